Background: an optimization exercise with open tools, aiming at small area. Do not read the settings as production practice. At most, simulation tests tie the RTL to the original design; equivalence was not proved. Order is by start time. A run may have started before the one above it ended, and the first run may already hold edits. The series may have gaps, and a smaller design here may also do less where the tests do not look. Only the layout flow was run in runs 1 and 3; the RTL was not checked for function there.

<file path="flow/config.mk">
export PLATFORM = sky130hd
export DESIGN_NAME = vending_machine
export DESIGN_NICKNAME = vending_machine
export VERILOG_FILES = /design/flow/design.v
export SDC_FILE = /design/flow/constraint.sdc
export NUM_CORES = 4
export LEC_CHECK = 0
export CAP_MARGIN = 20
export CORE_MARGIN = 2
export CORE_UTILIZATION = 40
export SLEW_MARGIN = 20
</file>
<file path="flow/constraint.sdc">
create_clock -name core_clock -period 30.0 [get_ports {clk}]
set_input_delay 6.0000 -clock core_clock [delete_from_list [all_inputs] [get_ports {clk}]]
set_output_delay 6.0000 -clock core_clock [all_outputs]
set_load 0.01 [all_outputs]
</file>
<file path="flow/design.v">
`timescale 1ns/1ps
module vending_machine #(
    parameter int NUM_ITEMS    = 10,
    parameter int MAX_CLIENTS  = 100,
    parameter logic [31:0] ADMIN_PASSWORD = 32'hA5A5_F00D
)(
    input  logic               clk,
    input  logic               rst_n,
    input  logic [31:0]        regs_data_in,
    output logic [31:0]        regs_data_out,
    input  logic               regs_we,
    input  logic [7:0]         regs_addr,
    input  logic               id_valid,
    input  logic [8:0]         client_id,
    input  logic [5:0]         coin_in,
    input  logic [1:0]         currency_type,
    input  logic               coin_insert,
    input  logic [NUM_ITEMS-1:0] item_select,
    input  logic               confirm,
    input  logic               admin_mode,
    input  logic [31:0]        admin_password,
    input  logic               tamper_detect,
    input  logic               jam_detect,
    input  logic               power_loss,
    output logic                 access_error,
    output logic [NUM_ITEMS-1:0] item_out,
    output logic [31:0]          change_out,
    output logic                 no_change,
    output logic [NUM_ITEMS-1:0] item_empty,
    output logic [7:0]           client_points,
    output logic                 alarm
);
    logic [31:0] r_current_admin_password;
    logic [4:0]  r_num_items;
    logic [7:0]  r_max_coins;
    logic [10:0] r_idle_timeout;
    logic [7:0]  r_exchange_rate;
    logic [7:0]  r_max_clients;
    logic [7:0]  r_item_prices   [NUM_ITEMS];
    logic [7:0]  r_item_count    [NUM_ITEMS];
    logic [7:0]  r_item_discount [NUM_ITEMS];
    logic admin_access_granted;
    always_ff @(posedge clk or negedge rst_n) begin
        if (!rst_n)
            admin_access_granted <= 1'b0;
        else if (admin_mode && admin_password == r_current_admin_password)
            admin_access_granted <= 1'b1;
        else if (!admin_mode)
            admin_access_granted <= 1'b0;
    end
    logic [7:0] regs_off;
    logic [3:0] wr_idx;
    logic [3:0] rd_idx;
    logic [2:0] rd_field;
    assign regs_off = regs_addr - 8'h0C;
    assign wr_idx   = regs_off[5:2];
    assign rd_idx   = regs_off[6:3];
    assign rd_field = regs_off[2:0];
    always_ff @(posedge clk or negedge rst_n) begin
        if (!rst_n) begin
            r_num_items     <= 5'(NUM_ITEMS);
            r_max_coins     <= 8'd100;
            r_idle_timeout  <= 11'd10;
            r_exchange_rate <= 8'd2;
            r_max_clients   <= 8'(MAX_CLIENTS);
            r_current_admin_password <= ADMIN_PASSWORD;
            for (int i = 0; i < NUM_ITEMS; i++) begin
                r_item_prices[i]   <= (i+1)*8'd10;
                r_item_count[i]    <= 8'd5;
                r_item_discount[i] <= 8'd0;
            end
        end else if (regs_we && admin_access_granted) begin
            unique case (regs_addr)
                8'h00: begin
                    r_num_items     <= regs_data_in[4:0];
                    r_max_coins     <= regs_data_in[12:5];
                    r_idle_timeout  <= regs_data_in[23:13];
                    r_exchange_rate <= regs_data_in[31:24];
                end
                8'h04: r_max_clients <= regs_data_in[7:0];
                8'h08: begin
                    if (regs_data_in[31:0] != 32'h0 && |regs_data_in[31:8]) begin
                        r_current_admin_password <= regs_data_in;
                    end
                end
                default: if (regs_addr >= 8'h0C && regs_addr < 8'h0C + NUM_ITEMS*4) begin
                    r_item_prices[wr_idx]   <= regs_data_in[7:0];
                    r_item_count[wr_idx]    <= regs_data_in[15:8];
                    r_item_discount[wr_idx] <= regs_data_in[23:16];
                end
            endcase
        end
    end
    always_comb begin
        regs_data_out = 32'h0;
        if (admin_access_granted) begin
            unique case (regs_addr)
                8'h00: regs_data_out = {r_exchange_rate, r_idle_timeout, r_max_coins, r_num_items};
                8'h04: regs_data_out = {24'h0, r_max_clients};
                8'h08: regs_data_out = r_current_admin_password;
                default: if (regs_addr >= 8'h0C && regs_addr < 8'h0C + NUM_ITEMS*8) begin
                    case (rd_field)
                        3'd0: regs_data_out = {24'h0, r_item_prices[rd_idx]};
                        3'd4: regs_data_out = {24'h0, r_item_count[rd_idx]};
                        3'd6: regs_data_out = {24'h0, r_item_discount[rd_idx]};
                        default: ;
                    endcase
                end
            endcase
        end else begin
            regs_data_out = 32'hDEAD_BEEF;  
        end
    end
    typedef struct packed {
        logic [7:0] points;
        logic [1:0] discount;
        logic       is_vip;
    } client_data_t;
    logic [7:0] client_pts  [MAX_CLIENTS];
    logic [1:0] client_disc [MAX_CLIENTS];
    logic       client_vip  [MAX_CLIENTS];
    client_data_t current_client;
    logic  [8:0]  current_id;
    typedef enum logic [2:0] {
        IDLE,
        ACCEPT_COINS,
        WAIT_CONFIRM,
        DISPENSE_ITEM,
        GIVE_CHANGE,
        ERROR_STATE,
        EMERGENCY
    } state_t;
    state_t current_state, next_state;
    logic [31:0] balance_rubles;
    logic [31:0] idle_timer;
    logic [1:0]  admin_substate;
    logic [5:0] r_id_valid, rr_id_valid;
    logic [8:0] r_client_id, rr_client_id;
    logic [5:0] r_coin_in, rr_coin_in;
    logic [1:0] r_currency_type, rr_currency_type;
    logic       r_coin_insert, rr_coin_insert;
    logic [NUM_ITEMS-1:0] r_item_select, rr_item_select;
    logic       r_confirm, rr_confirm;
    always_ff @(posedge clk or negedge rst_n) begin
        if (!rst_n) begin
            r_id_valid <= 0;
            r_client_id <= 0;
            r_coin_in <= 0;
            r_currency_type <= 0;
            r_coin_insert <= 0;
            r_item_select <= 0;
            r_confirm <= 0;
        end else begin
            r_id_valid <= id_valid;
            r_client_id <= client_id;
            r_coin_in <= coin_in;
            r_currency_type <= currency_type;
            r_coin_insert <= coin_insert;
            r_item_select <= item_select;
            r_confirm <= confirm;
        end
    end
    always_ff @(posedge clk or negedge rst_n) begin
        if (!rst_n) begin
            rr_id_valid <= 0;
            rr_client_id <= 0;
            rr_coin_in <= 0;
            rr_currency_type <= 0;
            rr_coin_insert <= 0;
            rr_item_select <= 0;
            rr_confirm <= 0;
        end else begin
            rr_id_valid <= r_id_valid;
            rr_client_id <= r_client_id;
            rr_coin_in <= r_coin_in;
            rr_currency_type <= r_currency_type;
            rr_coin_insert <= r_coin_insert;
            rr_item_select <= r_item_select;
            rr_confirm <= r_confirm;
        end
    end
    typedef enum logic [2:0] {
        ERR_NO_ERROR,
        ERR_SOLD_OUT,
        ERR_INVALID_ITEM,
        ERR_INSUFFICIENT_FUNDS
    } error_code_t;
    error_code_t current_error;
    always_ff @(posedge clk) begin
        if (current_state == WAIT_CONFIRM && r_confirm) begin
            int item;
            item = get_item_index(r_item_select);
            if (item == -1)
                current_error <= ERR_INVALID_ITEM;
            else if (r_item_count[item] == 0)
                current_error <= ERR_SOLD_OUT;
            else if (balance_rubles < get_discounted_price(item))
                current_error <= ERR_INSUFFICIENT_FUNDS;
        end
    end
    always_ff @(posedge clk or negedge rst_n) begin
        if (!rst_n) alarm <= 1'b0;
        else if (tamper_detect | jam_detect | power_loss) alarm <= 1'b1;
        else if (current_state == EMERGENCY && !(tamper_detect | jam_detect | power_loss)) alarm <= 1'b0;
    end
    always_ff @(posedge clk or negedge rst_n) begin
        if (!rst_n) current_state <= IDLE;
        else        current_state <= next_state;
    end
    always_comb begin
        next_state = current_state;
        unique case (current_state)
            IDLE: begin
                if (r_coin_insert) begin
                    next_state = ACCEPT_COINS;
                end
            end
            ACCEPT_COINS: begin
                if (r_coin_insert) begin
                end else if (r_item_select != '0) begin
                    next_state = WAIT_CONFIRM;
                end else if (idle_timer >= r_idle_timeout) begin
                    next_state = GIVE_CHANGE;
                end
            end
            WAIT_CONFIRM: begin
                if (r_confirm) begin
                    int item;
                    item = get_item_index(r_item_select);
                    if (item == -1) begin
                        next_state = ERROR_STATE;
                    end else if (r_item_count[item] == 0) begin
                        next_state = ERROR_STATE;
                    end else if (balance_rubles >= get_discounted_price(item)) begin
                        next_state = DISPENSE_ITEM;
                    end else if (idle_timer >= r_idle_timeout) begin
                        next_state = GIVE_CHANGE;
                    end
                end
            end
            DISPENSE_ITEM: begin
                next_state = GIVE_CHANGE;
            end
            GIVE_CHANGE: begin
                next_state = IDLE;
            end
            EMERGENCY: begin
                if (!(tamper_detect | jam_detect | power_loss)) next_state = IDLE;
            end
            ERROR_STATE: begin
                if (idle_timer >= r_idle_timeout) begin
                    next_state = IDLE;
                end
            end
        endcase
    end
    always_ff @(posedge clk or negedge rst_n) begin
        if (!rst_n) begin
            balance_rubles <= '0;
            idle_timer     <= '0;
            admin_substate <= 2'd0;
            item_empty     <= '0;
        end else begin
            if (current_state == IDLE && r_id_valid && r_client_id < r_max_clients)
                idle_timer <= 0;
            else if (next_state == current_state)
                idle_timer <= idle_timer + 1;
            else
                idle_timer <= 0;
            if (current_state == ACCEPT_COINS && r_coin_insert)
                balance_rubles <= balance_rubles + convert_to_rubles(r_coin_in, r_currency_type);
            else if (current_state == GIVE_CHANGE)
                balance_rubles <= 0;
            if (current_state == DISPENSE_ITEM) begin
                int item;
                item = get_item_index(rr_item_select);
                if (item != -1) begin
                    balance_rubles <= balance_rubles - get_discounted_price(item);
                end
            end
            if (current_state == DISPENSE_ITEM) begin
                int item;
                item = get_item_index(rr_item_select);
                if (item != -1 && r_item_count[item] == 0) begin
                    item_empty[item] <= 1'b1;
                end else if (current_state == IDLE) begin
                    item_empty <= '0;
                end
            end
        end
    end
    always_ff @(posedge clk or negedge rst_n) begin
        if (!rst_n) begin
            no_change <= 1'b0;
        end else begin
            if (current_state == GIVE_CHANGE) begin
                no_change <= (balance_rubles == 0);
            end else begin
                no_change <= 1'b0;
            end
        end
    end
    always_ff @(posedge clk or negedge rst_n) begin
        if (!rst_n) begin
            access_error <= 1'b0;
        end else begin
            access_error <= 1'b0;
            if (regs_we && !admin_access_granted) begin
                access_error <= 1'b1;
            end
            else if (regs_we && regs_addr == 8'h08 &&
                    (regs_data_in == 32'h0 || !(|regs_data_in[31:8]))) begin
                access_error <= 1'b1;
            end
        end
    end
    always_ff @(posedge clk or negedge rst_n) begin
        if (!rst_n) begin
            item_out <= '0;
        end else begin
            item_out <= '0;
            if (current_state == DISPENSE_ITEM) begin
                int item;
                item = get_item_index(rr_item_select);
                if (item != -1 && item < NUM_ITEMS) begin
                    item_out[item] <= 1'b1;
                end
            end
        end
    end
    always_ff @(posedge clk or negedge rst_n) begin
        if (!rst_n) begin
            change_out <= '0;
        end else if (current_state == GIVE_CHANGE) begin
            change_out <= (balance_rubles > 0) ? balance_rubles : '0;
        end else begin
            change_out <= '0;
        end
    end
    always_ff @(posedge clk or negedge rst_n) begin
        if (!rst_n) begin
            client_points <= '0;
        end else begin
            client_points <= (current_id < MAX_CLIENTS) ? client_pts[current_id] : 8'd0;
        end
    end
    always_ff @(posedge clk or negedge rst_n) begin
        if (!rst_n) begin
            for (int i = 0; i < MAX_CLIENTS; i++) begin
                client_pts[i]  <= 8'(i % 20);
                client_disc[i] <= 2'(i % 3);
                client_vip[i]  <= (i % 10 == 0);
            end
            current_client <= 11'd0;
            current_id <= 0;
        end
        else begin
            if (current_state == IDLE && r_id_valid && r_client_id < r_max_clients) begin
                current_id <= r_client_id;
                current_client <= (r_client_id < MAX_CLIENTS) ? {client_pts[r_client_id], client_disc[r_client_id], client_vip[r_client_id]} : 11'd0;
            end
            if (current_state == DISPENSE_ITEM && current_id < r_max_clients && current_id < MAX_CLIENTS) begin
                int item;
                item = get_item_index(rr_item_select);
                if (item != -1) begin
                    int new_points;
                    new_points = client_pts[current_id] + (get_discounted_price(item)/20);
                    if (new_points > 255) new_points = 255;
                    client_pts[current_id] <= 8'(new_points);
                    current_client.points <= 8'(new_points);
                end
            end
        end
    end
    function automatic int convert_to_rubles(input int amount, input int currency);
        unique case (currency)
            0: convert_to_rubles = amount;                            
            1: convert_to_rubles = amount * r_exchange_rate;          
            2: convert_to_rubles = (amount * r_exchange_rate * 3)/2;  
            default: convert_to_rubles = amount;
        endcase
    endfunction
    function automatic int get_discounted_price(input int item_idx);
        int base;
        int disc;
        base = r_item_prices[item_idx];
        disc = (current_client.discount * 10) + (current_client.is_vip ? 10 : 0);
        get_discounted_price = (base * (100 - disc)) / 100;
    endfunction
    function automatic int get_item_index(input logic [NUM_ITEMS-1:0] sel);
        get_item_index = -1;
        if ($countones(sel) == 1) begin
            for (int i = NUM_ITEMS - 1; i >= 0; i--) begin
                if (sel[i]) get_item_index = i;
            end
        end
    endfunction
endmodule
</file>
<file path="flow/run.sh">
#!/bin/bash
# synth_recipe.tcl (not shown) runs the flow's synth.tcl, then flattens the netlist and writes it again
# the make line also repeats each setting of config.mk as NAME=value (left out here)
make -C /OpenROAD-flow-scripts/flow DESIGN_CONFIG=/design/flow/config.mk WORK_HOME=/design/flow/orfs CLKGATE_MAP_FILE= SYNTH_SCRIPT=/design/flow/synth_recipe.tcl finish
</file>
==> flow_summary_export.csv, run 1 <==
group,metric,value,unit
synthesis,avgSynthCellArea,9.44,sq um
clock_network,numCtsBuffers,145,
sta,finalSetupTns,0,ns
sta,skew,0.0548,ns
critical_path,critPathLaunch,"r_item_select[8]$_DFF_PN0_",
clock_network,clock_latency,0.85,ns
synthesis,synth_top_area_share,34.8,%
synthesis,synth_area,73300,sq um
critical_path,cpMaxStageDelayCell,"nor2_1",
critical_path,cp.required,30.74,ns
critical_path,worst_path_largest_cell_delay,0.87,ns
placement,dpl.hpwl,202,mm
grt,antenna_found_initial,9,
worst_hold_path,hold_start,"r_item_select[4]$_DFF_PN0_",
critical_path,cp_max_fo,32,
detailed_routing,drt_iter0_markers,7467,
synthesis,ys_seq_area_share,44.7,%
run,max_cap_viol_count,0,
sta,period_needed,25.25,ns
critical_path,end_kind,"register",
outcome,status,"timing/DRC/antenna clean",
detailed_routing,routedWlPerCell,27.7,microns
clock_network,htreeDepth,4,
critical_path,worstPathArrival,25.99,ns
critical_path,start_kind,"register",
detailed_routing,drc,0,
floorplanning,die_w,432,microns
clock_network,clk_path_buf_depth,3,
finish,final_cell_mix,"1206 x nor2_1, 1043 x a21oi_1, 1020 x dfrtp_1",
clock_network,cts-root-buf,"clkbuf_16",
sta,period_share,84.2,%
critical_path,r2r_start,"r_item_select[8]$_DFF_PN0_",
synthesis,ys_top_cells_by_area,"dfrtp_1 35%, dfstp_2 9.9%, a21oi_1 7.1%, nor2_1 6.4%, mux2_2 5.0%",
critical_path,critPathKind,"register to register",
sta,fmax,0.0396,GHz
floorplanning,ios,204,
floorplanning,num_rows,157,
worst_hold_path,whs_endpoint,"rr_item_select[4]$_DFF_PN0_",
sta,tightest_slew,1.35,ns
sta,maxSlewViolCount,0,
clock_network,path_clk_slew,0.06,ns
finish,drive_above_1_share,16.7,%
synthesis,synth-edff-count,0,
critical_path,rr_endpoint,"idle_timer[23]$_DFF_PN0_",
grt,grt_pass1_vias,62200,
synthesis,ys_ff_latch,1295,
synthesis,synth_cell_types,130,
critical_path,r2r_slack,4.75,ns
detailed_routing,dr_total_vias,64600,
grt,grtUsageTotal,30.4,%
clock_network,cts_sinks,1295,
worst_hold_path,holdCritPathClass,"register to register",
synthesis,ys.flop_type,"dfrtp_1",
critical_path,path_common_cell,"a21oi_1",
synthesis,yosys.area.top_type,"dfrtp_1",
grt,grt_max_degree,165,
clock_network,cts_resized,0,
placement,place.gp.congestion,1.01,
synthesis,yosysWarnings,7,
placement,portBuffers,203,
clock_network,post-cts-setup-buffers,0,
finish,nNetsFinal,8350,
detailed_routing,drt-total-wl,288,mm
clock_network,cts_tree,"built",
floorplanning,die_area,187000,sq um
sta,slew_headroom,9.93,%
finish,area_growth,15.5,%
synthesis,synthCells,7766,
worst_hold_path,hold_depth,0,
detailed_routing,first_pass_iters,9,
sta,hold_violations,0,
sta,setup_viol,0,
grt,grt_pass1_wl,422,mm
clock_network,postCtsHoldBufs,0,
detailed_routing,final_antenna_net_count,0,
critical_path,r2r_cells,103,
finish,final_common_cell,"nor2_1",
floorplanning,fp.dieH,432,microns
grt,overflow,0,
floorplanning,core_area,182000,sq um
floorplanning,initial_utilization,40.2,%
sta,rsz0062_at_grt,"false",
detailed_routing,viasPerCell,6.21,
synthesis,async_flop_share,100,%
## logic make-up (layout without fill, tap and decap cells)
| family | Yosys count | in the layout | synth area share [%] |
|---|---|---|---|
| AO/OA/AOI/OAI | 2273 | 2273 | 20.4 |
| XOR/XNOR | 235 | 235 | 2.83 |
| adder cells (fa/ha/maj) | 363 | 363 | 7.08 |
| buffers and inverters | 745 | 994 | 3.89 |
| flip-flops | 1295 | 1295 | 44.7 |
| multiplexers | 368 | 368 | 5.67 |
| other | 0 | 3 | 0 |
| AND/OR/NAND/NOR | 2487 | 2487 | 15.4 |
## cell usage after synthesis (61+ instances only)
cell type and n:
inv_1 286, nor3_1 174, fa_1 90, dfstp_2 275, and3_1 71, o21ai_0 164, nor4_1 61, nand2_1 384
nor2_1 1245, mux2_2 325, ha_1 261, xor2_1 67, a21oi_1 1043, a22o_1 144, xnor2_1 166, nand4_1 108
nand3_1 144, a221oi_1 203, a22oi_1 184, dfrtp_1 1020, clkbuf_1 398
## flip-flops by register name (all words and copies together), names as in the netlist, 11 cells and up
register                  flops
idle_timer                   32
r_current_admin_password     32
balance_rubles               32
r_idle_timeout               11
change_out                   32
client_pts                  800
r_item_discount              80
r_item_prices                80
r_item_count                 80
## routing by layer
metal	vias to the layer above	share of wire (%)	global-route usage (%)
met5	-	0.023	0
met2	3369	44	45.6
met3	852	10	7.83
met4	10	6.5	17.6
met1	32000	40	39.7
li1	28400	-	-
## through the flow
step	std cells	cell area [sq um]	utilization, %	hold slack (ns)	setup WS [ns]
floorplan	7766	73300	-	0.387	9.49
global placement	10100	79300	43.4	0.417	5.38
detailed placement	10100	79300	43.5	0.424	5.03
CTS	10400	84400	46.3	0.437	4.91
global route	10400	84600	46.4	0.442	2.78
finish	10400	84600	46.4	0.431	4.75
## area by class of cell
cell class | instances | area (sq um)
fill | 17100 | 97900
multi-input combinational | 5726 | 38800
sequential | 1295 | 32800
clock buffer | 217 | 4240
timing repair buffer | 432 | 3890
tap | 2385 | 2980
inverter | 290 | 1090
clock inverter | 55 | 851
antenna | 3 | 7.51
## critical path: cells and delay by family (launching register included)
kind / cells / cell delay, ns
fa+ha+maj: 13 / 5.08
simple gates: 28 / 5.84
buf+inv: 9 / 1.19
flops: 1 / 0.48
mux: 2 / 0.69
xor+xnor: 2 / 0.62
compound gates: 49 / 11.16
## how the worst max path moves through the flow
stage | end | slack, ns | cells past startpoint
after floorplan | idle_timer[10]$_DFF_PN0_ | 9.49 | 107
after global placement | idle_timer[16]$_DFF_PN0_ | 5.38 | 103
after detailed placement | idle_timer[23]$_DFF_PN0_ | 5.03 | 103
after CTS | idle_timer[23]$_DFF_PN0_ | 4.91 | 103
after global routing | idle_timer[29]$_DFF_PN0_ | 2.78 | 103
final | idle_timer[23]$_DFF_PN0_ | 4.75 | 103
Power of run 1 is not shown: the default activity estimate is doubtful for this run.
==> inputs of run 2 (changes only) <==
==> flow/design.v (replaced) <==
`timescale 1ns/1ps
module vending_machine #(
    parameter int NUM_ITEMS    = 10,
    parameter int MAX_CLIENTS  = 100,
    parameter logic [31:0] ADMIN_PASSWORD = 32'hA5A5_F00D
)(
    input  logic               clk,
    input  logic               rst_n,
    input  logic [31:0]        regs_data_in,
    output logic [31:0]        regs_data_out,
    input  logic               regs_we,
    input  logic [7:0]         regs_addr,
    input  logic               id_valid,
    input  logic [8:0]         client_id,
    input  logic [5:0]         coin_in,
    input  logic [1:0]         currency_type,
    input  logic               coin_insert,
    input  logic [NUM_ITEMS-1:0] item_select,
    input  logic               confirm,
    input  logic               admin_mode,
    input  logic [31:0]        admin_password,
    input  logic               tamper_detect,
    input  logic               jam_detect,
    input  logic               power_loss,
    output logic                 access_error,
    output logic [NUM_ITEMS-1:0] item_out,
    output logic [31:0]          change_out,
    output logic                 no_change,
    output logic [NUM_ITEMS-1:0] item_empty,
    output logic [7:0]           client_points,
    output logic                 alarm
);
    logic        admin_access_granted;
    logic [31:0] r_cfg;             
    logic [7:0]  r_max_clients;
    logic [31:0] r_current_admin_password;
    wire [10:0] r_idle_timeout  = r_cfg[23:13];
    wire [7:0]  r_exchange_rate = r_cfg[31:24];
    always_ff @(posedge clk or negedge rst_n) begin
        if (!rst_n)
            admin_access_granted <= 1'b0;
        else if (admin_mode && admin_password == r_current_admin_password)
            admin_access_granted <= 1'b1;
        else if (!admin_mode)
            admin_access_granted <= 1'b0;
    end
    wire        wr_en    = regs_we && admin_access_granted;
    wire [7:0]  regs_off = regs_addr - 8'h0C;
    wire [3:0]  wr_idx   = regs_off[5:2];
    wire [3:0]  rd_idx   = regs_off[6:3];
    wire [2:0]  rd_field = regs_off[2:0];
    wire        wr_item  = regs_addr >= 8'h0C && regs_addr < 8'h34;
    wire        rd_item  = regs_addr >= 8'h0C && regs_addr < 8'h5C;
    always_ff @(posedge clk or negedge rst_n) begin
        if (!rst_n) begin
            r_cfg                    <= {8'd2, 11'd10, 8'd100, 5'd10};
            r_max_clients            <= 8'd100;
            r_current_admin_password <= ADMIN_PASSWORD;
        end else if (wr_en) begin
            if (regs_addr == 8'h00) r_cfg <= regs_data_in;
            if (regs_addr == 8'h04) r_max_clients <= regs_data_in[7:0];
            if (regs_addr == 8'h08 && |regs_data_in[31:8])
                r_current_admin_password <= regs_data_in;
        end
    end
    logic [7:0] item_rd;
    wire  [3:0] p_idx;
    wire  [7:0] p_base;
    wire        p_empty;
    vm_items u_items (.clk(clk), .rst_n(rst_n), .we(wr_en && wr_item), .wr_idx(wr_idx),
                      .wdata(regs_data_in[23:0]), .rd_idx(rd_idx), .rd_field(rd_field),
                      .rd_data(item_rd), .p_idx(p_idx), .p_base(p_base), .p_empty(p_empty));
    always_comb begin
        regs_data_out = 32'h0;
        if (!admin_access_granted)
            regs_data_out = 32'hDEAD_BEEF;
        else if (regs_addr == 8'h00)
            regs_data_out = r_cfg;
        else if (regs_addr == 8'h04)
            regs_data_out = {24'h0, r_max_clients};
        else if (regs_addr == 8'h08)
            regs_data_out = r_current_admin_password;
        else if (rd_item) begin
            regs_data_out[7:0] = item_rd;
        end
    end
    always_ff @(posedge clk or negedge rst_n) begin
        if (!rst_n)
            access_error <= 1'b0;
        else
            access_error <= regs_we && (!admin_access_granted ||
                            (regs_addr == 8'h08 && regs_data_in[31:8] == 24'h0));
    end
    always_ff @(posedge clk or negedge rst_n) begin
        if (!rst_n) alarm <= 1'b0;
        else if (tamper_detect | jam_detect | power_loss) alarm <= 1'b1;
    end
    logic [3:0] sel_code;
    always_comb begin
        sel_code = 4'd15;
        if (item_select != '0) sel_code = 4'd14;
        if ($countones(item_select) == 1)
            for (int i = 0; i < 10; i++)
                if (item_select[i]) sel_code = 4'(i);
    end
    logic       r_id_ok;           
    logic [7:0] r_client_id;
    logic [5:0] r_coin_in;
    logic [1:0] r_currency_type;
    logic       r_coin_insert;
    logic [3:0] r_sel;
    logic       r_confirm;
    always_ff @(posedge clk or negedge rst_n) begin
        if (!rst_n) begin
            r_id_ok <= 1'b0;
            r_client_id <= '0;
            r_coin_in <= '0;
            r_currency_type <= '0;
            r_coin_insert <= 1'b0;
            r_sel <= 4'd15;
            r_confirm <= 1'b0;
        end else begin
            r_id_ok <= id_valid && !client_id[8];
            r_client_id <= client_id[7:0];
            r_coin_in <= coin_in;
            r_currency_type <= currency_type;
            r_coin_insert <= coin_insert;
            r_sel <= sel_code;
            r_confirm <= confirm;
        end
    end
    wire r_sel_valid = r_sel < 4'd10;
    wire r_sel_nz    = r_sel != 4'd15;
    localparam logic [2:0] S_IDLE    = 3'd0,
                           S_IDLE_C  = 3'd1,    
                           S_ACCEPT  = 3'd2,
                           S_WAIT    = 3'd3,
                           S_DISP    = 3'd4,
                           S_GIVE    = 3'd5,
                           S_GIVE_D  = 3'd6,    
                           S_ERROR   = 3'd7;
    logic [2:0]  state, next_state;
    logic        stay;
    logic [31:0] balance;
    logic [31:0] idle_timer;
    logic [3:0]  d_idx;           
    logic [6:0]  cur_id;          
    logic        cur_nodisc;      
    wire is_idle   = (state == S_IDLE) || (state == S_IDLE_C);
    wire timed_out = idle_timer >= {21'h0, r_idle_timeout};
    wire id_load   = is_idle && r_id_ok && (r_client_id < r_max_clients);
    assign p_idx = (state == S_DISP) ? d_idx : r_sel;
    logic [1:0] cur_k;
    always_comb begin
        cur_k = 2'd0;
        if (!cur_nodisc && cur_id < 7'd100)
            cur_k = 2'(cur_id % 7'd3) + 2'(cur_id % 7'd10 == 7'd0);
    end
    wire [7:0] price;
    wire [3:0] p_points;
    vm_price u_price (.k(cur_k), .base(p_base), .price(price), .points(p_points));
    wire [14:0] coin_val;
    vm_coin u_coin (.coin(r_coin_in), .cur(r_currency_type), .rate(r_exchange_rate), .value(coin_val));
    wire        adding   = (state == S_ACCEPT);
    wire [31:0] add_b    = adding ? {17'd0, coin_val} : ~{24'd0, price};
    wire [32:0] add_res  = {1'b0, balance} + {1'b0, add_b} + {32'd0, !adding};
    wire        enough   = add_res[32];       
    always_comb begin
        next_state = state;
        stay = 1'b0;
        case (state)
            S_IDLE, S_IDLE_C: begin
                stay = !r_coin_insert;
                next_state = r_coin_insert ? S_ACCEPT : S_IDLE;
            end
            S_ACCEPT: begin
                stay = 1'b1;
                if (r_coin_insert) ;
                else if (r_sel_nz) begin next_state = S_WAIT; stay = 1'b0; end
                else if (timed_out) begin next_state = S_GIVE; stay = 1'b0; end
            end
            S_WAIT: begin
                stay = 1'b1;
                if (r_confirm) begin
                    stay = 1'b0;
                    if (!r_sel_valid || p_empty) next_state = S_ERROR;
                    else if (enough) next_state = S_DISP;
                    else if (timed_out) next_state = S_GIVE;
                    else stay = 1'b1;
                end
            end
            S_DISP:   next_state = S_GIVE_D;
            S_GIVE, S_GIVE_D: next_state = S_IDLE_C;
            S_ERROR: begin
                stay = !timed_out;
                if (timed_out) next_state = S_IDLE;
            end
            default: ;
        endcase
    end
    always_ff @(posedge clk or negedge rst_n) begin
        if (!rst_n) state <= S_IDLE;
        else        state <= next_state;
    end
    always_ff @(posedge clk or negedge rst_n) begin
        if (!rst_n) begin
            balance    <= '0;
            idle_timer <= '0;
            d_idx      <= '0;
            item_empty <= '0;
        end else begin
            if (id_load || !stay) idle_timer <= '0;
            else                  idle_timer <= idle_timer + 32'd1;
            if ((adding && r_coin_insert) || state == S_DISP)
                balance <= add_res[31:0];
            else if (state == S_IDLE_C)
                balance <= '0;
            if (state == S_WAIT) d_idx <= r_sel;
            if (state == S_DISP && p_empty)
                item_empty[d_idx] <= 1'b1;
        end
    end
    assign change_out = (state == S_IDLE_C) ? balance : 32'd0;
    assign no_change  = (state == S_IDLE_C) && (balance == 32'd0);
    always_comb begin
        item_out = '0;
        if (state == S_GIVE_D) item_out[d_idx] = 1'b1;
    end
    wire       cur_valid = cur_id < 7'd100;
    wire [8:0] pts_sum   = {1'b0, client_points} + {5'd0, p_points};
    wire [7:0] pts_new   = pts_sum[8] ? 8'hFF : pts_sum[7:0];
    wire       pts_we    = (state == S_DISP) && cur_valid && ({1'b0, cur_id} < r_max_clients);
    wire [7:0] pts_rd;
    vm_client_db u_db (.clk(clk), .rst_n(rst_n), .id(cur_id), .we(pts_we), .wdata(pts_new), .rdata(pts_rd));
    always_ff @(posedge clk or negedge rst_n) begin
        if (!rst_n) begin
            cur_id <= '0;
            cur_nodisc <= 1'b1;
            client_points <= '0;
        end else begin
            if (id_load) cur_nodisc <= 1'b0;
            if (id_load)
                cur_id <= (r_client_id < 8'd100) ? r_client_id[6:0] : 7'd127;
            client_points <= pts_rd;
        end
    end
endmodule
module vm_client_db (
    input  logic       clk,
    input  logic       rst_n,
    input  logic [6:0] id,
    input  logic       we,
    input  logic [7:0] wdata,
    output logic [7:0] rdata
);
    logic [7:0] ring [100];
    logic [6:0] off, ppos, pend_id;
    logic [7:0] pend_data;
    logic       pend_valid;
    wire [7:0] rsum  = {1'b0, id} + {1'b0, off};
    wire [6:0] rpos  = (rsum >= 8'd100) ? 7'(rsum - 8'd100) : rsum[6:0];
    wire [6:0] rpos1 = (rpos == 7'd99) ? 7'd0 : rpos + 7'd1;
    wire       flush = pend_valid && (ppos % 7'd5 == 7'd4);
    always_ff @(posedge clk or negedge rst_n) begin
        if (!rst_n) begin
            for (int i = 0; i < 100; i++) ring[i] <= 8'(i % 20);
        end else begin
            for (int i = 0; i < 100; i++) begin
                if (i % 5 == 0 && flush && ppos == 7'((i + 99) % 100))
                    ring[i] <= pend_data;
                else
                    ring[i] <= ring[(i + 99) % 100];
            end
        end
    end
    always_ff @(posedge clk or negedge rst_n) begin
        if (!rst_n) begin
            off <= '0;
            ppos <= '0;
            pend_id <= '0;
            pend_data <= '0;
            pend_valid <= 1'b0;
        end else begin
            off <= (off == 7'd99) ? 7'd0 : off + 7'd1;
            if (we) begin
                pend_valid <= 1'b1;
                pend_data  <= wdata;
                pend_id    <= id;
                ppos       <= rpos1;
            end else begin
                if (flush) pend_valid <= 1'b0;
                ppos <= (ppos == 7'd99) ? 7'd0 : ppos + 7'd1;
            end
        end
    end
    always_comb begin
        if (pend_valid && pend_id == id) rdata = pend_data;
        else if (id < 7'd100)            rdata = ring[rpos];
        else                             rdata = 8'd0;
    end
endmodule
module vm_items (
    input  logic        clk,
    input  logic        rst_n,
    input  logic        we,
    input  logic [3:0]  wr_idx,
    input  logic [23:0] wdata,
    input  logic [3:0]  rd_idx,
    input  logic [2:0]  rd_field,
    output logic [7:0]  rd_data,
    input  logic [3:0]  p_idx,
    output logic [7:0]  p_base,
    output logic        p_empty
);
    logic [7:0] prices [10];
    logic [7:0] counts [10];
    logic [7:0] discs  [10];
    logic [9:0] written;
    always_ff @(posedge clk) begin
        if (we) begin
            prices[wr_idx] <= wdata[7:0];
            counts[wr_idx] <= wdata[15:8];
            discs[wr_idx]  <= wdata[23:16];
        end
    end
    always_ff @(posedge clk or negedge rst_n) begin
        if (!rst_n)  written <= '0;
        else if (we) written[wr_idx] <= 1'b1;
    end
    logic [7:0] e_price [10];
    logic [7:0] e_count [10];
    logic [7:0] e_disc  [10];
    always_comb begin
        for (int i = 0; i < 10; i++) begin
            e_price[i] = written[i] ? prices[i] : 8'((i+1)*10);
            e_count[i] = written[i] ? counts[i] : 8'd5;
            e_disc[i]  = written[i] ? discs[i]  : 8'd0;
        end
    end
    always_comb begin
        case (rd_field)
            3'd0: rd_data = e_price[rd_idx];
            3'd4: rd_data = e_count[rd_idx];
            3'd6: rd_data = e_disc[rd_idx];
            default: rd_data = 8'd0;
        endcase
    end
    assign p_base  = e_price[p_idx];
    assign p_empty = e_count[p_idx] == 8'd0;
endmodule
module vm_price (
    input  logic [1:0] k,
    input  logic [7:0] base,
    output logic [7:0] price,
    output logic [3:0] points
);
    wire [9:0] kb = (k[0] ? {2'b0, base} : 10'd0) + (k[1] ? {1'b0, base, 1'b0} : 10'd0);
    logic [9:0] q;
    logic [3:0] r;
    always_comb begin
        r = 4'd0;
        for (int i = 9; i >= 0; i--) begin
            logic [4:0] t;
            t = {r, kb[i]};
            q[i] = t >= 5'd10;
            r = q[i] ? 4'(t - 5'd10) : t[3:0];
        end
    end
    assign price = base + ~q[7:0] + {7'd0, r == 4'd0};
    logic [2:0] pr;
    logic [3:0] pq;
    always_comb begin
        pr = 3'd0;
        for (int i = 7; i >= 2; i--) begin
            logic [3:0] t;
            t = {pr, price[i]};
            if (i <= 5) pq[i-2] = t >= 4'd5;
            pr = (t >= 4'd5) ? 3'(t - 4'd5) : t[2:0];
        end
    end
    assign points = pq;
endmodule
module vm_coin (
    input  logic [5:0]  coin,
    input  logic [1:0]  cur,
    input  logic [7:0]  rate,
    output logic [14:0] value
);
    logic [13:0] ar;
    always_comb begin
        ar = 14'd0;
        for (int i = 0; i < 6; i++)
            if (coin[i]) ar = ar + (14'(rate) << i);
    end
    always_comb begin
        case (cur)
            2'd1:    value = {1'b0, ar};
            2'd2:    value = {1'b0, ar} + {2'b0, ar[13:1]};
            default: value = {9'd0, coin};
        endcase
    end
endmodule
==> flow_summary_export.csv, run 2 <==
group,metric,value,unit
outcome,status,"timing/DRC/antenna clean",
detailed_routing,drc,0,
finish,n_fill_cell,12800,
clock_network,clock_latency,0.80,ns
floorplanning,die_area,147000,sq um
grt,overflow,0,
sta,setup_viol,0,
finish,largest_reg_flops,800,
grt,grt_max_degree,170,
sta,fmax,0.0537,GHz
detailed_routing,routedWlPerCell,32.0,microns
detailed_routing,drt-total-wl,233,mm
clock_network,cts-root-buf,"clkbuf_16",
critical_path,worst_path_largest_cell_delay,0.91,ns
critical_path,critPathKind,"register to register",
synthesis,avgSynthCellArea,11.7,sq um
synthesis,synth_area,57400,sq um
synthesis,synth_cell_types,100,
grt,grt_pass1_wl,329,mm
finish,regMostFlops,"u_db.ring",
critical_path,start_kind,"register",
placement,dpl.hpwl,156,mm
critical_path,end_kind,"register",
grt,antenna_found_initial,11,
clock_network,postCtsHoldBufs,0,
placement,portBuffers,203,
floorplanning,fp.dieH,383,microns
finish,nNetsFinal,5541,
synthesis,async_flop_share,81.2,%
critical_path,path_common_cell,"ha_1",
critical_path,cpMaxStageDelayCell,"dfrtp_1",
critical_path,cp.required,30.68,ns
clock_network,numCtsBuffers,137,
sta,slew_headroom,13.5,%
run,max_cap_viol_count,0,
clock_network,cts_resized,0,
grt,grt_pass1_vias,45100,
placement,place.gp.congestion,0.989,
detailed_routing,final_antenna_net_count,0,
sta,period_share,62.0,%
synthesis,ys_top_cells_by_area,"dfrtp_1 35%, edfxtp_1 13%, dfstp_2 11%, a22oi_1 4.4%, mux2_2 3.9%",
floorplanning,die_w,383,microns
grt,grtUsageTotal,31.4,%
sta,skew,0.0423,ns
synthesis,synthCells,4898,
synthesis,yosys.area.top_type,"dfrtp_1",
clock_network,htreeDepth,4,
clock_network,post-cts-setup-buffers,0,
synthesis,ys_seq_area_share,58.2,%
synthesis,synth_top_area_share,35.0,%
floorplanning,num_rows,139,
finish,final_common_cell,"dfrtp_1",
clock_network,path_clk_slew,0.06,ns
worst_hold_path,holdCritPathClass,"register to register",
synthesis,ys.flop_type,"dfrtp_1",
synthesis,synth.most_common_cell,"dfrtp_1",
clock_network,cts_tree,"built",
detailed_routing,drt_iter0_markers,6292,
synthesis,ys_ff_latch,1275,
clock_network,cts_sinks,1275,
detailed_routing,dr_total_vias,46000,
sta,hold_violations,0,
critical_path,worstPathArrival,19.29,ns
detailed_routing,viasPerCell,6.33,
synthesis,synth-edff-count,240,
critical_path,cp_max_fo,32,
floorplanning,initial_utilization,40.1,%
synthesis,netlist_top_cells_count,"804 x dfrtp_1, 356 x nand2_1, 340 x a22oi_1, 242 x o21ai_0, 240 x edfxtp_1",
synthesis,yosysWarnings,9,
finish,drive_above_1_share,18.3,%
floorplanning,ios,204,
floorplanning,core_area,143000,sq um
sta,period_needed,18.61,ns
sta,finalSetupTns,0,ns
sta,rsz0062_at_grt,"false",
detailed_routing,first_pass_iters,9,
finish,final_cell_mix,"804 x dfrtp_1, 356 x nand2_1, 340 x a22oi_1",
finish,area_growth,18.6,%
clock_network,clk_path_buf_depth,3,
sta,tightest_slew,1.26,ns
sta,maxSlewViolCount,0,
[run 2: cells by family (layout without fill, tap and decap cells)]
logic type               Yosys count  count (layout)  share of synthesized area (%)
AND/OR/NAND/NOR                 1417            1417                           12.6
flip-flops                      1275            1275                           58.2
AO/OA/AOI/OAI                   1251            1251                           15.2
buffers and inverters            360             808                           2.41
multiplexers                     223             223                           4.39
adder cells (fa/ha/maj)          197             197                           4.54
XOR/XNOR                         175             175                           2.67
other                              0              12                              0
[run 2: critical path, delay by kind of cell (launching register included)]
kind                       cells  cell delay, ns
AOI/OAI and AO/OA             37            9.23
buffers and inverters          2            0.15
DFF                            1            0.91
xor gates and xnor gates       5            1.12
and+or+nand+nor               11            2.18
adders and majority gates     12            3.86
muxes                          5            0.95
[run 2: final timing paths]
kind,slack [ns],start,endpoint,depth (start not counted)
min in group asynchronous,5.27,rst_n,u_db.pend_valid$_DFFE_PN0P_,1
max in group asynchronous,20.78,rst_n,u_db.ring[24][7]$_DFF_PN0_,5
min,0.35,u_db.ring[86][2]$_DFF_PN1_,u_db.ring[87][2]$_DFF_PN1_,0
max reg2reg,11.39,cur_id[6]$_DFFE_PN0P_,idle_timer[17]$_DFF_PN0_,72
max,11.39,cur_id[6]$_DFFE_PN0P_,idle_timer[17]$_DFF_PN0_,72
min reg2reg,0.35,u_db.ring[86][2]$_DFF_PN1_,u_db.ring[87][2]$_DFF_PN1_,0
[run 2: area by class of cell]
type                       count  area (sq um)  share of cell area (%)
timing repair buffer         384          3510                    5.15
inverter                     174           653                   0.959
tap                         1903          2380                    3.50
clock inverter                54           703                    1.03
multi-input combinational   3263         23500                    34.5
antenna                       12          30.0                  0.0441
clock buffer                 196          3910                    5.74
sequential                  1275         33400                    49.0
[run 2: per-layer routing]
layer  GRT usage (%)  share of wire (%)  vias up
met2            47.0                 44     2907
met3            10.7                 11      844
li1                -                  -    19100
met1            39.4                 38    23100
met5           0.397              0.065        -
met4            18.2                6.8       12
[run 2: through the flow]
stage	hold WS (ns)	setup WS (ns)	instance area (sq um)	std cells	utilization [%]
2_1_floorplan	0.346	14.46	57400	4898	-
6_report	0.346	11.39	68100	7261	47.6
3_3_place_gp	0.354	12.05	63300	6990	44.2
3_5_place_dp	0.356	11.63	63300	6992	44.2
5_1_grt	0.358	9.83	68100	7249	47.6
4_1_cts	0.348	11.45	67900	7242	47.5
Power of run 2 is not shown: default switching activity piles up to over one toggle a cycle in this logic, so the estimate is an artifact.
==> inputs of run 3 (changes only) <==
--- a/flow/design.v
+++ b/flow/design.v
@@ -64,11 +64,39 @@
         end
     end
+    logic [7:0] item_price [10];
+    logic [7:0] item_count [10];
+    logic [7:0] item_disc  [10];
+    logic [9:0] item_written;
+    wire        item_we = wr_en && wr_item;
+    always_ff @(posedge clk) begin
+        if (item_we) begin
+            item_price[wr_idx] <= regs_data_in[7:0];
+            item_count[wr_idx] <= regs_data_in[15:8];
+            item_disc[wr_idx]  <= regs_data_in[23:16];
+        end
+    end
+    always_ff @(posedge clk or negedge rst_n) begin
+        if (!rst_n)       item_written <= '0;
+        else if (item_we) item_written[wr_idx] <= 1'b1;
+    end
+    logic [7:0] e_price [10];
+    logic [7:0] e_count [10];
+    logic [7:0] e_disc  [10];
+    always_comb begin
+        for (int i = 0; i < 10; i++) begin
+            e_price[i] = item_written[i] ? item_price[i] : 8'((i+1)*10);
+            e_count[i] = item_written[i] ? item_count[i] : 8'd5;
+            e_disc[i]  = item_written[i] ? item_disc[i]  : 8'd0;
+        end
+    end
     logic [7:0] item_rd;
-    wire  [3:0] p_idx;
-    wire  [7:0] p_base;
-    wire        p_empty;
-    vm_items u_items (.clk(clk), .rst_n(rst_n), .we(wr_en && wr_item), .wr_idx(wr_idx),
-                      .wdata(regs_data_in[23:0]), .rd_idx(rd_idx), .rd_field(rd_field),
-                      .rd_data(item_rd), .p_idx(p_idx), .p_base(p_base), .p_empty(p_empty));
+    always_comb begin
+        case (rd_field)
+            3'd0: item_rd = e_price[rd_idx];
+            3'd4: item_rd = e_count[rd_idx];
+            3'd6: item_rd = e_disc[rd_idx];
+            default: item_rd = 8'd0;
+        endcase
+    end
     always_comb begin
         regs_data_out = 32'h0;
@@ -150,5 +178,7 @@
     wire timed_out = idle_timer >= {21'h0, r_idle_timeout};
     wire id_load   = is_idle && r_id_ok && (r_client_id < r_max_clients);
-    assign p_idx = (state == S_DISP) ? d_idx : r_sel;
+    wire [3:0] p_idx   = (state == S_DISP) ? d_idx : r_sel;
+    wire [7:0] p_base  = e_price[p_idx];
+    wire       p_empty = e_count[p_idx] == 8'd0;
     logic [1:0] cur_k;
     always_comb begin
@@ -157,9 +187,37 @@
             cur_k = 2'(cur_id % 7'd3) + 2'(cur_id % 7'd10 == 7'd0);
     end
-    wire [7:0] price;
-    wire [3:0] p_points;
-    vm_price u_price (.k(cur_k), .base(p_base), .price(price), .points(p_points));
-    wire [14:0] coin_val;
-    vm_coin u_coin (.coin(r_coin_in), .cur(r_currency_type), .rate(r_exchange_rate), .value(coin_val));
+    wire [9:0] kb = (cur_k[0] ? {2'b0, p_base} : 10'd0) + (cur_k[1] ? {1'b0, p_base, 1'b0} : 10'd0);
+    logic [9:0] kq;
+    logic [3:0] kr;
+    always_comb begin
+        kr = 4'd0;
+        for (int i = 9; i >= 0; i--) begin
+            logic [4:0] t;
+            t = {kr, kb[i]};
+            kq[i] = t >= 5'd10;
+            kr = kq[i] ? 4'(t - 5'd10) : t[3:0];
+        end
+    end
+    wire [7:0] price = p_base + ~kq[7:0] + {7'd0, kr == 4'd0};
+    logic [2:0] pr;
+    logic [3:0] p_points;
+    always_comb begin
+        pr = 3'd0;
+        for (int i = 7; i >= 2; i--) begin
+            logic [3:0] t;
+            t = {pr, price[i]};
+            if (i <= 5) p_points[i-2] = t >= 4'd5;
+            pr = (t >= 4'd5) ? 3'(t - 4'd5) : t[2:0];
+        end
+    end
+    wire [13:0] coin_ar = r_coin_in * r_exchange_rate;
+    logic [14:0] coin_val;
+    always_comb begin
+        case (r_currency_type)
+            2'd1:    coin_val = {1'b0, coin_ar};
+            2'd2:    coin_val = {1'b0, coin_ar} + {2'b0, coin_ar[13:1]};
+            default: coin_val = {9'd0, r_coin_in};
+        endcase
+    end
     wire        adding   = (state == S_ACCEPT);
     wire [31:0] add_b    = adding ? {17'd0, coin_val} : ~{24'd0, price};
@@ -294,109 +352,62 @@
         end
     end
+    logic [7:0]  rd_ao;
+    logic [7:0]  hi_n;
+    logic [15:0] lo_n;
+    always_comb begin
+        hi_n = '1;
+        hi_n[rpos[6:4]] = 1'b0;
+        lo_n = '1;
+        lo_n[rpos[3:0]] = 1'b0;
+    end
+    wire [99:0] sel;
+    for (genvar p = 0; p < 100; p++) begin : g_sel
+        vm_nor2 u_s (.a(hi_n[p/16]), .b(lo_n[p%16]), .y(sel[p]));
+    end
+    for (genvar b = 0; b < 8; b++) begin : g_bit
+        wire [33:0] t;       
+        wire [7:0]  u;       
+        wire [1:0]  v;
+        wire        w;
+        for (genvar k = 0; k < 33; k++) begin : g_t
+            vm_aoi222 u_a (.a(sel[3*k]),   .b(ring[3*k][b]),
+                           .c(sel[3*k+1]), .d(ring[3*k+1][b]),
+                           .e(sel[3*k+2]), .f(ring[3*k+2][b]), .y(t[k]));
+        end
+        vm_nand2 u_t33 (.a(sel[99]), .b(ring[99][b]), .y(t[33]));
+        for (genvar k = 0; k < 8; k++) begin : g_u
+            vm_nand4 u_n (.a(t[4*k]), .b(t[4*k+1]), .c(t[4*k+2]), .d(t[4*k+3]), .y(u[k]));
+        end
+        vm_and2 u_w  (.a(t[32]), .b(t[33]), .y(w));
+        vm_nor4 u_v0 (.a(u[0]), .b(u[1]), .c(u[2]), .d(u[3]), .y(v[0]));
+        vm_nor4 u_v1 (.a(u[4]), .b(u[5]), .c(u[6]), .d(u[7]), .y(v[1]));
+        vm_nand3 u_o (.a(v[0]), .b(v[1]), .c(w), .y(rd_ao[b]));
+    end
     always_comb begin
         if (pend_valid && pend_id == id) rdata = pend_data;
-        else if (id < 7'd100)            rdata = ring[rpos];
+        else if (id < 7'd100)            rdata = rd_ao;
         else                             rdata = 8'd0;
     end
 endmodule
-module vm_items (
-    input  logic        clk,
-    input  logic        rst_n,
-    input  logic        we,
-    input  logic [3:0]  wr_idx,
-    input  logic [23:0] wdata,
-    input  logic [3:0]  rd_idx,
-    input  logic [2:0]  rd_field,
-    output logic [7:0]  rd_data,
-    input  logic [3:0]  p_idx,
-    output logic [7:0]  p_base,
-    output logic        p_empty
-);
-    logic [7:0] prices [10];
-    logic [7:0] counts [10];
-    logic [7:0] discs  [10];
-    logic [9:0] written;
-    always_ff @(posedge clk) begin
-        if (we) begin
-            prices[wr_idx] <= wdata[7:0];
-            counts[wr_idx] <= wdata[15:8];
-            discs[wr_idx]  <= wdata[23:16];
-        end
-    end
-    always_ff @(posedge clk or negedge rst_n) begin
-        if (!rst_n)  written <= '0;
-        else if (we) written[wr_idx] <= 1'b1;
-    end
-    logic [7:0] e_price [10];
-    logic [7:0] e_count [10];
-    logic [7:0] e_disc  [10];
-    always_comb begin
-        for (int i = 0; i < 10; i++) begin
-            e_price[i] = written[i] ? prices[i] : 8'((i+1)*10);
-            e_count[i] = written[i] ? counts[i] : 8'd5;
-            e_disc[i]  = written[i] ? discs[i]  : 8'd0;
-        end
-    end
-    always_comb begin
-        case (rd_field)
-            3'd0: rd_data = e_price[rd_idx];
-            3'd4: rd_data = e_count[rd_idx];
-            3'd6: rd_data = e_disc[rd_idx];
-            default: rd_data = 8'd0;
-        endcase
-    end
-    assign p_base  = e_price[p_idx];
-    assign p_empty = e_count[p_idx] == 8'd0;
+module vm_nor2 (input logic a, input logic b, output logic y);
+    assign y = ~(a | b);
 endmodule
-module vm_price (
-    input  logic [1:0] k,
-    input  logic [7:0] base,
-    output logic [7:0] price,
-    output logic [3:0] points
-);
-    wire [9:0] kb = (k[0] ? {2'b0, base} : 10'd0) + (k[1] ? {1'b0, base, 1'b0} : 10'd0);
-    logic [9:0] q;
-    logic [3:0] r;
-    always_comb begin
-        r = 4'd0;
-        for (int i = 9; i >= 0; i--) begin
-            logic [4:0] t;
-            t = {r, kb[i]};
-            q[i] = t >= 5'd10;
-            r = q[i] ? 4'(t - 5'd10) : t[3:0];
-        end
-    end
-    assign price = base + ~q[7:0] + {7'd0, r == 4'd0};
-    logic [2:0] pr;
-    logic [3:0] pq;
-    always_comb begin
-        pr = 3'd0;
-        for (int i = 7; i >= 2; i--) begin
-            logic [3:0] t;
-            t = {pr, price[i]};
-            if (i <= 5) pq[i-2] = t >= 4'd5;
-            pr = (t >= 4'd5) ? 3'(t - 4'd5) : t[2:0];
-        end
-    end
-    assign points = pq;
+module vm_nand2 (input logic a, input logic b, output logic y);
+    assign y = ~(a & b);
 endmodule
-module vm_coin (
-    input  logic [5:0]  coin,
-    input  logic [1:0]  cur,
-    input  logic [7:0]  rate,
-    output logic [14:0] value
-);
-    logic [13:0] ar;
-    always_comb begin
-        ar = 14'd0;
-        for (int i = 0; i < 6; i++)
-            if (coin[i]) ar = ar + (14'(rate) << i);
-    end
-    always_comb begin
-        case (cur)
-            2'd1:    value = {1'b0, ar};
-            2'd2:    value = {1'b0, ar} + {2'b0, ar[13:1]};
-            default: value = {9'd0, coin};
-        endcase
-    end
+module vm_and2 (input logic a, input logic b, output logic y);
+    assign y = a & b;
+endmodule
+module vm_nand3 (input logic a, input logic b, input logic c, output logic y);
+    assign y = ~(a & b & c);
+endmodule
+module vm_nand4 (input logic a, input logic b, input logic c, input logic d, output logic y);
+    assign y = ~(a & b & c & d);
+endmodule
+module vm_nor4 (input logic a, input logic b, input logic c, input logic d, output logic y);
+    assign y = ~(a | b | c | d);
+endmodule
+module vm_aoi222 (input logic a, input logic b, input logic c, input logic d,
+                  input logic e, input logic f, output logic y);
+    assign y = ~((a & b) | (c & d) | (e & f));
 endmodule
==> flow/flow/run.sh (new file) <==
#!/bin/bash
# Own layout flow: the standard ORFS flow (standard.sh), run with a
# private copy of the ORFS scripts in which the ABC mapping script is the
# area-oriented one in flow/abc_area.script, and with the ports buffered
# by the smallest buffer. Clock tree: clkbuf_16 leaf clusters of up to 30
# flip-flops, without dummy loads. All of make's output (every tool) goes to
# flow_make.log here; ORFS keeps each step's log under orfs/logs/.
set -euo pipefail
work=$(pwd)
rm -rf "$work/orfs_scripts"
cp -r "$FLOW_HOME/scripts" "$work/orfs_scripts"
cp "$work/flow/abc_area.script" "$work/orfs_scripts/abc_speed.script"
bash "$work/standard.sh" "SCRIPTS_DIR=$work/orfs_scripts" \
    "BUFFER_PORTS_ARGS=-buffer_cell sky130_fd_sc_hd__buf_1" \
    "CTS_ARGS=-sink_clustering_enable -repair_clock_nets -dont_use_dummy_load -buf_list sky130_fd_sc_hd__clkbuf_16 -sink_clustering_size 30 -sink_clustering_max_diameter 60" \
    finish > "$work/flow_make.log" 2>&1
==> flow/flow/abc_area.script (new file) <==
strash
dc2
dch -f
amap
strash
dc2
dch -f
amap
topo
==> flow/standard.sh (new file) <==
#!/bin/bash
# synth_recipe.tcl (not shown) runs the flow's synth.tcl, then flattens the netlist and writes it again
# the make line also repeats each setting of config.mk as NAME=value (left out here)
make -C /OpenROAD-flow-scripts/flow DESIGN_CONFIG=/design/flow/config.mk WORK_HOME=/design/flow/orfs CLKGATE_MAP_FILE= SYNTH_SCRIPT=/design/flow/synth_recipe.tcl "${@:-finish}"
--- a/flow/config.mk
+++ b/flow/config.mk
@@ -10,2 +10,3 @@
 export CORE_UTILIZATION = 40
 export SLEW_MARGIN = 20
+export SYNTH_HIERARCHICAL = 1
removed: flow/run.sh
==> flow_summary_export.csv, run 3 <==
group,metric,value,unit
sta,finalSetupTns,0,ns
run,max_cap_viol_count,0,
synthesis,ys_ff_latch,1275,
placement,place.gp.congestion,0.967,
floorplanning,fp.dieH,368,microns
synthesis,ys_top_cells_by_area,"dfrtp_1 38%, edfxtp_1 14%, dfstp_2 11%, a222oi_1 5.5%, nor2_1 5.4%",
finish,regMostFlops,"u_db.ring",
outcome,status,"timing/DRC/antenna clean",
placement,dpl.hpwl,116,mm
finish,final_cell_mix,"804 x dfrtp_1, 742 x nor2_1, 438 x clkinv_1",
sta,skew,0.0902,ns
grt,grt_max_degree,189,
finish,drive_above_1_share,9.12,%
synthesis,synth_mux_area_share,0,%
finish,largest_reg_flops,800,
sta,fmax,0.0448,GHz
floorplanning,ios,204,
clock_network,cts_sinks,1275,
synthesis,ys_seq_area_share,63.2,%
worst_hold_path,holdCritPathClass,"register to register",
sta,setup_viol,0,
clock_network,post-cts-setup-buffers,0,
grt,grt_pass1_vias,39300,
clock_network,path_clk_slew,0.09,ns
critical_path,start_kind,"register",
floorplanning,num_rows,133,
sta,period_share,74.4,%
placement,portBuffers,203,
finish,area_growth,12.0,%
critical_path,cp.required,30.57,ns
synthesis,synth.most_common_cell,"dfrtp_1",
clock_network,postCtsHoldBufs,0,
synthesis,ys.flop_type,"dfrtp_1",
clock_network,cts_resized,0,
clock_network,clk_path_buf_depth,3,
detailed_routing,routedWlPerCell,24.9,microns
finish,nNetsFinal,5240,
synthesis,avgSynthCellArea,11.6,sq um
critical_path,cpMaxStageDelayCell,"clkinv_1",
floorplanning,die_area,135000,sq um
synthesis,synth_fa_ha_area_share,5.43,%
critical_path,worst_path_largest_cell_delay,0.84,ns
sta,slew_headroom,25.1,%
detailed_routing,drt-total-wl,166,mm
detailed_routing,drt_iter0_markers,5414,
finish,layout.cells.non_filler,6684,
synthesis,synth_area,52900,sq um
synthesis,synth_cell_types,58,
critical_path,end_kind,"register",
synthesis,netlist_top_cells_count,"804 x dfrtp_1, 758 x nor2_1, 442 x clkinv_1, 290 x a222oi_1, 274 x a21oi_1",
clock_network,cts-root-buf,"clkbuf_16",
critical_path,cp_max_fo,30,
synthesis,yosys.area_share.simple,11.5,%
clock_network,clock_latency,0.77,ns
grt,grt_pass1_wl,251,mm
sta,hold_violations,0,
clock_network,numCtsBuffers,103,
detailed_routing,final_antenna_net_count,0,
detailed_routing,dr_total_vias,40000,
synthesis,synthCells,4544,
critical_path,worstPathArrival,22.88,ns
detailed_routing,drc,0,
critical_path,critPathKind,"register to register",
floorplanning,core_area,131000,sq um
synthesis,synth_xor_area_share,0,%
sta,period_needed,22.31,ns
synthesis,yosysWarnings,13,
sta,maxSlewViolCount,0,
grt,overflow,0,
detailed_routing,first_pass_iters,9,
grt,antenna_found_initial,8,
synthesis,async_flop_share,81.2,%
synthesis,synth_compound_area_share,16.7,%
synthesis,yosys.area.top_type,"dfrtp_1",
placement,dp.cells,6573,
finish,final_common_cell,"dfrtp_1",
sta,rsz0062_at_grt,"false",
sta,tightest_slew,1.11,ns
floorplanning,die_w,368,microns
critical_path,path_common_cell,"nor2_1",
synthesis,synth_top_area_share,38.1,%
clock_network,cts_tree,"built",
floorplanning,initial_utilization,40.3,%
detailed_routing,viasPerCell,5.98,
synthesis,synth_top_family_by_area,"compound AO/OA/AOI/OAI gates",
grt,grtUsageTotal,24.5,%
synthesis,synth-edff-count,240,
clock_network,htreeDepth,3,
[run 3: cell count changes after synthesis, sizes merged, moves of 119 or more]
cell    change
a222oi    +255
clkinv    +440
o22ai     +119
clkbuf    -156
nand2     -119
mux2      -203
inv       -172
a22oi     -328
nor2      +529
xnor2     -124
[run 3: worst paths after layout]
path / start / end / slack (ns) / depth (start not counted)
max in group asynchronous: rst_n / u_db.ring[40][1]$_DFF_PN0_ / 20.87 / 5
min in group asynchronous: rst_n / u_db.ring[89][2]$_DFF_PN0_ / 5.36 / 1
setup / recovery: cur_id[4]$_DFFE_PN0P_ / idle_timer[21]$_DFF_PN0_ / 7.69 / 124
setup reg to reg: cur_id[4]$_DFFE_PN0P_ / idle_timer[21]$_DFF_PN0_ / 7.69 / 124
hold reg to reg: u_db.ring[28][7]$_DFF_PN0_ / u_db.ring[29][7]$_DFF_PN0_ / 0.30 / 0
hold / removal: u_db.ring[28][7]$_DFF_PN0_ / u_db.ring[29][7]$_DFF_PN0_ / 0.30 / 0
[run 3: worst max-delay path: cells and delay by family (launching register included)]
kind / cells / cell delay, ns
compound gates: 50 / 10.81
fa+ha+maj: 13 / 3.55
buf+inv: 11 / 2.21
flops: 1 / 0.52
simple gates: 50 / 5.08
[run 3: per-module statistics from Yosys, one instance, submodules excluded]
module,area [sq um],copies in the design,flops+latches
vm_aoi222,10.0,264,0
vm_nand4,6.26,64,0
vm_client_db,24200,1,830
vm_and2,6.26,8,0
vm_nand2,3.75,8,0
vm_nand3,5.00,8,0
vm_nor2,3.75,100,0
vm_nor4,6.26,16,0
vending_machine,25000,1,445
[run 3: cells by family after synthesis]
group	Yosys count
buffers and inverters	442
DFF	1275
and+or+nand+nor	1398
AOI/OAI and AO/OA	1223
adders and majority gates	206
[run 3: metal layers]
metal | track usage, % | part of all wire, % | up-vias
li1 | - | - | 17700
met1 | 34.1 | 43 | 20100
met2 | 37.8 | 45 | 1779
met3 | 4.46 | 7.9 | 330
met4 | 9.74 | 4.2 | 0
met5 | 0 | 0 | -
[run 3: cell type report]
class / count / area, sq um
Multi-Input combinational cell: 2827 / 18000
Clock buffer: 103 / 2580
Inverter: 442 / 1660
Timing Repair Buffer: 276 / 1370
Sequential cell: 1275 / 33400
Fill cell: 12100 / 72100
Tap cell: 1755 / 2200
Antenna cell: 6 / 15.0
[run 3: through the flow]
| stage | hold slack, ns | util, % | worst slack, ns | area [sq um] |
|---|---|---|---|---|
| 2_1_floorplan | 0.353 | - | 11.42 | 52900 |
| 3_3_place_gp | 0.354 | 43.0 | 8.95 | 56500 |
| 3_5_place_dp | 0.355 | 43.1 | 7.97 | 56500 |
| 4_1_cts | 0.288 | 45.0 | 7.93 | 59100 |
| 5_1_grt | 0.299 | 45.1 | 5.16 | 59200 |
| 6_report | 0.297 | 45.1 | 7.69 | 59200 |
Power of run 3 is left out for the same reason.
==> inputs of run 4 (changes only) <==
--- a/flow/design.v
+++ b/flow/design.v
@@ -80,23 +80,20 @@
         else if (item_we) item_written[wr_idx] <= 1'b1;
     end
-    logic [7:0] e_price [10];
-    logic [7:0] e_count [10];
-    logic [7:0] e_disc  [10];
+    wire        rf_price = rd_field == 3'd0;
+    wire        rf_count = rd_field == 3'd4;
+    wire        rf_disc  = rd_field == 3'd6;
+    logic [7:0] item_rd;
     always_comb begin
+        item_rd = 8'd0;
         for (int i = 0; i < 10; i++) begin
-            e_price[i] = item_written[i] ? item_price[i] : 8'((i+1)*10);
-            e_count[i] = item_written[i] ? item_count[i] : 8'd5;
-            e_disc[i]  = item_written[i] ? item_disc[i]  : 8'd0;
+            if (rd_idx == 4'(i)) begin
+                if (item_written[i])
+                    item_rd = item_rd | ({8{rf_price}} & item_price[i]) | ({8{rf_count}} & item_count[i])
+                                      | ({8{rf_disc}} & item_disc[i]);
+                else
+                    item_rd = item_rd | ({8{rf_price}} & 8'((i+1)*10)) | ({8{rf_count}} & 8'd5);
+            end
         end
     end
-    logic [7:0] item_rd;
-    always_comb begin
-        case (rd_field)
-            3'd0: item_rd = e_price[rd_idx];
-            3'd4: item_rd = e_count[rd_idx];
-            3'd6: item_rd = e_disc[rd_idx];
-            default: item_rd = 8'd0;
-        endcase
-    end
     always_comb begin
         regs_data_out = 32'h0;
@@ -179,6 +176,19 @@
     wire id_load   = is_idle && r_id_ok && (r_client_id < r_max_clients);
     wire [3:0] p_idx   = (state == S_DISP) ? d_idx : r_sel;
-    wire [7:0] p_base  = e_price[p_idx];
-    wire       p_empty = e_count[p_idx] == 8'd0;
+    logic [7:0] p_base;
+    logic       p_empty;
+    always_comb begin
+        p_base  = 8'd0;
+        p_empty = 1'b0;
+        for (int i = 0; i < 10; i++) begin
+            if (p_idx == 4'(i)) begin
+                if (item_written[i]) begin
+                    p_base  = p_base | item_price[i];
+                    p_empty = p_empty | (item_count[i] == 8'd0);
+                end else
+                    p_base  = p_base | 8'((i+1)*10);
+            end
+        end
+    end
     logic [1:0] cur_k;
     always_comb begin
@@ -316,18 +326,21 @@
     logic [7:0] pend_data;
     logic       pend_valid;
+    logic [2:0] init_cnt;        
+    wire        init = init_cnt != 3'd5;
     wire [7:0] rsum  = {1'b0, id} + {1'b0, off};
     wire [6:0] rpos  = (rsum >= 8'd100) ? 7'(rsum - 8'd100) : rsum[6:0];
     wire [6:0] rpos1 = (rpos == 7'd99) ? 7'd0 : rpos + 7'd1;
     wire       flush = pend_valid && (ppos % 7'd5 == 7'd4);
-    always_ff @(posedge clk or negedge rst_n) begin
-        if (!rst_n) begin
-            for (int i = 0; i < 100; i++) ring[i] <= 8'(i % 20);
-        end else begin
-            for (int i = 0; i < 100; i++) begin
-                if (i % 5 == 0 && flush && ppos == 7'((i + 99) % 100))
-                    ring[i] <= pend_data;
-                else
-                    ring[i] <= ring[(i + 99) % 100];
-            end
+    logic [7:0] port_data [4];
+    always_comb begin
+        for (int c = 0; c < 4; c++)
+            port_data[c] = init ? 8'(5*c + 19 - init_cnt) % 8'd20 : pend_data;
+    end
+    always_ff @(posedge clk) begin
+        for (int i = 0; i < 100; i++) begin
+            if (i % 5 == 0 && (init || (flush && ppos == 7'((i + 99) % 100))))
+                ring[i] <= port_data[(i / 5) % 4];
+            else
+                ring[i] <= ring[(i + 99) % 100];
         end
     end
@@ -335,4 +348,5 @@
         if (!rst_n) begin
             off <= '0;
+            init_cnt <= '0;
             ppos <= '0;
             pend_id <= '0;
@@ -341,4 +355,5 @@
         end else begin
             off <= (off == 7'd99) ? 7'd0 : off + 7'd1;
+            if (init) init_cnt <= init_cnt + 3'd1;
             if (we) begin
                 pend_valid <= 1'b1;
@@ -386,6 +401,7 @@
     always_comb begin
         if (pend_valid && pend_id == id) rdata = pend_data;
-        else if (id < 7'd100)            rdata = rd_ao;
-        else                             rdata = 8'd0;
+        else if (id >= 7'd100)           rdata = 8'd0;
+        else if (init)                   rdata = 8'(id % 7'd20);
+        else                             rdata = rd_ao;
     end
 endmodule
==> flow_summary_export.csv, run 4 <==
group,metric,value,unit
finish,final_cell_mix,"800 x dfxtp_1, 566 x nor2_1, 500 x clkinv_1",
placement,place_ws,9.65,ns
detailed_routing,viasPerCell,5.95,
finish,seqCellArea,29200,sq um
worst_hold_path,holdCritPathClass,"register to register",
clock_network,clk_path_buf_depth,3,
worst_hold_path,hold_depth,0,
clock_network,clock_latency,0.73,ns
sta,setup_viol,0,
synthesis,synth_area,49700,sq um
synthesis,synth.most_common_cell,"dfxtp_1",
finish,area_growth,11.6,%
detailed_routing,dr_total_vias,40000,
sta,fmax,0.0485,GHz
clock_network,postCtsHoldBufs,0,
synthesis,avgSynthCellArea,10.5,sq um
finish,final_common_cell,"dfxtp_1",
critical_path,start_kind,"register",
finish,regMostFlops,"u_db.ring",
detailed_routing,first_pass_iters,9,
sta,rsz0062_at_grt,"false",
sta,worst_slack,9.39,ns
sta,whs,0.268,ns
floorplanning,die_w,357,microns
clock_network,path_clk_slew,0.07,ns
synthesis,ys_seq_area_share,58.7,%
synthesis,synth_cell_types,57,
critical_path,critPathLaunch,"state[2]$_DFFE_PN0P_",
critical_path,path_common_cell,"nor2_1",
critical_path,worst_path_largest_cell_delay,0.60,ns
critical_path,cp.required,30.52,ns
synthesis,synth_fa_ha_area_share,6.10,%
sta,period_share,68.7,%
placement,place.gp.congestion,1.01,
worst_hold_path,hold_start,"u_db.ring[26][6]$_DFF_P_",
detailed_routing,drc,0,
synthesis,yosys.area.top_type,"dfxtp_1",
placement,portBuffers,203,
sta,skew,0.124,ns
floorplanning,fp.dieH,357,microns
critical_path,worstPathArrival,21.13,ns
clock_network,post-cts-setup-buffers,0,
grt,overflow,0,
critical_path,critPathKind,"register to register",
synthesis,synth-edff-count,240,
run,max_cap_viol_count,0,
clock_network,cts_resized,0,
critical_path,cp_max_fo,19,
synthesis,synth_compound_area_share,18.1,%
grt,grtUsageTotal,25.5,%
synthesis,synth_top_family_by_area,"compound AO/OA/AOI/OAI gates",
clock_network,cts_tree,"built",
detailed_routing,routedWlPerCell,24.6,microns
synthesis,synth_top_area_share,32.2,%
clock_network,cts_sinks,1278,
placement,dpl.hpwl,122,mm
sta,tightest_slew,1.20,ns
grt,grt_pass1_vias,38300,
grt,grt_pass1_wl,245,mm
floorplanning,die_area,127000,sq um
synthesis,ys_top_cells_by_area,"dfxtp_1 32%, edfxtp_1 14%, dfrtp_1 10%, a222oi_1 5.4%, ha_1 4.5%",
grt,grt_max_degree,72,
detailed_routing,final_antenna_net_count,0,
floorplanning,core_area,123000,sq um
synthesis,yosysWarnings,12,
floorplanning,num_rows,129,
synthesis,ys_ff_latch,1278,
clock_network,numCtsBuffers,94,
floorplanning,ios,204,
finish,multi_input_area,18800,sq um
detailed_routing,drt_iter0_markers,4851,
clock_network,htreeDepth,3,
finish,largest_reg_flops,800,
critical_path,end_kind,"register",
synthesis,ys.flop_type,"dfxtp_1",
sta,slew_headroom,19.6,%
critical_path,r2r_start,"state[2]$_DFFE_PN0P_",
synthesis,synth_xor_area_share,0,%
critical_path,r2r_cells,117,
sta,maxSlewViolCount,0,
grt,antenna_found_initial,9,
clock_network,cts-root-buf,"clkbuf_16",
synthesis,synth_mux_area_share,0,%
finish,drive_above_1_share,4.17,%
outcome,status,"timing/DRC/antenna clean",
synthesis,netlist_top_cells_count,"800 x dfxtp_1, 581 x nor2_1, 501 x clkinv_1, 431 x nand2_1, 281 x o21ai_0",
floorplanning,initial_utilization,40.3,%
critical_path,cpMaxStageDelayCell,"or3_1",
synthesis,synthCells,4730,
finish,nNetsFinal,5412,
sta,finalSetupTns,0,ns
sta,period_needed,20.61,ns
synthesis,async_flop_share,18.6,%
sta,hold_violations,0,
synthesis,yosys.area_share.simple,13.3,%
finish,n_fill_cell,11800,
detailed_routing,drt-total-wl,165,mm
-- run 4: changes by cell type after synthesis, moves of 177 or more --
cell / before / now
nor2_1: 758 / 581
dfxtp_1: 0 / 800
a21oi_1: 274 / 97
dfstp_2: 231 / 31
nand2_1: 238 / 431
dfrtp_1: 804 / 207
-- run 4: logic make-up after synthesis --
logic type	after synthesis
adder cells (fa/ha/maj)	219
AO/OA/AOI/OAI	1226
AND/OR/NAND/NOR	1506
flip-flops	1278
buffers and inverters	501
-- run 4: critical path: cells and delay by family (launching register included) --
kind	cells	cell delay, ns
AOI/OAI and AO/OA	39	8.14
and+or+nand+nor	52	6.83
adders and majority gates	10	2.55
buffers and inverters	16	2.50
DFF	1	0.47
-- run 4: Yosys stat by module, one instance, submodules excluded --
| module | cell area [sq um] | cells inside | times used |
|---|---|---|---|
| vm_and2 | 6.26 | 1 | 8 |
| vm_nor4 | 6.26 | 1 | 16 |
| vm_aoi222 | 10.0 | 1 | 264 |
| vm_nand2 | 3.75 | 1 | 8 |
| vm_nand3 | 5.00 | 1 | 8 |
| vm_nand4 | 6.26 | 1 | 64 |
| vending_machine | 25300 | 2639 | 1 |
| vm_nor2 | 3.75 | 1 | 100 |
| vm_client_db | 20800 | 1623 | 1 |
-- run 4: worst paths after layout --
check	to	slack, ns
setup / recovery	idle_timer[11]$_DFF_PN0_	9.39
hold / removal	u_db.ring[27][6]$_DFF_P_	0.27
setup reg to reg	idle_timer[11]$_DFF_PN0_	9.39
hold reg to reg	u_db.ring[27][6]$_DFF_P_	0.27
max in group asynchronous	idle_timer[11]$_DFF_PN0_	22.24
min in group asynchronous	item_empty[1]$_DFFE_PN0P_	5.43
-- run 4: cell type report --
type	count	share of cell area, %
Multi-Input combinational cell	2951	33.8
Sequential cell	1278	52.6
Antenna cell	7	0.0316
Clock buffer	94	4.24
Timing Repair Buffer	258	2.20
Inverter	501	3.39
Tap cell	1637	3.69
-- run 4: metal layers --
layer  track usage, %  part of all wire (%)  vias to the layer above
li1                 -                     -                    18400
met1             36.1                    44                    19500
met2             38.9                    44                     1782
met3             4.38                   8.5                      341
met4             10.2                   4.2                        0
met5                0                     0                        -
-- run 4: through the flow --
stage	area, sq um	utilization [%]	instances
final	55500	45.0	6726
after global placement	53100	43.0	6622
after floorplan	49700	-	4730
after detailed placement	53100	43.0	6624
after CTS	55500	44.9	6718
after global routing	55500	44.9	6719
Power of run 4 is not shown: the default activity estimate is doubtful for this run.
==> inputs of run 5 (changes only) <==
--- a/flow/design.v
+++ b/flow/design.v
@@ -83,17 +83,29 @@
     wire        rf_count = rd_field == 3'd4;
     wire        rf_disc  = rd_field == 3'd6;
-    logic [7:0] item_rd;
+    logic [9:0] rs_pw, rs_cw, rs_dw;     
+    logic [7:0] rd_const;                
     always_comb begin
-        item_rd = 8'd0;
+        rd_const = 8'd0;
         for (int i = 0; i < 10; i++) begin
-            if (rd_idx == 4'(i)) begin
-                if (item_written[i])
-                    item_rd = item_rd | ({8{rf_price}} & item_price[i]) | ({8{rf_count}} & item_count[i])
-                                      | ({8{rf_disc}} & item_disc[i]);
-                else
-                    item_rd = item_rd | ({8{rf_price}} & 8'((i+1)*10)) | ({8{rf_count}} & 8'd5);
-            end
+            rs_pw[i] = rd_idx == 4'(i) && rf_price && item_written[i];
+            rs_cw[i] = rd_idx == 4'(i) && rf_count && item_written[i];
+            rs_dw[i] = rd_idx == 4'(i) && rf_disc  && item_written[i];
+            if (rd_idx == 4'(i) && !item_written[i])
+                rd_const = rd_const | ({8{rf_price}} & 8'((i+1)*10)) | ({8{rf_count}} & 8'd5);
         end
     end
+    logic [7:0] item_rd;
+    for (genvar b = 0; b < 8; b++) begin : g_ird
+        wire [9:0] t;
+        wire [2:0] u;
+        for (genvar i = 0; i < 10; i++) begin : g_t
+            vm_aoi222 u_a (.a(rs_pw[i]), .b(item_price[i][b]), .c(rs_cw[i]), .d(item_count[i][b]),
+                           .e(rs_dw[i]), .f(item_disc[i][b]), .y(t[i]));
+        end
+        vm_nand4 u_n0 (.a(t[0]), .b(t[1]), .c(t[2]), .d(t[3]), .y(u[0]));
+        vm_nand4 u_n1 (.a(t[4]), .b(t[5]), .c(t[6]), .d(t[7]), .y(u[1]));
+        vm_nand2 u_n2 (.a(t[8]), .b(t[9]), .y(u[2]));
+        vm_or4   u_o  (.a(u[0]), .b(u[1]), .c(u[2]), .d(rd_const[b]), .y(item_rd[b]));
+    end
     always_comb begin
         regs_data_out = 32'h0;
@@ -176,19 +188,30 @@
     wire id_load   = is_idle && r_id_ok && (r_client_id < r_max_clients);
     wire [3:0] p_idx   = (state == S_DISP) ? d_idx : r_sel;
-    logic [7:0] p_base;
+    logic [9:0] ps_w;        
+    logic [7:0] p_const;     
     logic       p_empty;
     always_comb begin
-        p_base  = 8'd0;
+        p_const = 8'd0;
         p_empty = 1'b0;
         for (int i = 0; i < 10; i++) begin
-            if (p_idx == 4'(i)) begin
-                if (item_written[i]) begin
-                    p_base  = p_base | item_price[i];
-                    p_empty = p_empty | (item_count[i] == 8'd0);
-                end else
-                    p_base  = p_base | 8'((i+1)*10);
-            end
+            ps_w[i] = p_idx == 4'(i) && item_written[i];
+            if (ps_w[i] && item_count[i] == 8'd0) p_empty = 1'b1;
+            if (p_idx == 4'(i) && !item_written[i]) p_const = p_const | 8'((i+1)*10);
         end
     end
+    logic [7:0] p_base;
+    for (genvar b = 0; b < 8; b++) begin : g_pb
+        wire [3:0] t;
+        wire       u;
+        vm_aoi222 u_a0 (.a(ps_w[0]), .b(item_price[0][b]), .c(ps_w[1]), .d(item_price[1][b]),
+                        .e(ps_w[2]), .f(item_price[2][b]), .y(t[0]));
+        vm_aoi222 u_a1 (.a(ps_w[3]), .b(item_price[3][b]), .c(ps_w[4]), .d(item_price[4][b]),
+                        .e(ps_w[5]), .f(item_price[5][b]), .y(t[1]));
+        vm_aoi222 u_a2 (.a(ps_w[6]), .b(item_price[6][b]), .c(ps_w[7]), .d(item_price[7][b]),
+                        .e(ps_w[8]), .f(item_price[8][b]), .y(t[2]));
+        vm_nand2  u_a3 (.a(ps_w[9]), .b(item_price[9][b]), .y(t[3]));
+        vm_nand4  u_n  (.a(t[0]), .b(t[1]), .c(t[2]), .d(t[3]), .y(u));
+        vm_or2    u_o  (.a(u), .b(p_const[b]), .y(p_base[b]));
+    end
     logic [1:0] cur_k;
     always_comb begin
@@ -197,17 +220,26 @@
             cur_k = 2'(cur_id % 7'd3) + 2'(cur_id % 7'd10 == 7'd0);
     end
-    wire [9:0] kb = (cur_k[0] ? {2'b0, p_base} : 10'd0) + (cur_k[1] ? {1'b0, p_base, 1'b0} : 10'd0);
-    logic [9:0] kq;
-    logic [3:0] kr;
+    logic [4:0] bq;
+    logic [3:0] br;
     always_comb begin
-        kr = 4'd0;
-        for (int i = 9; i >= 0; i--) begin
+        br = 4'd0;
+        for (int i = 7; i >= 0; i--) begin
             logic [4:0] t;
-            t = {kr, kb[i]};
-            kq[i] = t >= 5'd10;
-            kr = kq[i] ? 4'(t - 5'd10) : t[3:0];
+            t = {br, p_base[i]};
+            if (i <= 4) bq[i] = t >= 5'd10;
+            br = (t >= 5'd10) ? 4'(t - 5'd10) : t[3:0];
         end
     end
-    wire [7:0] price = p_base + ~kq[7:0] + {7'd0, kr == 4'd0};
+    logic [1:0] kc;
+    always_comb begin
+        case (cur_k)
+            2'd1:    kc = (br != 4'd0) ? 2'd1 : 2'd0;
+            2'd2:    kc = (br == 4'd0) ? 2'd0 : (br <= 4'd5) ? 2'd1 : 2'd2;
+            2'd3:    kc = (br == 4'd0) ? 2'd0 : (br <= 4'd3) ? 2'd1 : (br <= 4'd6) ? 2'd2 : 2'd3;
+            default: kc = 2'd0;
+        endcase
+    end
+    wire [6:0] kq = (cur_k[0] ? {2'b0, bq} : 7'd0) + (cur_k[1] ? {1'b0, bq, 1'b0} : 7'd0);
+    wire [7:0] price = p_base - 8'(kq) - 8'(kc);
     logic [2:0] pr;
     logic [3:0] p_points;
@@ -428,2 +460,8 @@
     assign y = ~((a & b) | (c & d) | (e & f));
 endmodule
+module vm_or2 (input logic a, input logic b, output logic y);
+    assign y = a | b;
+endmodule
+module vm_or4 (input logic a, input logic b, input logic c, input logic d, output logic y);
+    assign y = a | b | c | d;
+endmodule
==> flow_summary_export.csv, run 5 <==
group,metric,value,unit
grt,grt_most_used_layer,"met2",
finish,regMostFlops,"u_db.ring",
finish,seqCellArea,29200,sq um
synthesis,synth.most_common_cell,"dfxtp_1",
sta,skew,0.154,ns
synthesis,yosysWarnings,10,
grt,grt_pass1_vias,36700,
critical_path,path_common_cell,"nor2_1",
grt,grt_util_met2,37.3,%
synthesis,ys_top_cells_by_area,"dfxtp_1 33%, edfxtp_1 15%, dfrtp_1 11%, a222oi_1 7.5%, ha_1 4.6%",
sta,period_needed,18.18,ns
grt,grt_pass1_wl,233,mm
floorplanning,num_rows,128,
sta,period_share,60.6,%
sta,hold_violations,0,
synthesis,ys_ff_latch,1278,
detailed_routing,viasPerCell,5.92,
finish,area_growth,12.1,%
finish,n_fill_cell,11400,
sta,tightest_slew,1.16,ns
synthesis,ys_seq_area_share,59.7,%
detailed_routing,dr_total_vias,38300,
worst_hold_path,hold_start,"u_db.ring[55][7]$_DFF_P_",
clock_network,cts_sinks,1278,
clock_network,postCtsHoldBufs,0,
grt,grt_max_degree,69,
clock_network,post-cts-setup-buffers,0,
critical_path,worst_path_largest_cell_delay,0.74,ns
detailed_routing,final_antenna_net_count,0,
finish,final_common_cell,"dfxtp_1",
critical_path,cp_max_fo,32,
floorplanning,die_w,354,microns
synthesis,async_flop_share,18.6,%
sta,worst_slack,11.82,ns
finish,nNetsFinal,5175,
placement,place.gp.congestion,0.957,
floorplanning,ios,204,
sta,fmax,0.0550,GHz
outcome,status,"timing/DRC/antenna clean",
sta,slew_headroom,22.6,%
sta,setup_viol,0,
synthesis,synth-edff-count,240,
critical_path,cp.required,30.55,ns
critical_path,start_kind,"register",
synthesis,ys.flop_type,"dfxtp_1",
detailed_routing,drt_iter0_markers,5547,
worst_hold_path,holdCritPathClass,"register to register",
floorplanning,fp.dieH,354,microns
floorplanning,die_area,125000,sq um
sta,finalSetupTns,0,ns
finish,multi_input_area,18100,sq um
clock_network,htreeDepth,3,
critical_path,cpMaxStageDelayCell,"or3_2",
sta,maxSlewViolCount,0,
clock_network,numCtsBuffers,99,
detailed_routing,routedWlPerCell,24.2,microns
synthesis,synth_top_area_share,32.7,%
placement,dpl.hpwl,115,mm
grt,gr-usage-met3,4.36,%
critical_path,end_kind,"register",
detailed_routing,drc,0,
finish,final_util,45.1,%
grt,grtUsageTotal,24.5,%
floorplanning,core_area,122000,sq um
sta,rsz0062_at_grt,"false",
finish,drive_above_1_share,4.54,%
synthesis,avgSynthCellArea,10.9,sq um
detailed_routing,drt-total-wl,156,mm
synthesis,synth_cell_types,55,
placement,portBuffers,203,
finish,largest_reg_flops,800,
clock_network,path_clk_slew,0.08,ns
synthesis,netlist_top_cells_count,"800 x dfxtp_1, 523 x nor2_1, 460 x clkinv_1, 369 x a222oi_1, 350 x nand2_1",
run,max_cap_viol_count,0,
placement,place_ws,11.94,ns
grt,antenna_found_initial,14,
critical_path,r2r_start,"state[2]$_DFFE_PN0P_",
finish,final_cell_mix,"800 x dfxtp_1, 512 x nor2_1, 460 x clkinv_1",
critical_path,worstPathArrival,18.73,ns
critical_path,worst-path-buf-inv,14,
clock_network,cts_tree,"built",
clock_network,cts_resized,0,
synthesis,yosys.area.top_type,"dfxtp_1",
detailed_routing,first_pass_iters,13,
grt,use_met1,35.4,%
synthesis,synthCells,4472,
critical_path,critPathLaunch,"state[2]$_DFFE_PN0P_",
synthesis,synth_area,48900,sq um
floorplanning,initial_utilization,40.2,%
clock_network,clk_path_buf_depth,3,
critical_path,crit_family,"compound AO/OA/AOI/OAI gates",
clock_network,cts-root-buf,"clkbuf_16",
clock_network,clock_latency,0.78,ns
grt,overflow,0,
critical_path,critPathKind,"register to register",
## run 5: cell count changes after synthesis, sizes merged, moves of 37 or more
cell	previous run	this run
a222oi	270	369
nand2	431	350
nand3	107	47
nor2	581	523
clkinv	501	460
a32oi	37	0
## run 5: metal layers
metal,vias to the layer above,part of all wire [%]
met2,1667,44
met1,18700,45
li1,17600,-
met3,264,8.6
met5,-,0.017
met4,4,3.2
## run 5: cell type report
cell class              instances  share of cell area, %
flip-flops and latches       1278                   53.3
multi-input cells            2736                   33.0
clock buffers                  99                   4.52
well taps                    1625                   3.71
inverters                     460                   3.15
repair buffers                269                   2.35
diodes                          3                 0.0137
## run 5: cells by family (layout without fill, tap and decap cells)
| logic type | count (synthesis) | in the layout | share of synthesized area, % |
|---|---|---|---|
| AND/OR/NAND/NOR | 1340 | 1340 | 12.3 |
| flip-flops | 1278 | 1278 | 59.7 |
| AO/OA/AOI/OAI | 1171 | 1171 | 18.1 |
| buffers and inverters | 460 | 828 | 3.53 |
| adder cells (fa/ha/maj) | 222 | 222 | 6.34 |
| other | 1 | 6 | 0.00767 |
## run 5: modules after synthesis, one instance, submodules excluded, excerpt
module | cells | flip-flops and latches | copies in the design
vm_client_db | 1593 | 833 | 1
vm_or4 | 1 | 0 | 8
vm_or2 | 1 | 0 | 8
vending_machine | 2251 | 445 | 1
vm_nand4 | 1 | 0 | 88
vm_nor2 | 1 | 0 | 100
vm_nor4 | 1 | 0 | 16
vm_nand3 | 1 | 0 | 8
vm_aoi222 | 1 | 0 | 368
## run 5: worst reg2reg max path: cells and delay by family, from the launching register on
| kind | cells | cell delay, ns |
|---|---|---|
| AOI/OAI and AO/OA | 39 | 7.50 |
| and+or+nand+nor | 38 | 5.31 |
| adders and majority gates | 10 | 2.86 |
| buffers and inverters | 14 | 2.01 |
| DFF | 1 | 0.44 |
## run 5: through the flow
stage / instance area [sq um] / instances / hold WS, ns
CTS: 54800 / 6466 / 0.249
finish: 54800 / 6470 / 0.250
global route: 54800 / 6469 / 0.261
floorplan: 48900 / 4474 / 0.330
global placement: 52300 / 6366 / 0.331
detailed placement: 52300 / 6367 / 0.335
## run 5: worst paths after layout
| path | to | slack (ns) | cells past startpoint |
|---|---|---|---|
| setup / recovery | idle_timer[19]$_DFF_PN0_ | 11.82 | 101 |
| hold / removal | u_db.ring[56][7]$_DFF_P_ | 0.25 | 0 |
| setup reg to reg | idle_timer[19]$_DFF_PN0_ | 11.82 | 101 |
| hold reg to reg | u_db.ring[56][7]$_DFF_P_ | 0.25 | 0 |
| max in group asynchronous | client_points[5]$_DFF_PN0_ | 22.32 | 3 |
| min in group asynchronous | r_current_admin_password[27]$_DFFE_PN0P_ | 5.41 | 1 |
Power of run 5 is not shown: the default activity estimate is doubtful for this run.
==> inputs of run 6 (changes only) <==
--- a/flow/config.mk
+++ b/flow/config.mk
@@ -8,5 +8,6 @@
 export CAP_MARGIN = 20
 export CORE_MARGIN = 2
-export CORE_UTILIZATION = 40
+export CORE_UTILIZATION = 60
+export PLACE_DENSITY = 0.75
 export SLEW_MARGIN = 20
 export SYNTH_HIERARCHICAL = 1
==> flow_summary_export.csv, run 6 <==
group,metric,value,unit
synthesis,async_flop_share,18.6,%
grt,grt_max_degree,77,
run,max_cap_viol_count,0,
grt,grt_pass1_wl,224,mm
sta,fmax,0.0549,GHz
floorplanning,ios,204,
finish,regMostFlops,"u_db.ring",
detailed_routing,drt_iter0_markers,6110,
critical_path,cp.required,30.48,ns
critical_path,path_common_cell,"nor2_1",
sta,hold_violations,0,
finish,drive_above_1_share,3.97,%
grt,antenna_found_initial,8,
clock_network,postCtsHoldBufs,0,
sta,slew_headroom,10.6,%
synthesis,synth_top_area_share,32.7,%
synthesis,synth_area,48900,sq um
synthesis,ys.flop_type,"dfxtp_1",
synthesis,ys_top_cells_by_area,"dfxtp_1 33%, edfxtp_1 15%, dfrtp_1 11%, a222oi_1 7.5%, ha_1 4.6%",
synthesis,synth_fa_ha_area_share,6.34,%
grt,overflow,0,
detailed_routing,first_pass_iters,12,
critical_path,crit_family,"compound AO/OA/AOI/OAI gates",
critical_path,worstPathArrival,18.69,ns
outcome,status,"timing/DRC/antenna clean",
critical_path,cpMaxStageDelayCell,"or3_2",
grt,grt_pass1_vias,36800,
synthesis,yosys.area.top_type,"dfxtp_1",
floorplanning,core_area,80700,sq um
sta,maxSlewViolCount,0,
sta,period_needed,18.21,ns
synthesis,synth-edff-count,240,
clock_network,path_clk_slew,0.10,ns
critical_path,worst_path_largest_cell_delay,0.73,ns
synthesis,avgSynthCellArea,10.9,sq um
synthesis,synthCells,4472,
synthesis,synth_cell_types,55,
clock_network,cts_sinks,1278,
synthesis,synth_compound_area_share,18.1,%
synthesis,netlist_top_cells_count,"800 x dfxtp_1, 523 x nor2_1, 460 x clkinv_1, 369 x a222oi_1, 350 x nand2_1",
critical_path,end_kind,"register",
finish,area_growth,9.58,%
synthesis,yosys.area_share.simple,12.3,%
floorplanning,initial_utilization,60.6,%
finish,nNetsFinal,5146,
sta,skew,0.0930,ns
worst_hold_path,holdCritPathClass,"register to register",
detailed_routing,drc,0,
floorplanning,num_rows,104,
clock_network,cts-root-buf,"clkbuf_16",
detailed_routing,dr_total_vias,39100,
synthesis,synth_xor_area_share,0,%
sta,setup_viol,0,
grt,grtUsageTotal,35.5,%
sta,period_share,60.7,%
clock_network,cts_tree,"built",
critical_path,start_kind,"register",
critical_path,cp_max_fo,32,
critical_path,critPathKind,"register to register",
clock_network,clock_latency,0.68,ns
sta,finalSetupTns,0,ns
sta,tightest_slew,1.34,ns
synthesis,ys_ff_latch,1278,
synthesis,synth.most_common_cell,"dfxtp_1",
finish,final_cell_mix,"800 x dfxtp_1, 513 x nor2_1, 458 x clkinv_1",
detailed_routing,routedWlPerCell,25.5,microns
critical_path,r2r_slack,11.79,ns
clock_network,numCtsBuffers,83,
placement,dpl.hpwl,109,mm
floorplanning,die_w,290,microns
floorplanning,die_area,83800,sq um
critical_path,worst-path-buf-inv,14,
detailed_routing,drt-total-wl,150,mm
detailed_routing,viasPerCell,6.65,
synthesis,synth_mux_area_share,0,%
synthesis,synth_top_family_by_area,"compound AO/OA/AOI/OAI gates",
detailed_routing,final_antenna_net_count,0,
floorplanning,fp.dieH,290,microns
placement,place.gp.congestion,1.08,
sta,rsz0062_at_grt,"false",
finish,largest_reg_flops,800,
synthesis,ys_seq_area_share,59.7,%
clock_network,htreeDepth,3,
placement,portBuffers,203,
clock_network,clk_path_buf_depth,3,
synthesis,yosysWarnings,10,
finish,final_common_cell,"dfxtp_1",
clock_network,post-cts-setup-buffers,0,
clock_network,cts_resized,0,
run 6: cell types whose count changed in the layout (fill, tap and decap cells not counted), moves of 4 or more:
cell / previous run / this run
clkbuf_16: 99 / 83
buf_4: 64 / 49
a31oi_1: 20 / 24
a31oi_2: 4 / 0
run 6: kinds of logic (layout without fill, tap and decap cells):
logic type / count (synthesis) / count (layout)
compound gates: 1171 / 1171
fa+ha+maj: 222 / 222
buf+inv: 460 / 799
flops: 1278 / 1278
other cells: 1 / 8
simple gates: 1340 / 1340
run 6: worst paths after layout:
kind	endpoint	start	cells after the start
worst max-delay path	idle_timer[10]$_DFF_PN0_	state[2]$_DFFE_PN0P_	101
worst max register to register	idle_timer[10]$_DFF_PN0_	state[2]$_DFFE_PN0P_	101
min in group asynchronous	r_coin_in[3]$_DFF_PN0_	rst_n	1
max in group asynchronous	r_max_clients[0]$_DFFE_PN0P_	rst_n	2
worst min register to register	u_db.ring[53][6]$_DFF_P_	u_db.ring[52][6]$_DFF_P_	0
worst min-delay path	u_db.ring[53][6]$_DFF_P_	u_db.ring[52][6]$_DFF_P_	0
run 6: worst reg2reg max path: cells and delay by family, from the launching register on:
kind / cells / cell delay (ns)
DFF: 1 / 0.44
AOI/OAI and AO/OA: 39 / 7.54
buffers and inverters: 14 / 1.93
adders and majority gates: 10 / 2.88
and+or+nand+nor: 38 / 5.29
run 6: final cells by class:
type	count	area, sq um
Sequential cell	1278	29200
Fill cell	6269	27100
Multi-Input combinational cell	2736	18100
Clock buffer	83	2080
Inverter	460	1730
Tap cell	1060	1330
Timing Repair Buffer	256	1170
Antenna cell	5	12.5
run 6: modules after synthesis (local to each module, per instance):
module	flops+latches	cell area (sq um)
vm_nand2	0	3.75
vm_or4	0	7.51
vm_nand4	0	6.26
vending_machine	445	23200
vm_client_db	833	20700
vm_nor4	0	6.26
vm_or2	0	6.26
vm_aoi222	0	10.0
vm_nand3	0	5.00
vm_and2	0	6.26
vm_nor2	0	3.75
run 6: per-layer routing:
| layer | GRT usage, % | vias to the layer above | routed length, microns |
|---|---|---|---|
| met4 | 12.5 | 2 | 6230 |
| met3 | 7.56 | 387 | 16100 |
| li1 | - | 17600 | - |
| met5 | 0 | - | 13 |
| met2 | 53.0 | 2177 | 64500 |
| met1 | 51.4 | 18900 | 63100 |
run 6: stage by stage:
step	area, sq um	worst slack [ns]	cells	hold WS [ns]	utilization [%]
after global routing	53600	9.92	5876	0.284	66.4
after detailed placement	51500	12.02	5789	0.335	63.8
after floorplan	48900	14.82	4474	0.330	-
after CTS	53500	11.98	5872	0.281	66.4
after global placement	51400	12.42	5785	0.331	63.7
final	53600	11.79	5878	0.285	66.4
Power of run 6 is not shown: the default activity estimate is doubtful for this run.
==> inputs of run 7 (changes only) <==
--- a/flow/config.mk
+++ b/flow/config.mk
@@ -8,6 +8,6 @@
 export CAP_MARGIN = 20
 export CORE_MARGIN = 2
-export CORE_UTILIZATION = 60
-export PLACE_DENSITY = 0.75
+export CORE_UTILIZATION = 70
+export PLACE_DENSITY = 0.85
 export SLEW_MARGIN = 20
 export SYNTH_HIERARCHICAL = 1
==> flow_summary_export.csv, run 7 <==
group,metric,value,unit
floorplanning,fp.dieH,268,microns
synthesis,synth-edff-count,240,
synthesis,yosys.area.top_type,"dfxtp_1",
detailed_routing,drc,0,
synthesis,netlist_top_cells_count,"800 x dfxtp_1, 523 x nor2_1, 460 x clkinv_1, 369 x a222oi_1, 350 x nand2_1",
critical_path,worstPathArrival,18.64,ns
placement,place_area,51300,sq um
sta,tightest_slew,1.25,ns
sta,setup_viol,0,
synthesis,ys_top_cells_by_area,"dfxtp_1 33%, edfxtp_1 15%, dfrtp_1 11%, a222oi_1 7.5%, ha_1 4.6%",
finish,area_growth,8.51,%
sta,period_share,60.5,%
critical_path,end_kind,"register",
clock_network,postCtsHoldBufs,0,
grt,overflow,0,
synthesis,yosysWarnings,10,
sta,hold_violations,0,
clock_network,cts_sinks,1278,
sta,maxSlewViolCount,0,
synthesis,ys_ff_latch,1278,
detailed_routing,routedWlPerCell,26.8,microns
detailed_routing,dr_total_vias,40100,
sta,rsz0062_at_grt,"false",
clock_network,clock_latency,0.66,ns
worst_hold_path,holdCritPathClass,"register to register",
synthesis,avgSynthCellArea,10.9,sq um
clock_network,post-cts-setup-buffers,0,
synthesis,ys_seq_area_share,59.7,%
sta,period_needed,18.15,ns
finish,final_area,53100,sq um
critical_path,cp.required,30.49,ns
floorplanning,ios,204,
floorplanning,die_area,72000,sq um
synthesis,synthCells,4472,
critical_path,worst_path_largest_cell_delay,0.74,ns
detailed_routing,final_antenna_net_count,0,
critical_path,start_kind,"register",
synthesis,synth_area,48900,sq um
floorplanning,num_rows,96,
floorplanning,core_area,68900,sq um
floorplanning,initial_utilization,71.0,%
sta,slew_headroom,16.5,%
critical_path,crit_family,"compound AO/OA/AOI/OAI gates",
detailed_routing,viasPerCell,6.99,
grt,grt_max_degree,78,
sta,skew,0.0876,ns
run,max_cap_viol_count,0,
clock_network,htreeDepth,3,
grt,grtUsageTotal,42.3,%
clock_network,clk_path_buf_depth,3,
critical_path,path_common_cell,"nor2_1",
clock_network,path_clk_slew,0.10,ns
detailed_routing,drt-total-wl,153,mm
outcome,status,"timing/DRC/antenna clean",
synthesis,async_flop_share,18.6,%
placement,portBuffers,203,
clock_network,cts_tree,"built",
placement,place.gp.congestion,1.10,
finish,nNetsFinal,5132,
finish,largest_reg_flops,800,
finish,drive_above_1_share,3.67,%
clock_network,cts_resized,0,
critical_path,cp_max_fo,32,
clock_network,numCtsBuffers,66,
sta,finalSetupTns,0,ns
synthesis,ys.flop_type,"dfxtp_1",
finish,final_cell_mix,"800 x dfxtp_1, 514 x nor2_1, 460 x clkinv_1",
detailed_routing,first_pass_iters,22,
grt,grt_pass1_wl,227,mm
finish,final_common_cell,"dfxtp_1",
grt,grt_pass1_vias,37700,
synthesis,synth.most_common_cell,"dfxtp_1",
grt,antenna_found_initial,7,
floorplanning,die_w,268,microns
critical_path,worst-path-buf-inv,14,
detailed_routing,drt_iter0_markers,7574,
critical_path,cpMaxStageDelayCell,"or3_2",
clock_network,cts-root-buf,"clkbuf_16",
placement,dpl.hpwl,110,mm
synthesis,synth_top_area_share,32.7,%
sta,fmax,0.0551,GHz
finish,regMostFlops,"u_db.ring",
synthesis,synth_cell_types,55,
critical_path,critPathKind,"register to register",
## run 7: cell count changes in the layout (fill, tap and decap cells not counted), moves of 2 or more
cell       previous run  this run
clkinv_1            458       460
buf_6                 2         0
buf_4                49        53
diode_2               5         7
a31oi_1              24        21
clkbuf_16            83        66
a31oi_2               0         3
## run 7: logic make-up after synthesis
group,count (synthesis),synth area share [%]
other,1,0.00767
adders and majority gates,222,6.34
AOI/OAI and AO/OA,1171,18.1
and+or+nand+nor,1340,12.3
DFF,1278,59.7
buffers and inverters,460,3.53
## run 7: per-module statistics from Yosys, one instance, submodules excluded
module           area, sq um  copies in the design  cells
vending_machine        23200                     1   2251
vm_and2                 6.26                     8      1
vm_aoi222               10.0                   368      1
vm_client_db           20700                     1   1593
vm_nand2                3.75                    24      1
vm_nand3                5.00                     8      1
vm_nand4                6.26                    88      1
vm_nor2                 3.75                   100      1
vm_nor4                 6.26                    16      1
vm_or2                  6.26                     8      1
vm_or4                  7.51                     8      1
## run 7: metal layers
| metal | part of all wire [%] | up-vias | GRT usage (%) |
|---|---|---|---|
| met5 | 0.0046 | - | 0 |
| met4 | 6.1 | 2 | 21.3 |
| met3 | 13 | 628 | 11.4 |
| met2 | 43 | 2860 | 62.4 |
| met1 | 38 | 19000 | 58.0 |
| li1 | - | 17600 | - |
## run 7: area by class of cell
cell class | count | area, sq um
Antenna cell | 7 | 17.5
Timing Repair Buffer | 259 | 1210
Multi-Input combinational cell | 2736 | 18100
Clock buffer | 66 | 1650
Sequential cell | 1278 | 29200
Tap cell | 931 | 1160
Fill cell | 4571 | 15900
Inverter | 460 | 1730
## run 7: final timing paths
check / from / to / slack, ns / cells after the start
worst min register to register: u_db.ring[50][5]$_DFF_P_ / u_db.ring[51][5]$_DFF_P_ / 0.30 / 0
worst min-delay path: u_db.ring[50][5]$_DFF_P_ / u_db.ring[51][5]$_DFF_P_ / 0.30 / 0
worst max register to register: state[2]$_DFFE_PN0P_ / idle_timer[19]$_DFF_PN0_ / 11.85 / 101
max in group asynchronous: rst_n / u_db.pend_id[6]$_DFFE_PN0P_ / 22.41 / 3
min in group asynchronous: rst_n / balance[25]$_DFFE_PN0P_ / 5.31 / 1
worst max-delay path: state[2]$_DFFE_PN0P_ / idle_timer[19]$_DFF_PN0_ / 11.85 / 101
## run 7: per-stage QoR
| stage | instances | setup WS [ns] | utilization (%) | hold WS [ns] |
|---|---|---|---|---|
| 6_report | 5737 | 11.85 | 77.0 | 0.297 |
| 5_1_grt | 5735 | 10.15 | 77.0 | 0.295 |
| 4_1_cts | 5727 | 12.06 | 76.9 | 0.295 |
| 3_5_place_dp | 5661 | 12.04 | 74.5 | 0.335 |
| 3_3_place_gp | 5659 | 12.61 | 74.4 | 0.331 |
| 2_1_floorplan | 4474 | 14.82 | - | 0.330 |
Power of run 7 is not shown: the default activity estimate is doubtful for this run.
==> inputs of run 8 (changes only) <==
--- a/flow/design.v
+++ b/flow/design.v
@@ -135,9 +135,15 @@
     logic [3:0] sel_code;
     always_comb begin
-        sel_code = 4'd15;
-        if (item_select != '0) sel_code = 4'd14;
-        if ($countones(item_select) == 1)
-            for (int i = 0; i < 10; i++)
-                if (item_select[i]) sel_code = 4'(i);
+        logic seen, multi;
+        logic [3:0] enc;
+        seen  = 1'b0;
+        multi = 1'b0;
+        enc   = 4'd0;
+        for (int i = 0; i < 10; i++) begin
+            multi = multi | (item_select[i] & seen);
+            seen  = seen | item_select[i];
+            enc   = enc | ({4{item_select[i]}} & 4'(i));
+        end
+        sel_code = multi ? 4'd14 : (!seen ? 4'd15 : enc);
     end
     logic       r_id_ok;           
@@ -214,9 +220,14 @@
         vm_or2    u_o  (.a(u), .b(p_const[b]), .y(p_base[b]));
     end
+    function automatic logic [1:0] k_of_id(input logic [6:0] id);
+        k_of_id = 2'd0;
+        for (int i = 0; i < 100; i++)
+            if (id == 7'(i)) k_of_id = 2'(i % 3) + 2'(i % 10 == 0);
+    endfunction
     logic [1:0] cur_k;
     always_comb begin
         cur_k = 2'd0;
         if (!cur_nodisc && cur_id < 7'd100)
-            cur_k = 2'(cur_id % 7'd3) + 2'(cur_id % 7'd10 == 7'd0);
+            cur_k = k_of_id(cur_id);
     end
     logic [4:0] bq;
@@ -363,9 +374,15 @@
     wire [6:0] rpos  = (rsum >= 8'd100) ? 7'(rsum - 8'd100) : rsum[6:0];
     wire [6:0] rpos1 = (rpos == 7'd99) ? 7'd0 : rpos + 7'd1;
-    wire       flush = pend_valid && (ppos % 7'd5 == 7'd4);
+    logic      ppos_port;    
+    always_comb begin
+        ppos_port = 1'b0;
+        for (int i = 4; i < 100; i += 5)
+            if (ppos == 7'(i)) ppos_port = 1'b1;
+    end
+    wire       flush = pend_valid && ppos_port;
     logic [7:0] port_data [4];
     always_comb begin
         for (int c = 0; c < 4; c++)
-            port_data[c] = init ? 8'(5*c + 19 - init_cnt) % 8'd20 : pend_data;
+            port_data[c] = init ? 8'((c == 0 ? 19 : 5*c - 1) - init_cnt) : pend_data;
     end
     always_ff @(posedge clk) begin
@@ -431,8 +448,14 @@
         vm_nand3 u_o (.a(v[0]), .b(v[1]), .c(w), .y(rd_ao[b]));
     end
+    logic [7:0] id_mod20;
+    always_comb begin
+        id_mod20 = 8'd0;
+        for (int i = 0; i < 100; i++)
+            if (id == 7'(i)) id_mod20 = 8'(i % 20);
+    end
     always_comb begin
         if (pend_valid && pend_id == id) rdata = pend_data;
         else if (id >= 7'd100)           rdata = 8'd0;
-        else if (init)                   rdata = 8'(id % 7'd20);
+        else if (init)                   rdata = id_mod20;
         else                             rdata = rd_ao;
     end
==> flow_summary_export.csv, run 8 <==
group,metric,value,unit
outcome,status,"timing/DRC/antenna clean",
sta,slew_headroom,12.6,%
sta,maxSlewViolCount,0,
finish,final_area,52500,sq um
finish,seqCellArea,29200,sq um
finish,drive_above_1_share,3.87,%
synthesis,yosysWarnings,10,
finish,regMostFlops,"u_db.ring",
floorplanning,die_w,267,microns
clock_network,path_clk_slew,0.10,ns
synthesis,synth_compound_area_share,18.1,%
clock_network,postCtsHoldBufs,0,
detailed_routing,first_pass_iters,14,
critical_path,end_kind,"register",
critical_path,worstPathArrival,18.64,ns
detailed_routing,drc,0,
critical_path,r2r_start,"state[2]$_DFFE_PN0P_",
clock_network,post-cts-setup-buffers,0,
detailed_routing,viasPerCell,7.12,
critical_path,cpMaxStageDelayCell,"nor3_1",
sta,fmax,0.0551,GHz
synthesis,synth_xor_area_share,0,%
critical_path,worst-path-buf-inv,11,
clock_network,clk_path_buf_depth,3,
synthesis,synth_area,48400,sq um
placement,portBuffers,203,
floorplanning,ios,204,
detailed_routing,routedWlPerCell,27.3,microns
clock_network,cts_sinks,1278,
finish,multi_input_area,17600,sq um
synthesis,ys_top_cells_by_area,"dfxtp_1 33%, edfxtp_1 15%, dfrtp_1 11%, a222oi_1 7.7%, nor2_1 4.3%",
sta,skew,0.101,ns
synthesis,synth.most_common_cell,"dfxtp_1",
synthesis,synth_fa_ha_area_share,5.67,%
detailed_routing,drt-total-wl,153,mm
finish,largest_reg_flops,800,
critical_path,path_common_cell,"nor2_1",
finish,area_growth,8.57,%
finish,final_cell_mix,"800 x dfxtp_1, 547 x nor2_1, 437 x clkinv_1",
grt,grtUsageTotal,42.3,%
critical_path,start_kind,"register",
sta,setup_viol,0,
worst_hold_path,whs_endpoint,"u_db.ring[38][6]$_DFF_P_",
synthesis,ys.flop_type,"dfxtp_1",
run,max_cap_viol_count,0,
synthesis,synth_cell_types,55,
critical_path,cp.required,30.51,ns
floorplanning,fp.dieH,267,microns
grt,antenna_found_initial,7,
floorplanning,die_area,71200,sq um
synthesis,yosys.area_share.simple,12.5,%
worst_hold_path,hold_depth,0,
clock_network,numCtsBuffers,67,
floorplanning,num_rows,96,
sta,hold_violations,0,
critical_path,worst_path_largest_cell_delay,0.61,ns
critical_path,r2r_slack,11.86,ns
detailed_routing,drt_iter0_markers,7417,
clock_network,clock_latency,0.67,ns
sta,tightest_slew,1.31,ns
worst_hold_path,holdCritPathClass,"register to register",
grt,grt_max_degree,76,
sta,period_needed,18.14,ns
synthesis,synth_mux_area_share,0,%
grt,grt_pass1_vias,37400,
synthesis,avgSynthCellArea,11.1,sq um
floorplanning,initial_utilization,70.7,%
synthesis,yosys.area.top_type,"dfxtp_1",
finish,nNetsFinal,5014,
synthesis,synthCells,4370,
sta,period_share,60.5,%
sta,rsz0062_at_grt,"false",
worst_hold_path,hold_start,"u_db.ring[37][6]$_DFF_P_",
grt,overflow,0,
sta,finalSetupTns,0,ns
floorplanning,core_area,68500,sq um
synthesis,synth_top_family_by_area,"compound AO/OA/AOI/OAI gates",
clock_network,cts_resized,0,
critical_path,critPathKind,"register to register",
critical_path,rr_endpoint,"idle_timer[16]$_DFF_PN0_",
synthesis,netlist_top_cells_count,"800 x dfxtp_1, 556 x nor2_1, 437 x clkinv_1, 370 x a222oi_1, 279 x nand2_1",
finish,final_common_cell,"dfxtp_1",
clock_network,cts-root-buf,"clkbuf_16",
critical_path,crit_family,"simple AND/OR/NAND/NOR gates",
synthesis,async_flop_share,18.6,%
synthesis,synth-edff-count,240,
grt,grt_pass1_wl,225,mm
clock_network,htreeDepth,3,
detailed_routing,dr_total_vias,39800,
critical_path,r2r_cells,98,
synthesis,ys_seq_area_share,60.4,%
synthesis,synth_top_area_share,33.1,%
placement,place_area,50800,sq um
placement,dpl.hpwl,110,mm
critical_path,cp_max_fo,32,
clock_network,cts_tree,"built",
finish,n_fill_cell,4502,
placement,place.gp.congestion,1.08,
detailed_routing,final_antenna_net_count,0,
synthesis,ys_ff_latch,1278,
-- run 8: cell types whose count changed after synthesis, sizes merged, moves of 9 or more --
cell | previous run | this run
o21ai | 268 | 182
nand2 | 350 | 279
nor2 | 523 | 556
o22a | 5 | 35
clkinv | 460 | 437
a21oi | 83 | 104
ha | 179 | 160
nand3 | 47 | 60
o21a | 83 | 71
a22o | 12 | 22
nand2b | 6 | 16
a211oi | 21 | 30
o22ai | 128 | 137
or3 | 32 | 41
-- run 8: cells by family (layout without fill, tap and decap cells) --
family / count (synthesis) / count (layout)
DFF: 1278 / 1278
other: 1 / 10
and+or+nand+nor: 1326 / 1326
adders and majority gates: 197 / 197
AOI/OAI and AO/OA: 1131 / 1131
buffers and inverters: 437 / 771
-- run 8: worst max path at each step --
stage                     cells after the start  slack (ns)                  endpoint            startpoint
after floorplan                              99       14.49  idle_timer[16]$_DFF_PN0_  state[2]$_DFFE_PN0P_
after global placement                      100       12.64  idle_timer[16]$_DFF_PN0_  state[2]$_DFFE_PN0P_
after detailed placement                     98       12.11  idle_timer[16]$_DFF_PN0_  state[2]$_DFFE_PN0P_
after CTS                                    98       12.05  idle_timer[16]$_DFF_PN0_  state[2]$_DFFE_PN0P_
after global routing                         98        9.93  idle_timer[16]$_DFF_PN0_  state[2]$_DFFE_PN0P_
final                                        98       11.86  idle_timer[16]$_DFF_PN0_  state[2]$_DFFE_PN0P_
-- run 8: through the flow --
stage / hold slack (ns) / worst slack [ns] / util [%] / std cells
finish: 0.306 / 11.86 / 76.7 / 5595
floorplan: 0.330 / 14.49 / - / 4372
detailed placement: 0.335 / 12.11 / 74.2 / 5519
global placement: 0.331 / 12.64 / 74.2 / 5518
CTS: 0.301 / 12.05 / 76.6 / 5586
global route: 0.303 / 9.93 / 76.7 / 5588
-- run 8: final cells by class --
| class | instances | share of cell area (%) |
|---|---|---|
| Tap cell | 882 | 2.10 |
| Clock buffer | 67 | 3.19 |
| Inverter | 437 | 3.12 |
| Sequential cell | 1278 | 55.6 |
| Antenna cell | 7 | 0.0334 |
| Multi-Input combinational cell | 2657 | 33.5 |
| Timing Repair Buffer | 267 | 2.41 |
-- run 8: per-module statistics from Yosys, one instance, submodules excluded --
| module | cells inside | area, sq um | flip-flops and latches | times used |
|---|---|---|---|---|
| vending_machine | 2214 | 22800 | 445 | 1 |
| vm_nor4 | 1 | 6.26 | 0 | 16 |
| vm_nand3 | 1 | 5.00 | 0 | 8 |
| vm_client_db | 1528 | 20600 | 833 | 1 |
| vm_or2 | 1 | 6.26 | 0 | 8 |
| vm_and2 | 1 | 6.26 | 0 | 8 |
| vm_nor2 | 1 | 3.75 | 0 | 100 |
| vm_aoi222 | 1 | 10.0 | 0 | 368 |
| vm_nand2 | 1 | 3.75 | 0 | 24 |
| vm_nand4 | 1 | 6.26 | 0 | 88 |
| vm_or4 | 1 | 7.51 | 0 | 8 |
-- run 8: per-layer routing --
metal,part of all wire (%),vias up,track usage [%]
li1,-,17300,-
met1,37,19000,56.4
met2,42,2921,61.4
met3,15,606,14.8
met4,6.2,8,21.7
met5,0.029,-,0
Power of run 8 is not shown: the default activity estimate is doubtful for this run.
==> inputs of run 9 (changes only) <==
--- a/flow/config.mk
+++ b/flow/config.mk
@@ -8,6 +8,6 @@
 export CAP_MARGIN = 20
 export CORE_MARGIN = 2
-export CORE_UTILIZATION = 70
-export PLACE_DENSITY = 0.85
+export CORE_UTILIZATION = 60
+export PLACE_DENSITY = 0.75
 export SLEW_MARGIN = 20
 export SYNTH_HIERARCHICAL = 1
==> flow_summary_export.csv, run 9 <==
group,metric,value,unit
critical_path,r2r_slack,11.85,ns
clock_network,cts_resized,0,
clock_network,cts-root-buf,"clkbuf_16",
finish,nNetsFinal,5030,
synthesis,async_flop_share,18.6,%
critical_path,worstPathArrival,18.70,ns
clock_network,cts_tree,"built",
clock_network,postCtsHoldBufs,0,
finish,final_common_cell,"dfxtp_1",
detailed_routing,routedWlPerCell,26.3,microns
synthesis,avgSynthCellArea,11.1,sq um
worst_hold_path,holdCritPathClass,"register to register",
finish,drive_above_1_share,4.34,%
clock_network,path_clk_slew,0.11,ns
detailed_routing,viasPerCell,6.69,
sta,slew_headroom,18.6,%
floorplanning,ios,204,
synthesis,synth.most_common_cell,"dfxtp_1",
sta,setup_viol,0,
placement,dpl.hpwl,111,mm
placement,place_area,51100,sq um
sta,hold_violations,0,
detailed_routing,dr_total_vias,38700,
critical_path,critPathKind,"register to register",
critical_path,r2r_cells,100,
detailed_routing,drt-total-wl,152,mm
clock_network,htreeDepth,3,
finish,final_area,53100,sq um
finish,final_cell_mix,"800 x dfxtp_1, 547 x nor2_1, 437 x clkinv_1",
placement,dp.cells,5704,
synthesis,synthCells,4370,
synthesis,yosys.area.top_type,"dfxtp_1",
critical_path,path_common_cell,"nor2_1",
run,max_cap_viol_count,0,
critical_path,end_kind,"register",
sta,worst_slack,11.85,ns
sta,skew,0.0778,ns
critical_path,start_kind,"register",
floorplanning,die_w,288,microns
critical_path,rr_endpoint,"idle_timer[16]$_DFF_PN0_",
clock_network,clk_path_buf_depth,3,
sta,tightest_slew,1.22,ns
placement,place.gp.congestion,1.05,
outcome,status,"timing/DRC/antenna clean",
synthesis,synth-edff-count,240,
grt,grt_pass1_vias,35600,
sta,maxSlewViolCount,0,
grt,grtUsageTotal,36.1,%
floorplanning,initial_utilization,60.3,%
synthesis,ys.flop_type,"dfxtp_1",
detailed_routing,drc,0,
worst_hold_path,hold_depth,0,
grt,grt_pass1_wl,223,mm
sta,finalSetupTns,0,ns
floorplanning,fp.dieH,288,microns
clock_network,numCtsBuffers,77,
critical_path,worst_path_largest_cell_delay,0.66,ns
detailed_routing,final_antenna_net_count,0,
synthesis,ys_ff_latch,1278,
sta,period_share,60.5,%
clock_network,cts_sinks,1278,
synthesis,synth_top_area_share,33.1,%
critical_path,cpMaxStageDelayCell,"nor3_1",
worst_hold_path,whs_endpoint,"u_db.ring[7][6]$_DFF_P_",
finish,layout.cells.non_filler,5785,
critical_path,cp.required,30.55,ns
sta,rsz0062_at_grt,"false",
finish,largest_reg_flops,800,
grt,overflow,0,
synthesis,ys_seq_area_share,60.4,%
synthesis,ys_top_cells_by_area,"dfxtp_1 33%, edfxtp_1 15%, dfrtp_1 11%, a222oi_1 7.7%, nor2_1 4.3%",
detailed_routing,drt_iter0_markers,6059,
synthesis,synth_cell_types,55,
grt,grt_max_degree,78,
sta,fmax,0.0551,GHz
finish,regMostFlops,"u_db.ring",
floorplanning,die_area,82900,sq um
synthesis,synth_area,48400,sq um
grt,antenna_found_initial,9,
clock_network,post-cts-setup-buffers,0,
floorplanning,core_area,80200,sq um
worst_hold_path,hold_start,"u_db.ring[6][6]$_DFF_P_",
placement,portBuffers,203,
floorplanning,num_rows,104,
critical_path,r2r_start,"state[2]$_DFFE_PN0P_",
synthesis,netlist_top_cells_count,"800 x dfxtp_1, 556 x nor2_1, 437 x clkinv_1, 370 x a222oi_1, 279 x nand2_1",
detailed_routing,first_pass_iters,15,
clock_network,clock_latency,0.66,ns
critical_path,cp_max_fo,32,
synthesis,yosysWarnings,10,
placement,place_ws,12.07,ns
sta,period_needed,18.15,ns
finish,area_growth,9.73,%
run 9: cell types whose count changed in the layout (fill, tap and decap cells not counted), moves of 2 or more:
cell	before	now
a21oi_1	103	101
a21oi_2	1	3
buf_4	62	67
clkbuf_16	68	77
diode_2	7	3
nand2_1	278	276
nand2_2	1	3
nor2_2	8	6
nor2_4	1	3
run 9: per-stage QoR:
stage | hold slack (ns) | util [%]
floorplan | 0.330 | -
global placement | 0.331 | 63.7
detailed placement | 0.335 | 63.8
CTS | 0.308 | 66.2
global route | 0.306 | 66.2
finish | 0.300 | 66.2
run 9: modules after synthesis (local to each module, per instance):
module	cells inside	area [sq um]	times used	flip-flops and latches
vm_nand2	1	3.75	24	0
vending_machine	2214	22800	1	445
vm_nor2	1	3.75	100	0
vm_nand3	1	5.00	8	0
vm_nand4	1	6.26	88	0
vm_aoi222	1	10.0	368	0
vm_or2	1	6.26	8	0
vm_and2	1	6.26	8	0
vm_or4	1	7.51	8	0
vm_client_db	1528	20600	1	833
vm_nor4	1	6.26	16	0
run 9: cell families (layout without fill, tap and decap cells):
logic type / Yosys count / in the layout / synth area share [%]
fa+ha+maj: 197 / 197 / 5.67
flops: 1278 / 1278 / 60.4
buf+inv: 437 / 787 / 3.39
simple gates: 1326 / 1326 / 12.5
other cells: 1 / 6 / 0.00775
compound gates: 1131 / 1131 / 18.1
run 9: metal layers:
layer | share of wire (%) | track usage, % | up-vias
met5 | 0.062 | 0.465 | -
met1 | 41 | 51.8 | 18600
li1 | - | - | 17300
met3 | 13 | 11.1 | 373
met2 | 42 | 51.6 | 2347
met4 | 4.1 | 12.9 | 8
run 9: worst max-delay path by stage:
stage / startpoint / end / cells after the start
after floorplan: state[2]$_DFFE_PN0P_ / idle_timer[16]$_DFF_PN0_ / 99
after global routing: state[2]$_DFFE_PN0P_ / idle_timer[16]$_DFF_PN0_ / 100
final: state[2]$_DFFE_PN0P_ / idle_timer[16]$_DFF_PN0_ / 100
after CTS: state[2]$_DFFE_PN0P_ / idle_timer[16]$_DFF_PN0_ / 100
after detailed placement: state[2]$_DFFE_PN0P_ / idle_timer[16]$_DFF_PN0_ / 100
after global placement: state[2]$_DFFE_PN0P_ / idle_timer[16]$_DFF_PN0_ / 100
run 9: final cells by class:
class	count	area [sq um]
sequential	1278	29200
fill	6251	27100
multi-input combinational	2657	17600
clock buffer	77	1930
inverter	437	1640
tap	1060	1330
timing repair buffer	273	1320
antenna	3	7.51
run 9: critical path, delay by kind of cell (launching register included):
family	cells	cell delay, ns
and+or+nand+nor	47	6.72
AOI/OAI and AO/OA	33	6.48
adders and majority gates	9	2.56
buffers and inverters	11	1.79
DFF	1	0.45
Power of run 9 is not shown: the default activity estimate is doubtful for this run.
==> inputs of run 10 (changes only) <==
--- a/flow/design.v
+++ b/flow/design.v
@@ -264,10 +264,18 @@
         end
     end
-    wire [13:0] coin_ar = r_coin_in * r_exchange_rate;
+    wire [13:0] coin_ar;
+    vm_mul6x8 u_mul (.a(r_coin_in), .b(r_exchange_rate), .p(coin_ar));
+    wire [14:0] coin_eur;
+    wire [13:0] eur_c;
+    vm_ha u_eur0 (.a(coin_ar[0]), .b(coin_ar[1]), .s(coin_eur[0]), .co(eur_c[0]));
+    for (genvar i = 1; i < 13; i++) begin : g_eur
+        vm_fa u_eur (.a(coin_ar[i]), .b(coin_ar[i+1]), .c(eur_c[i-1]), .s(coin_eur[i]), .co(eur_c[i]));
+    end
+    vm_ha u_eur13 (.a(coin_ar[13]), .b(eur_c[12]), .s(coin_eur[13]), .co(coin_eur[14]));
     logic [14:0] coin_val;
     always_comb begin
         case (r_currency_type)
             2'd1:    coin_val = {1'b0, coin_ar};
-            2'd2:    coin_val = {1'b0, coin_ar} + {2'b0, coin_ar[13:1]};
+            2'd2:    coin_val = coin_eur;
             default: coin_val = {9'd0, r_coin_in};
         endcase
@@ -489,2 +497,101 @@
     assign y = a | b | c | d;
 endmodule
+module vm_ha (input logic a, input logic b, output logic s, output logic co);
+    assign {co, s} = a + b;
+endmodule
+module vm_fa (input logic a, input logic b, input logic c, output logic s, output logic co);
+    assign {co, s} = a + b + c;
+endmodule
+module vm_mul6x8 (input logic [5:0] a, input logic [7:0] b, output logic [13:0] p);
+    wire pp_0_0, pp_0_1, pp_0_2, pp_0_3, pp_0_4, pp_0_5, pp_0_6, pp_0_7, pp_1_0, pp_1_1, pp_1_2, pp_1_3, pp_1_4, pp_1_5, pp_1_6, pp_1_7, pp_2_0, pp_2_1, pp_2_2, pp_2_3, pp_2_4, pp_2_5, pp_2_6, pp_2_7, pp_3_0, pp_3_1, pp_3_2, pp_3_3, pp_3_4, pp_3_5, pp_3_6, pp_3_7, pp_4_0, pp_4_1, pp_4_2, pp_4_3, pp_4_4, pp_4_5, pp_4_6, pp_4_7, pp_5_0, pp_5_1, pp_5_2, pp_5_3, pp_5_4, pp_5_5, pp_5_6, pp_5_7, s1, c2, s3, c4, s5, c6, s7, c8, s9, c10, s11, c12, s13, c14, s15, c16, s17, c18, s19, c20, s21, c22, s23, c24, s25, c26, s27, c28, s29, c30, s31, c32, s33, c34, s35, c36, s37, c38, s39, c40, s41, c42, s43, c44, s45, c46, s47, c48, s49, c50, s51, c52, s53, c54, s55, c56, r57, r58, r59, r60, r61, r62, r63, r64, r65, r66, r67, r68;
+    vm_and2 u_pp_0_0 (.a(a[0]), .b(b[0]), .y(pp_0_0));
+    vm_and2 u_pp_0_1 (.a(a[0]), .b(b[1]), .y(pp_0_1));
+    vm_and2 u_pp_0_2 (.a(a[0]), .b(b[2]), .y(pp_0_2));
+    vm_and2 u_pp_0_3 (.a(a[0]), .b(b[3]), .y(pp_0_3));
+    vm_and2 u_pp_0_4 (.a(a[0]), .b(b[4]), .y(pp_0_4));
+    vm_and2 u_pp_0_5 (.a(a[0]), .b(b[5]), .y(pp_0_5));
+    vm_and2 u_pp_0_6 (.a(a[0]), .b(b[6]), .y(pp_0_6));
+    vm_and2 u_pp_0_7 (.a(a[0]), .b(b[7]), .y(pp_0_7));
+    vm_and2 u_pp_1_0 (.a(a[1]), .b(b[0]), .y(pp_1_0));
+    vm_and2 u_pp_1_1 (.a(a[1]), .b(b[1]), .y(pp_1_1));
+    vm_and2 u_pp_1_2 (.a(a[1]), .b(b[2]), .y(pp_1_2));
+    vm_and2 u_pp_1_3 (.a(a[1]), .b(b[3]), .y(pp_1_3));
+    vm_and2 u_pp_1_4 (.a(a[1]), .b(b[4]), .y(pp_1_4));
+    vm_and2 u_pp_1_5 (.a(a[1]), .b(b[5]), .y(pp_1_5));
+    vm_and2 u_pp_1_6 (.a(a[1]), .b(b[6]), .y(pp_1_6));
+    vm_and2 u_pp_1_7 (.a(a[1]), .b(b[7]), .y(pp_1_7));
+    vm_and2 u_pp_2_0 (.a(a[2]), .b(b[0]), .y(pp_2_0));
+    vm_and2 u_pp_2_1 (.a(a[2]), .b(b[1]), .y(pp_2_1));
+    vm_and2 u_pp_2_2 (.a(a[2]), .b(b[2]), .y(pp_2_2));
+    vm_and2 u_pp_2_3 (.a(a[2]), .b(b[3]), .y(pp_2_3));
+    vm_and2 u_pp_2_4 (.a(a[2]), .b(b[4]), .y(pp_2_4));
+    vm_and2 u_pp_2_5 (.a(a[2]), .b(b[5]), .y(pp_2_5));
+    vm_and2 u_pp_2_6 (.a(a[2]), .b(b[6]), .y(pp_2_6));
+    vm_and2 u_pp_2_7 (.a(a[2]), .b(b[7]), .y(pp_2_7));
+    vm_and2 u_pp_3_0 (.a(a[3]), .b(b[0]), .y(pp_3_0));
+    vm_and2 u_pp_3_1 (.a(a[3]), .b(b[1]), .y(pp_3_1));
+    vm_and2 u_pp_3_2 (.a(a[3]), .b(b[2]), .y(pp_3_2));
+    vm_and2 u_pp_3_3 (.a(a[3]), .b(b[3]), .y(pp_3_3));
+    vm_and2 u_pp_3_4 (.a(a[3]), .b(b[4]), .y(pp_3_4));
+    vm_and2 u_pp_3_5 (.a(a[3]), .b(b[5]), .y(pp_3_5));
+    vm_and2 u_pp_3_6 (.a(a[3]), .b(b[6]), .y(pp_3_6));
+    vm_and2 u_pp_3_7 (.a(a[3]), .b(b[7]), .y(pp_3_7));
+    vm_and2 u_pp_4_0 (.a(a[4]), .b(b[0]), .y(pp_4_0));
+    vm_and2 u_pp_4_1 (.a(a[4]), .b(b[1]), .y(pp_4_1));
+    vm_and2 u_pp_4_2 (.a(a[4]), .b(b[2]), .y(pp_4_2));
+    vm_and2 u_pp_4_3 (.a(a[4]), .b(b[3]), .y(pp_4_3));
+    vm_and2 u_pp_4_4 (.a(a[4]), .b(b[4]), .y(pp_4_4));
+    vm_and2 u_pp_4_5 (.a(a[4]), .b(b[5]), .y(pp_4_5));
+    vm_and2 u_pp_4_6 (.a(a[4]), .b(b[6]), .y(pp_4_6));
+    vm_and2 u_pp_4_7 (.a(a[4]), .b(b[7]), .y(pp_4_7));
+    vm_and2 u_pp_5_0 (.a(a[5]), .b(b[0]), .y(pp_5_0));
+    vm_and2 u_pp_5_1 (.a(a[5]), .b(b[1]), .y(pp_5_1));
+    vm_and2 u_pp_5_2 (.a(a[5]), .b(b[2]), .y(pp_5_2));
+    vm_and2 u_pp_5_3 (.a(a[5]), .b(b[3]), .y(pp_5_3));
+    vm_and2 u_pp_5_4 (.a(a[5]), .b(b[4]), .y(pp_5_4));
+    vm_and2 u_pp_5_5 (.a(a[5]), .b(b[5]), .y(pp_5_5));
+    vm_and2 u_pp_5_6 (.a(a[5]), .b(b[6]), .y(pp_5_6));
+    vm_and2 u_pp_5_7 (.a(a[5]), .b(b[7]), .y(pp_5_7));
+    vm_ha u_ha2 (.a(pp_0_4), .b(pp_1_3), .s(s1), .co(c2));
+    vm_fa u_fa4 (.a(pp_0_5), .b(pp_1_4), .c(pp_2_3), .s(s3), .co(c4));
+    vm_ha u_ha6 (.a(pp_3_2), .b(pp_4_1), .s(s5), .co(c6));
+    vm_fa u_fa8 (.a(pp_0_6), .b(pp_1_5), .c(pp_2_4), .s(s7), .co(c8));
+    vm_fa u_fa10 (.a(pp_3_3), .b(pp_4_2), .c(pp_5_1), .s(s9), .co(c10));
+    vm_fa u_fa12 (.a(pp_0_7), .b(pp_1_6), .c(pp_2_5), .s(s11), .co(c12));
+    vm_fa u_fa14 (.a(pp_3_4), .b(pp_4_3), .c(pp_5_2), .s(s13), .co(c14));
+    vm_fa u_fa16 (.a(pp_1_7), .b(pp_2_6), .c(pp_3_5), .s(s15), .co(c16));
+    vm_ha u_ha18 (.a(pp_4_4), .b(pp_5_3), .s(s17), .co(c18));
+    vm_fa u_fa20 (.a(pp_2_7), .b(pp_3_6), .c(pp_4_5), .s(s19), .co(c20));
+    vm_ha u_ha22 (.a(pp_0_3), .b(pp_1_2), .s(s21), .co(c22));
+    vm_fa u_fa24 (.a(s1), .b(pp_2_2), .c(pp_3_1), .s(s23), .co(c24));
+    vm_fa u_fa26 (.a(s3), .b(s5), .c(pp_5_0), .s(s25), .co(c26));
+    vm_fa u_fa28 (.a(s7), .b(s9), .c(c4), .s(s27), .co(c28));
+    vm_fa u_fa30 (.a(s11), .b(s13), .c(c8), .s(s29), .co(c30));
+    vm_fa u_fa32 (.a(s15), .b(s17), .c(c12), .s(s31), .co(c32));
+    vm_fa u_fa34 (.a(s19), .b(pp_5_4), .c(c16), .s(s33), .co(c34));
+    vm_fa u_fa36 (.a(pp_3_7), .b(pp_4_6), .c(pp_5_5), .s(s35), .co(c36));
+    vm_ha u_ha38 (.a(pp_0_2), .b(pp_1_1), .s(s37), .co(c38));
+    vm_fa u_fa40 (.a(s21), .b(pp_2_1), .c(pp_3_0), .s(s39), .co(c40));
+    vm_fa u_fa42 (.a(s23), .b(pp_4_0), .c(c22), .s(s41), .co(c42));
+    vm_fa u_fa44 (.a(s25), .b(c2), .c(c24), .s(s43), .co(c44));
+    vm_fa u_fa46 (.a(s27), .b(c6), .c(c26), .s(s45), .co(c46));
+    vm_fa u_fa48 (.a(s29), .b(c10), .c(c28), .s(s47), .co(c48));
+    vm_fa u_fa50 (.a(s31), .b(c14), .c(c30), .s(s49), .co(c50));
+    vm_fa u_fa52 (.a(s33), .b(c18), .c(c32), .s(s51), .co(c52));
+    vm_fa u_fa54 (.a(s35), .b(c20), .c(c34), .s(s53), .co(c54));
+    vm_fa u_fa56 (.a(pp_4_7), .b(pp_5_6), .c(c36), .s(s55), .co(c56));
+    assign p[0] = pp_0_0;
+    vm_ha u_rha1 (.a(pp_0_1), .b(pp_1_0), .s(p[1]), .co(r57));
+    vm_fa u_rfa2 (.a(s37), .b(pp_2_0), .c(r57), .s(p[2]), .co(r58));
+    vm_fa u_rfa3 (.a(s39), .b(c38), .c(r58), .s(p[3]), .co(r59));
+    vm_fa u_rfa4 (.a(s41), .b(c40), .c(r59), .s(p[4]), .co(r60));
+    vm_fa u_rfa5 (.a(s43), .b(c42), .c(r60), .s(p[5]), .co(r61));
+    vm_fa u_rfa6 (.a(s45), .b(c44), .c(r61), .s(p[6]), .co(r62));
+    vm_fa u_rfa7 (.a(s47), .b(c46), .c(r62), .s(p[7]), .co(r63));
+    vm_fa u_rfa8 (.a(s49), .b(c48), .c(r63), .s(p[8]), .co(r64));
+    vm_fa u_rfa9 (.a(s51), .b(c50), .c(r64), .s(p[9]), .co(r65));
+    vm_fa u_rfa10 (.a(s53), .b(c52), .c(r65), .s(p[10]), .co(r66));
+    vm_fa u_rfa11 (.a(s55), .b(c54), .c(r66), .s(p[11]), .co(r67));
+    vm_fa u_rfa12 (.a(pp_5_7), .b(c56), .c(r67), .s(p[12]), .co(r68));
+    assign p[13] = r68;
+endmodule
==> flow_summary_export.csv, run 10 <==
group,metric,value,unit
sta,rsz0062_at_grt,"false",
synthesis,synthCells,4272,
finish,largest_reg_flops,800,
sta,setup_viol,0,
critical_path,path_common_cell,"nor2_1",
sta,hold_violations,0,
sta,fmax,0.0565,GHz
finish,area_growth,9.42,%
detailed_routing,drt-total-wl,144,mm
synthesis,yosys.area_share.simple,12.7,%
detailed_routing,drt_iter0_markers,6921,
floorplanning,num_rows,103,
finish,seqCellArea,29200,sq um
floorplanning,core_area,79100,sq um
synthesis,async_flop_share,18.6,%
synthesis,synth_xor_area_share,0,%
synthesis,synth_area,48100,sq um
sta,maxSlewViolCount,0,
run,max_cap_viol_count,0,
critical_path,start_kind,"register",
sta,period_share,59.0,%
synthesis,ys.flop_type,"dfxtp_1",
synthesis,ys_seq_area_share,60.8,%
critical_path,critPathLaunch,"state[0]$_DFFE_PN0P_",
detailed_routing,final_antenna_net_count,0,
detailed_routing,drc,0,
grt,use_met1,49.0,%
synthesis,ys_ff_latch,1278,
grt,grt_pass1_vias,35500,
clock_network,cts_tree,"built",
synthesis,ys_top_cells_by_area,"dfxtp_1 33%, edfxtp_1 15%, dfrtp_1 11%, a222oi_1 7.7%, nor2_1 3.9%",
grt,grt_most_used_layer,"met2",
synthesis,synth-edff-count,240,
finish,n_fill_cell,6017,
synthesis,synth_cell_types,56,
floorplanning,ios,204,
sta,skew,0.0873,ns
clock_network,numCtsBuffers,76,
finish,final_common_cell,"dfxtp_1",
clock_network,postCtsHoldBufs,0,
clock_network,cts_sinks,1278,
worst_hold_path,holdCritPathClass,"register to register",
synthesis,synth_fa_ha_area_share,5.78,%
critical_path,cpMaxStageDelayCell,"a311oi_1",
synthesis,synth_compound_area_share,17.8,%
sta,finalSetupTns,0,ns
floorplanning,initial_utilization,60.8,%
clock_network,cts-root-buf,"clkbuf_16",
grt,overflow,0,
critical_path,end_kind,"register",
finish,drive_above_1_share,4.12,%
synthesis,avgSynthCellArea,11.3,sq um
critical_path,critPathKind,"register to register",
critical_path,cp.required,30.50,ns
sta,period_needed,17.71,ns
clock_network,clock_latency,0.66,ns
critical_path,r2r_slack,12.29,ns
critical_path,worstPathArrival,18.21,ns
placement,place_area,50700,sq um
synthesis,yosys.area.top_type,"dfxtp_1",
grt,grt_pass1_wl,214,mm
detailed_routing,routedWlPerCell,25.5,microns
synthesis,synth_top_family_by_area,"compound AO/OA/AOI/OAI gates",
clock_network,htreeDepth,3,
placement,place.gp.congestion,1.03,
critical_path,setup.worst_path.end,"idle_timer[11]$_DFF_PN0_",
synthesis,synth.most_common_cell,"dfxtp_1",
finish,multi_input_area,17500,sq um
grt,grtUsageTotal,34.3,%
clock_network,cts_resized,0,
synthesis,netlist_top_cells_count,"800 x dfxtp_1, 500 x nor2_1, 382 x clkinv_1, 371 x a222oi_1, 279 x nand2_1",
critical_path,cp_max_fo,32,
floorplanning,die_area,82400,sq um
synthesis,synth_top_area_share,33.3,%
critical_path,worst_path_largest_cell_delay,0.61,ns
detailed_routing,dr_total_vias,38200,
grt,grt_util_met2,51.1,%
floorplanning,die_w,287,microns
grt,grt_max_degree,73,
floorplanning,fp.dieH,287,microns
critical_path,r2r_start,"state[0]$_DFFE_PN0P_",
finish,nNetsFinal,4910,
clock_network,path_clk_slew,0.11,ns
clock_network,clk_path_buf_depth,3,
sta,tightest_slew,1.27,ns
placement,portBuffers,203,
clock_network,post-cts-setup-buffers,0,
detailed_routing,viasPerCell,6.74,
outcome,status,"timing/DRC/antenna clean",
synthesis,synth_mux_area_share,0,%
placement,dpl.hpwl,106,mm
synthesis,yosysWarnings,10,
finish,final_cell_mix,"800 x dfxtp_1, 489 x nor2_1, 381 x clkinv_1",
finish,regMostFlops,"u_db.ring",
grt,gr-usage-met3,8.44,%
critical_path,r2r_cells,95,
critical_path,rr_endpoint,"idle_timer[11]$_DFF_PN0_",
sta,slew_headroom,14.6,%
finish,final_area,52600,sq um
detailed_routing,first_pass_iters,12,
grt,antenna_found_initial,3,
## run 10: cell count changes after synthesis, sizes merged, moves of 13 or more
cell,change
ha,-29
and2,+42
nand3,+17
a31oi,-13
a22o,-16
clkinv,-55
o21ai,+22
a21oi,-14
fa,+20
nor2,-56
nand2b,-13
## run 10: kinds of logic after synthesis
group,Yosys count
buffers and inverters,384
DFF,1278
and+or+nand+nor,1315
adders and majority gates,188
AOI/OAI and AO/OA,1106
other,1
## run 10: through the flow
| step | setup slack, ns | instances | util [%] | hold slack [ns] |
|---|---|---|---|---|
| after global routing | 10.39 | 5661 | 66.5 | 0.270 |
| after floorplan | 14.98 | 4274 | - | 0.330 |
| after detailed placement | 12.70 | 5583 | 64.0 | 0.335 |
| after global placement | 13.17 | 5583 | 64.0 | 0.332 |
| final | 12.29 | 5663 | 66.5 | 0.266 |
| after CTS | 12.72 | 5659 | 66.4 | 0.279 |
## run 10: worst max-delay path: cells and delay by family, from the launching register on
kind | cells | cell delay (ns)
adders and majority gates | 9 | 2.58
buffers and inverters | 10 | 1.64
and+or+nand+nor | 42 | 5.74
DFF | 1 | 0.43
AOI/OAI and AO/OA | 34 | 7.19
## run 10: cell type report
cell class                 instances  area share [%]
sequential                      1278            55.5
multi-input combinational       2612            33.3
clock buffer                      76            3.61
inverter                         382            2.73
tap                             1050            2.50
timing repair buffer             263            2.34
antenna                            2         0.00951
## run 10: worst min path at each step
stage	to	slack, ns	startpoint	cells past startpoint
final	u_db.ring[27][6]$_DFF_P_	0.27	u_db.ring[26][6]$_DFF_P_	0
after floorplan	u_db.ring[12][0]$_DFF_P_	0.33	u_db.ring[11][0]$_DFF_P_	0
after CTS	u_db.ring[27][6]$_DFF_P_	0.28	u_db.ring[26][6]$_DFF_P_	0
after global placement	u_db.ring[26][0]$_DFF_P_	0.33	u_db.ring[25][0]$_DFF_P_	0
after detailed placement	u_db.ring[18][7]$_DFF_P_	0.34	u_db.ring[17][7]$_DFF_P_	0
after global routing	u_db.ring[27][6]$_DFF_P_	0.27	u_db.ring[26][6]$_DFF_P_	0
## run 10: per-module statistics from Yosys, one instance, submodules excluded
module / cell area (sq um) / times used
vm_nand4: 6.26 / 88
vm_nand2: 3.75 / 24
vending_machine: 21000 / 1
vm_and2: 6.26 / 56
vm_mul6x8: 15.0 / 1
vm_nor4: 6.26 / 16
vm_aoi222: 10.0 / 368
vm_nor2: 3.75 / 100
vm_or4: 7.51 / 8
vm_or2: 6.26 / 8
vm_client_db: 20700 / 1
vm_fa: 20.0 / 46
vm_ha: 12.5 / 8
vm_nand3: 5.00 / 8
## run 10: layer usage
layer / share of wire, % / up-vias
met2: 43 / 2410
met5: 0.043 / -
li1: - / 17000
met4: 4.0 / 2
met3: 13 / 390
met1: 40 / 18400
Power of run 10 is not shown: the default activity estimate is doubtful for this run.
==> inputs of run 11 (changes only) <==
--- a/flow/config.mk
+++ b/flow/config.mk
@@ -8,6 +8,6 @@
 export CAP_MARGIN = 20
 export CORE_MARGIN = 2
-export CORE_UTILIZATION = 60
-export PLACE_DENSITY = 0.75
+export CORE_UTILIZATION = 70
+export PLACE_DENSITY = 0.85
 export SLEW_MARGIN = 20
 export SYNTH_HIERARCHICAL = 1
==> flow_summary_export.csv, run 11 <==
group,metric,value,unit
finish,drive_above_1_share,3.89,%
detailed_routing,first_pass_iters,15,
grt,grtUsageTotal,41.6,%
floorplanning,die_area,70800,sq um
sta,skew,0.104,ns
grt,grt_pass1_vias,37000,
placement,place_ws,12.84,ns
detailed_routing,drc,0,
sta,maxSlewViolCount,0,
synthesis,synth_top_area_share,33.3,%
synthesis,synth-edff-count,240,
floorplanning,num_rows,96,
synthesis,synth_fa_ha_area_share,5.78,%
clock_network,cts_sinks,1278,
synthesis,yosys.area_share.simple,12.7,%
critical_path,start_kind,"register",
clock_network,postCtsHoldBufs,0,
clock_network,path_clk_slew,0.10,ns
worst_hold_path,hold_start,"u_db.ring[31][0]$_DFF_P_",
sta,slew_headroom,9.41,%
critical_path,path_common_cell,"nor2_1",
critical_path,cp.required,30.49,ns
worst_hold_path,whs_endpoint,"u_db.ring[32][0]$_DFF_P_",
synthesis,ys_ff_latch,1278,
synthesis,synth_xor_area_share,0,%
grt,grt_pass1_wl,222,mm
detailed_routing,drt_iter0_markers,7850,
finish,final_cell_mix,"800 x dfxtp_1, 489 x nor2_1, 382 x clkinv_1",
placement,place.gp.congestion,1.12,
floorplanning,die_w,266,microns
finish,regMostFlops,"u_db.ring",
floorplanning,core_area,68300,sq um
synthesis,avgSynthCellArea,11.3,sq um
synthesis,synthCells,4272,
detailed_routing,viasPerCell,7.16,
synthesis,ys_seq_area_share,60.8,%
synthesis,ys_top_cells_by_area,"dfxtp_1 33%, edfxtp_1 15%, dfrtp_1 11%, a222oi_1 7.7%, nor2_1 3.9%",
finish,nNetsFinal,4899,
synthesis,async_flop_share,18.6,%
synthesis,synth_compound_area_share,17.8,%
sta,period_needed,17.65,ns
finish,final_common_cell,"dfxtp_1",
clock_network,cts_resized,0,
finish,largest_reg_flops,800,
run,max_cap_viol_count,0,
synthesis,synth_top_family_by_area,"compound AO/OA/AOI/OAI gates",
worst_hold_path,holdCritPathClass,"register to register",
critical_path,r2r_cells,94,
grt,overflow,0,
clock_network,cts-root-buf,"clkbuf_16",
placement,dp.cells,5414,
placement,dpl.hpwl,107,mm
critical_path,critPathKind,"register to register",
critical_path,worst-path-buf-inv,10,
finish,area_growth,8.50,%
critical_path,end_kind,"register",
finish,seqCellArea,29200,sq um
critical_path,worst_path_largest_cell_delay,0.60,ns
outcome,status,"timing/DRC/antenna clean",
critical_path,cpMaxStageDelayCell,"a311oi_1",
finish,multi_input_area,17500,sq um
floorplanning,fp.dieH,266,microns
synthesis,netlist_top_cells_count,"800 x dfxtp_1, 500 x nor2_1, 382 x clkinv_1, 371 x a222oi_1, 279 x nand2_1",
synthesis,ys.flop_type,"dfxtp_1",
critical_path,crit_cells,94,
clock_network,cts_tree,"built",
synthesis,synth_area,48100,sq um
synthesis,synth.most_common_cell,"dfxtp_1",
sta,finalSetupTns,0,ns
critical_path,worstPathArrival,18.14,ns
critical_path,cp_max_fo,32,
finish,layout.cells.non_filler,5487,
floorplanning,initial_utilization,70.4,%
detailed_routing,dr_total_vias,39300,
critical_path,critPathLaunch,"state[2]$_DFFE_PN0P_",
clock_network,numCtsBuffers,67,
worst_hold_path,hold_depth,0,
clock_network,clock_latency,0.66,ns
synthesis,yosysWarnings,10,
sta,rsz0062_at_grt,"false",
sta,tightest_slew,1.36,ns
critical_path,r2r_slack,12.35,ns
synthesis,synth_mux_area_share,0,%
sta,fmax,0.0567,GHz
detailed_routing,drt-total-wl,150,mm
sta,setup_viol,0,
clock_network,htreeDepth,3,
clock_network,post-cts-setup-buffers,0,
sta,period_share,58.8,%
detailed_routing,routedWlPerCell,27.3,microns
grt,grt_max_degree,75,
synthesis,synth_cell_types,56,
placement,portBuffers,203,
floorplanning,ios,204,
synthesis,yosys.area.top_type,"dfxtp_1",
sta,worst_slack,12.35,ns
clock_network,clk_path_buf_depth,3,
grt,antenna_found_initial,10,
critical_path,rr_endpoint,"idle_timer[13]$_DFF_PN0_",
critical_path,r2r_start,"state[2]$_DFFE_PN0P_",
finish,n_fill_cell,4506,
critical_path,crit_family,"compound AO/OA/AOI/OAI gates",
sta,hold_violations,0,
detailed_routing,final_antenna_net_count,0,
[run 11: cell types whose count changed in the layout (fill, tap and decap cells not counted), moves of 3 or more]
cell       change
clkbuf_16      -9
diode_2        +3
o21ai_1        -4
o21ai_2        +3
[run 11: worst max path at each step]
stage / end / slack (ns)
final: idle_timer[13]$_DFF_PN0_ / 12.35
after global routing: idle_timer[13]$_DFF_PN0_ / 10.70
after CTS: idle_timer[13]$_DFF_PN0_ / 12.64
after detailed placement: idle_timer[6]$_DFF_PN0_ / 12.84
after global placement: idle_timer[13]$_DFF_PN0_ / 13.29
after floorplan: idle_timer[10]$_DFF_PN0_ / 14.98
[run 11: modules after synthesis, one instance, submodules excluded]
module / area (sq um) / flip-flops and latches / cells / times used
vm_nand2: 3.75 / 0 / 1 / 24
vending_machine: 21000 / 445 / 1972 / 1
vm_mul6x8: 15.0 / 0 / 2 / 1
vm_fa: 20.0 / 0 / 1 / 46
vm_nand3: 5.00 / 0 / 1 / 8
vm_or2: 6.26 / 0 / 1 / 8
vm_and2: 6.26 / 0 / 1 / 56
vm_nor4: 6.26 / 0 / 1 / 16
vm_nor2: 3.75 / 0 / 1 / 100
vm_ha: 12.5 / 0 / 1 / 8
vm_nand4: 6.26 / 0 / 1 / 88
vm_or4: 7.51 / 0 / 1 / 8
vm_aoi222: 10.0 / 0 / 1 / 368
vm_client_db: 20700 / 833 / 1568 / 1
[run 11: cell families (layout without fill, tap and decap cells)]
| group | Yosys count | after routing |
|---|---|---|
| and+or+nand+nor | 1315 | 1315 |
| DFF | 1278 | 1278 |
| AOI/OAI and AO/OA | 1106 | 1106 |
| buffers and inverters | 384 | 710 |
| adders and majority gates | 188 | 188 |
| other | 1 | 8 |
[run 11: metrics by stage]
step                area, sq um  util, %  hold WS [ns]
CTS                       52100     76.3         0.294
detailed placement        50400     73.8         0.335
global route              52200     76.3         0.294
global placement          50400     73.8         0.330
floorplan                 48100        -         0.330
finish                    52200     76.3         0.299
[run 11: final cells by class]
cell class | instances | area share, %
flip-flops and latches | 1278 | 56.0
multi-input cells | 2612 | 33.6
clock buffers | 67 | 3.21
inverters | 382 | 2.75
repair buffers | 261 | 2.32
well taps | 882 | 2.12
diodes | 5 | 0.0240
[run 11: metal layers]
metal / global-route usage [%] / part of all wire (%) / up-vias
li1: - / - / 17000
met4: 19.4 / 5.5 / 6
met2: 61.1 / 43 / 2998
met1: 56.9 / 37 / 18700
met3: 12.7 / 15 / 595
met5: 0 / 0.042 / -
[run 11: worst register-to-register path, delay by kind of cell (launching register included)]
family          cells  cell delay (ns)
fa+ha+maj           9             2.60
simple gates       41             5.69
flops               1             0.43
buf+inv            10             1.68
compound gates     34             7.18
Power of run 11 is not shown: the default activity estimate is doubtful for this run.
==> inputs of run 12 (changes only) <==
--- a/flow/config.mk
+++ b/flow/config.mk
@@ -8,6 +8,6 @@
 export CAP_MARGIN = 20
 export CORE_MARGIN = 2
-export CORE_UTILIZATION = 70
-export PLACE_DENSITY = 0.85
+export CORE_UTILIZATION = 75
+export PLACE_DENSITY = 0.9
 export SLEW_MARGIN = 20
 export SYNTH_HIERARCHICAL = 1
==> flow_summary_export.csv, run 12 <==
group,metric,value,unit
critical_path,cp.required,30.60,ns
finish,final_util,82.1,%
finish,drive_above_1_share,3.64,%
worst_hold_path,whs_endpoint,"u_db.ring[53][1]$_DFF_P_",
critical_path,start_kind,"register",
synthesis,synth_cell_types,56,
grt,overflow,0,
synthesis,avgSynthCellArea,11.3,sq um
floorplanning,fp.dieH,257,microns
detailed_routing,drt_iter0_markers,9323,
detailed_routing,routedWlPerCell,29.7,microns
clock_network,path_clk_slew,0.11,ns
grt,antenna_found_initial,12,
finish,nNetsFinal,4885,
synthesis,synth_compound_area_share,17.8,%
synthesis,ys.flop_type,"dfxtp_1",
placement,portBuffers,203,
synthesis,ys_ff_latch,1278,
synthesis,netlist_top_cells_count,"800 x dfxtp_1, 500 x nor2_1, 382 x clkinv_1, 371 x a222oi_1, 279 x nand2_1",
critical_path,end_kind,"register",
critical_path,r2r_start,"state[1]$_DFFE_PN0P_",
sta,finalSetupTns,0,ns
clock_network,clock_latency,0.72,ns
floorplanning,ios,204,
sta,rsz0062_at_grt,"false",
finish,final_common_cell,"dfxtp_1",
detailed_routing,first_pass_iters,14,
worst_hold_path,hold_depth,0,
grt,grtUsageTotal,47.7,%
floorplanning,die_area,66200,sq um
clock_network,htreeDepth,2,
critical_path,cpMaxStageDelayCell,"a311oi_1",
floorplanning,core_area,63200,sq um
finish,largest_reg_flops,800,
sta,maxSlewViolCount,0,
synthesis,yosys.area_share.simple,12.7,%
grt,grt_pass1_vias,38900,
detailed_routing,final_antenna_net_count,0,
synthesis,synth_xor_area_share,0,%
critical_path,r2r_cells,96,
clock_network,cts_sinks,1278,
synthesis,synth_area,48100,sq um
synthesis,synth_top_area_share,33.3,%
synthesis,synth_mux_area_share,0,%
placement,place.gp.congestion,1.09,
synthesis,synthCells,4272,
synthesis,async_flop_share,18.6,%
sta,hold_violations,0,
outcome,status,"timing/DRC/antenna clean",
synthesis,synth_top_family_by_area,"compound AO/OA/AOI/OAI gates",
grt,grt_max_degree,75,
clock_network,cts_tree,"built",
critical_path,critPathKind,"register to register",
critical_path,critPathLaunch,"state[1]$_DFFE_PN0P_",
finish,area_growth,7.94,%
synthesis,synth_fa_ha_area_share,5.78,%
floorplanning,num_rows,92,
critical_path,rr_endpoint,"idle_timer[12]$_DFF_PN0_",
synthesis,ys_top_cells_by_area,"dfxtp_1 33%, edfxtp_1 15%, dfrtp_1 11%, a222oi_1 7.7%, nor2_1 3.9%",
synthesis,yosysWarnings,10,
sta,tightest_slew,1.27,ns
detailed_routing,viasPerCell,7.54,
synthesis,yosys.area.top_type,"dfxtp_1",
clock_network,postCtsHoldBufs,0,
finish,regMostFlops,"u_db.ring",
worst_hold_path,hold_start,"u_db.ring[52][1]$_DFF_P_",
clock_network,numCtsBuffers,59,
clock_network,cts_resized,0,
detailed_routing,drc,0,
worst_hold_path,holdCritPathClass,"register to register",
synthesis,ys_seq_area_share,60.8,%
floorplanning,initial_utilization,76.1,%
synthesis,synth-edff-count,240,
critical_path,path_common_cell,"nor2_1",
run,max_cap_viol_count,0,
sta,period_share,59.1,%
sta,slew_headroom,15.0,%
clock_network,cts-root-buf,"clkbuf_16",
synthesis,synth.most_common_cell,"dfxtp_1",
critical_path,worstPathArrival,18.32,ns
detailed_routing,drt-total-wl,161,mm
critical_path,r2r_slack,12.28,ns
floorplanning,die_w,257,microns
sta,fmax,0.0564,GHz
finish,final_cell_mix,"800 x dfxtp_1, 489 x nor2_1, 382 x clkinv_1",
detailed_routing,dr_total_vias,41000,
sta,period_needed,17.72,ns
sta,skew,0.156,ns
placement,dpl.hpwl,114,mm
grt,grt_pass1_wl,238,mm
sta,setup_viol,0,
clock_network,clk_path_buf_depth,3,
critical_path,cp_max_fo,32,
clock_network,post-cts-setup-buffers,0,
critical_path,worst_path_largest_cell_delay,0.62,ns
[run 12: cell counts after synthesis]
No cell type changed its count.
[run 12: layout make-up]
class,instances,area [sq um]
flip-flops and latches,1278,29200
inverters,382,1430
diodes,9,22.5
repair buffers,255,1180
fillers,3391,11300
clock buffers,59,1480
well taps,846,1060
multi-input cells,2612,17500
[run 12: through the flow]
stage	instance area [sq um]	hold WS [ns]	worst slack (ns)	std cells
6_report	51900	0.251	12.28	5441
5_1_grt	51900	0.258	10.36	5433
4_1_cts	51800	0.260	12.63	5431
3_5_place_dp	50400	0.335	12.76	5372
3_3_place_gp	50300	0.331	13.39	5367
2_1_floorplan	48100	0.330	14.98	4274
[run 12: Yosys stat by module (local to each module, per instance)]
module           copies in the design  flip-flops and latches  cell area (sq um)  cells
vm_nand4                           88                       0               6.26      1
vm_and2                            56                       0               6.26      1
vm_nand3                            8                       0               5.00      1
vm_nor2                           100                       0               3.75      1
vm_ha                               8                       0               12.5      1
vm_or2                              8                       0               6.26      1
vending_machine                     1                     445              21000   1972
vm_aoi222                         368                       0               10.0      1
vm_client_db                        1                     833              20700   1568
vm_mul6x8                           1                       0               15.0      2
vm_nor4                            16                       0               6.26      1
vm_fa                              46                       0               20.0      1
vm_nand2                           24                       0               3.75      1
vm_or4                              8                       0               7.51      1
[run 12: kinds of logic (layout without fill, tap and decap cells)]
| family | after synthesis | in the layout |
|---|---|---|
| buffers and inverters | 384 | 696 |
| AOI/OAI and AO/OA | 1106 | 1106 |
| other | 1 | 12 |
| and+or+nand+nor | 1315 | 1315 |
| DFF | 1278 | 1278 |
| adders and majority gates | 188 | 188 |
[run 12: metal layers]
metal  wire, microns  GRT usage, %
met1           55700          63.7
met2           68500          70.3
met3           25700          14.9
met4           11400          25.0
met5              85             0
[run 12: worst max path at each step]
stage                          endpoint  slack [ns]  cells past startpoint
5_1_grt        idle_timer[12]$_DFF_PN0_       10.36                     94
3_5_place_dp   idle_timer[22]$_DFF_PN0_       12.76                     95
3_3_place_gp   idle_timer[19]$_DFF_PN0_       13.39                     95
6_report       idle_timer[12]$_DFF_PN0_       12.28                     96
2_1_floorplan  idle_timer[10]$_DFF_PN0_       14.98                     94
4_1_cts        idle_timer[12]$_DFF_PN0_       12.63                     96
[run 12: worst max-delay path, delay by kind of cell, from the launching register on]
family                     cells  cell delay, ns
AOI/OAI and AO/OA             33            7.02
adders and majority gates      9            2.67
buffers and inverters          9            1.45
DFF                            1            0.40
and+or+nand+nor               45            6.10
Power of run 12 is not shown: the default activity estimate is doubtful for this run.
==> inputs of run 13 (changes only) <==
--- a/flow/flow/run.sh
+++ b/flow/flow/run.sh
@@ -2,5 +2,5 @@
 # Own layout flow: the standard ORFS flow (standard.sh), run with a
 # private copy of the ORFS scripts in which the ABC mapping script is the
-# area-oriented one in flow/abc_area.script, and with the ports buffered
+# area-oriented one in flow/abc_area.script (deepsyn, then mapping with amap), and with the ports buffered
 # by the smallest buffer. Clock tree: clkbuf_16 leaf clusters of up to 30
 # flip-flops, without dummy loads. All of make's output (every tool) goes to
==> flow/flow/abc_area.script (replaced) <==
strash
&get -n
&deepsyn -T 30
&put
dch -f
amap
topo
--- a/flow/config.mk
+++ b/flow/config.mk
@@ -8,6 +8,6 @@
 export CAP_MARGIN = 20
 export CORE_MARGIN = 2
-export CORE_UTILIZATION = 75
-export PLACE_DENSITY = 0.9
+export CORE_UTILIZATION = 70
+export PLACE_DENSITY = 0.85
 export SLEW_MARGIN = 20
 export SYNTH_HIERARCHICAL = 1
==> flow_summary_export.csv, run 13 <==
group,metric,value,unit
clock_network,post-cts-setup-buffers,0,
clock_network,cts_resized,0,
synthesis,yosys.area.top_type,"dfxtp_1",
clock_network,numCtsBuffers,67,
finish,regMostFlops,"u_db.ring",
placement,portBuffers,203,
grt,grtUsageTotal,40.7,%
sta,finalSetupTns,0,ns
critical_path,cp_max_fo,32,
sta,rsz0062_at_grt,"false",
critical_path,r2r_start,"state[1]$_DFFE_PN0P_",
detailed_routing,dr_total_vias,38000,
synthesis,synth-edff-count,240,
synthesis,async_flop_share,18.6,%
placement,dpl.hpwl,103,mm
worst_hold_path,holdCritPathClass,"register to register",
critical_path,path_common_cell,"nor2_1",
critical_path,cp.required,30.53,ns
synthesis,ys_top_cells_by_area,"dfxtp_1 34%, edfxtp_1 15%, dfrtp_1 11%, a222oi_1 7.8%, nor2_1 3.7%",
detailed_routing,drt_iter0_markers,7388,
placement,place_ws,11.99,ns
clock_network,htreeDepth,3,
finish,final_util,76.8,%
synthesis,netlist_top_cells_count,"800 x dfxtp_1, 472 x nor2_1, 395 x clkinv_1, 371 x a222oi_1, 240 x edfxtp_1",
detailed_routing,final_antenna_net_count,0,
detailed_routing,first_pass_iters,14,
synthesis,synth_cell_types,55,
floorplanning,die_area,70100,sq um
critical_path,critPathKind,"register to register",
sta,maxSlewViolCount,0,
grt,grt_pass1_wl,217,mm
worst_hold_path,hold_start,"u_db.ring[17][0]$_DFF_P_",
grt,grt_util_met2,59.5,%
critical_path,cpMaxStageDelayCell,"or3_1",
grt,use_met1,55.8,%
detailed_routing,drt-total-wl,144,mm
floorplanning,fp.dieH,265,microns
synthesis,ys_ff_latch,1278,
detailed_routing,routedWlPerCell,27.2,microns
critical_path,rr_endpoint,"idle_timer[7]$_DFF_PN0_",
clock_network,clock_latency,0.68,ns
floorplanning,initial_utilization,70.7,%
finish,largest_reg_flops,800,
sta,period_share,61.1,%
synthesis,synth_top_area_share,33.7,%
sta,worst_slack,11.67,ns
synthesis,synth.most_common_cell,"dfxtp_1",
synthesis,ys.flop_type,"dfxtp_1",
synthesis,synthCells,4095,
floorplanning,die_w,265,microns
worst_hold_path,hold_depth,0,
floorplanning,core_area,67300,sq um
run,max_cap_viol_count,0,
synthesis,ys_seq_area_share,61.4,%
grt,grt_pass1_vias,36200,
finish,nNetsFinal,4723,
clock_network,cts-root-buf,"clkbuf_16",
sta,slew_headroom,16.9,%
grt,gr-usage-met3,12.6,%
finish,n_fill_cell,4352,
placement,dp.cells,5228,
detailed_routing,viasPerCell,7.17,
grt,antenna_found_initial,8,
sta,fmax,0.0546,GHz
finish,area_growth,8.58,%
grt,overflow,0,
critical_path,r2r_slack,11.67,ns
critical_path,crit_family,"compound AO/OA/AOI/OAI gates",
placement,place.gp.congestion,1.09,
floorplanning,num_rows,95,
finish,final_cell_mix,"800 x dfxtp_1, 458 x nor2_1, 394 x clkinv_1",
clock_network,path_clk_slew,0.10,ns
sta,skew,0.0867,ns
critical_path,worstPathArrival,18.85,ns
clock_network,cts_sinks,1278,
detailed_routing,drc,0,
critical_path,start_kind,"register",
finish,final_common_cell,"dfxtp_1",
critical_path,r2r_cells,98,
floorplanning,ios,204,
synthesis,avgSynthCellArea,11.6,sq um
sta,setup_viol,0,
critical_path,worst-path-buf-inv,12,
outcome,status,"timing/DRC/antenna clean",
sta,tightest_slew,1.24,ns
finish,layout.cells.non_filler,5302,
sta,period_needed,18.33,ns
clock_network,cts_tree,"built",
worst_hold_path,whs_endpoint,"u_db.ring[18][0]$_DFF_P_",
critical_path,end_kind,"register",
clock_network,postCtsHoldBufs,0,
critical_path,worst_path_largest_cell_delay,0.50,ns
grt,grt_most_used_layer,"met2",
finish,drive_above_1_share,4.02,%
grt,grt_max_degree,76,
clock_network,clk_path_buf_depth,3,
synthesis,yosysWarnings,10,
sta,hold_violations,0,
synthesis,synth_area,47600,sq um
-- run 13: cell types whose count changed after synthesis, sizes merged, moves of 28 or more --
cell   previous run  this run
o22a             38       116
a21oi            90        54
nand3            77        40
nand2           279       209
o21ai           204       136
nor2            500       472
-- run 13: worst reg2reg max path: cells and delay by family, from the launching register on --
kind | cells | cell delay, ns
compound gates | 38 | 8.24
fa+ha+maj | 10 | 2.97
buf+inv | 12 | 2.14
flops | 1 | 0.41
simple gates | 38 | 4.54
-- run 13: worst max path at each step --
stage                     slack [ns]  depth (start not counted)                  from                        to
final                          11.67                         98  state[1]$_DFFE_PN0P_   idle_timer[7]$_DFF_PN0_
after global routing            9.89                         99  state[1]$_DFFE_PN0P_  idle_timer[25]$_DFF_PN0_
after CTS                      11.96                         98  state[1]$_DFFE_PN0P_  idle_timer[25]$_DFF_PN0_
after detailed placement       11.99                         98  state[1]$_DFFE_PN0P_   idle_timer[2]$_DFF_PN0_
after global placement         12.65                         98  state[1]$_DFFE_PN0P_   idle_timer[2]$_DFF_PN0_
after floorplan                13.74                         97  state[1]$_DFFE_PN0P_   idle_timer[2]$_DFF_PN0_
-- run 13: cell families after synthesis --
logic type / share of synthesized area [%]
AOI/OAI and AO/OA: 18.3
other: 0.00788
DFF: 61.4
adders and majority gates: 5.84
buffers and inverters: 3.15
and+or+nand+nor: 11.3
-- run 13: Yosys stat by module, one instance, submodules excluded, excerpt --
| module | area, sq um | flip-flops and latches |
|---|---|---|
| vm_client_db | 20500 | 833 |
| vm_fa | 20.0 | 0 |
| vm_mul6x8 | 15.0 | 0 |
| vm_ha | 12.5 | 0 |
| vm_or4 | 7.51 | 0 |
| vm_or2 | 6.26 | 0 |
| vm_nand4 | 6.26 | 0 |
-- run 13: layout make-up --
type | count | area, sq um | share of cell area [%]
timing repair buffer | 262 | 1230 | 2.39
sequential | 1278 | 29200 | 56.5
inverter | 395 | 1480 | 2.87
clock buffer | 67 | 1680 | 3.24
tap | 873 | 1090 | 2.11
antenna | 5 | 12.5 | 0.0242
multi-input combinational | 2422 | 17000 | 32.8
-- run 13: stage by stage --
| step | cell area [sq um] | hold slack (ns) |
|---|---|---|
| after floorplan | 47600 | 0.330 |
| after global placement | 49900 | 0.331 |
| after detailed placement | 49900 | 0.335 |
| after CTS | 51600 | 0.291 |
| after global routing | 51700 | 0.290 |
| final | 51700 | 0.287 |
-- run 13: layer usage --
| layer | routed length [microns] | part of all wire (%) |
|---|---|---|
| met4 | 7890 | 5.5 |
| met1 | 54300 | 38 |
| met2 | 61400 | 43 |
| met3 | 20400 | 14 |
| met5 | 13 | 0.0090 |
Power of run 13 is not shown: the default activity estimate is doubtful for this run.
==> inputs of run 14 (changes only) <==
--- a/flow/config.mk
+++ b/flow/config.mk
@@ -8,6 +8,6 @@
 export CAP_MARGIN = 20
 export CORE_MARGIN = 2
-export CORE_UTILIZATION = 70
-export PLACE_DENSITY = 0.85
+export CORE_UTILIZATION = 75
+export PLACE_DENSITY = 0.9
 export SLEW_MARGIN = 20
 export SYNTH_HIERARCHICAL = 1
==> flow_summary_export.csv, run 14 <==
group,metric,value,unit
synthesis,synthCells,4095,
placement,dpl.hpwl,106,mm
critical_path,crit_family,"compound AO/OA/AOI/OAI gates",
worst_hold_path,holdCritPathClass,"register to register",
critical_path,cpMaxStageDelayCell,"or3_1",
clock_network,post-cts-setup-buffers,0,
clock_network,htreeDepth,2,
placement,place_ws,11.77,ns
grt,overflow,0,
detailed_routing,routedWlPerCell,28.0,microns
finish,nNetsFinal,4715,
synthesis,synth_top_area_share,33.7,%
clock_network,numCtsBuffers,59,
clock_network,cts_resized,0,
finish,final_common_cell,"dfxtp_1",
grt,grt_pass1_vias,37200,
detailed_routing,final_antenna_net_count,0,
detailed_routing,drc,0,
critical_path,cp.required,30.56,ns
clock_network,postCtsHoldBufs,0,
finish,drive_above_1_share,3.83,%
synthesis,ys.flop_type,"dfxtp_1",
finish,area_growth,8.07,%
synthesis,synth-edff-count,240,
clock_network,cts_tree,"built",
worst_hold_path,hold_start,"u_db.ring[58][5]$_DFF_P_",
synthesis,ys_top_cells_by_area,"dfxtp_1 34%, edfxtp_1 15%, dfrtp_1 11%, a222oi_1 7.8%, nor2_1 3.7%",
placement,place_area,49900,sq um
critical_path,end_kind,"register",
synthesis,netlist_top_cells_count,"800 x dfxtp_1, 472 x nor2_1, 395 x clkinv_1, 371 x a222oi_1, 240 x edfxtp_1",
critical_path,cp_max_fo,32,
grt,grt_max_degree,74,
finish,regMostFlops,"u_db.ring",
grt,grt_pass1_wl,221,mm
sta,period_share,62.0,%
synthesis,ys_seq_area_share,61.4,%
critical_path,r2r_start,"state[1]$_DFFE_PN0P_",
placement,portBuffers,203,
synthesis,async_flop_share,18.6,%
sta,finalSetupTns,0,ns
sta,worst_slack,11.40,ns
floorplanning,ios,204,
detailed_routing,drt-total-wl,148,mm
synthesis,avgSynthCellArea,11.6,sq um
outcome,status,"timing/DRC/antenna clean",
sta,fmax,0.0538,GHz
clock_network,clock_latency,0.70,ns
critical_path,r2r_cells,98,
floorplanning,initial_utilization,75.7,%
sta,setup_viol,0,
synthesis,synth_area,47600,sq um
sta,hold_violations,0,
sta,tightest_slew,1.37,ns
synthesis,synth.most_common_cell,"dfxtp_1",
floorplanning,die_w,256,microns
synthesis,yosys.area.top_type,"dfxtp_1",
clock_network,cts_sinks,1278,
clock_network,clk_path_buf_depth,3,
detailed_routing,first_pass_iters,14,
critical_path,path_common_cell,"nor2_1",
critical_path,r2r_slack,11.40,ns
detailed_routing,drt_iter0_markers,8317,
floorplanning,num_rows,92,
finish,largest_reg_flops,800,
clock_network,cts-root-buf,"clkbuf_16",
critical_path,critPathKind,"register to register",
clock_network,path_clk_slew,0.11,ns
finish,final_util,81.8,%
floorplanning,fp.dieH,256,microns
sta,maxSlewViolCount,0,
synthesis,synth_cell_types,55,
critical_path,rr_endpoint,"idle_timer[4]$_DFF_PN0_",
finish,final_cell_mix,"800 x dfxtp_1, 458 x nor2_1, 394 x clkinv_1",
run,max_cap_viol_count,0,
grt,antenna_found_initial,7,
sta,skew,0.123,ns
sta,slew_headroom,8.39,%
grt,grtUsageTotal,44.2,%
finish,final_area,51400,sq um
detailed_routing,viasPerCell,7.34,
critical_path,worst_path_largest_cell_delay,0.49,ns
floorplanning,core_area,62900,sq um
detailed_routing,dr_total_vias,38700,
critical_path,start_kind,"register",
sta,rsz0062_at_grt,"false",
worst_hold_path,whs_endpoint,"u_db.ring[59][5]$_DFF_P_",
synthesis,yosysWarnings,10,
worst_hold_path,hold_depth,0,
critical_path,worstPathArrival,19.15,ns
synthesis,ys_ff_latch,1278,
floorplanning,die_area,65500,sq um
critical_path,worst-path-buf-inv,12,
placement,place.gp.congestion,1.17,
sta,period_needed,18.60,ns
-- run 14: cell counts after synthesis --
Identical to the previous run, type by type.
-- run 14: cell families after synthesis --
| logic type | Yosys count | synth area share (%) |
|---|---|---|
| DFF | 1278 | 61.4 |
| AOI/OAI and AO/OA | 1080 | 18.3 |
| adders and majority gates | 188 | 5.84 |
| buffers and inverters | 397 | 3.15 |
| other | 1 | 0.00788 |
| and+or+nand+nor | 1151 | 11.3 |
-- run 14: per-stage QoR --
step	instances	hold WS, ns
final	5269	0.242
after global routing	5262	0.270
after CTS	5261	0.258
after detailed placement	5202	0.335
after global placement	5201	0.331
after floorplan	4097	0.330
-- run 14: how the worst max path moves through the flow --
stage | startpoint | to | slack [ns] | cells after the start
finish | state[1]$_DFFE_PN0P_ | idle_timer[4]$_DFF_PN0_ | 11.40 | 98
global route | state[1]$_DFFE_PN0P_ | idle_timer[18]$_DFF_PN0_ | 9.46 | 99
CTS | state[1]$_DFFE_PN0P_ | idle_timer[13]$_DFF_PN0_ | 11.81 | 98
detailed placement | state[1]$_DFFE_PN0P_ | idle_timer[13]$_DFF_PN0_ | 11.77 | 98
global placement | state[1]$_DFFE_PN0P_ | idle_timer[7]$_DFF_PN0_ | 12.75 | 98
floorplan | state[1]$_DFFE_PN0P_ | idle_timer[2]$_DFF_PN0_ | 13.74 | 97
-- run 14: worst reg2reg max path, delay by kind of cell, from the launching register on --
family	cells	cell delay (ns)
AOI/OAI and AO/OA	38	8.33
adders and majority gates	10	2.94
buffers and inverters	12	2.17
DFF	1	0.42
and+or+nand+nor	38	4.68
-- run 14: cell type report --
class | instances | area [sq um]
Antenna cell | 7 | 17.5
Clock buffer | 59 | 1480
Fill cell | 3686 | 11400
Inverter | 395 | 1480
Multi-Input combinational cell | 2422 | 17000
Sequential cell | 1278 | 29200
Tap cell | 846 | 1060
Timing Repair Buffer | 262 | 1230
-- run 14: Yosys stat by module (local to each module, per instance), excerpt --
module | flip-flops and latches | copies in the design | cells inside
vm_and2 | 0 | 56 | 1
vm_aoi222 | 0 | 368 | 1
vm_client_db | 833 | 1 | 1462
vm_fa | 0 | 46 | 1
vm_ha | 0 | 8 | 1
vm_mul6x8 | 0 | 1 | 2
vm_nand3 | 0 | 8 | 1
vm_nor2 | 0 | 100 | 1
vm_nor4 | 0 | 16 | 1
vm_or2 | 0 | 8 | 1
vm_or4 | 0 | 8 | 1
-- run 14: metal layers --
metal	routed length (microns)	track usage [%]
met1	53000	59.3
met5	30	0
met4	9060	22.7
met2	63200	65.0
met3	22500	14.2
Power of run 14 is not shown: the default activity estimate is doubtful for this run.
==> inputs of run 15 (changes only) <==
--- a/flow/config.mk
+++ b/flow/config.mk
@@ -6,8 +6,8 @@
 export NUM_CORES = 4
 export LEC_CHECK = 0
-export CAP_MARGIN = 20
+export CAP_MARGIN = 12
 export CORE_MARGIN = 2
 export CORE_UTILIZATION = 75
 export PLACE_DENSITY = 0.9
-export SLEW_MARGIN = 20
+export SLEW_MARGIN = 12
 export SYNTH_HIERARCHICAL = 1
==> flow_summary_export.csv, run 15 <==
group,metric,value,unit
clock_network,path_clk_slew,0.11,ns
detailed_routing,drt_iter0_markers,7515,
placement,place.gp.congestion,1.17,
critical_path,worst_path_largest_cell_delay,0.50,ns
grt,overflow,0,
synthesis,synth_top_area_share,33.7,%
floorplanning,ios,204,
finish,regMostFlops,"u_db.ring",
placement,dpl.hpwl,106,mm
worst_hold_path,holdCritPathClass,"register to register",
finish,area_growth,8.07,%
grt,grt_pass1_wl,223,mm
synthesis,yosysWarnings,10,
synthesis,async_flop_share,18.6,%
clock_network,post-cts-setup-buffers,0,
critical_path,cp_max_fo,32,
clock_network,clock_latency,0.69,ns
clock_network,cts_sinks,1278,
finish,n_fill_cell,3604,
synthesis,synthCells,4095,
synthesis,ys_top_cells_by_area,"dfxtp_1 34%, edfxtp_1 15%, dfrtp_1 11%, a222oi_1 7.8%, nor2_1 3.7%",
detailed_routing,drt-total-wl,149,mm
finish,nNetsFinal,4715,
floorplanning,fp.dieH,256,microns
sta,skew,0.114,ns
floorplanning,die_area,65500,sq um
critical_path,worstPathArrival,19.21,ns
clock_network,cts_resized,0,
critical_path,critPathKind,"register to register",
clock_network,postCtsHoldBufs,0,
finish,final_common_cell,"dfxtp_1",
sta,period_share,62.3,%
grt,antenna_found_initial,11,
finish,largest_reg_flops,800,
critical_path,end_kind,"register",
finish,final_util,81.8,%
placement,portBuffers,203,
finish,final_cell_mix,"800 x dfxtp_1, 458 x nor2_1, 395 x clkinv_1",
detailed_routing,dr_total_vias,38800,
grt,grtUsageTotal,44.6,%
synthesis,synth.most_common_cell,"dfxtp_1",
sta,hold_violations,0,
detailed_routing,viasPerCell,7.37,
critical_path,start_kind,"register",
grt,grt_pass1_vias,37200,
placement,place_ws,11.77,ns
clock_network,clk_path_buf_depth,3,
clock_network,htreeDepth,2,
synthesis,ys_seq_area_share,61.4,%
detailed_routing,first_pass_iters,13,
synthesis,ys.flop_type,"dfxtp_1",
clock_network,numCtsBuffers,59,
sta,rsz0062_at_grt,"false",
sta,tightest_slew,1.41,ns
detailed_routing,drc,0,
floorplanning,core_area,62900,sq um
grt,grt_max_degree,74,
synthesis,yosys.area.top_type,"dfxtp_1",
sta,slew_headroom,5.35,%
floorplanning,initial_utilization,75.7,%
run,max_cap_viol_count,0,
clock_network,cts-root-buf,"clkbuf_16",
clock_network,cts_tree,"built",
finish,final_area,51400,sq um
floorplanning,num_rows,92,
placement,place_area,49900,sq um
outcome,status,"timing/DRC/antenna clean",
floorplanning,die_w,256,microns
sta,period_needed,18.68,ns
sta,finalSetupTns,0,ns
detailed_routing,final_antenna_net_count,0,
sta,fmax,0.0535,GHz
sta,setup_viol,0,
detailed_routing,routedWlPerCell,28.3,microns
critical_path,cp.required,30.53,ns
synthesis,avgSynthCellArea,11.6,sq um
synthesis,synth-edff-count,240,
sta,worst_slack,11.32,ns
synthesis,ys_ff_latch,1278,
synthesis,synth_cell_types,55,
sta,maxSlewViolCount,0,
synthesis,netlist_top_cells_count,"800 x dfxtp_1, 472 x nor2_1, 395 x clkinv_1, 371 x a222oi_1, 240 x edfxtp_1",
finish,drive_above_1_share,3.78,%
critical_path,path_common_cell,"nor2_1",
synthesis,synth_area,47600,sq um
critical_path,cpMaxStageDelayCell,"nor2_1",
[run 15: cell count changes in the layout (fill, tap and decap cells not counted), sizes merged]
cell,change
clkinv,+1
inv,-1
diode,+1
[run 15: critical path, delay by kind of cell, from the launching register on]
kind,cells,cell delay (ns)
DFF,1,0.43
adders and majority gates,10,2.95
AOI/OAI and AO/OA,38,8.37
buffers and inverters,12,2.12
and+or+nand+nor,38,4.62
[run 15: per-module statistics from Yosys, one instance, submodules excluded, a selection]
| module | flip-flops and latches | cell area (sq um) |
|---|---|---|
| vending_machine | 445 | 20800 |
| vm_client_db | 833 | 20500 |
| vm_fa | 0 | 20.0 |
| vm_ha | 0 | 12.5 |
| vm_and2 | 0 | 6.26 |
| vm_nand4 | 0 | 6.26 |
| vm_or2 | 0 | 6.26 |
[run 15: layout make-up]
type	count	area [sq um]	area share, %
antenna	8	20.0	0.0389
multi-input combinational	2422	16900	32.9
timing repair buffer	262	1240	2.40
clock buffer	59	1480	2.87
tap	846	1060	2.06
sequential	1278	29200	56.8
inverter	395	1480	2.88
[run 15: kinds of logic after synthesis]
kind of cell / synth area share, %
adder cells (fa/ha/maj): 5.84
AO/OA/AOI/OAI: 18.3
other: 0.00788
buffers and inverters: 3.15
AND/OR/NAND/NOR: 11.3
flip-flops: 61.4
[run 15: metrics by stage]
| stage | hold WS [ns] | instances |
|---|---|---|
| floorplan | 0.330 | 4097 |
| global placement | 0.331 | 5201 |
| detailed placement | 0.335 | 5201 |
| CTS | 0.268 | 5260 |
| global route | 0.265 | 5264 |
| finish | 0.251 | 5270 |
[run 15: layer usage]
metal | wire length, microns | global-route usage (%)
met1 | 53600 | 59.9
met4 | 8920 | 21.8
met5 | 96 | 0
met2 | 64000 | 66.1
met3 | 22400 | 14.1
[run 15: worst paths after layout]
check	from	endpoint	slack (ns)	depth (start not counted)
hold reg to reg	u_db.ring[58][5]$_DFF_P_	u_db.ring[59][5]$_DFF_P_	0.25	0
hold / removal	u_db.ring[58][5]$_DFF_P_	u_db.ring[59][5]$_DFF_P_	0.25	0
setup reg to reg	state[1]$_DFFE_PN0P_	idle_timer[13]$_DFF_PN0_	11.32	98
setup / recovery	state[1]$_DFFE_PN0P_	idle_timer[13]$_DFF_PN0_	11.32	98
min in group asynchronous	rst_n	r_cfg[24]$_DFFE_PN0P_	5.31	1
max in group asynchronous	rst_n	balance[15]$_DFFE_PN0P_	22.37	3
Power of run 15 is not shown: the default activity estimate is doubtful for this run.
==> inputs of run 16 (changes only) <==
--- a/flow/design.v
+++ b/flow/design.v
@@ -228,5 +228,5 @@
     always_comb begin
         cur_k = 2'd0;
-        if (!cur_nodisc && cur_id < 7'd100)
+        if (!cur_nodisc)
             cur_k = k_of_id(cur_id);
     end
@@ -346,5 +346,5 @@
         if (state == S_GIVE_D) item_out[d_idx] = 1'b1;
     end
-    wire       cur_valid = cur_id < 7'd100;
+    wire       cur_valid = !(cur_id[6] & cur_id[5] & cur_id[2]);
     wire [8:0] pts_sum   = {1'b0, client_points} + {5'd0, p_points};
     wire [7:0] pts_new   = pts_sum[8] ? 8'hFF : pts_sum[7:0];
@@ -464,5 +464,5 @@
     always_comb begin
         if (pend_valid && pend_id == id) rdata = pend_data;
-        else if (id >= 7'd100)           rdata = 8'd0;
+        else if (id[6] & id[5] & id[2])  rdata = 8'd0;    
         else if (init)                   rdata = id_mod20;
         else                             rdata = rd_ao;
--- a/flow/config.mk
+++ b/flow/config.mk
@@ -6,8 +6,8 @@
 export NUM_CORES = 4
 export LEC_CHECK = 0
-export CAP_MARGIN = 12
+export CAP_MARGIN = 20
 export CORE_MARGIN = 2
 export CORE_UTILIZATION = 75
 export PLACE_DENSITY = 0.9
-export SLEW_MARGIN = 12
+export SLEW_MARGIN = 20
 export SYNTH_HIERARCHICAL = 1
==> flow_summary_export.csv, run 16 <==
group,metric,value,unit
detailed_routing,first_pass_iters,17,
synthesis,ys_seq_area_share,61.2,%
grt,antenna_found_initial,12,
synthesis,synth_area,47800,sq um
floorplanning,initial_utilization,75.8,%
clock_network,numCtsBuffers,59,
worst_hold_path,holdCritPathClass,"register to register",
critical_path,start_kind,"register",
synthesis,synth-edff-count,240,
placement,portBuffers,203,
detailed_routing,viasPerCell,7.49,
sta,slew_headroom,15.5,%
run,max_cap_viol_count,0,
clock_network,clk_path_buf_depth,3,
clock_network,path_clk_slew,0.11,ns
critical_path,crit_family,"compound AO/OA/AOI/OAI gates",
placement,place.gp.congestion,1.09,
synthesis,yosys.area.top_type,"dfxtp_1",
placement,place_area,50100,sq um
critical_path,worst-path-buf-inv,11,
grt,grtUsageTotal,46.7,%
finish,final_area,51600,sq um
critical_path,cpMaxStageDelayCell,"nor3_1",
floorplanning,fp.dieH,256,microns
grt,grt_pass1_wl,232,mm
sta,maxSlewViolCount,0,
critical_path,worstPathArrival,17.96,ns
placement,dpl.hpwl,110,mm
synthesis,avgSynthCellArea,11.6,sq um
floorplanning,die_w,256,microns
sta,worst_slack,12.63,ns
synthesis,ys_top_cells_by_area,"dfxtp_1 34%, edfxtp_1 15%, dfrtp_1 11%, a222oi_1 7.8%, nor2_1 4.1%",
grt,gr-usage-met3,16.1,%
synthesis,synth_top_area_share,33.5,%
detailed_routing,drc,0,
floorplanning,num_rows,92,
sta,period_needed,17.37,ns
synthesis,netlist_top_cells_count,"800 x dfxtp_1, 522 x nor2_1, 379 x clkinv_1, 371 x a222oi_1, 240 x edfxtp_1",
sta,finalSetupTns,0,ns
clock_network,htreeDepth,2,
sta,period_share,57.9,%
finish,drive_above_1_share,3.69,%
outcome,status,"timing/DRC/antenna clean",
grt,grt_max_degree,72,
sta,setup_viol,0,
sta,hold_violations,0,
placement,place_ws,12.82,ns
finish,nNetsFinal,4749,
critical_path,cp_max_fo,32,
clock_network,postCtsHoldBufs,0,
sta,fmax,0.0576,GHz
critical_path,critPathKind,"register to register",
synthesis,yosysWarnings,10,
finish,largest_reg_flops,800,
clock_network,post-cts-setup-buffers,0,
finish,final_cell_mix,"800 x dfxtp_1, 510 x nor2_1, 379 x clkinv_1",
clock_network,cts_resized,0,
floorplanning,ios,204,
finish,final_common_cell,"dfxtp_1",
synthesis,ys.flop_type,"dfxtp_1",
clock_network,cts_sinks,1278,
sta,skew,0.133,ns
critical_path,end_kind,"register",
finish,area_growth,8.04,%
sta,rsz0062_at_grt,"false",
synthesis,synth_cell_types,56,
detailed_routing,dr_total_vias,39800,
synthesis,async_flop_share,18.6,%
critical_path,worst_path_largest_cell_delay,0.82,ns
synthesis,synthCells,4133,
detailed_routing,routedWlPerCell,29.4,microns
grt,grt_most_used_layer,"met2",
finish,regMostFlops,"u_db.ring",
sta,tightest_slew,1.27,ns
clock_network,cts-root-buf,"clkbuf_16",
grt,overflow,0,
critical_path,cp.required,30.58,ns
clock_network,cts_tree,"built",
critical_path,path_common_cell,"nor2_1",
floorplanning,core_area,63000,sq um
floorplanning,die_area,65700,sq um
detailed_routing,drt_iter0_markers,8672,
grt,use_met1,60.4,%
synthesis,synth.most_common_cell,"dfxtp_1",
finish,final_util,81.9,%
clock_network,clock_latency,0.71,ns
synthesis,ys_ff_latch,1278,
detailed_routing,drt-total-wl,156,mm
detailed_routing,final_antenna_net_count,0,
grt,grt_pass1_vias,38000,
grt,grt_util_met2,69.2,%
## run 16: cell type report
| class | instances | area [sq um] |
|---|---|---|
| Multi-Input combinational cell | 2476 | 17200 |
| Tap cell | 846 | 1060 |
| Inverter | 379 | 1420 |
| Sequential cell | 1278 | 29200 |
| Antenna cell | 14 | 35.0 |
| Clock buffer | 59 | 1480 |
| Timing Repair Buffer | 258 | 1180 |
| Fill cell | 3449 | 11400 |
## run 16: kinds of logic after synthesis
logic type               count (synthesis)  share of synthesized area, %
other                                    1                       0.00785
AO/OA/AOI/OAI                         1089                          18.3
AND/OR/NAND/NOR                       1196                          11.7
adder cells (fa/ha/maj)                188                          5.82
flip-flops                            1278                          61.2
buffers and inverters                  381                          3.01
## run 16: worst register-to-register path, delay by kind of cell (launching register included)
kind	cells	cell delay [ns]
buffers and inverters	11	1.68
AOI/OAI and AO/OA	39	7.89
adders and majority gates	10	2.99
DFF	1	0.45
and+or+nand+nor	37	4.27
## run 16: final timing paths
path                                           from                        to  slack (ns)  cells past startpoint
setup / recovery               state[2]$_DFFE_PN0P_  idle_timer[19]$_DFF_PN0_       12.63                     97
hold / removal             u_db.ring[91][7]$_DFF_P_  u_db.ring[92][7]$_DFF_P_        0.24                      0
setup reg to reg               state[2]$_DFFE_PN0P_  idle_timer[19]$_DFF_PN0_       12.63                     97
hold reg to reg            u_db.ring[91][7]$_DFF_P_  u_db.ring[92][7]$_DFF_P_        0.24                      0
max in group asynchronous                     rst_n     cur_id[6]$_DFFE_PN0P_       23.03                      2
min in group asynchronous                     rst_n     r_cfg[23]$_DFFE_PN0P_        5.41                      1
## run 16: modules after synthesis, one instance, submodules excluded
| module | cells inside | flip-flops and latches |
|---|---|---|
| vending_machine | 1924 | 445 |
| vm_client_db | 1477 | 833 |
| vm_fa | 1 | 0 |
| vm_mul6x8 | 2 | 0 |
| vm_ha | 1 | 0 |
| vm_aoi222 | 1 | 0 |
| vm_or4 | 1 | 0 |
| vm_and2 | 1 | 0 |
| vm_nand4 | 1 | 0 |
| vm_nor4 | 1 | 0 |
| vm_or2 | 1 | 0 |
| vm_nand3 | 1 | 0 |
| vm_nand2 | 1 | 0 |
| vm_nor2 | 1 | 0 |
## run 16: routing by layer
metal | wire, microns | vias to the layer above
met5 | 148 | -
met4 | 11500 | 16
met3 | 24200 | 874
met2 | 66500 | 3646
met1 | 53700 | 18700
li1 | - | 16500
## run 16: through the flow
step,hold WS (ns),std cells
5_1_grt,0.254,5298
3_3_place_gp,0.331,5237
3_5_place_dp,0.336,5237
2_1_floorplan,0.330,4135
6_report,0.235,5310
4_1_cts,0.252,5296
Power of run 16 is not shown: the default activity estimate is doubtful for this run.

## static timing again, ports no longer ideal
In the flow no input, the clock included, has a driving cell. The finished layouts below were timed again as built, in two steps.
Step 1: set_driving_cell puts a clkbuf_16 on clk and a buf_2 on each other input, an assumption about the parent block.
Step 2 also shifts input and output timing later by t, the mid clock arrival at the registers, as if the neighbouring blocks saw the same clock.
Slacks: no drivers / after step 1 / after step 2; pairs: no drivers / after step 1.
run	t (ns)	setup slack, ns	hold WS [ns]
run 1	0.917	4.745 / 4.745 / 4.745	0.431 / 0.431 / 0.431
run 2	0.860	11.392 / 11.392 / 11.392	0.346 / 0.346 / 0.346
run 3	0.780	7.685 / 7.685 / 7.685	0.297 / 0.297 / 0.297
run 4	0.746	9.395 / 9.395 / 9.395	0.268 / 0.268 / 0.268
run 5	0.783	11.820 / 11.820 / 11.820	0.250 / 0.250 / 0.250
run 6	0.694	11.793 / 11.793 / 11.793	0.285 / 0.285 / 0.285
run 7	0.686	11.853 / 11.853 / 11.853	0.297 / 0.297 / 0.297
run 8	0.684	11.863 / 11.863 / 11.863	0.306 / 0.306 / 0.306
run 9	0.698	11.848 / 11.848 / 11.848	0.300 / 0.300 / 0.300
run 10	0.685	12.287 / 12.287 / 12.287	0.266 / 0.266 / 0.266
run 11	0.675	12.352 / 12.352 / 12.352	0.299 / 0.299 / 0.299
run 12	0.716	12.277 / 12.277 / 12.277	0.251 / 0.251 / 0.251
run 13	0.689	11.673 / 11.673 / 11.673	0.287 / 0.287 / 0.287
run 14	0.706	11.404 / 11.404 / 11.404	0.242 / 0.242 / 0.242
run 15	0.703	11.318 / 11.318 / 11.318	0.251 / 0.251 / 0.251
run 16	0.712	12.629 / 12.629 / 12.629	0.235 / 0.235 / 0.235
After both steps setup and hold are still met in every run listed.
